This design comes from an exercise in tuning for small area on the open sky130 flow, not from production work. RTL that was checked went through simulation tests only; none was proved equivalent to the original. Runs are listed by start time; runs that overlapped did not see each other's results, and the first one shown may already differ from the original design. Some runs may be left out. An edit can pass the tests and still lose a function that they never use. The RTL of run 10 was laid out without a check of its function. Power figures rest on the tool's default switching activity, not on a simulated workload.

$ cat flow/design.v
`timescale 1ns / 1ps
module clk_10(clk,rst,clk_1ms,clk_10ms);
input clk;
input rst;
input clk_1ms;
output clk_10ms;
reg [3:0]cnter;
reg c10ms;
reg c10ms_d;
always@(posedge clk) begin
	if(rst) begin
		cnter[3:0]<=0;
		c10ms<=0;
	end
	else if(clk_1ms) begin
	if(cnter[3:0]==4'b1010) begin
		cnter[3:0]<=0;
		c10ms<=1;
	end
	else if(cnter[3:0]<4'b1010) begin
		cnter[3:0]<=cnter[3:0]+4'b0001;
		c10ms<=0;
	end
	end
end
always@(posedge clk) begin
	if(rst) c10ms_d<=0;
	else c10ms_d<=c10ms;
end
assign clk_10ms=c10ms&&!c10ms_d;
endmodule
`timescale 1ns / 1ps
module bossp(clk,rst,enma1,enma2,enma3,enma4,bosshp,bossx,bossy,boss);
input clk;
input rst;
input enma1;
input enma2;
input enma3;
input enma4;
input [9:0]bosshp;
output reg [9:0]bossx;
output [9:0]bossy;
output reg boss;
wire enma;
assign enma=enma1|enma2|enma3|enma4; 
assign bossy=10'd166;
always @(*) begin
	if((bosshp>0)&&(!enma))
		boss=1;
	else
		boss=0;
end
always@(posedge clk)if(rst)begin bossx<=0; end else begin
	if(boss)begin
		if(bossx<344)
			bossx<=bossx+1;
		else
			bossx<=344;
	end
	else
		bossx<=0;
end
endmodule
`timescale 1ns / 1ps
module plane(clk,rst,en,gameover,btnstate,planex,planey);
input clk;
input rst;
input en;
input gameover;
input [3:0]btnstate;
output reg [9:0]planex;
output reg [9:0]planey;
always@(posedge clk)if(rst)begin planex<=10'd344; planey<=10'd413; end else if(en)begin
	if(gameover)begin
		planex<=0;
		planey<=planey+1;
	end
	else begin
		if(btnstate[0]&&(planex>=199)&&(planex<=489)&&(planey>=91)&&(planey<=453))
			planey<=planey-1;
		else if(btnstate[1]&&(planex>=200)&&(planex<=489)&&(planey>=90)&&(planey<=453))
			planex<=planex-1;
		else if(btnstate[3]&&(planex>=199)&&(planex<=489)&&(planey>=90)&&(planey<=452))
			planey<=planey+1;
		else if(btnstate[2]&&(planex>=199)&&(planex<=488)&&(planey>=90)&&(planey<=453))
			planex<=planex+1;
		else if(planex<=0) begin
			planex<=160+184;
			planey<=342+71;
		end
		else
			planex<=planex;
	end
end
endmodule
`timescale 1ns / 1ps
module enm(
		input clk,
		input rst,
		input en,
		input switch,
		input [6:0]enmhp1,
		input [6:0]enmhp2,
		input [6:0]enmhp3,
		input [6:0]enmhp4,
		input [9:0]planex,
		input [9:0]planey,
		output reg [9:0]enmx1,
		output reg [9:0]enmy1,
		output reg [9:0]enmx2,
		output reg [9:0]enmy2,
		output reg [9:0]enmx3,
		output reg [9:0]enmy3,
		output reg [9:0]enmx4,
		output reg [9:0]enmy4,
		output enmrst);
assign enmrst=1'b0;
always@(posedge clk)if(rst)begin enmx1<=0; enmy1<=0; end else if(en)begin
	if(switch)begin
		enmx1<=248;
		enmy1<=40;
	end
	else begin
		if(enmhp1>80)begin
			if(enmy1<200)enmy1<=enmy1+1;
			else enmy1<=200;
		end
		else if(enmhp1>40)begin
			if(enmx1<504)enmx1<=enmx1+1;
			else enmx1<=184;
		end
		else if(enmhp1==0)
			enmx1<=0;
		else begin
			if(enmx1<344)begin
				enmx1<=enmx1+1;
				enmy1<=enmx1+87;
			end
			else if(enmx1<504)begin
				enmx1<=enmx1+1;
				enmy1<=775-enmx1;
			end
			else begin
				enmx1<=184;
				enmy1<=271;
			end
		end
	end
end
always@(posedge clk)if(rst)begin enmx2<=0; enmy2<=0; end else if(en)begin
	if(switch)begin
		enmx2<=312;
		enmy2<=40;
	end
	else begin
		if(enmhp2>80)begin
			if(enmy2<150)enmy2<=enmy2+1;
			else enmy2<=150;
		end
		else if(enmhp2>40)begin
			if(enmx2<504)enmx2<=enmx2+1;
			else enmx2<=184;
		end
		else if(enmhp2==0)
			enmx2<=0;
		else begin
			if(enmx2>344)begin
				enmx2<=enmx2-1;
				enmy2<=enmx2-233;
			end
			else if(enmx2>184)begin
				enmx2<=enmx2-1;
				enmy2<=455-enmx2;
			end
			else begin
				enmx2<=504;
				enmy2<=271;
			end
		end
	end
end
always@(posedge clk)if(rst)begin enmx3<=0; enmy3<=0; end else if(en)begin
	if(switch)begin
		enmx3<=376;
		enmy3<=40;
	end
	else begin
		if(enmhp3>80)begin
			if(enmy3<150)enmy3<=enmy3+1;
			else enmy3<=150;
		end
		else if(enmhp3>40)begin
			if(enmx3<504)enmx3<=enmx3+1;
			else enmx3<=184;
		end
		else if(enmhp3==0)
			enmx3<=0;
		else begin
			if(enmx3>344)begin
				enmx3<=enmx3-1;
				enmy3<=enmx3-233;
			end
			else if(enmx3>184)begin
				enmx3<=enmx3-1;
				enmy3<=455-enmx3;
			end
			else begin
				enmx3<=504;
				enmy3<=271;
			end
		end
	end
end
always@(posedge clk)if(rst)begin enmx4<=0; enmy4<=0; end else if(en)begin
	if(switch)begin
		enmx4<=440;
		enmy4<=40;
	end
	else begin
		if(enmhp4>80)begin
			if(enmy4<200)enmy4<=enmy4+1;
			else enmy4<=200;
		end
		else if(enmhp4>40)begin
			if(enmx4<504)enmx4<=enmx4+1;
			else enmx4<=184;
		end
		else if(enmhp4==0)
			enmx4<=0;
		else begin
			if(enmx4<344)begin
				enmx4<=enmx4+1;
				enmy4<=enmx4+87;
			end
			else if(enmx4<504)begin
				enmx4<=enmx4+1;
				enmy4<=775-enmx4;
			end
			else begin
				enmx4<=184;
				enmy4<=271;
			end
		end
	end
end
endmodule
`timescale 1ns / 1ps
module bullet(
	input clk,
	input rst,
	input en,
	input [9:0]planex,
	input [9:0]planey,
	input [9:0]enmx1,
	input [9:0]enmy1,
	input [9:0]enmx2,
	input [9:0]enmy2,
	input [9:0]enmx3,
	input [9:0]enmy3,
	input [9:0]enmx4,
	input [9:0]enmy4,
	input [6:0]enmhp1,
	input [6:0]enmhp2,
	input [6:0]enmhp3,
	input [6:0]enmhp4,
	input [9:0]bossx,
	input [9:0]bossy,
	input boss,
	input switch,
	output shot,
	output reg [9:0]bigbulletx1,
	output reg [9:0]bigbullety1,
	output reg [9:0]bigbulletx2,
	output reg [9:0]bigbullety2,
	output reg [9:0]bulletx1,
	output reg [9:0]bullety1,
	output reg [9:0]bulletx2,
	output reg [9:0]bullety2,
	output reg [9:0]bulletx3,
	output reg [9:0]bullety3,
	output reg [9:0]bulletx4,
	output reg [9:0]bullety4,
	output reg [9:0]bulletx5,
	output reg [9:0]bullety5,
	output reg [9:0]bulletx6,
	output reg [9:0]bullety6,
	output reg [9:0]bulletx7,
	output reg [9:0]bullety7,
	output reg [9:0]bulletx8,
	output reg [9:0]bullety8,
	output reg [9:0]bulletx9,
	output reg [9:0]bullety9,
	output reg [9:0]bulletx10,
	output reg [9:0]bullety10,
	output reg [9:0]bulletx11,
	output reg [9:0]bullety11,
	output reg [9:0]bulletx12,
	output reg [9:0]bullety12);
reg shot1,shot2,shot3,shot4,shot5,shot6,shot7,shot8,shot9,shot10,shot11,shot12,shot13,shot14;
assign shot=shot1|shot2|shot3|shot4|shot5|shot6|shot7|shot8|shot9|shot10|shot11|shot12|shot13|shot14;
reg [6:0]fst;
reg [4:0]counter30;
always@(posedge clk)if(rst)begin fst<=7'b1111111; counter30<=0; end else if(en)begin
	if(switch)begin
		fst<=7'b1111111;
		counter30<=0;
	end
	else begin
		if(boss)begin
			if(counter30>=30)begin
				counter30<=0;
				fst<=fst<<1;
			end
			else
				counter30<=counter30+1;
		end
		else counter30<=0;
	end
end
always@(posedge clk)if(rst)begin shot13<=0; end else if(en)begin
	if((bigbulletx1>planex-25)&&(bigbulletx1<planex+25)&&(bigbullety1<planey+25)&&(bigbullety1>planey-25))
		shot13<=1;
	else
		shot13<=0;
end
always@(posedge clk)if(rst)begin bigbulletx1<=0; bigbullety1<=0; end else if(en)begin
	if(boss&&(!switch))begin
		if((bigbulletx1<184)||(bigbulletx1>504)||(bigbullety1<61)||(bigbullety1>471))begin
			bigbulletx1<=260;
			bigbullety1<=190;
		end
		else begin
			bigbullety1<=bigbullety1+1;
		end
	end
	else begin
		bigbulletx1<=0;
		bigbullety1<=0;
	end
end
always@(posedge clk)if(rst)begin shot14<=0; end else if(en)begin
	if((bigbulletx2>planex-25)&&(bigbulletx2<planex+25)&&(bigbullety2<planey+25)&&(bigbullety2>planey-25))
		shot14<=1;
	else
		shot14<=0;
end
always@(posedge clk)if(rst)begin bigbulletx2<=0; bigbullety2<=0; end else if(en)begin
	if(boss&&(!switch))begin
		if((bigbulletx2<184)||(bigbulletx2>504)||(bigbullety2<61)||(bigbullety2>471))begin
			bigbulletx2<=428;
			bigbullety2<=190;
		end
		else begin
			bigbullety2<=bigbullety2+1;
		end
	end
	else begin
		bigbulletx2<=0;
		bigbullety2<=0;
	end
end
always@(posedge clk)if(rst)begin shot1<=0; end else if(en)begin
	if((bulletx1>planex-6)&&(bulletx1<planex+6)&&(bullety1<planey+6)&&(bullety1>planey-6))
		shot1<=1;
	else
		shot1<=0;
end
always@(posedge clk)if(rst)begin bulletx1<=0; bullety1<=0; end else if(en)begin
	if(!boss)begin
		if((bulletx1<184)||(bulletx1>504)||(bullety1<61)||(bullety1>471)||switch)begin
			bulletx1<=enmx1;
			bullety1<=enmy1;
		end
		else if((enmhp1>80)||(0<enmhp1<40))
			bullety1<=bullety1+1;
		else
			bullety1<=bullety1;
	end
	else begin
		if(fst[0]) begin
			bulletx1<=294;
			bullety1<=221;
		end
		else begin
			if((bulletx1<184)||(bulletx1>504)||(bullety1<61)||(bullety1>471))begin
				bulletx1<=294;
				bullety1<=221;
			end
			else
				bullety1<=bullety1+1;
		end
	end
end
always@(posedge clk)if(rst)begin shot2<=0; end else if(en)begin
	if((bulletx2>planex-6)&&(bulletx2<planex+6)&&(bullety2<planey+6)&&(bullety2>planey-6))
		shot2<=1;
	else
		shot2<=0;
end
always@(posedge clk)if(rst)begin bulletx2<=0; bullety2<=0; end else if(en)begin
	if(!boss)begin
		if((bulletx2<184)||(bulletx2>504)||(bullety2<61)||(bullety2>471)||switch)begin
			bulletx2<=enmx2;
			bullety2<=enmy2;
		end
		else if((enmhp2>80)||(0<enmhp2<40))
			bullety2<=bullety2+1;
		else
			bullety2<=bullety2;
	end
	else begin
		if(fst[1]) begin
			bulletx2<=344;
			bullety2<=221;
		end
		else begin
			if((bulletx2<184)||(bulletx2>504)||(bullety2<61)||(bullety2>471))begin
				bulletx2<=344;
				bullety2<=221;
			end
			else
				bullety2<=bullety2+1;
		end
	end
end
always@(posedge clk)if(rst)begin shot3<=0; end else if(en)begin
	if((bulletx3>planex-6)&&(bulletx3<planex+6)&&(bullety3<planey+6)&&(bullety3>planey-6))
		shot3<=1;
	else
		shot3<=0;
end
always@(posedge clk)if(rst)begin bulletx3<=0; bullety3<=0; end else if(en)begin
	if(!boss)begin
		if((bulletx3<184)||(bulletx3>504)||(bullety3<61)||(bullety3>471)||switch)begin
			bulletx3<=enmx3;
			bullety3<=enmy3;
		end
		else if((enmhp3>80)||(0<enmhp3<40))
			bullety3<=bullety3+1;
		else
			bullety3<=bullety3;
	end
	else begin
		if(fst[2])begin
			bulletx3<=394;
			bullety3<=221;
		end
		else begin
			if((bulletx3<184)||(bulletx3>504)||(bullety3<61)||(bullety3>471))begin
				bulletx3<=394;
				bullety3<=221;
			end
			else
				bullety3<=bullety3+1;
		end
	end
end
always@(posedge clk)if(rst)begin shot4<=0; end else if(en)begin
	if((bulletx4>planex-6)&&(bulletx4<planex+6)&&(bullety4<planey+6)&&(bullety4>planey-6))
		shot4<=1;
	else
		shot4<=0;
end
always@(posedge clk)if(rst)begin bulletx4<=0; bullety4<=0; end else if(en)begin
	if(!boss)begin
		if((bulletx4<184)||(bulletx4>504)||(bullety4<61)||(bullety4>471)||switch)begin
			bulletx4<=enmx4;
			bullety4<=enmy4;
		end
		else if((enmhp4>80)||(0<enmhp4<40))
			bullety4<=bullety4+1;
		else
			bullety4<=bullety4;
	end
	else begin
		if(fst[3])begin
			bulletx4<=419;
			bullety4<=221;
		end
		else begin
			if((bulletx4<184)||(bulletx4>504)||(bullety4<61)||(bullety4>471))begin
				bulletx4<=419;
				bullety4<=221;
			end
			else
				bullety4<=bullety4+1;
		end
	end
end
always@(posedge clk)if(rst)begin shot5<=0; end else if(en)begin
	if((bulletx5>planex-6)&&(bulletx5<planex+6)&&(bullety5<planey+6)&&(bullety5>planey-6))
		shot5<=1;
	else
		shot5<=0;
end
always@(posedge clk)if(rst)begin bulletx5<=0; bullety5<=0; end else if(en)begin
	if(!boss)begin
		if((bulletx5<184)||(bulletx5>504)||(bullety5<61)||(bullety5>471)||switch)begin
			bulletx5<=enmx1;
			bullety5<=enmy1;
		end
		else if(enmhp1<=80)begin
			bulletx5<=bulletx5+1;
			bullety5<=bullety5+1;
		end
		else begin
			bulletx5<=bulletx5;
			bullety5<=bullety5;
		end
	end
	else begin
		if(fst[4])begin
			bulletx5<=369;
			bullety5<=221;
		end
		else begin
			if((bulletx5<184)||(bulletx5>504)||(bullety5<61)||(bullety5>471))begin
				bulletx5<=369;
				bullety5<=221;
			end
			else
				bullety5<=bullety5+1;
		end
	end
end
always@(posedge clk)if(rst)begin shot6<=0; end else if(en)begin
	if((bulletx6>planex-6)&&(bulletx6<planex+6)&&(bullety6<planey+6)&&(bullety6>planey-6))
		shot6<=1;
	else
		shot6<=0;
end
always@(posedge clk)if(rst)begin bulletx6<=0; bullety6<=0; end else if(en)begin
	if(!boss)begin
		if((bulletx6<184)||(bulletx6>504)||(bullety6<61)||(bullety6>471)||switch)begin
			bulletx6<=enmx2;
			bullety6<=enmy2;
		end
		else if(enmhp2<=80)begin
			bulletx6<=bulletx6+1;
			bullety6<=bullety6+1;
		end
		else begin
			bulletx6<=bulletx6;
			bullety6<=bullety6;
		end
	end
	else begin
		if(fst[5])begin
			bulletx6<=319;
			bullety6<=221;
		end
		else begin
			if((bulletx6<184)||(bulletx6>504)||(bullety6<61)||(bullety6>471))begin
				bulletx6<=319;
				bullety6<=221;
			end
			else
				bullety6<=bullety6+1;
		end
	end
end
always@(posedge clk)if(rst)begin shot7<=0; end else if(en)begin
	if((bulletx7>planex-6)&&(bulletx7<planex+6)&&(bullety7<planey+6)&&(bullety7>planey-6))
		shot7<=1;
	else
		shot7<=0;
end
always@(posedge clk)if(rst)begin bulletx7<=0; bullety7<=0; end else if(en)begin
	if(!boss)begin
		if((bulletx7<184)||(bulletx7>504)||(bullety7<61)||(bullety7>471)||switch)begin
			bulletx7<=enmx3;
			bullety7<=enmy3;
		end
		else if(enmhp3<=80)begin
			bulletx7<=bulletx7+1;
			bullety7<=bullety7+1;
		end
		else begin
			bulletx7<=bulletx7;
			bullety7<=bullety7;
		end
	end
	else begin
		if(fst[6])begin
			bulletx7<=269;
			bullety7<=221;
		end
		else begin
			if((bulletx7<184)||(bulletx7>504)||(bullety7<61)||(bullety7>471))begin
				bulletx7<=269;
				bullety7<=221;
			end
			else
				bullety7<=bullety7+1;
		end
	end
end
always@(posedge clk)if(rst)begin shot8<=0; end else if(en)begin
	if((bulletx8>planex-6)&&(bulletx8<planex+6)&&(bullety8<planey+6)&&(bullety8>planey-6))
		shot8<=1;
	else
		shot8<=0;
end
always@(posedge clk)if(rst)begin bulletx8<=0; bullety8<=0; end else if(en)begin
	if((bulletx8<184)||(bulletx8>504)||(bullety8<61)||(bullety8>471)||switch)begin
		bulletx8<=enmx4;
		bullety8<=enmy4;
	end
	else if(enmhp4<=80)begin
		bulletx8<=bulletx8+1;
		bullety8<=bullety8+1;
	end
	else begin
		bulletx8<=bulletx8;
		bullety8<=bullety8;
	end
end
always@(posedge clk)if(rst)begin shot9<=0; end else if(en)begin
	if((bulletx9>planex-6)&&(bulletx9<planex+6)&&(bullety9<planey+6)&&(bullety9>planey-6))
		shot9<=1;
	else
		shot9<=0;
end
always@(posedge clk)if(rst)begin bulletx9<=0; bullety9<=0; end else if(en)begin
	if(((bulletx9<184)||(bulletx9>504)||(bullety9<61)||(bullety9>471)||switch)&&(enmhp1<=80))begin
		bulletx9<=enmx1;
		bullety9<=enmy1;
	end
	else begin
		bulletx9<=bulletx9-1;
		bullety9<=bullety9+1;
	end
end
always@(posedge clk)if(rst)begin shot10<=0; end else if(en)begin
	if((bulletx10>planex-6)&&(bulletx10<planex+6)&&(bullety10<planey+6)&&(bullety10>planey-6))
		shot10<=1;
	else
		shot10<=0;
end
always@(posedge clk)if(rst)begin bulletx10<=0; bullety10<=0; end else if(en)begin
	if(((bulletx10<184)||(bulletx10>504)||(bullety10<61)||(bullety10>471)||switch)&&(enmhp2<=80))begin
		bulletx10<=enmx2;
		bullety10<=enmy2;
	end
	else begin
		bulletx10<=bulletx10-1;
		bullety10<=bullety10+1;
	end
end
always@(posedge clk)if(rst)begin shot11<=0; end else if(en)begin
	if((bulletx11>planex-6)&&(bulletx11<planex+6)&&(bullety11<planey+6)&&(bullety11>planey-6))
		shot11<=1;
	else
		shot11<=0;
end
always@(posedge clk)if(rst)begin bulletx11<=0; bullety11<=0; end else if(en)begin
	if(((bulletx11<184)||(bulletx11>504)||(bullety11<61)||(bullety11>471)||switch)&&(enmhp3<=80))begin
		bulletx11<=enmx3;
		bullety11<=enmy3;
	end
	else begin
		bulletx11<=bulletx11-1;
		bullety11<=bullety11+1;
	end
end
always@(posedge clk)if(rst)begin shot12<=0; end else if(en)begin
	if((bulletx12>planex-6)&&(bulletx12<planex+6)&&(bullety12<planey+6)&&(bullety12>planey-6))
		shot12<=1;
	else
		shot12<=0;
end
always@(posedge clk)if(rst)begin bulletx12<=0; bullety12<=0; end else if(en)begin
	if(((bulletx12<184)||(bulletx12>504)||(bullety12<61)||(bullety12>471)||switch)&&(enmhp4<=80))begin
		bulletx12<=enmx4;
		bullety12<=enmy4;
	end
	else begin
		bulletx12<=bulletx12-1;
		bullety12<=bullety12+1;
	end
end
endmodule
`timescale 1ns / 1ps
module myb(
	input clk,
	input rst,
	input en,
	input switch,
	output reg [9:0]mybx,
	output reg [9:0]myby,
	input [9:0]planex,
	input [9:0]planey,
	input [9:0]bossx,
	input [9:0]bossy,
	input [9:0]enmx1,
	input [9:0]enmy1,
	input [9:0]enmx2,
	input [9:0]enmy2,
	input [9:0]enmx3,
	input [9:0]enmy3,
	input [9:0]enmx4,
	input [9:0]enmy4,
	input enmrst,
	output reg [6:0]enmhp1,
	output reg [6:0]enmhp2,
	output reg [6:0]enmhp3,
	output reg [6:0]enmhp4,
	output reg [9:0]bosshp
			);
always@(posedge clk)if(rst)begin enmhp1<=7'd120; enmhp2<=7'd120; enmhp3<=7'd120; enmhp4<=7'd120; bosshp<=10'd600; mybx<=planex; myby<=planey; end else if(en)begin
	if(switch)begin
		enmhp1<=120;
		enmhp2<=120;
		enmhp3<=120;
		enmhp4<=120;
		bosshp<=600;
	end
	else begin
		if(((mybx>=bossx-41)&&(mybx<=bossx+41)&&(myby<=bossy+24)))begin 
			mybx<=planex;
			myby<=planey;
			if(bosshp>0) bosshp<=bosshp-2;
			else bosshp<=0;
		end
		else if((mybx>enmx1-15)&&(mybx<enmx1+15)&&(myby<enmy1+18)&&(myby>enmy1-18))begin 
			mybx<=planex;
			myby<=planey;
			if(enmhp1>0) enmhp1<=enmhp1-5'b00010;
			else enmhp1<=0;
		end
		else if((mybx>enmx2-15)&&(mybx<enmx2+15)&&(myby<enmy2+18)&&(myby>enmy2-18))begin 
			mybx<=planex;
			myby<=planey;
			if(enmhp2>0) enmhp2<=enmhp2-5'b00010;
			else enmhp2<=0;
		end
		else if((mybx>enmx3-15)&&(mybx<enmx3+15)&&(myby<enmy3+18)&&(myby>enmy3-18))begin 
			mybx<=planex;
			myby<=planey;
			if(enmhp3>0) enmhp3<=enmhp3-5'b00010;
			else enmhp3<=0;
		end
		else if((mybx>enmx4-15)&&(mybx<enmx4+15)&&(myby<enmy4+18)&&(myby>enmy4-18))begin 
			mybx<=planex;
			myby<=planey;
			if(enmhp4>0) enmhp4<=enmhp4-5'b00010;
			else enmhp4<=0; 
		end
		else if(myby<=71)begin
			mybx<=planex;
			myby<=planey;
		end
		else
			myby<=myby-1;
	end
end
endmodule
`timescale 1ns / 1ps
module stg_game(
	clk,
	rst,
	tick_1ms,
	btnstate,
	switch,
	planex,
	planey,
	mybx,
	myby,
	bossx,
	bossy,
	enmx1,
	enmy1,
	enmx2,
	enmy2,
	enmx3,
	enmy3,
	enmx4,
	enmy4,
	bigbulletx1,
	bigbullety1,
	bigbulletx2,
	bigbullety2,
	bulletx1,
	bullety1,
	bulletx2,
	bullety2,
	bulletx3,
	bullety3,
	bulletx4,
	bullety4,
	bulletx5,
	bullety5,
	bulletx6,
	bullety6,
	bulletx7,
	bullety7,
	bulletx8,
	bullety8,
	bulletx9,
	bullety9,
	bulletx10,
	bullety10,
	bulletx11,
	bullety11,
	bulletx12,
	bullety12,
	life,
	boss,
	enma1,
	enma2,
	enma3,
	enma4,
	gameclear
	);
input clk;
input rst;
input tick_1ms;
input [3:0]btnstate;
input switch;
output [9:0]planex;
output [9:0]planey;
output [9:0]mybx;
output [9:0]myby;
output [9:0]bossx;
output [9:0]bossy;
output [9:0]enmx1;
output [9:0]enmy1;
output [9:0]enmx2;
output [9:0]enmy2;
output [9:0]enmx3;
output [9:0]enmy3;
output [9:0]enmx4;
output [9:0]enmy4;
output [9:0]bigbulletx1;
output [9:0]bigbullety1;
output [9:0]bigbulletx2;
output [9:0]bigbullety2;
output [9:0]bulletx1;
output [9:0]bullety1;
output [9:0]bulletx2;
output [9:0]bullety2;
output [9:0]bulletx3;
output [9:0]bullety3;
output [9:0]bulletx4;
output [9:0]bullety4;
output [9:0]bulletx5;
output [9:0]bullety5;
output [9:0]bulletx6;
output [9:0]bullety6;
output [9:0]bulletx7;
output [9:0]bullety7;
output [9:0]bulletx8;
output [9:0]bullety8;
output [9:0]bulletx9;
output [9:0]bullety9;
output [9:0]bulletx10;
output [9:0]bullety10;
output [9:0]bulletx11;
output [9:0]bullety11;
output [9:0]bulletx12;
output [9:0]bullety12;
output reg [2:0]life;
output boss;
output enma1,enma2,enma3,enma4;
output reg gameclear;
wire clk_1ms;
wire clk_10ms;
reg gameover;
wire shot;
reg shot_d;
wire [6:0]enmhp1;
wire [6:0]enmhp2;
wire [6:0]enmhp3;
wire [6:0]enmhp4;
wire [9:0]bosshp;
wire enmrst;
assign clk_1ms=tick_1ms;
always@(posedge clk)begin
	if(rst)begin
		life<=3'b111;
		shot_d<=0;
	end
	else begin
		shot_d<=shot;
		if(switch) life<=3'b111;
		else if(shot&&!shot_d) life<=life<<1;
	end
end
always @(*) begin
	if(switch)
		gameover=0;
	else begin
		if(life==3'b000)
			gameover=1;
		else
			gameover=0;
	end
end
always @(*) begin
	if(switch)
		gameclear=0;
	else begin
		if(bosshp==0)
			gameclear=1;
		else
			gameclear=0;
	end
end
assign enma1=enmhp1[0]|enmhp1[1]|enmhp1[2]|enmhp1[3]|enmhp1[4]|enmhp1[5]|enmhp1[6];
assign enma2=enmhp2[0]|enmhp2[1]|enmhp2[2]|enmhp2[3]|enmhp2[4]|enmhp1[5]|enmhp1[6];
assign enma3=enmhp3[0]|enmhp3[1]|enmhp3[2]|enmhp3[3]|enmhp3[4]|enmhp1[5]|enmhp1[6];
assign enma4=enmhp4[0]|enmhp4[1]|enmhp4[2]|enmhp4[3]|enmhp4[4]|enmhp1[5]|enmhp1[6];
clk_10 c0(clk,rst,clk_1ms,clk_10ms);
bossp m2(clk,rst,enma1,enma2,enma3,enma4,bosshp,bossx,bossy,boss);
plane m4(clk,rst,clk_10ms,gameover,btnstate,planex,planey);
enm m5(clk,rst,clk_10ms,switch,
		enmhp1,enmhp2,enmhp3,enmhp4,
		planex,planey,
		enmx1,enmy1,
		enmx2,enmy2,
		enmx3,enmy3,
		enmx4,enmy4,
		enmrst);
bullet m6(clk,rst,clk_10ms,planex,planey,
			enmx1,enmy1,
			enmx2,enmy2,
			enmx3,enmy3,
			enmx4,enmy4,
			enmhp1,enmhp2,enmhp3,enmhp4,
			bossx,bossy,boss,switch,
			shot,
			bigbulletx1,bigbullety1,
			bigbulletx2,bigbullety2,
			bulletx1,bullety1,
			bulletx2,bullety2,
			bulletx3,bullety3,
			bulletx4,bullety4,
			bulletx5,bullety5,
			bulletx6,bullety6,
			bulletx7,bullety7,
			bulletx8,bullety8,
			bulletx9,bullety9,
			bulletx10,bullety10,
			bulletx11,bullety11,
			bulletx12,bullety12);
myb m3(clk,rst,clk_1ms,switch,mybx,myby,
			planex,planey,
			bossx,bossy,
			enmx1,enmy1,
			enmx2,enmy2,
			enmx3,enmy3,
			enmx4,enmy4,
			enmrst,
			enmhp1,enmhp2,enmhp3,enmhp4,bosshp
			);
endmodule
$ cat flow/run.sh
#!/bin/bash
# synth_recipe.tcl (not shown) runs the flow's synth.tcl, then flattens the netlist and writes it again
# the make line also repeats each setting of config.mk as NAME=value (left out here)
make -C /OpenROAD-flow-scripts/flow DESIGN_CONFIG=/design/flow/config.mk WORK_HOME=/design/flow/orfs CLKGATE_MAP_FILE= SYNTH_SCRIPT=/design/flow/synth_recipe.tcl finish
$ cat flow/config.mk
export PLATFORM = sky130hd
export DESIGN_NAME = stg_game
export DESIGN_NICKNAME = stg_game
export VERILOG_FILES = /design/flow/design.v
export SDC_FILE = /design/flow/constraint.sdc
export NUM_CORES = 4
export LEC_CHECK = 0
export CAP_MARGIN = 20
export CORE_MARGIN = 2
export CORE_UTILIZATION = 40
export PLACE_DENSITY = 0.6
export SLEW_MARGIN = 20
$ cat flow/constraint.sdc
create_clock -name core_clock -period 10.0 [get_ports {clk}]
set_input_delay 2.0000 -clock core_clock [delete_from_list [all_inputs] [get_ports {clk}]]
set_output_delay 2.0000 -clock core_clock [all_outputs]
set_load 0.01 [all_outputs]
==> results.json, run 1 <==
{
  "rsz0062_at_grt": "no",
  "min_to": "m6.shot6$_SDFFE_PP0P_",
  "tightest_slew_ps": 1380,
  "stdcell_area_um2": 53500,
  "timing.reg2reg.setup_slack_ps": 4960,
  "cp_max_fo": 33,
  "cp_common_cell": "buf_4",
  "seq_area_frac_synth": 0.209,
  "postPlaceCellArea_um2": 51100,
  "cts_root_buf": "clkbuf_16",
  "crit_path_max_incr_delay_ps": 540,
  "synth.largest_area_cell": "ha_1",
  "dr.first_iter.drc_count": 5356,
  "dieHeight_um": 340,
  "gp_congestion": 0.980,
  "ys_warn_count": 7,
  "htree_num_levels": 2,
  "start_util": 0.403,
  "path_clk_slew_ps": 70,
  "die_width_um": 340,
  "cts_buffers": 61,
  "post-dp-hpwl_um": 147000,
  "fill_cells": 11100,
  "p_int_mw": 3.50,
  "netSwitchingFraction": 0.252,
  "synth_top_area_frac": 0.211,
  "synth_ff_type": "dfxtp_1",
  "hold_class": "register to register",
  "track_usage": 0.347,
  "synthCells": 5931,
  "setup_violations": 0,
  "vias_per_cell": 6.28,
  "num_io_pins": 437,
  "drive_gt1_frac": 0.0511,
  "vias": 48800,
  "drc_errors": 0,
  "grt-ovfl-total": 0,
  "grt_first_pass_wirelength_um": 304000,
  "critical_path_arrival_ps": 3730,
  "cts_max_path_buffers": 3,
  "finalCriticalPeriod_ps": 5730,
  "io_buffers": 413,
  "reg2regPathDepth": 14,
  "rows": 123,
  "p_sw_mw": 1.18,
  "fin_ws_ps": 4270,
  "min_from": "m6.shot6$_SDFFE_PP0P_",
  "max_cap_violations": 0,
  "crit_path_start_kind": "primary input",
  "power_density_nw_per_um2": 87.4,
  "hold_buffers": 0,
  "fin_cells": 7764,
  "areaGrowthSynthToFinish_pct": 18.4,
  "first_global_vias": 45400,
  "r2r_end": "m3.mybx[2]$_DFFE_PP_",
  "async_flop_share": 0,
  "slew_headroom": 0.0585,
  "maxSlewViolCount": 0,
  "ir_drop_v": 0.000149,
  "firstDrtPassIters": 7,
  "status": "no timing/DRC/antenna violations",
  "pre_cts_ws_ps": 4300,
  "grt_antenna_before_repair": 9,
  "required_ps": 8000,
  "timing.rr.start": "m5.enmx2[3]$_SDFFE_PP0P_",
  "hold_violations": 0,
  "synth.area.top_cells": "ha_1, dfxtp_1, a21oi_1",
  "routedWlPerCell_um": 26.9,
  "crit_type": "primary input to primary output",
  "cts_resized": 0,
  "syn_avg_cell_area_um2": 7.62,
  "synthDistinctLibCells": 96,
  "die_area_um2": 116000,
  "period_share": 0.573,
  "crit_chain": "buf_2 -> buf_4 -> inv_1 -> buf_4 -> and2_1 -> clkdlybuf4s50_1",
  "pwr-share-comb": 0.040,
  "hold_depth": 2,
  "p_seq_frac": 0.402,
  "clkLatencyLatePin_ps": 730,
  "final_antenna_net_count": 0,
  "leakagePower_nw": 21.6,
  "endpoint_kind": "primary output",
  "coreArea_um2": 112000,
  "netlist_area_um2": 45200,
  "synth-seq-cells": 461,
  "skew_ps": 41.8,
  "cts_tree": "yes",
  "placed_cells": 7645,
  "nets": 6980,
  "post-cts-setup-buffer-count": 0,
  "fmax_mhz": 174,
  "grt_max_degree": 184,
  "cts_sinks": 461,
  "finalSetupTns_ps": 0,
  "wl_um": 209000,
  "slowest_stage": "clkdlybuf4s50_1",
  "synth-edff-count": 20,
  "clkPwrFrac": 0.558
}
[cells in the mapped netlist, drive strengths merged (18+ instances only)]
cell type	number
a2111oi	32
a211oi	68
a21o	143
a21oi	606
a221oi	36
a22oi	36
a311oi	29
a31oi	58
and2	22
and3	39
buf	87
clkbuf	245
dfxtp	441
edfxtp	20
ha	763
inv	208
mux2i	37
nand2	533
nand2b	90
nand3	234
nand4	123
nor2	500
nor2b	79
nor3	205
nor3b	32
nor4	61
o211ai	44
o21a	68
o21ai	417
o221ai	38
o22ai	34
o31ai	42
or3	42
or4	18
xnor2	204
xor2	85
[cell families after synthesis]
kind of cell,after synthesis,share of synthesized area
muxes,43,0.00969
AOI/OAI and AO/OA,1804,0.250
adders and majority gates,763,0.211
and+or+nand+nor,2026,0.215
DFF,461,0.209
buffers and inverters,543,0.0484
other,2,0.000166
xor gates and xnor gates,289,0.0560
[metrics by stage]
step / total power, mW / utilization / hold slack, ps
after CTS: 4.69 / 0.476 / 469
after floorplan: 2.03 / - / 411
after global placement: 2.10 / 0.455 / 455
after global routing: 4.78 / 0.477 / 505
final: 4.68 / 0.477 / 467
after detailed placement: 2.10 / 0.456 / 453
[worst max-delay path: cells and delay by family]
| kind | cells | cell delay, ps |
|---|---|---|
| simple gates | 1 | 210 |
| buf+inv | 5 | 1500 |
[metal layers]
metal  part of all wire  track usage
met3               0.11       0.0949
met2               0.44        0.550
met1               0.38        0.415
met5            0.00051            0
met4              0.072        0.219
[power groups by stage]
stage	Sequential, mW	Clock (mW)	Combinational [mW]
floorplan	1.91	0	0.122
global placement	1.92	0	0.181
detailed placement	1.92	0	0.184
CTS	1.88	2.63	0.185
global route	1.88	2.70	0.204
finish	1.88	2.61	0.188
[worst max path at each step]
stage / from / endpoint
2_1_floorplan: switch / gameclear
3_3_place_gp: switch / gameclear
3_5_place_dp: switch / gameclear
4_1_cts: switch / gameclear
5_1_grt: switch / gameclear
6_report: switch / gameclear
[placed cells by master (no fill, tap or decap), types with 109 or more instances in the layout]
cell,Yosys,layout
dfxtp_1,441,437
nand2_1,533,533
a21oi_1,606,605
buf_4,32,109
nor3_1,205,205
a21o_1,143,143
o21ai_0,407,406
nand4_1,123,123
ha_1,763,763
xnor2_1,204,184
nand3_1,233,233
nor2_1,499,496
inv_1,205,205
clkdlybuf4s50_1,0,411
[area by class of cell]
class | instances | area, um^2 | area share
inverters | 211 | 792 | 0.0148
repair buffers | 525 | 5020 | 0.0939
clock buffers | 76 | 1680 | 0.0315
flip-flops and latches | 461 | 9430 | 0.176
diodes | 5 | 12.5 | 0.000234
multi-input cells | 4949 | 34000 | 0.636
well taps | 1500 | 1880 | 0.0351
clock inverters | 37 | 633 | 0.0118
==> inputs of run 2 (changes only) <==
==> flow/design.v (replaced) <==
`timescale 1ns / 1ps
module stg_game(
	clk,
	rst,
	tick_1ms,
	btnstate,
	switch,
	planex,
	planey,
	mybx,
	myby,
	bossx,
	bossy,
	enmx1,
	enmy1,
	enmx2,
	enmy2,
	enmx3,
	enmy3,
	enmx4,
	enmy4,
	bigbulletx1,
	bigbullety1,
	bigbulletx2,
	bigbullety2,
	bulletx1,
	bullety1,
	bulletx2,
	bullety2,
	bulletx3,
	bullety3,
	bulletx4,
	bullety4,
	bulletx5,
	bullety5,
	bulletx6,
	bullety6,
	bulletx7,
	bullety7,
	bulletx8,
	bullety8,
	bulletx9,
	bullety9,
	bulletx10,
	bullety10,
	bulletx11,
	bullety11,
	bulletx12,
	bullety12,
	life,
	boss,
	enma1,
	enma2,
	enma3,
	enma4,
	gameclear
	);
input clk;
input rst;
input tick_1ms;
input [3:0]btnstate;
input switch;
output [9:0]planex;
output [9:0]planey;
output [9:0]mybx;
output [9:0]myby;
output [9:0]bossx;
output [9:0]bossy;
output [9:0]enmx1;
output [9:0]enmy1;
output [9:0]enmx2;
output [9:0]enmy2;
output [9:0]enmx3;
output [9:0]enmy3;
output [9:0]enmx4;
output [9:0]enmy4;
output [9:0]bigbulletx1;
output [9:0]bigbullety1;
output [9:0]bigbulletx2;
output [9:0]bigbullety2;
output [9:0]bulletx1;
output [9:0]bullety1;
output [9:0]bulletx2;
output [9:0]bullety2;
output [9:0]bulletx3;
output [9:0]bullety3;
output [9:0]bulletx4;
output [9:0]bullety4;
output [9:0]bulletx5;
output [9:0]bullety5;
output [9:0]bulletx6;
output [9:0]bullety6;
output [9:0]bulletx7;
output [9:0]bullety7;
output [9:0]bulletx8;
output [9:0]bullety8;
output [9:0]bulletx9;
output [9:0]bullety9;
output [9:0]bulletx10;
output [9:0]bullety10;
output [9:0]bulletx11;
output [9:0]bullety11;
output [9:0]bulletx12;
output [9:0]bullety12;
output reg [2:0]life;
output boss;
output enma1,enma2,enma3,enma4;
output gameclear;
function [9:0] inc10;
	input [9:0] a; input c;
	integer i; reg k;
	begin
		k=c;
		for(i=0;i<10;i=i+1) begin inc10[i]=a[i]^k; k=a[i]&k; end
	end
endfunction
function [9:0] dec10;
	input [9:0] a; input c;
	integer i; reg k;
	begin
		k=c;
		for(i=0;i<10;i=i+1) begin dec10[i]=a[i]^k; k=~a[i]&k; end
	end
endfunction
function [9:0] updn10;
	input [9:0] a; input up;
	integer i; reg k;
	begin
		k=1'b1;
		for(i=0;i<10;i=i+1) begin updn10[i]=a[i]^k; k=k&~(a[i]^up); end
	end
endfunction
function [9:0] sub10;
	input [9:0] a; input [9:0] b;
	integer i; reg k;
	begin
		k=1'b1;
		for(i=0;i<10;i=i+1) begin
			sub10[i]=a[i]^~b[i]^k;
			k=(a[i]&~b[i])|(a[i]&k)|(~b[i]&k);
		end
	end
endfunction
function [9:0] add10;
	input [9:0] a; input [9:0] b;
	integer i; reg k;
	begin
		k=1'b0;
		for(i=0;i<10;i=i+1) begin
			add10[i]=a[i]^b[i]^k;
			k=(a[i]&b[i])|(a[i]&k)|(b[i]&k);
		end
	end
endfunction
function [8:0] inc9; input [8:0] a; input c; reg [9:0] t; begin t=inc10({1'b0,a},c); inc9=t[8:0]; end endfunction
function [8:0] dec9; input [8:0] a; input c; reg [9:0] t; begin t=dec10({1'b0,a},c); dec9=t[8:0]; end endfunction
function [8:0] add9; input [8:0] a; input [8:0] b; reg [9:0] t; begin t=add10({1'b0,a},{1'b0,b}); add9=t[8:0]; end endfunction
function [8:0] sub9; input [8:0] a; input [8:0] b; reg [9:0] t; begin t=sub10({1'b0,a},{1'b0,b}); sub9=t[8:0]; end endfunction
function lt10;
	input [9:0] a; input [9:0] b;
	integer i; reg k;
	begin
		k=1'b0;
		for(i=0;i<10;i=i+1) k=(~a[i]&b[i])|(~(a[i]^b[i])&k);
		lt10=k;
	end
endfunction
reg [3:0] cnter;         
reg step;                
reg shot, shot_d;        
reg pend;                
reg [2:0] sc;            
reg [8:0] px;            
reg [9:0] py;
reg [8:0] mx;            
reg [9:0] my;
reg [8:0] bx;            
reg [5:0] hp1,hp2,hp3,hp4;    
reg [8:0] hpb;           
reg [8:0] ex1,ey1,ex2,ey2,ex3,ey3,ex4,ey4;
reg [2:0] fn;            
reg [4:0] c30;           
reg [8:0] bby;           
reg [8:0] b1x,b1y,b2x,b2y,b3x,b3y,b4x,b4y,b5x,b5y,b6x,b6y,b7x,b7y,b8x,b8y;
reg [9:0] b9x,b9y,b10x,b10y,b11x,b11y,b12x,b12y;
assign planex={1'b0,px};
assign planey=py;
assign mybx={1'b0,mx};
assign myby=my;
assign bossx={1'b0,bx};
assign bossy=10'd166;
assign enmx1={1'b0,ex1}; assign enmy1={1'b0,ey1};
assign enmx2={1'b0,ex2}; assign enmy2={1'b0,ey2};
assign enmx3={1'b0,ex3}; assign enmy3={1'b0,ey3};
assign enmx4={1'b0,ex4}; assign enmy4={1'b0,ey4};
wire bact = bby[8]|bby[7];            
assign bigbulletx1 = bact ? 10'd260 : 10'd0;
assign bigbulletx2 = bact ? 10'd428 : 10'd0;
assign bigbullety1 = {1'b0,bby};
assign bigbullety2 = {1'b0,bby};
assign bulletx1={1'b0,b1x}; assign bullety1={1'b0,b1y};
assign bulletx2={1'b0,b2x}; assign bullety2={1'b0,b2y};
assign bulletx3={1'b0,b3x}; assign bullety3={1'b0,b3y};
assign bulletx4={1'b0,b4x}; assign bullety4={1'b0,b4y};
assign bulletx5={1'b0,b5x}; assign bullety5={1'b0,b5y};
assign bulletx6={1'b0,b6x}; assign bullety6={1'b0,b6y};
assign bulletx7={1'b0,b7x}; assign bullety7={1'b0,b7y};
assign bulletx8={1'b0,b8x}; assign bullety8={1'b0,b8y};
assign bulletx9=b9x;   assign bullety9=b9y;
assign bulletx10=b10x; assign bullety10=b10y;
assign bulletx11=b11x; assign bullety11=b11y;
assign bulletx12=b12x; assign bullety12=b12y;
wire hp1nz = |hp1;
assign enma1 = hp1nz;
assign enma2 = (|hp2[3:0])|hp1[4]|hp1[5];
assign enma3 = (|hp3[3:0])|hp1[4]|hp1[5];
assign enma4 = (|hp4[3:0])|hp1[4]|hp1[5];
wire enma = hp1nz|(|hp2[3:0])|(|hp3[3:0])|(|hp4[3:0]);
wire hpbnz = |hpb;
assign boss = hpbnz & ~enma;
assign gameclear = ~switch & ~hpbnz;
wire gameover = ~switch & ~life[2];
wire c10 = cnter[3]&cnter[1];
wire [9:0] cntn = inc10({6'd0,cnter},1'b1);
always @(posedge clk) begin
	if(rst) begin
		cnter<=0;
		step<=0;
	end
	else begin
		step<=tick_1ms&c10;
		if(tick_1ms) cnter<= c10 ? 4'd0 : cntn[3:0];
	end
end
always @(posedge clk) begin
	if(rst) begin
		life<=3'b111;
		shot_d<=0;
	end
	else begin
		shot_d<=shot;
		if(switch) life<=3'b111;
		else if(shot&&!shot_d) life<={life[1:0],1'b0};
	end
end
always @(posedge clk) begin
	if(rst) bx<=0;
	else if(boss) bx<=inc9(bx,bx!=9'd344);
	else bx<=0;
end
wire pxnz = |px;     
wire pyge90 = ~lt10(py,10'd90);
wire pyle453 = lt10(py,10'd454);
wire mvup = btnstate[0] & pxnz & ~lt10(py,10'd91) & pyle453;
wire mvlf = btnstate[1] & ~lt10({1'b0,px},10'd200) & pyge90 & pyle453;
wire mvdn = btnstate[3] & pxnz & pyge90 & lt10(py,10'd453);
wire mvrt = btnstate[2] & pxnz & lt10({1'b0,px},10'd489) & pyge90 & pyle453;
wire [9:0] pyud = updn10(py, gameover | ~mvup);
wire [9:0] pxud = updn10({1'b0,px}, ~mvlf);
always @(posedge clk) begin
	if(rst) begin px<=9'd344; py<=10'd413; end
	else if(step) begin
		if(gameover) begin px<=0; py<=pyud; end
		else if(mvup) py<=pyud;
		else if(mvlf) px<=pxud[8:0];
		else if(mvdn) py<=pyud;
		else if(mvrt) px<=pxud[8:0];
		else if(!pxnz) begin px<=9'd344; py<=10'd413; end
	end
end
wire [9:0] dbx = sub10({1'b0,mx},{1'b0,bx});
wire hitb = ~lt10({1'b0,bx},10'd41) & (lt10(dbx,10'd42) | ~lt10(dbx,10'd983)) & lt10(my,10'd191);
function ehit;
	input [8:0] mxx; input [9:0] myy; input [8:0] ex; input [8:0] ey;
	reg [9:0] dx, dy;
	begin
		dx = sub10({1'b0,mxx},{1'b0,ex});
		dy = sub10(myy,{1'b0,ey});
		ehit = ~lt10({1'b0,ex},10'd15) & (lt10(dx,10'd15) | ~lt10(dx,10'd1010))
		     & ~lt10({1'b0,ey},10'd18) & (lt10(dy,10'd18) | ~lt10(dy,10'd1007));
	end
endfunction
wire hit1 = ehit(mx,my,ex1,ey1);
wire hit2 = ehit(mx,my,ex2,ey2);
wire hit3 = ehit(mx,my,ex3,ey3);
wire hit4 = ehit(mx,my,ex4,ey4);
wire [9:0] hp1t=dec10({4'd0,hp1},hp1nz), hp2t=dec10({4'd0,hp2},|hp2), hp3t=dec10({4'd0,hp3},|hp3), hp4t=dec10({4'd0,hp4},|hp4);
wire [5:0] hp1d=hp1t[5:0], hp2d=hp2t[5:0], hp3d=hp3t[5:0], hp4d=hp4t[5:0];
wire mtop = lt10(my,10'd72);
always @(posedge clk) begin
	if(rst) begin
		hp1<=6'd60; hp2<=6'd60; hp3<=6'd60; hp4<=6'd60; hpb<=9'd300;
		mx<=px; my<=py;
	end
	else if(tick_1ms) begin
		if(switch) begin
			hp1<=6'd60; hp2<=6'd60; hp3<=6'd60; hp4<=6'd60; hpb<=9'd300;
		end
		else begin
			if(hitb|hit1|hit2|hit3|hit4|mtop) begin mx<=px; my<=py; end
			else my<=dec10(my,1'b1);
			if(hitb) hpb<=dec9(hpb,hpbnz);
			else if(hit1) hp1<=hp1d;
			else if(hit2) hp2<=hp2d;
			else if(hit3) hp3<=hp3d;
			else if(hit4) hp4<=hp4d;
		end
	end
end
function [17:0] enmA;    
	input [8:0] x; input [8:0] y; input [5:0] hp; input [8:0] cap;
	begin
		if(lt10(10'd40,{4'd0,hp})) enmA = {x, lt10({1'b0,y},{1'b0,cap}) ? inc9(y,1'b1) : cap};
		else if(lt10(10'd20,{4'd0,hp})) enmA = {lt10({1'b0,x},10'd504) ? inc9(x,1'b1) : 9'd184, y};
		else if(hp==6'd0) enmA = {9'd0, y};
		else if(lt10({1'b0,x},10'd344)) enmA = {inc9(x,1'b1), add9(x,9'd87)};
		else if(lt10({1'b0,x},10'd504)) enmA = {inc9(x,1'b1), sub9(9'd263,x)};
		else enmA = {9'd184, 9'd271};
	end
endfunction
function [17:0] enmB;
	input [8:0] x; input [8:0] y; input [5:0] hp; input [8:0] cap;
	begin
		if(lt10(10'd40,{4'd0,hp})) enmB = {x, lt10({1'b0,y},{1'b0,cap}) ? inc9(y,1'b1) : cap};
		else if(lt10(10'd20,{4'd0,hp})) enmB = {lt10({1'b0,x},10'd504) ? inc9(x,1'b1) : 9'd184, y};
		else if(hp==6'd0) enmB = {9'd0, y};
		else if(lt10(10'd344,{1'b0,x})) enmB = {dec9(x,1'b1), sub9(x,9'd233)};
		else if(lt10(10'd184,{1'b0,x})) enmB = {dec9(x,1'b1), sub9(9'd455,x)};
		else enmB = {9'd504, 9'd271};
	end
endfunction
wire [17:0] e1n = enmA(ex1,ey1,hp1,9'd200);
wire [17:0] e2n = enmB(ex2,ey2,hp2,9'd150);
wire [17:0] e3n = enmB(ex3,ey3,hp3,9'd150);
wire [17:0] e4n = enmA(ex4,ey4,hp4,9'd200);
always @(posedge clk) begin
	if(rst) begin
		ex1<=0; ey1<=0; ex2<=0; ey2<=0; ex3<=0; ey3<=0; ex4<=0; ey4<=0;
	end
	else if(step) begin
		if(switch) begin
			ex1<=9'd248; ey1<=9'd40;
			ex2<=9'd312; ey2<=9'd40;
			ex3<=9'd376; ey3<=9'd40;
			ex4<=9'd440; ey4<=9'd40;
		end
		else begin
			{ex1,ey1}<=e1n;
			{ex2,ey2}<=e2n;
			{ex3,ey3}<=e3n;
			{ex4,ey4}<=e4n;
		end
	end
end
function oob;    
	input [9:0] x; input [9:0] y;
	oob = lt10(x,10'd184) | lt10(10'd504,x) | lt10(y,10'd61) | lt10(10'd471,y);
endfunction
wire [9:0] fnt = inc10({7'd0,fn},~&fn);
wire [2:0] fnn = fnt[2:0];
wire [9:0] c30t = inc10({5'd0,c30},1'b1);
wire [4:0] c30n = c30t[4:0];
wire c30top = c30[4]&c30[3]&c30[2]&c30[1];    
always @(posedge clk) begin
	if(rst) begin fn<=0; c30<=0; end
	else if(step) begin
		if(switch) begin fn<=0; c30<=0; end
		else if(boss) begin
			if(c30top) begin
				c30<=0;
				fn<=fnn;
			end
			else c30<=c30n;
		end
		else c30<=0;
	end
end
wire [6:0] fst;
assign fst[0] = ~fn[2]&~fn[1]&~fn[0];
assign fst[1] = ~fn[2]&~fn[1];
assign fst[2] = ~fn[2]&~(fn[1]&fn[0]);
assign fst[3] = ~fn[2];
assign fst[4] = ~fn[2]|(~fn[1]&~fn[0]);
assign fst[5] = ~fn[2]|~fn[1];
assign fst[6] = ~(fn[2]&fn[1]&fn[0]);
always @(posedge clk) begin
	if(rst) bby<=0;
	else if(step) begin
		if(boss&&!switch) begin
			if(!bact || lt10(10'd471,{1'b0,bby})) bby<=9'd190;
			else bby<=inc9(bby,1'b1);
		end
		else bby<=0;
	end
end
function [17:0] bstr;
	input [8:0] x; input [8:0] y; input [8:0] ex; input [8:0] ey; input f; input [8:0] cx;
	reg o;
	begin
		o = oob({1'b0,x},{1'b0,y});
		if(!boss) bstr = (o|switch) ? {ex,ey} : {x, inc9(y,1'b1)};
		else bstr = (f|o) ? {cx,9'd221} : {x, inc9(y,1'b1)};
	end
endfunction
function [17:0] bdia;
	input [8:0] x; input [8:0] y; input [8:0] ex; input [8:0] ey; input mv; input bs; input f; input [8:0] cx;
	reg o;
	begin
		o = oob({1'b0,x},{1'b0,y});
		if(!bs) bdia = (o|switch) ? {ex,ey} : mv ? {inc9(x,1'b1), inc9(y,1'b1)} : {x,y};
		else bdia = (f|o) ? {cx,9'd221} : {x, inc9(y,1'b1)};
	end
endfunction
function [19:0] bback;
	input [9:0] x; input [9:0] y; input [8:0] ex; input [8:0] ey; input ld;
	begin
		bback = ((oob(x,y)|switch)&ld) ? {1'b0,ex,1'b0,ey} : {dec10(x,1'b1), inc10(y,1'b1)};
	end
endfunction
wire hp1le40 = lt10({4'd0,hp1},10'd41);
wire hp2le40 = lt10({4'd0,hp2},10'd41);
wire hp3le40 = lt10({4'd0,hp3},10'd41);
wire hp4le40 = lt10({4'd0,hp4},10'd41);
wire [17:0] n1 = bstr(b1x,b1y,ex1,ey1,fst[0],9'd294);
wire [17:0] n2 = bstr(b2x,b2y,ex2,ey2,fst[1],9'd344);
wire [17:0] n3 = bstr(b3x,b3y,ex3,ey3,fst[2],9'd394);
wire [17:0] n4 = bstr(b4x,b4y,ex4,ey4,fst[3],9'd419);
wire [17:0] n5 = bdia(b5x,b5y,ex1,ey1,hp1le40,boss,fst[4],9'd369);
wire [17:0] n6 = bdia(b6x,b6y,ex2,ey2,hp2le40,boss,fst[5],9'd319);
wire [17:0] n7 = bdia(b7x,b7y,ex3,ey3,hp3le40,boss,fst[6],9'd269);
wire [17:0] n8 = bdia(b8x,b8y,ex4,ey4,hp4le40,1'b0,1'b0,9'd0);
wire [19:0] n9 = bback(b9x,b9y,ex1,ey1,hp1le40);
wire [19:0] n10 = bback(b10x,b10y,ex2,ey2,hp2le40);
wire [19:0] n11 = bback(b11x,b11y,ex3,ey3,hp3le40);
wire [19:0] n12 = bback(b12x,b12y,ex4,ey4,hp4le40);
always @(posedge clk) begin
	if(rst) begin
		b1x<=0; b1y<=0; b2x<=0; b2y<=0; b3x<=0; b3y<=0; b4x<=0; b4y<=0;
		b5x<=0; b5y<=0; b6x<=0; b6y<=0; b7x<=0; b7y<=0; b8x<=0; b8y<=0;
		b9x<=0; b9y<=0; b10x<=0; b10y<=0; b11x<=0; b11y<=0; b12x<=0; b12y<=0;
	end
	else if(step) begin
		{b1x,b1y}<=n1; {b2x,b2y}<=n2; {b3x,b3y}<=n3; {b4x,b4y}<=n4;
		{b5x,b5y}<=n5; {b6x,b6y}<=n6; {b7x,b7y}<=n7; {b8x,b8y}<=n8;
		{b9x,b9y}<=n9; {b10x,b10y}<=n10; {b11x,b11y}<=n11; {b12x,b12y}<=n12;
	end
end
wire pyok = ~lt10(py,10'd6) & lt10(py,10'd1018);
function shit;
	input [9:0] x; input [9:0] y; input [8:0] pxx; input [9:0] pyy;
	reg [9:0] dx, dy;
	begin
		dx = sub10(x,{1'b0,pxx});
		dy = sub10(y,pyy);
		shit = (lt10(dx,10'd6) | ~lt10(dx,10'd1019)) & (lt10(dy,10'd6) | ~lt10(dy,10'd1019));
	end
endfunction
wire [9:0] sct = inc10({7'd0,sc},1'b1);
wire [2:0] scn = sct[2:0];
reg [9:0] sa_x, sa_y, sb_x, sb_y;
always @(*) begin
	case(sc)
	3'd0: begin sa_x={1'b0,b1x}; sa_y={1'b0,b1y}; sb_x={1'b0,b7x}; sb_y={1'b0,b7y}; end
	3'd1: begin sa_x={1'b0,b2x}; sa_y={1'b0,b2y}; sb_x={1'b0,b8x}; sb_y={1'b0,b8y}; end
	3'd2: begin sa_x={1'b0,b3x}; sa_y={1'b0,b3y}; sb_x=b9x; sb_y=b9y; end
	3'd3: begin sa_x={1'b0,b4x}; sa_y={1'b0,b4y}; sb_x=b10x; sb_y=b10y; end
	3'd4: begin sa_x={1'b0,b5x}; sa_y={1'b0,b5y}; sb_x=b11x; sb_y=b11y; end
	default: begin sa_x={1'b0,b6x}; sa_y={1'b0,b6y}; sb_x=b12x; sb_y=b12y; end
	endcase
end
wire hsa = shit(sa_x,sa_y,px,py);
wire hsb = shit(sb_x,sb_y,px,py);
wire [9:0] dby = sub10({1'b0,bby},py);
wire hbig = bact & ((~lt10({1'b0,px},10'd236) & lt10({1'b0,px},10'd285)) | (~lt10({1'b0,px},10'd404) & lt10({1'b0,px},10'd453)))
          & (lt10(dby,10'd25) | ~lt10(dby,10'd1000));
wire hnow = hbig | (pxnz & pyok & (hsa|hsb));
always @(posedge clk) begin
	if(rst) begin
		sc<=0; pend<=0; shot<=0;
	end
	else begin
		sc<=scn;
		if(step) begin
			shot<=pend|hnow;
			pend<=0;
		end
		else pend<=pend|hnow;
	end
end
endmodule
==> results.json, run 2 <==
{
  "min_from": "sc[0]$_SDFF_PP0_",
  "cts_resized": 0,
  "cp_max_fo": 11,
  "dieHeight_um": 279,
  "status": "no timing/DRC/antenna violations",
  "start_util": 0.402,
  "drive_gt1_frac": 0.0624,
  "grt_busiest_layer": "met2",
  "crit_type": "register to register",
  "synth.most_common_cell": "dfxtp_1",
  "io_buffers": 384,
  "critical_path_arrival_ps": 7310,
  "seq_area_frac_synth": 0.275,
  "synth-edff-count": 19,
  "areaGrowthSynthToFinish_pct": 20.7,
  "synth-seq-cells": 407,
  "grtUsageMet2": 0.504,
  "met3_usage": 0.0818,
  "crit_path_start_kind": "register",
  "cts_sinks": 407,
  "synth_top_area_frac": 0.256,
  "ir_drop_v": 0.000126,
  "grt_first_pass_wirelength_um": 194000,
  "skew_ps": 32.5,
  "final_antenna_net_count": 0,
  "netlist_area_um2": 30400,
  "clkLatencyLatePin_ps": 630,
  "slew_headroom": 0.292,
  "vias_per_cell": 6.26,
  "hold_buffers": 0,
  "final_cell_mix": "dfxtp_1, clkdlybuf4s50_1, ha_1",
  "track_usage": 0.335,
  "first_global_vias": 27700,
  "fill_cells": 7329,
  "cts_max_path_buffers": 3,
  "num_io_pins": 437,
  "finalSetupTns_ps": 0,
  "vias": 30400,
  "ys_warn_count": 1,
  "routedWlPerCell_um": 28.0,
  "n_antenna_cell": 0,
  "synth.area.top_cells": "dfxtp_1, ha_1, fa_1",
  "maxSlewViolCount": 0,
  "timing.rr.start": "mx[0]$_DFFE_PP_",
  "drc_errors": 0,
  "cts_tree": "yes",
  "synthCells": 3550,
  "gp_congestion": 0.997,
  "synthDistinctLibCells": 93,
  "fmax_mhz": 142,
  "coreArea_um2": 75600,
  "rsz0062_at_grt": "no",
  "nets": 4321,
  "max_cap_violations": 0,
  "path_clk_slew_ps": 60,
  "post-dp-hpwl_um": 103000,
  "grt-ovfl-total": 0,
  "wl_um": 136000,
  "final_common_cell": "dfxtp_1",
  "endpoint_kind": "register",
  "utilization": 0.485,
  "synth_ff_type": "dfxtp_1",
  "synth.largest_area_cell": "dfxtp_1",
  "rows": 101,
  "syn_avg_cell_area_um2": 8.55,
  "use_met1": 0.449,
  "tightest_slew_ps": 1060,
  "htree_num_levels": 2,
  "async_flop_share": 0,
  "grt_max_degree": 84,
  "hold_violations": 0,
  "dr.first_iter.drc_count": 4068,
  "period_share": 0.703,
  "hold_class": "register to register",
  "required_ps": 10290,
  "ff_latch_area_um2": 8340,
  "synth_commonest_cells": "dfxtp_1, ha_1, nor2_1",
  "leakagePower_nw": 14.0,
  "finalCriticalPeriod_ps": 7030,
  "cts_buffers": 51,
  "die_area_um2": 78100,
  "post-cts-setup-buffer-count": 0,
  "die_width_um": 279,
  "multiInputGateArea_um2": 20000,
  "setup_violations": 0,
  "cts_root_buf": "clkbuf_16",
  "critPathLaunch": "mx[0]$_DFFE_PP_",
  "firstDrtPassIters": 11,
  "grt_antenna_before_repair": 3,
  "power_density_nw_per_um2": 105
}
## run 2: logic make-up after synthesis
group,share of synthesized area
compound gates,0.238
xor+xnor,0.0107
fa+ha+maj,0.225
buf+inv,0.0769
flops,0.275
mux,0.0194
other cells,0.000247
simple gates,0.156
## run 2: layout make-up
cell class / instances / share of cell area
Multi-Input combinational cell: 2646 / 0.545
Inverter: 275 / 0.0282
Clock inverter: 17 / 0.00488
Timing Repair Buffer: 454 / 0.119
Clock buffer: 77 / 0.0414
Tap cell: 978 / 0.0334
Sequential cell: 407 / 0.228
## run 2: stage by stage
stage	total power, mW	cells	setup slack (ps)	instance area [um^2]	hold WS, ps
2_1_floorplan	1.88	3600	3570	30500	418
3_3_place_gp	1.94	4759	3170	34900	443
3_5_place_dp	1.94	4760	3020	34900	448
4_1_cts	3.84	4854	3020	36600	461
5_1_grt	3.94	4854	2610	36600	503
6_report	3.83	4854	2970	36600	460
## run 2: final timing paths
kind	to	slack [ps]	depth (start not counted)
setup reg to reg	mx[3]$_DFFE_PP_	2970	18
hold reg to reg	sc[0]$_SDFF_PP0_	460	1
hold / removal	sc[0]$_SDFF_PP0_	460	1
setup / recovery	mx[3]$_DFFE_PP_	2970	18
## run 2: critical path, stage by stage, from the launching register on
cell	delay, ps
edfxtp_1	390
inv_1	430
ha_1	240
inv_1	50
fa_1	370
fa_1	390
fa_1	390
fa_1	380
fa_1	400
fa_1	410
fa_1	380
inv_1	80
fa_1	420
and4b_1	220
o21ai_0	410
nor2_1	220
nor4_2	520
and3_1	670
nor2b_1	340
## run 2: metal layers
metal | routed length, um | up-vias
met3 | 15600 | 336
met2 | 58300 | 1805
li1 | - | 13600
met1 | 54100 | 14700
met5 | 114 | -
met4 | 7780 | 2
## run 2: power breakdown
group | total [mW] | switching [mW] | internal, mW
Combinational | 0.261 | 0.178 | 0.0825
Sequential | 1.66 | 0.0177 | 1.64
Clock | 1.92 | 0.796 | 1.12
==> inputs of run 3 (changes only) <==
--- a/flow/design.v
+++ b/flow/design.v
@@ -130,6 +130,14 @@
 		for(i=0;i<10;i=i+1) begin updn10[i]=a[i]^k; k=k&~(a[i]^up); end
 	end
 endfunction
+function [9:0] updne10;
+	input [9:0] a; input up; input en;
+	integer i; reg k;
+	begin
+		k=en;
+		for(i=0;i<10;i=i+1) begin updne10[i]=a[i]^k; k=k&~(a[i]^up); end
+	end
+endfunction
 function [9:0] sub10;
 	input [9:0] a; input [9:0] b;
 	integer i; reg k;
@@ -152,6 +160,7 @@
 		end
 	end
 endfunction
+function [8:0] updne9; input [8:0] a; input up; input en; reg [9:0] t; begin t=updne10({1'b0,a},up,en); updne9=t[8:0]; end endfunction
 function [8:0] inc9; input [8:0] a; input c; reg [9:0] t; begin t=inc10({1'b0,a},c); inc9=t[8:0]; end endfunction
 function [8:0] dec9; input [8:0] a; input c; reg [9:0] t; begin t=dec10({1'b0,a},c); dec9=t[8:0]; end endfunction
 function [8:0] add9; input [8:0] a; input [8:0] b; reg [9:0] t; begin t=add10({1'b0,a},{1'b0,b}); add9=t[8:0]; end endfunction
@@ -170,13 +179,16 @@
 reg shot, shot_d;        
 reg pend;                
 reg [2:0] sc;            
+reg [12:1] of;           
 reg [8:0] px;            
 reg [9:0] py;
 reg [8:0] mx;            
 reg [9:0] my;
 reg [8:0] bx;            
-reg [5:0] hp1,hp2,hp3,hp4;    
-reg [8:0] hpb;           
+reg [5:0] hpc1,hpc2,hpc3,hpc4;    
+wire [5:0] hp1=~hpc1, hp2=~hpc2, hp3=~hpc3, hp4=~hpc4;
+reg [8:0] hpbc;          
+wire [8:0] hpb=~hpbc;
 reg [8:0] ex1,ey1,ex2,ey2,ex3,ey3,ex4,ey4;
 reg [2:0] fn;            
 reg [4:0] c30;           
@@ -244,9 +256,8 @@
 	end
 end
 always @(posedge clk) begin
-	if(rst) bx<=0;
-	else if(boss) bx<=inc9(bx,bx!=9'd344);
-	else bx<=0;
+	if(rst|~boss) bx<=0;
+	else bx<=inc9(bx,bx!=9'd344);
 end
 wire pxnz = |px;     
 wire pyge90 = ~lt10(py,10'd90);
@@ -255,27 +266,27 @@
 wire mvlf = btnstate[1] & ~lt10({1'b0,px},10'd200) & pyge90 & pyle453;
 wire mvdn = btnstate[3] & pxnz & pyge90 & lt10(py,10'd453);
 wire mvrt = btnstate[2] & pxnz & lt10({1'b0,px},10'd489) & pyge90 & pyle453;
-wire [9:0] pyud = updn10(py, gameover | ~mvup);
-wire [9:0] pxud = updn10({1'b0,px}, ~mvlf);
+wire pmv = step & ~gameover;
+wire pxL = pmv & ~mvup & mvlf;
+wire pxR = pmv & ~mvup & ~mvlf & ~mvdn & mvrt;
+wire pyU = pmv & mvup;
+wire pyD = step & (gameover | (~mvup & ~mvlf & mvdn));
+wire prst = pmv & ~pxnz;      
 always @(posedge clk) begin
-	if(rst) begin px<=9'd344; py<=10'd413; end
-	else if(step) begin
-		if(gameover) begin px<=0; py<=pyud; end
-		else if(mvup) py<=pyud;
-		else if(mvlf) px<=pxud[8:0];
-		else if(mvdn) py<=pyud;
-		else if(mvrt) px<=pxud[8:0];
-		else if(!pxnz) begin px<=9'd344; py<=10'd413; end
+	if(rst|prst) begin px<=9'd344; py<=10'd413; end
+	else begin
+		px <= (step&gameover) ? 9'd0 : updne9(px, ~mvlf, pxL|pxR);
+		py <= updne10(py, ~pyU, pyU|pyD);
 	end
 end
-wire [9:0] dbx = sub10({1'b0,mx},{1'b0,bx});
+wire [9:0] dbx = sub10({1'b0,bx},{1'b0,mx});
 wire hitb = ~lt10({1'b0,bx},10'd41) & (lt10(dbx,10'd42) | ~lt10(dbx,10'd983)) & lt10(my,10'd191);
 function ehit;
 	input [8:0] mxx; input [9:0] myy; input [8:0] ex; input [8:0] ey;
 	reg [9:0] dx, dy;
 	begin
-		dx = sub10({1'b0,mxx},{1'b0,ex});
-		dy = sub10(myy,{1'b0,ey});
+		dx = sub10({1'b0,ex},{1'b0,mxx});
+		dy = sub10({1'b0,ey},myy);
 		ehit = ~lt10({1'b0,ex},10'd15) & (lt10(dx,10'd15) | ~lt10(dx,10'd1010))
 		     & ~lt10({1'b0,ey},10'd18) & (lt10(dy,10'd18) | ~lt10(dy,10'd1007));
 	end
@@ -284,72 +295,81 @@
 wire hit2 = ehit(mx,my,ex2,ey2);
 wire hit3 = ehit(mx,my,ex3,ey3);
 wire hit4 = ehit(mx,my,ex4,ey4);
-wire [9:0] hp1t=dec10({4'd0,hp1},hp1nz), hp2t=dec10({4'd0,hp2},|hp2), hp3t=dec10({4'd0,hp3},|hp3), hp4t=dec10({4'd0,hp4},|hp4);
-wire [5:0] hp1d=hp1t[5:0], hp2d=hp2t[5:0], hp3d=hp3t[5:0], hp4d=hp4t[5:0];
 wire mtop = lt10(my,10'd72);
+wire tk = tick_1ms & ~switch;
+wire hrst = rst | (tick_1ms & switch);
+wire reload = tk & (hitb|hit1|hit2|hit3|hit4|mtop);
+wire [9:0] myd = dec10(my, tk);
 always @(posedge clk) begin
-	if(rst) begin
-		hp1<=6'd60; hp2<=6'd60; hp3<=6'd60; hp4<=6'd60; hpb<=9'd300;
-		mx<=px; my<=py;
+	if(rst|reload) begin mx<=px; my<=py; end
+	else my<=myd;
+end
+wire [9:0] hp1t=inc10({4'd0,hpc1},tk&~hitb&hit1&hp1nz);
+wire [9:0] hp2t=inc10({4'd0,hpc2},tk&~hitb&~hit1&hit2&(|hp2));
+wire [9:0] hp3t=inc10({4'd0,hpc3},tk&~hitb&~hit1&~hit2&hit3&(|hp3));
+wire [9:0] hp4t=inc10({4'd0,hpc4},tk&~hitb&~hit1&~hit2&~hit3&hit4&(|hp4));
+always @(posedge clk) begin
+	if(hrst) begin
+		hpc1<=~6'd60; hpc2<=~6'd60; hpc3<=~6'd60; hpc4<=~6'd60; hpbc<=~9'd300;
 	end
-	else if(tick_1ms) begin
-		if(switch) begin
-			hp1<=6'd60; hp2<=6'd60; hp3<=6'd60; hp4<=6'd60; hpb<=9'd300;
-		end
-		else begin
-			if(hitb|hit1|hit2|hit3|hit4|mtop) begin mx<=px; my<=py; end
-			else my<=dec10(my,1'b1);
-			if(hitb) hpb<=dec9(hpb,hpbnz);
-			else if(hit1) hp1<=hp1d;
-			else if(hit2) hp2<=hp2d;
-			else if(hit3) hp3<=hp3d;
-			else if(hit4) hp4<=hp4d;
-		end
+	else begin
+		hpbc<=inc9(hpbc,tk&hitb&hpbnz);
+		hpc1<=hp1t[5:0]; hpc2<=hp2t[5:0]; hpc3<=hp3t[5:0]; hpc4<=hp4t[5:0];
 	end
 end
-function [17:0] enmA;    
-	input [8:0] x; input [8:0] y; input [5:0] hp; input [8:0] cap;
+function [17:0] enmA;
+	input [8:0] x; input [8:0] y; input [5:0] hp; input [8:0] cap; input st; input sw; input [8:0] x0;
+	reg ph1, ph2, hz, ph3, xl504, xl344;
 	begin
-		if(lt10(10'd40,{4'd0,hp})) enmA = {x, lt10({1'b0,y},{1'b0,cap}) ? inc9(y,1'b1) : cap};
-		else if(lt10(10'd20,{4'd0,hp})) enmA = {lt10({1'b0,x},10'd504) ? inc9(x,1'b1) : 9'd184, y};
-		else if(hp==6'd0) enmA = {9'd0, y};
-		else if(lt10({1'b0,x},10'd344)) enmA = {inc9(x,1'b1), add9(x,9'd87)};
-		else if(lt10({1'b0,x},10'd504)) enmA = {inc9(x,1'b1), sub9(9'd263,x)};
-		else enmA = {9'd184, 9'd271};
+		ph1 = lt10(10'd40,{4'd0,hp});
+		ph2 = ~ph1 & lt10(10'd20,{4'd0,hp});
+		hz = hp==6'd0;
+		ph3 = ~ph1 & ~ph2 & ~hz;
+		xl504 = lt10({1'b0,x},10'd504);
+		xl344 = lt10({1'b0,x},10'd344);
+		if(st&sw) enmA = {x0, 9'd40};
+		else begin
+			enmA[17:9] = (st&~ph1&hz) ? 9'd0 : (st&~ph1&~xl504) ? 9'd184 : inc9(x, st&~ph1);
+			enmA[8:0] = (st&ph1&~lt10({1'b0,y},{1'b0,cap})) ? cap :
+			            (st&ph3) ? (xl504 ? add9(x^{9{~xl344}}, {~xl344,1'b0,xl344,1'b0,xl344,~xl344,xl344,xl344,xl344}) : 9'd271) :
+			            inc9(y, st&ph1);
+		end
 	end
 endfunction
 function [17:0] enmB;
-	input [8:0] x; input [8:0] y; input [5:0] hp; input [8:0] cap;
+	input [8:0] x; input [8:0] y; input [5:0] hp; input [8:0] cap; input st; input sw; input [8:0] x0;
+	reg ph1, ph2, hz, ph3, xl504, xg344, xg184;
 	begin
-		if(lt10(10'd40,{4'd0,hp})) enmB = {x, lt10({1'b0,y},{1'b0,cap}) ? inc9(y,1'b1) : cap};
-		else if(lt10(10'd20,{4'd0,hp})) enmB = {lt10({1'b0,x},10'd504) ? inc9(x,1'b1) : 9'd184, y};
-		else if(hp==6'd0) enmB = {9'd0, y};
-		else if(lt10(10'd344,{1'b0,x})) enmB = {dec9(x,1'b1), sub9(x,9'd233)};
-		else if(lt10(10'd184,{1'b0,x})) enmB = {dec9(x,1'b1), sub9(9'd455,x)};
-		else enmB = {9'd504, 9'd271};
+		ph1 = lt10(10'd40,{4'd0,hp});
+		ph2 = ~ph1 & lt10(10'd20,{4'd0,hp});
+		hz = hp==6'd0;
+		ph3 = ~ph1 & ~ph2 & ~hz;
+		xl504 = lt10({1'b0,x},10'd504);
+		xg344 = lt10(10'd344,{1'b0,x});
+		xg184 = lt10(10'd184,{1'b0,x});
+		if(st&sw) enmB = {x0, 9'd40};
+		else begin
+			enmB[17:9] = (st&~ph1&hz) ? 9'd0 : (st&ph2&~xl504) ? 9'd184 : (st&ph3&~xg184) ? 9'd504 :
+			             updne9(x, ph2, st&(ph2|ph3));
+			enmB[8:0] = (st&ph1&~lt10({1'b0,y},{1'b0,cap})) ? cap :
+			            (st&ph3) ? (xg184 ? add9(x^{9{~xg344}}, {1'b1,~xg344,~xg344,1'b0,xg344,~xg344,xg344,xg344,xg344}) : 9'd271) :
+			            inc9(y, st&ph1);
+		end
 	end
 endfunction
-wire [17:0] e1n = enmA(ex1,ey1,hp1,9'd200);
-wire [17:0] e2n = enmB(ex2,ey2,hp2,9'd150);
-wire [17:0] e3n = enmB(ex3,ey3,hp3,9'd150);
-wire [17:0] e4n = enmA(ex4,ey4,hp4,9'd200);
+wire [17:0] e1n = enmA(ex1,ey1,hp1,9'd200,step,switch,9'd248);
+wire [17:0] e2n = enmB(ex2,ey2,hp2,9'd150,step,switch,9'd312);
+wire [17:0] e3n = enmB(ex3,ey3,hp3,9'd150,step,switch,9'd376);
+wire [17:0] e4n = enmA(ex4,ey4,hp4,9'd200,step,switch,9'd440);
 always @(posedge clk) begin
 	if(rst) begin
 		ex1<=0; ey1<=0; ex2<=0; ey2<=0; ex3<=0; ey3<=0; ex4<=0; ey4<=0;
 	end
-	else if(step) begin
-		if(switch) begin
-			ex1<=9'd248; ey1<=9'd40;
-			ex2<=9'd312; ey2<=9'd40;
-			ex3<=9'd376; ey3<=9'd40;
-			ex4<=9'd440; ey4<=9'd40;
-		end
-		else begin
-			{ex1,ey1}<=e1n;
-			{ex2,ey2}<=e2n;
-			{ex3,ey3}<=e3n;
-			{ex4,ey4}<=e4n;
-		end
+	else begin
+		{ex1,ey1}<=e1n;
+		{ex2,ey2}<=e2n;
+		{ex3,ey3}<=e3n;
+		{ex4,ey4}<=e4n;
 	end
 end
 function oob;    
@@ -384,62 +404,54 @@
 assign fst[5] = ~fn[2]|~fn[1];
 assign fst[6] = ~(fn[2]&fn[1]&fn[0]);
 always @(posedge clk) begin
-	if(rst) bby<=0;
-	else if(step) begin
-		if(boss&&!switch) begin
-			if(!bact || lt10(10'd471,{1'b0,bby})) bby<=9'd190;
-			else bby<=inc9(bby,1'b1);
-		end
-		else bby<=0;
-	end
+	if(rst | (step&~(boss&~switch))) bby<=0;
+	else if(step & (~bact | lt10(10'd471,{1'b0,bby}))) bby<=9'd190;
+	else bby<=inc9(bby,step);
 end
 function [17:0] bstr;
 	input [8:0] x; input [8:0] y; input [8:0] ex; input [8:0] ey; input f; input [8:0] cx;
-	reg o;
+	input st; input bs; input sw; input o;
 	begin
-		o = oob({1'b0,x},{1'b0,y});
-		if(!boss) bstr = (o|switch) ? {ex,ey} : {x, inc9(y,1'b1)};
-		else bstr = (f|o) ? {cx,9'd221} : {x, inc9(y,1'b1)};
+		bstr = (st&~bs&(o|sw)) ? {ex,ey} : (st&bs&(f|o)) ? {cx,9'd221} : {x, inc9(y,st)};
 	end
 endfunction
 function [17:0] bdia;
 	input [8:0] x; input [8:0] y; input [8:0] ex; input [8:0] ey; input mv; input bs; input f; input [8:0] cx;
-	reg o;
+	input st; input sw; input o;
 	begin
-		o = oob({1'b0,x},{1'b0,y});
-		if(!bs) bdia = (o|switch) ? {ex,ey} : mv ? {inc9(x,1'b1), inc9(y,1'b1)} : {x,y};
-		else bdia = (f|o) ? {cx,9'd221} : {x, inc9(y,1'b1)};
+		bdia = (st&~bs&(o|sw)) ? {ex,ey} : (st&bs&(f|o)) ? {cx,9'd221} :
+		       {inc9(x, st&~bs&mv), inc9(y, st&(bs|mv))};
 	end
 endfunction
 function [19:0] bback;
-	input [9:0] x; input [9:0] y; input [8:0] ex; input [8:0] ey; input ld;
+	input [9:0] x; input [9:0] y; input [8:0] ex; input [8:0] ey; input ld; input st; input sw; input o;
 	begin
-		bback = ((oob(x,y)|switch)&ld) ? {1'b0,ex,1'b0,ey} : {dec10(x,1'b1), inc10(y,1'b1)};
+		bback = (st&(o|sw)&ld) ? {1'b0,ex,1'b0,ey} : {dec10(x,st), inc10(y,st)};
 	end
 endfunction
 wire hp1le40 = lt10({4'd0,hp1},10'd41);
 wire hp2le40 = lt10({4'd0,hp2},10'd41);
 wire hp3le40 = lt10({4'd0,hp3},10'd41);
 wire hp4le40 = lt10({4'd0,hp4},10'd41);
-wire [17:0] n1 = bstr(b1x,b1y,ex1,ey1,fst[0],9'd294);
-wire [17:0] n2 = bstr(b2x,b2y,ex2,ey2,fst[1],9'd344);
-wire [17:0] n3 = bstr(b3x,b3y,ex3,ey3,fst[2],9'd394);
-wire [17:0] n4 = bstr(b4x,b4y,ex4,ey4,fst[3],9'd419);
-wire [17:0] n5 = bdia(b5x,b5y,ex1,ey1,hp1le40,boss,fst[4],9'd369);
-wire [17:0] n6 = bdia(b6x,b6y,ex2,ey2,hp2le40,boss,fst[5],9'd319);
-wire [17:0] n7 = bdia(b7x,b7y,ex3,ey3,hp3le40,boss,fst[6],9'd269);
-wire [17:0] n8 = bdia(b8x,b8y,ex4,ey4,hp4le40,1'b0,1'b0,9'd0);
-wire [19:0] n9 = bback(b9x,b9y,ex1,ey1,hp1le40);
-wire [19:0] n10 = bback(b10x,b10y,ex2,ey2,hp2le40);
-wire [19:0] n11 = bback(b11x,b11y,ex3,ey3,hp3le40);
-wire [19:0] n12 = bback(b12x,b12y,ex4,ey4,hp4le40);
+wire [17:0] n1 = bstr(b1x,b1y,ex1,ey1,fst[0],9'd294,step,boss,switch,of[1]);
+wire [17:0] n2 = bstr(b2x,b2y,ex2,ey2,fst[1],9'd344,step,boss,switch,of[2]);
+wire [17:0] n3 = bstr(b3x,b3y,ex3,ey3,fst[2],9'd394,step,boss,switch,of[3]);
+wire [17:0] n4 = bstr(b4x,b4y,ex4,ey4,fst[3],9'd419,step,boss,switch,of[4]);
+wire [17:0] n5 = bdia(b5x,b5y,ex1,ey1,hp1le40,boss,fst[4],9'd369,step,switch,of[5]);
+wire [17:0] n6 = bdia(b6x,b6y,ex2,ey2,hp2le40,boss,fst[5],9'd319,step,switch,of[6]);
+wire [17:0] n7 = bdia(b7x,b7y,ex3,ey3,hp3le40,boss,fst[6],9'd269,step,switch,of[7]);
+wire [17:0] n8 = bdia(b8x,b8y,ex4,ey4,hp4le40,1'b0,1'b0,9'd0,step,switch,of[8]);
+wire [19:0] n9 = bback(b9x,b9y,ex1,ey1,hp1le40,step,switch,of[9]);
+wire [19:0] n10 = bback(b10x,b10y,ex2,ey2,hp2le40,step,switch,of[10]);
+wire [19:0] n11 = bback(b11x,b11y,ex3,ey3,hp3le40,step,switch,of[11]);
+wire [19:0] n12 = bback(b12x,b12y,ex4,ey4,hp4le40,step,switch,of[12]);
 always @(posedge clk) begin
 	if(rst) begin
 		b1x<=0; b1y<=0; b2x<=0; b2y<=0; b3x<=0; b3y<=0; b4x<=0; b4y<=0;
 		b5x<=0; b5y<=0; b6x<=0; b6y<=0; b7x<=0; b7y<=0; b8x<=0; b8y<=0;
 		b9x<=0; b9y<=0; b10x<=0; b10y<=0; b11x<=0; b11y<=0; b12x<=0; b12y<=0;
 	end
-	else if(step) begin
+	else begin
 		{b1x,b1y}<=n1; {b2x,b2y}<=n2; {b3x,b3y}<=n3; {b4x,b4y}<=n4;
 		{b5x,b5y}<=n5; {b6x,b6y}<=n6; {b7x,b7y}<=n7; {b8x,b8y}<=n8;
 		{b9x,b9y}<=n9; {b10x,b10y}<=n10; {b11x,b11y}<=n11; {b12x,b12y}<=n12;
@@ -469,17 +481,30 @@
 	endcase
 end
 wire hsa = shit(sa_x,sa_y,px,py);
+wire oa = oob(sa_x,sa_y);
+wire ob = oob(sb_x,sb_y);
+always @(posedge clk) begin
+	case(sc)
+	3'd0: begin of[1]<=oa; of[7]<=ob; end
+	3'd1: begin of[2]<=oa; of[8]<=ob; end
+	3'd2: begin of[3]<=oa; of[9]<=ob; end
+	3'd3: begin of[4]<=oa; of[10]<=ob; end
+	3'd4: begin of[5]<=oa; of[11]<=ob; end
+	3'd5: begin of[6]<=oa; of[12]<=ob; end
+	default: ;
+	endcase
+end
 wire hsb = shit(sb_x,sb_y,px,py);
 wire [9:0] dby = sub10({1'b0,bby},py);
 wire hbig = bact & ((~lt10({1'b0,px},10'd236) & lt10({1'b0,px},10'd285)) | (~lt10({1'b0,px},10'd404) & lt10({1'b0,px},10'd453)))
           & (lt10(dby,10'd25) | ~lt10(dby,10'd1000));
 wire hnow = hbig | (pxnz & pyok & (hsa|hsb));
+always @(posedge clk) sc<= rst ? 3'd0 : scn;    
 always @(posedge clk) begin
 	if(rst) begin
-		sc<=0; pend<=0; shot<=0;
+		pend<=0; shot<=0;
 	end
 	else begin
-		sc<=scn;
 		if(step) begin
 			shot<=pend|hnow;
 			pend<=0;
==> flow/flow/run.sh (new file) <==
#!/bin/bash
cp standard.sh standard_sh_copy.txt
export BUFFER_PORTS_ARGS="-buffer_cell sky130_fd_sc_hd__buf_1"
export CTS_ARGS="-sink_clustering_enable -repair_clock_nets -dont_use_dummy_load -sink_clustering_size 30 -sink_clustering_max_diameter 100 -buf_list sky130_fd_sc_hd__clkbuf_16"
bash standard.sh > standard.log 2>&1
==> flow/standard.sh (new file) <==
#!/bin/bash
# synth_recipe.tcl (not shown) runs the flow's synth.tcl, then flattens the netlist and writes it again
# the make line also repeats each setting of config.mk as NAME=value (left out here)
make -C /OpenROAD-flow-scripts/flow DESIGN_CONFIG=/design/flow/config.mk WORK_HOME=/design/flow/orfs CLKGATE_MAP_FILE= SYNTH_SCRIPT=/design/flow/synth_recipe.tcl "${@:-finish}"
removed: flow/run.sh
==> results.json, run 3 <==
{
  "coreArea_um2": 65600,
  "syn_avg_cell_area_um2": 9.21,
  "synth_ff_type": "dfxtp_1",
  "synth.area.top_cells": "dfxtp_1, ha_1, fa_1",
  "hold_buffers": 0,
  "final_common_cell": "dfxtp_1",
  "slew_headroom": 0.216,
  "track_usage": 0.309,
  "fill_cells": 6550,
  "die_width_um": 261,
  "post-cts-setup-buffer-count": 0,
  "finalCriticalPeriod_ps": 7320,
  "synth.most_common_cell": "dfxtp_1",
  "cts_resized": 0,
  "period_share": 0.732,
  "wl_um": 109000,
  "grt_first_pass_wirelength_um": 153000,
  "cp_max_fo": 27,
  "vias_per_cell": 5.95,
  "tightest_slew_ps": 1170,
  "grt_max_degree": 83,
  "fmax_mhz": 137,
  "postPlaceCellArea_um2": 28500,
  "stdcell_area_um2": 29100,
  "path_clk_slew_ps": 110,
  "clkLatencyLatePin_ps": 610,
  "routedWlPerCell_um": 27.2,
  "async_flop_share": 0,
  "leakagePower_nw": 12.1,
  "maxSlewViolCount": 0,
  "num_io_pins": 437,
  "cts_sinks": 419,
  "nets": 3582,
  "multiInputGateArea_um2": 16500,
  "status": "no timing/DRC/antenna violations",
  "cts_buffers": 21,
  "required_ps": 10470,
  "cts_root_buf": "clkbuf_16",
  "max_cap_violations": 0,
  "drive_gt1_frac": 0.0532,
  "skew_ps": 76.3,
  "grt-ovfl-total": 0,
  "cts_tree": "yes",
  "netlist_area_um2": 26500,
  "final_antenna_net_count": 0,
  "die_area_um2": 68300,
  "ir_drop_v": 0.000123,
  "synth_fa_ha_area_frac": 0.227,
  "setup_violations": 0,
  "gp_congestion": 0.980,
  "ff_latch_area_um2": 8600,
  "synth_top_family_by_area": "adder cells",
  "dr.first_iter.drc_count": 2976,
  "first_global_vias": 21600,
  "htree_num_levels": 1,
  "synthXorXnorAreaFrac": 0.0351,
  "synthSimpleGateAreaFrac": 0.161,
  "crit_path_start_kind": "register",
  "critical_path_arrival_ps": 7790,
  "endpoint_kind": "register",
  "top_register": "of",
  "rows": 94,
  "synthDistinctLibCells": 85,
  "grt_antenna_before_repair": 8,
  "final_cell_mix": "dfxtp_1, buf_1, ha_1",
  "vias": 23900,
  "firstDrtPassIters": 7,
  "cts_max_path_buffers": 3,
  "rsz0062_at_grt": "no",
  "finalSetupTns_ps": 0,
  "io_buffers": 384,
  "largest_register_ffs": 12,
  "synth-compound-area-share": 0.168,
  "hold_class": "register to register",
  "synth-seq-cells": 419,
  "synth_top_area_frac": 0.301,
  "synth-edff-count": 21,
  "muxShareOfSynthArea": 0.0203,
  "n_antenna_cell": 0,
  "power_density_nw_per_um2": 98.3,
  "ys_warn_count": 1,
  "hold_violations": 0,
  "areaGrowthSynthToFinish_pct": 9.81,
  "drc_errors": 0,
  "synth_commonest_cells": "dfxtp_1, ha_1, nor2_1",
  "synth.largest_area_cell": "dfxtp_1",
  "post-dp-hpwl_um": 83800,
  "seq_area_frac_synth": 0.325,
  "crit_type": "register to register",
  "synthCells": 2877,
  "dieHeight_um": 261,
  "start_util": 0.404
}
-- run 3: worst max-delay path: stages (launching register included) --
cell and delay (ps):
dfxtp_1 360, inv_1 100, ha_2 490, and2_1 850
a222oi_1 270, o211ai_1 250, o21ai_0 190, ha_1 230
fa_1 380, fa_1 410, fa_1 390, fa_1 390
fa_1 390, fa_1 390, fa_1 360, inv_1 70
fa_1 420, or4b_2 670, mux2i_1 200, a21oi_1 90
a2111oi_0 350
-- run 3: logic make-up (layout without fill, tap and decap cells) --
group	Yosys count	in the layout
other cells	2	52
simple gates	877	877
mux	52	52
compound gates	641	641
buf+inv	367	599
flops	419	419
fa+ha+maj	413	413
xor+xnor	106	106
-- run 3: through the flow --
stage	worst slack, ps	util	total power, mW	instances	hold WS, ps
floorplan	3210	-	1.89	2927	418
global placement	2950	0.435	1.93	4002	442
detailed placement	2750	0.435	1.93	4002	450
CTS	2800	0.443	2.86	4023	472
global route	2370	0.443	2.94	4023	485
finish	2680	0.443	2.86	4023	468
-- run 3: path summary, 6_finish.rpt --
path / startpoint / cells past startpoint / slack [ps] / to
hold / removal: life[0]$_SDFFE_PP1P_ / 2 / 470 / life[0]$_SDFFE_PP1P_
setup / recovery: sc[0]$_SDFF_PP0_ / 20 / 2680 / pend$_SDFF_PP0_
hold reg to reg: life[0]$_SDFFE_PP1P_ / 2 / 470 / life[0]$_SDFFE_PP1P_
setup reg to reg: sc[0]$_SDFF_PP0_ / 20 / 2680 / pend$_SDFF_PP0_
-- run 3: final cells by class --
class,count,area share
Tap cell,864,0.0372
Inverter,131,0.0169
Sequential cell,419,0.296
Timing Repair Buffer,447,0.0660
Clock buffer,21,0.0181
Multi-Input combinational cell,2141,0.566
-- run 3: where the power goes --
group          leakage, nW  switching, mW  total (mW)  internal [mW]
logic                 8.43          0.153       0.209         0.0560
registers             3.38        0.00514        1.69           1.69
clock network        0.259          0.582       0.960          0.378
-- run 3: routing by layer --
metal  part of all wire  GRT usage
met1               0.39      0.401
met2               0.44      0.479
met3               0.11     0.0773
met4              0.054      0.149
met5                  0          0
==> inputs of run 4 (changes only) <==
==> flow/flow/run.sh (replaced) <==
#!/bin/bash
# The standard layout (standard.sh) with three changes:
#  - synthesis is synth_recipe.tcl unchanged except that the final abc call
#    maps with an area-oriented script (flow/area.abc);
#  - port buffers are sky130_fd_sc_hd__buf_1;
#  - the clock tree uses larger sink clusters and no dummy loads.
set -euo pipefail
W=$(pwd)
{
  echo "proc abc {args} { set i [lsearch \$args -script]; if {\$i >= 0} { lset args [expr {\$i+1}] $W/flow/area.abc }; yosys abc {*}\$args }"
  cat synth_recipe.tcl
} > area_synth.tcl
sed -e "s#SYNTH_SCRIPT=[^ ]*#SYNTH_SCRIPT=$W/area_synth.tcl#" standard.sh > area_standard.sh
export BUFFER_PORTS_ARGS="-buffer_cell sky130_fd_sc_hd__buf_1"
export CTS_ARGS="-sink_clustering_enable -repair_clock_nets -dont_use_dummy_load -sink_clustering_size 24 -sink_clustering_max_diameter 100 -buf_list sky130_fd_sc_hd__clkbuf_16"
bash area_standard.sh > area_standard.log 2>&1
==> flow/flow/area.abc (new file) <==
strash
ifraig
scorr
dc2
dc2
strash
dch -f
amap -F 3 -A 10
topo
--- a/flow/config.mk
+++ b/flow/config.mk
@@ -7,6 +7,7 @@
 export LEC_CHECK = 0
 export CAP_MARGIN = 20
 export CORE_MARGIN = 2
-export CORE_UTILIZATION = 40
-export PLACE_DENSITY = 0.6
+export CORE_UTILIZATION = 50
+export GPL_TIMING_DRIVEN = 0
+export PLACE_DENSITY = 0.65
 export SLEW_MARGIN = 20
==> results.json, run 4 <==
{
  "top_register": "of",
  "synth.most_common_cell": "nor2_1",
  "synth_ff_type": "dfxtp_1",
  "drive_gt1_frac": 0.0471,
  "htree_num_levels": 1,
  "largest_register_ffs": 12,
  "max_cap_violations": 0,
  "slew_headroom": 0.222,
  "coreArea_um2": 48800,
  "period_share": 0.847,
  "hold_violations": 0,
  "grt_antenna_before_repair": 8,
  "maxSlewViolCount": 0,
  "synth.largest_area_cell": "dfxtp_1",
  "met3_length_um": 10800,
  "finalCriticalPeriod_ps": 8470,
  "grt_first_pass_wirelength_um": 148000,
  "first_global_vias": 22500,
  "final_cell_mix": "nor2_1, dfxtp_1, buf_1",
  "drc_errors": 0,
  "vias_per_cell": 6.35,
  "vias": 24200,
  "grt-ovfl-total": 0,
  "routed.top_layer": "met5",
  "seq_area_frac_synth": 0.348,
  "nets": 3565,
  "final_antenna_net_count": 0,
  "postPlaceCellArea_um2": 27800,
  "cts_resized": 0,
  "post-dp-hpwl_um": 79800,
  "multiInputGateArea_um2": 14900,
  "ys_warn_count": 1,
  "synth_top_area_frac": 0.322,
  "crit_type": "register to register",
  "synth_commonest_cells": "nor2_1, dfxtp_1, ha_1",
  "firstDrtPassIters": 9,
  "stdcell_area_um2": 28300,
  "synthCells": 2655,
  "rows": 81,
  "cts_max_path_buffers": 3,
  "skew_ps": 47.9,
  "utilization": 0.579,
  "syn_avg_cell_area_um2": 9.31,
  "n_antenna_cell": 0,
  "die_area_um2": 51200,
  "grt_max_degree": 40,
  "routedWlPerCell_um": 27.1,
  "fmax_mhz": 118,
  "met1Wirelength_um": 39400,
  "rsz0062_at_grt": "no",
  "fill_cells": 4584,
  "hold_buffers": 0,
  "fin_ws_ps": 1530,
  "wl_met2_um": 45800,
  "dr.first_iter.drc_count": 2922,
  "synthDistinctLibCells": 60,
  "cts_sinks": 419,
  "start_util": 0.506,
  "crit_path_start_kind": "register",
  "ir_drop_v": 0.000129,
  "required_ps": 10450,
  "endpoint_kind": "register",
  "synth-seq-cells": 419,
  "synth.area.top_cells": "dfxtp_1, ha_1, fa_1",
  "tightest_slew_ps": 1150,
  "num_io_pins": 437,
  "ff_latch_area_um2": 8600,
  "hold_class": "register to register",
  "pre_cts_ws_ps": 1770,
  "path_clk_slew_ps": 100,
  "track_usage": 0.393,
  "cts_buffers": 21,
  "cts_root_buf": "clkbuf_16",
  "critical_path_arrival_ps": 8910,
  "cts_tree": "yes",
  "setup_violations": 0,
  "async_flop_share": 0,
  "final_common_cell": "nor2_1",
  "post-cts-setup-buffer-count": 0,
  "gp_congestion": 0.986,
  "netlist_area_um2": 24700,
  "die_width_um": 226,
  "areaGrowthSynthToFinish_pct": 14.5,
  "io_buffers": 384,
  "leakagePower_nw": 11.6,
  "clkLatencyLatePin_ps": 580,
  "dieHeight_um": 226,
  "cp_max_fo": 35,
  "status": "no timing/DRC/antenna violations",
  "wl_um": 103000,
  "synth-edff-count": 21,
  "power_density_nw_per_um2": 101
}
[run 4: cell types whose count changed in the layout (fill, tap and decap cells not counted), moves of 37 or more]
| cell | change |
|---|---|
| clkinv_1 | +269 |
| nand2_1 | -176 |
| nor2_1 | +172 |
| inv_1 | -131 |
| xnor2_1 | -75 |
| a221oi_1 | +57 |
| mux2i_1 | -49 |
| o221a_1 | +45 |
| and2_1 | -37 |
[run 4: routing by layer]
layer,vias up,global-route usage
met5,-,0
li1,10700,-
met2,1406,0.613
met3,358,0.0956
met1,11700,0.498
met4,8,0.228
[run 4: path summary, 6_finish.rpt]
path | cells past startpoint | slack (ps) | endpoint | startpoint
worst max-delay path | 24 | 1530 | shot$_SDFFE_PP0P_ | sc[0]$_SDFF_PP0_
worst min-delay path | 2 | 450 | shot_d$_SDFF_PP0_ | shot$_SDFFE_PP0P_
worst max register to register | 24 | 1530 | shot$_SDFFE_PP0P_ | sc[0]$_SDFF_PP0_
worst min register to register | 2 | 450 | shot_d$_SDFF_PP0_ | shot$_SDFFE_PP0P_
[run 4: cell type report]
class,instances,share of cell area
repair buffers,416,0.0682
flip-flops and latches,419,0.304
plain buffers,70,0.0183
clock buffers,21,0.0186
well taps,664,0.0294
multi-input cells,1943,0.525
inverters,273,0.0364
[run 4: report_power, final]
part	switching (mW)	internal (mW)
sequential	0.00919	1.69
combinational	0.150	0.0683
clock	0.570	0.378
[run 4: critical path: stages (launching register included)]
cell	delay, ps
dfxtp_1	410
clkinv_1	120
ha_1	220
nand2_1	350
clkinv_2	650
nor4_2	560
buf_4	260
buf_4	200
clkinv_1	410
o211ai_1	580
clkinv_1	190
fa_1	450
fa_1	400
fa_1	390
fa_1	410
fa_1	430
fa_1	400
fa_1	380
clkinv_1	70
fa_1	430
a31o_1	230
a31oi_1	190
nor3_1	60
a311oi_1	360
a221oi_1	130
[run 4: logic make-up after synthesis]
| logic type | share of synthesized area |
|---|---|
| compound gates | 0.217 |
| flops | 0.348 |
| fa+ha+maj | 0.243 |
| buf+inv | 0.0624 |
| simple gates | 0.129 |
| xor+xnor | 0.000709 |
| other cells | 0.000304 |
[run 4: through the flow]
step                      total power [mW]  hold WS, ps  cells   TNS, ps
after floorplan                       1.84          415   2705         0
after global placement                1.91          432   3753  -1009910
after detailed placement              1.94          440   3785         0
after CTS                             2.86          455   3806         0
after global routing                  2.94          484   3806         0
final                                 2.86          452   3806         0
==> inputs of run 5 (changes only) <==
--- a/flow/config.mk
+++ b/flow/config.mk
@@ -7,7 +7,6 @@
 export LEC_CHECK = 0
 export CAP_MARGIN = 20
 export CORE_MARGIN = 2
-export CORE_UTILIZATION = 50
-export GPL_TIMING_DRIVEN = 0
-export PLACE_DENSITY = 0.65
+export CORE_UTILIZATION = 40
+export PLACE_DENSITY = 0.6
 export SLEW_MARGIN = 20
==> results.json, run 5 <==
{
  "nets": 3534,
  "maxSlewViolCount": 0,
  "final_common_cell": "nor2_1",
  "hold_buffers": 0,
  "grt_max_degree": 53,
  "grt_first_pass_wirelength_um": 158000,
  "drive_gt1_frac": 0.0328,
  "num_io_pins": 437,
  "cts_root_buf": "clkbuf_16",
  "synth-edff-count": 21,
  "status": "no timing/DRC/antenna violations",
  "cts_resized": 0,
  "fill_cells": 6063,
  "async_flop_share": 0,
  "cp_top_family": "adder cells",
  "crit_chain": "clkinv_1 -> ha_1 -> nand2_1 -> clkinv_1 -> nor4_2 -> buf_4 -> clkinv_1 -> o211ai_1 -> clkinv_1 -> fa_1 -> fa_1 -> fa_1 -> fa_1 -> fa_1 -> fa_1 -> fa_1 -> clkinv_1 -> fa_1 -> nand4b_1 -> o21ai_0 -> a31oi_1 -> nor3_1 -> a311oi_1 -> a221oi_1",
  "timing.reg2reg.setup_slack_ps": 2890,
  "rows": 91,
  "hold_class": "register to register",
  "setup_violations": 0,
  "slew_headroom": 0.214,
  "slowest_stage": "fa_1",
  "synthCells": 2655,
  "cts_tree": "yes",
  "power_mw": 2.91,
  "ys_warn_count": 1,
  "top_register": "of",
  "required_ps": 10500,
  "cts_buffers": 24,
  "synth-seq-cells": 419,
  "synth.most_common_cell": "nor2_1",
  "n_antenna_cell": 0,
  "postPlaceCellArea_um2": 27400,
  "rsz0062_at_grt": "no",
  "stdcell_area_um2": 28000,
  "crit_path_max_incr_delay_ps": 420,
  "finalCriticalPeriod_ps": 7110,
  "synth_ff_type": "dfxtp_1",
  "ir_drop_v": 0.000118,
  "tightest_slew_ps": 1170,
  "utilization": 0.456,
  "finalSetupTns_ps": 0,
  "crit_type": "register to register",
  "synth_commonest_cells": "nor2_1, dfxtp_1, ha_1",
  "crit_path_start_kind": "register",
  "synth.area.top_cells": "dfxtp_1, ha_1, fa_1",
  "drc_errors": 0,
  "htree_num_levels": 1,
  "vias": 24100,
  "final_cell_mix": "nor2_1, dfxtp_1, buf_1",
  "firstDrtPassIters": 9,
  "synth_top_area_frac": 0.322,
  "track_usage": 0.339,
  "post-cts-setup-buffer-count": 0,
  "clkLatencyLatePin_ps": 600,
  "die_width_um": 253,
  "grt-ovfl-total": 0,
  "io_buffers": 384,
  "cp_max_fo": 31,
  "period_share": 0.711,
  "cts_sinks": 419,
  "post-dp-hpwl_um": 86700,
  "largest_register_ffs": 12,
  "wl_um": 112000,
  "netlist_area_um2": 24700,
  "skew_ps": 57.7,
  "grt_antenna_before_repair": 3,
  "power_density_nw_per_um2": 104,
  "areaGrowthSynthToFinish_pct": 13.2,
  "hold_violations": 0,
  "endpoint_kind": "register",
  "dieHeight_um": 253,
  "crit_buf_inv": 6,
  "fmax_mhz": 141,
  "final_antenna_net_count": 0,
  "path_clk_slew_ps": 100,
  "seq_area_frac_synth": 0.348,
  "synth.largest_area_cell": "dfxtp_1",
  "routedWlPerCell_um": 28.6,
  "die_area_um2": 63800,
  "coreArea_um2": 61400,
  "gp_congestion": 0.992,
  "first_global_vias": 22800,
  "critical_path_arrival_ps": 7610,
  "synthDistinctLibCells": 60,
  "vias_per_cell": 6.18,
  "start_util": 0.403,
  "cts_max_path_buffers": 3,
  "cp_common_cell": "fa_1",
  "max_cap_violations": 0,
  "dr.first_iter.drc_count": 2885,
  "syn_avg_cell_area_um2": 9.31,
  "leakagePower_nw": 11.3
}
[run 5: cell counts after synthesis]
Identical to the previous run, type by type.
[run 5: worst register-to-register path, stage by stage, from the launching register on]
cell      delay (ps)
dfxtp_1          410
clkinv_1         130
ha_1             220
nand2_1          290
clkinv_1         180
nor4_2           160
buf_4            380
clkinv_1         380
o211ai_1         340
clkinv_1         140
fa_1             420
fa_1             400
fa_1             400
fa_1             390
fa_1             400
fa_1             400
fa_1             380
clkinv_1          70
fa_1             410
nand4b_1         180
o21ai_0          230
a31oi_1          170
nor3_1           160
a311oi_1          80
a221oi_1         280
[run 5: where the power goes]
part	internal, mW	switching, mW	total [mW]
registers	1.69	0.00815	1.70
clock network	0.428	0.603	1.03
logic	0.0416	0.143	0.185
total	2.16	0.755	2.91
[run 5: area by class of cell]
type                       instances  area [um^2]  share of cell area
sequential                       419         8600               0.307
inverter                         273         1020              0.0366
tap                              790          988              0.0353
clock buffer                      24          601              0.0215
multi-input combinational       1943        14800               0.530
timing repair buffer             452         1960              0.0699
[run 5: cell families (layout without fill, tap and decap cells)]
kind of cell	after synthesis	after routing	share of synthesized area
other	2	52	0.000304
buffers and inverters	343	749	0.0624
AOI/OAI and AO/OA	753	753	0.217
xor gates and xnor gates	2	2	0.000709
DFF	419	419	0.348
adders and majority gates	413	413	0.243
and+or+nand+nor	723	723	0.129
[run 5: path summary, 6_finish.rpt]
path	from	to	depth (start not counted)
setup / recovery	sc[0]$_SDFF_PP0_	shot$_SDFFE_PP0P_	24
hold / removal	shot$_SDFFE_PP0P_	shot_d$_SDFF_PP0_	2
setup reg to reg	sc[0]$_SDFF_PP0_	shot$_SDFFE_PP0P_	24
hold reg to reg	shot$_SDFFE_PP0P_	shot_d$_SDFF_PP0_	2
[run 5: through the flow]
step                hold slack (ps)  worst slack [ps]  std cells
finish                          472              2890       3901
global route                    495              2480       3901
CTS                             472              2990       3901
detailed placement              453              3010       3877
global placement                435              3210       3877
floorplan                       415              1000       2705
[run 5: metal layers]
metal,global-route usage,part of all wire
met1,0.438,0.39
met2,0.535,0.45
met3,0.0661,0.10
met4,0.180,0.062
met5,0,0
==> inputs of run 6 (changes only) <==
--- a/flow/flow/run.sh
+++ b/flow/flow/run.sh
@@ -12,5 +12,6 @@
 } > area_synth.tcl
 sed -e "s#SYNTH_SCRIPT=[^ ]*#SYNTH_SCRIPT=$W/area_synth.tcl#" standard.sh > area_standard.sh
 export BUFFER_PORTS_ARGS="-buffer_cell sky130_fd_sc_hd__buf_1"
-export CTS_ARGS="-sink_clustering_enable -repair_clock_nets -dont_use_dummy_load -sink_clustering_size 24 -sink_clustering_max_diameter 100 -buf_list sky130_fd_sc_hd__clkbuf_16"
+export SYNTH_INSBUF=0
+export CTS_ARGS="-sink_clustering_enable -repair_clock_nets -dont_use_dummy_load -sink_clustering_size 16 -sink_clustering_max_diameter 80 -buf_list sky130_fd_sc_hd__clkbuf_8"
 bash area_standard.sh > area_standard.log 2>&1
==> results.json, run 6 <==
{
  "status": "no timing/DRC/antenna violations",
  "synth-compound-area-share": 0.221,
  "grt_antenna_before_repair": 2,
  "cts_resized": 0,
  "clkLatencyLatePin_ps": 660,
  "ff_latch_area_um2": 8600,
  "ir_drop_v": 0.0000813,
  "final_antenna_net_count": 0,
  "largest_register_ffs": 12,
  "synth.area.top_cells": "dfxtp_1, ha_1, fa_1",
  "power_density_nw_per_um2": 101,
  "final_common_cell": "nor2_1",
  "crit_path_start_kind": "register",
  "pwr-share-comb": 0.067,
  "slew_headroom": 0.205,
  "htree_num_levels": 2,
  "p_sw_uw": 762,
  "synth_ff_type": "dfxtp_1",
  "post-cts-setup-buffer-count": 0,
  "crit_chain": "clkinv_1 -> fa_1 -> fa_1 -> fa_1 -> fa_1 -> fa_1 -> fa_1 -> fa_1 -> clkinv_1 -> fa_1 -> clkinv_1 -> or4_1 -> nor4_1 -> a21oi_1 -> nor4_1 -> clkinv_1 -> nand4_1 -> nor2_1 -> ha_1 -> ha_1 -> ha_1 -> ha_1 -> ha_1 -> a211oi_1",
  "track_usage": 0.345,
  "cp_common_cell": "fa_1",
  "routedWlPerCell_um": 28.5,
  "synthXorXnorAreaFrac": 0.000723,
  "netlist_area_um2": 24200,
  "synthCells": 2587,
  "num_io_pins": 437,
  "grt_max_degree": 70,
  "maxSlewViolCount": 0,
  "cts_root_buf": "clkbuf_8",
  "syn_avg_cell_area_um2": 9.36,
  "start_util": 0.403,
  "crit_type": "register to register",
  "synth-edff-count": 21,
  "seq_area_frac_synth": 0.355,
  "synthSimpleGateAreaFrac": 0.132,
  "p_int_mw": 2.05,
  "coreArea_um2": 60100,
  "hold_violations": 0,
  "p_seq_frac": 0.604,
  "synth.most_common_cell": "nor2_1",
  "drc_errors": 0,
  "hold_class": "register to register",
  "areaGrowthSynthToFinish_pct": 14.7,
  "synth-seq-cells": 419,
  "finalSetupTns_ps": 0,
  "vias_per_cell": 6.20,
  "grt_first_pass_wirelength_um": 157000,
  "finalCriticalPeriod_ps": 7390,
  "required_ps": 10540,
  "async_flop_share": 0,
  "leakagePower_nw": 11.2,
  "drive_gt1_frac": 0.0312,
  "period_share": 0.739,
  "timing.reg2reg.setup_slack_ps": 2610,
  "clkPwrFrac": 0.329,
  "multiInputGateArea_um2": 14800,
  "tightest_slew_ps": 1180,
  "setup_violations": 0,
  "synth_fa_ha_area_frac": 0.248,
  "synth_top_family_by_area": "adder cells",
  "muxShareOfSynthArea": 0,
  "rsz0062_at_grt": "no",
  "post-dp-hpwl_um": 85100,
  "skew_ps": 86.3,
  "power_mw": 2.81,
  "crit_path_max_incr_delay_ps": 670,
  "dieHeight_um": 250,
  "firstDrtPassIters": 6,
  "fill_cells": 5928,
  "max_cap_violations": 0,
  "vias": 24100,
  "hold_buffers": 0,
  "cp_top_family": "adder cells",
  "die_width_um": 250,
  "dr.first_iter.drc_count": 2700,
  "cp_max_fo": 5,
  "path_clk_slew_ps": 110,
  "critical_path_arrival_ps": 7930,
  "crit_buf_inv": 4,
  "nets": 3529,
  "cts_buffers": 35,
  "fmax_mhz": 135,
  "wl_um": 111000,
  "io_buffers": 384,
  "synth_commonest_cells": "nor2_1, dfxtp_1, ha_1",
  "cts_sinks": 419,
  "netSwitchingFraction": 0.271,
  "endpoint_kind": "register",
  "synthDistinctLibCells": 59,
  "cts_max_path_buffers": 3,
  "first_global_vias": 22400,
  "synth_top_area_frac": 0.329,
  "gp_congestion": 0.992,
  "ys_warn_count": 1,
  "synth.largest_area_cell": "dfxtp_1",
  "grt-ovfl-total": 0,
  "top_register": "of",
  "final_cell_mix": "nor2_1, dfxtp_1, buf_1",
  "die_area_um2": 62500,
  "cts_tree": "yes",
  "slowest_stage": "fa_1",
  "rows": 90
}
==> run 6: layout make-up <==
| class | instances | area share |
|---|---|---|
| inverters | 273 | 0.0369 |
| well taps | 782 | 0.0352 |
| flip-flops and latches | 419 | 0.310 |
| repair buffers | 436 | 0.0668 |
| clock buffers | 35 | 0.0174 |
| multi-input cells | 1943 | 0.534 |
| diodes | 3 | 0.000270 |
==> run 6: layer usage <==
metal / wire (um) / track usage / up-vias
met3: 11800 / 0.0818 / 290
met2: 47900 / 0.521 / 1449
li1: - / - / 10600
met5: 16 / 0 / -
met4: 6810 / 0.177 / 2
met1: 44300 / 0.459 / 11700
==> run 6: stage by stage <==
step	cell area (um^2)	std cells	hold WS [ps]	setup slack, ps	util
2_1_floorplan	24400	2637	415	1000	-
3_3_place_gp	27200	3851	442	2910	0.453
3_5_place_dp	27200	3851	450	2750	0.453
4_1_cts	27700	3886	477	2710	0.461
5_1_grt	27800	3888	500	2290	0.462
6_report	27800	3891	474	2610	0.462
==> run 6: path summary, 6_finish.rpt <==
kind | startpoint | endpoint | cells past startpoint
min reg2reg | c30[0]$_SDFFE_PP0P_ | c30[0]$_SDFFE_PP0P_ | 1
max | mx[1]$_DFFE_PP_ | hpc3[5]$_SDFF_PP0_ | 24
min | c30[0]$_SDFFE_PP0P_ | c30[0]$_SDFFE_PP0P_ | 1
max reg2reg | mx[1]$_DFFE_PP_ | hpc3[5]$_SDFF_PP0_ | 24
==> run 6: kinds of logic (layout without fill, tap and decap cells) <==
| logic type | after synthesis | in the layout |
|---|---|---|
| other | 2 | 55 |
| XOR/XNOR | 2 | 2 |
| AND/OR/NAND/NOR | 723 | 723 |
| adder cells (fa/ha/maj) | 413 | 413 |
| buffers and inverters | 275 | 744 |
| flip-flops | 419 | 419 |
| AO/OA/AOI/OAI | 753 | 753 |
==> run 6: power by group through the flow <==
| stage | Sequential (mW) | Combinational, mW | Clock (mW) |
|---|---|---|---|
| final | 1.70 | 0.187 | 0.924 |
| after global routing | 1.70 | 0.199 | 0.986 |
| after CTS | 1.70 | 0.180 | 0.931 |
| after detailed placement | 1.73 | 0.180 | 0 |
| after global placement | 1.73 | 0.175 | 0 |
| after floorplan | 1.73 | 0.0934 | 0 |
==> inputs of run 7 (changes only) <==
--- a/flow/config.mk
+++ b/flow/config.mk
@@ -8,5 +8,6 @@
 export CAP_MARGIN = 20
 export CORE_MARGIN = 2
 export CORE_UTILIZATION = 40
+export GPL_TIMING_DRIVEN = 0
 export PLACE_DENSITY = 0.6
 export SLEW_MARGIN = 20
==> results.json, run 7 <==
{
  "status": "no timing/DRC/antenna violations",
  "power_density_nw_per_um2": 101,
  "coreArea_um2": 60100,
  "post-dp-hpwl_um": 83600,
  "track_usage": 0.334,
  "cts_max_path_buffers": 3,
  "gp_congestion": 0.968,
  "rows": 90,
  "cts_tree": "yes",
  "reg2regPathDepth": 21,
  "synth.largest_area_cell": "dfxtp_1",
  "skew_ps": 69.4,
  "crit_type": "register to register",
  "stdcell_area_um2": 27900,
  "dr.first_iter.drc_count": 2810,
  "crit_path_start_kind": "register",
  "syn_avg_cell_area_um2": 9.36,
  "synth_fa_ha_area_frac": 0.248,
  "final_cell_mix": "nor2_1, dfxtp_1, buf_1",
  "drive_gt1_frac": 0.0298,
  "grt-ovfl-total": 0,
  "hold_violations": 0,
  "fmax_mhz": 119,
  "setup_violations": 0,
  "slowest_stage": "nor4_2",
  "p_int_mw": 2.06,
  "r2r_end": "shot$_SDFFE_PP0P_",
  "async_flop_share": 0,
  "ir_drop_v": 0.0000623,
  "clkPwrFrac": 0.328,
  "num_io_pins": 437,
  "grt_antenna_before_repair": 2,
  "path_clk_slew_ps": 100,
  "hold_buffers": 0,
  "pwr-share-comb": 0.071,
  "first_global_vias": 22500,
  "postPlaceCellArea_um2": 27400,
  "top_register": "of",
  "synth_top_area_frac": 0.329,
  "fin_cells": 3869,
  "synth_commonest_cells": "nor2_1, dfxtp_1, ha_1",
  "p_seq_frac": 0.601,
  "ys_warn_count": 1,
  "utilization": 0.464,
  "endpoint_kind": "register",
  "timing.reg2reg.setup_slack_ps": 1610,
  "timing.rr.start": "sc[2]$_SDFF_PP0_",
  "nets": 3508,
  "hold_class": "register to register",
  "die_area_um2": 62500,
  "slew_headroom": 0.125,
  "crit_path_max_incr_delay_ps": 700,
  "synthDistinctLibCells": 59,
  "dieHeight_um": 250,
  "largest_register_ffs": 12,
  "synthXorXnorAreaFrac": 0.000723,
  "cts_root_buf": "clkbuf_8",
  "post-cts-setup-buffer-count": 0,
  "htree_num_levels": 2,
  "synth-compound-area-share": 0.221,
  "io_buffers": 384,
  "min_from": "shot$_SDFFE_PP0P_",
  "wl_um": 108000,
  "fin_ws_ps": 1610,
  "netlist_area_um2": 24200,
  "max_cap_violations": 0,
  "firstDrtPassIters": 19,
  "synth-seq-cells": 419,
  "pre_cts_ws_ps": 1870,
  "synthSimpleGateAreaFrac": 0.132,
  "final_common_cell": "nor2_1",
  "required_ps": 10490,
  "netSwitchingFraction": 0.272,
  "cts_resized": 0,
  "grt_max_degree": 67,
  "synth.most_common_cell": "nor2_1",
  "routedWlPerCell_um": 27.8,
  "vias": 23800,
  "synth_top_family_by_area": "adder cells",
  "hold_depth": 2,
  "p_sw_uw": 767,
  "muxShareOfSynthArea": 0,
  "synth.area.top_cells": "dfxtp_1, ha_1, fa_1",
  "cts_sinks": 419,
  "critical_path_arrival_ps": 8890,
  "fill_cells": 5958,
  "leakagePower_nw": 11.2,
  "final_antenna_net_count": 0,
  "tightest_slew_ps": 1310,
  "rsz0062_at_grt": "no",
  "cp_max_fo": 35,
  "drc_errors": 0,
  "areaGrowthSynthToFinish_pct": 15.2,
  "grt_first_pass_wirelength_um": 153000,
  "maxSlewViolCount": 0,
  "placed_cells": 3832,
  "vias_per_cell": 6.16,
  "synth_ff_type": "dfxtp_1",
  "min_to": "shot_d$_SDFF_PP0_",
  "clkLatencyLatePin_ps": 660,
  "start_util": 0.403,
  "die_width_um": 250,
  "synth-edff-count": 21,
  "seq_area_frac_synth": 0.355,
  "cp_common_cell": "fa_1",
  "crit_chain": "clkinv_1 -> nand2_1 -> clkinv_2 -> nor4_2 -> clkinv_1 -> o211ai_1 -> clkinv_1 -> fa_1 -> fa_1 -> fa_1 -> fa_1 -> fa_1 -> fa_1 -> fa_1 -> clkinv_1 -> fa_1 -> a31o_1 -> a31oi_1 -> nor3_1 -> a311oi_1 -> a221oi_1",
  "power_mw": 2.82,
  "period_share": 0.839,
  "holdWs_ps": 446,
  "finalCriticalPeriod_ps": 8390,
  "cts_buffers": 35,
  "synthCells": 2587,
  "critPathLaunch": "sc[2]$_SDFF_PP0_",
  "finalSetupTns_ps": 0
}
run 7: changes by cell type in the layout (fill, tap and decap cells not counted), moves of 2 or more:
cell      before  now
buf_12         0    6
o21ai_0      113  107
o21ai_1        9    7
buf_2          0    4
clkinv_1     272  269
buf_16         1    8
buf_6          0    6
buf_4         51    7
o21ai_2        1    8
clkinv_2       0    3
run 7: cell families (layout without fill, tap and decap cells):
kind of cell / after synthesis / after routing
compound gates: 753 / 753
simple gates: 723 / 723
flops: 419 / 419
fa+ha+maj: 413 / 413
buf+inv: 275 / 723
other cells: 2 / 54
xor+xnor: 2 / 2
run 7: final cells by class:
cell class,count,area (um^2),area share
diodes,2,5.00,0.000179
plain buffers,2,7.51,0.000269
clock buffers,35,482,0.0173
inverters,273,1030,0.0370
multi-input cells,1943,14900,0.533
flip-flops and latches,419,8600,0.308
well taps,782,978,0.0351
repair buffers,413,1910,0.0686
run 7: worst max-delay path: cells and delay by family, from the launching register on:
kind	cells	cell delay (ps)
AO/OA/AOI/OAI	5	1600
flip-flops	1	460
buffers and inverters	5	1770
adder cells (fa/ha/maj)	8	3240
AND/OR/NAND/NOR	3	1190
run 7: worst max path at each step:
stage / to / slack [ps]
finish: shot$_SDFFE_PP0P_ / 1610
global route: shot$_SDFFE_PP0P_ / 1390
CTS: shot$_SDFFE_PP0P_ / 1830
detailed placement: shot$_SDFFE_PP0P_ / 1870
global placement: my[7]$_DFF_P_ / -8390
floorplan: shot$_SDFFE_PP0P_ / 1000
run 7: per-layer routing:
metal,up-vias,share of wire,global-route usage
met5,-,0,0
met4,0,0.063,0.175
met3,297,0.11,0.0924
met2,1331,0.43,0.510
met1,11600,0.40,0.430
li1,10600,-,-
run 7: power by group through the flow:
stage | sequential, mW | combinational [mW] | clock (mW)
floorplan | 1.73 | 0.0934 | 0
global placement | 1.73 | 0.164 | 0
detailed placement | 1.73 | 0.195 | 0
CTS | 1.70 | 0.196 | 0.935
global route | 1.70 | 0.213 | 0.989
finish | 1.70 | 0.202 | 0.926
==> inputs of run 8 (changes only) <==
--- a/flow/flow/run.sh
+++ b/flow/flow/run.sh
@@ -13,5 +13,5 @@
 sed -e "s#SYNTH_SCRIPT=[^ ]*#SYNTH_SCRIPT=$W/area_synth.tcl#" standard.sh > area_standard.sh
 export BUFFER_PORTS_ARGS="-buffer_cell sky130_fd_sc_hd__buf_1"
 export SYNTH_INSBUF=0
-export CTS_ARGS="-sink_clustering_enable -repair_clock_nets -dont_use_dummy_load -sink_clustering_size 16 -sink_clustering_max_diameter 80 -buf_list sky130_fd_sc_hd__clkbuf_8"
+export CTS_ARGS="-sink_clustering_enable -repair_clock_nets -dont_use_dummy_load -sink_clustering_size 22 -sink_clustering_max_diameter 70 -buf_list sky130_fd_sc_hd__clkbuf_8"
 bash area_standard.sh > area_standard.log 2>&1
--- a/flow/config.mk
+++ b/flow/config.mk
@@ -8,6 +8,5 @@
 export CAP_MARGIN = 20
 export CORE_MARGIN = 2
 export CORE_UTILIZATION = 40
-export GPL_TIMING_DRIVEN = 0
 export PLACE_DENSITY = 0.6
 export SLEW_MARGIN = 20
==> results.json, run 8 <==
{
  "reg2regPathDepth": 24,
  "num_io_pins": 437,
  "synth-compound-area-share": 0.221,
  "synthXorXnorAreaFrac": 0.000723,
  "cp_max_fo": 5,
  "firstDrtPassIters": 9,
  "synth_top_family_by_area": "adder cells",
  "netSwitchingFraction": 0.269,
  "nets": 3529,
  "dr.first_iter.drc_count": 2699,
  "gp_congestion": 0.992,
  "hold_buffers": 0,
  "crit_type": "register to register",
  "hold_class": "register to register",
  "grt_max_degree": 70,
  "netlist_area_um2": 24200,
  "power_density_nw_per_um2": 101,
  "vias": 24100,
  "synth_commonest_cells": "nor2_1, dfxtp_1, ha_1",
  "synth_ff_type": "dfxtp_1",
  "ir_drop_v": 0.0000731,
  "pwr-share-comb": 0.067,
  "drive_gt1_frac": 0.0312,
  "cts_root_buf": "clkbuf_8",
  "r2r_end": "hpc3[5]$_SDFF_PP0_",
  "fmax_mhz": 135,
  "fill_cells": 5909,
  "drc_errors": 0,
  "dieHeight_um": 250,
  "critical_path_arrival_ps": 7920,
  "coreArea_um2": 60100,
  "routedWlPerCell_um": 28.5,
  "top_register": "of",
  "grt_antenna_before_repair": 4,
  "synth_top_area_frac": 0.329,
  "grt_first_pass_wirelength_um": 157000,
  "cts_tree": "yes",
  "synth-edff-count": 21,
  "muxShareOfSynthArea": 0,
  "crit_path_start_kind": "register",
  "cts_sinks": 419,
  "p_sw_uw": 752,
  "skew_ps": 84.4,
  "grt-ovfl-total": 0,
  "power_mw": 2.80,
  "maxSlewViolCount": 0,
  "hold_depth": 1,
  "p_seq_frac": 0.606,
  "setup_violations": 0,
  "synthSimpleGateAreaFrac": 0.132,
  "placed_cells": 3851,
  "holdWs_ps": 462,
  "seq_area_frac_synth": 0.355,
  "rsz0062_at_grt": "no",
  "slew_headroom": 0.258,
  "status": "no timing/DRC/antenna violations",
  "synthDistinctLibCells": 59,
  "post-cts-setup-buffer-count": 0,
  "max_cap_violations": 0,
  "synth-seq-cells": 419,
  "endpoint_kind": "register",
  "wl_um": 111000,
  "synthCells": 2587,
  "leakagePower_nw": 11.2,
  "async_flop_share": 0,
  "tightest_slew_ps": 1110,
  "cts_resized": 0,
  "p_int_mw": 2.04,
  "start_util": 0.403,
  "clkPwrFrac": 0.327,
  "syn_avg_cell_area_um2": 9.36,
  "final_cell_mix": "nor2_1, dfxtp_1, buf_1",
  "min_to": "sc[0]$_SDFF_PP0_",
  "min_from": "sc[0]$_SDFF_PP0_",
  "first_global_vias": 22400,
  "synth.largest_area_cell": "dfxtp_1",
  "fin_ws_ps": 2620,
  "timing.rr.start": "mx[1]$_DFFE_PP_",
  "clkLatencyLatePin_ps": 660,
  "track_usage": 0.344,
  "hold_violations": 0,
  "post-dp-hpwl_um": 85100,
  "timing.reg2reg.setup_slack_ps": 2620,
  "period_share": 0.738,
  "synth.most_common_cell": "nor2_1",
  "io_buffers": 384,
  "areaGrowthSynthToFinish_pct": 14.6,
  "n_antenna_cell": 0,
  "critPathLaunch": "mx[1]$_DFFE_PP_",
  "cts_max_path_buffers": 3,
  "htree_num_levels": 2,
  "path_clk_slew_ps": 100,
  "die_area_um2": 62500,
  "finalCriticalPeriod_ps": 7380,
  "ys_warn_count": 1,
  "synth_fa_ha_area_frac": 0.248,
  "final_antenna_net_count": 0,
  "required_ps": 10540,
  "synth.area.top_cells": "dfxtp_1, ha_1, fa_1",
  "die_width_um": 250,
  "finalSetupTns_ps": 0,
  "pre_cts_ws_ps": 2750,
  "vias_per_cell": 6.19,
  "cts_buffers": 35,
  "rows": 90,
  "fin_cells": 3888,
  "largest_register_ffs": 12,
  "final_common_cell": "nor2_1"
}
run 8: cell counts after synthesis:
No cell type changed its count.
run 8: final cells by class:
cell class / instances / area (um^2) / share of cell area
clock buffers: 35 / 482 / 0.0174
flip-flops and latches: 419 / 8600 / 0.310
well taps: 782 / 978 / 0.0353
multi-input cells: 1943 / 14800 / 0.534
inverters: 273 / 1020 / 0.0369
repair buffers: 436 / 1850 / 0.0666
run 8: cell families after synthesis:
kind of cell	count (synthesis)
buf+inv	275
fa+ha+maj	413
simple gates	723
compound gates	753
flops	419
other cells	2
xor+xnor	2
run 8: metal layers:
| layer | track usage | up-vias | wire, um |
|---|---|---|---|
| li1 | - | 10600 | - |
| met1 | 0.457 | 11700 | 44900 |
| met2 | 0.520 | 1434 | 47700 |
| met3 | 0.0812 | 279 | 11400 |
| met4 | 0.178 | 8 | 6700 |
| met5 | 0 | - | 51 |
run 8: power by group through the flow:
stage / logic [mW] / clock network (mW) / registers [mW]
4_1_cts: 0.181 / 0.925 / 1.70
3_5_place_dp: 0.180 / 0 / 1.73
5_1_grt: 0.199 / 0.978 / 1.70
6_report: 0.188 / 0.914 / 1.70
3_3_place_gp: 0.175 / 0 / 1.73
2_1_floorplan: 0.0934 / 0 / 1.73
run 8: metrics by stage:
step,cell area (um^2),util
after floorplan,24400,-
after global placement,27200,0.453
after detailed placement,27200,0.453
after CTS,27700,0.461
after global routing,27700,0.461
final,27700,0.461
run 8: worst max-delay path by stage:
| stage | endpoint | cells past startpoint |
|---|---|---|
| final | hpc3[5]$_SDFF_PP0_ | 24 |
| after global routing | shot$_SDFFE_PP0P_ | 23 |
| after floorplan | shot$_SDFFE_PP0P_ | 22 |
| after global placement | hpc4[4]$_SDFF_PP0_ | 24 |
| after CTS | hpc3[5]$_SDFF_PP0_ | 24 |
| after detailed placement | hpc4[4]$_SDFF_PP0_ | 24 |
run 8: worst max-delay path: stages, from the launching register on:
cell and delay [ps]:
edfxtp_1 370, clkinv_1 600, fa_1 680, fa_1 390, fa_1 390, fa_1 390, fa_1 400, fa_1 410
fa_1 390, clkinv_1 70, fa_1 170, clkinv_1 80, or4_1 490, nor4_1 240, a21oi_1 80, nor4_1 460
clkinv_1 210, nand4_1 210, nor2_1 80, ha_1 190, ha_1 180, ha_1 190, ha_1 180, ha_1 190
a211oi_1 250
==> inputs of run 9 (changes only) <==
--- a/flow/flow/run.sh
+++ b/flow/flow/run.sh
@@ -13,5 +13,5 @@
 sed -e "s#SYNTH_SCRIPT=[^ ]*#SYNTH_SCRIPT=$W/area_synth.tcl#" standard.sh > area_standard.sh
 export BUFFER_PORTS_ARGS="-buffer_cell sky130_fd_sc_hd__buf_1"
 export SYNTH_INSBUF=0
-export CTS_ARGS="-sink_clustering_enable -repair_clock_nets -dont_use_dummy_load -sink_clustering_size 22 -sink_clustering_max_diameter 70 -buf_list sky130_fd_sc_hd__clkbuf_8"
+export CTS_ARGS="-sink_clustering_enable -repair_clock_nets -dont_use_dummy_load -sink_clustering_size 16 -sink_clustering_max_diameter 80 -buf_list sky130_fd_sc_hd__clkbuf_8"
 bash area_standard.sh > area_standard.log 2>&1
--- a/flow/config.mk
+++ b/flow/config.mk
@@ -7,6 +7,6 @@
 export LEC_CHECK = 0
 export CAP_MARGIN = 20
 export CORE_MARGIN = 2
-export CORE_UTILIZATION = 40
-export PLACE_DENSITY = 0.6
+export CORE_UTILIZATION = 55
+export PLACE_DENSITY = 0.7
 export SLEW_MARGIN = 20
==> results.json, run 9 <==
{
  "cts_tree": "yes",
  "vias": 24500,
  "postPlaceCellArea_um2": 27000,
  "crit_path_max_incr_delay_ps": 540,
  "first_global_vias": 22400,
  "routedWlPerCell_um": 27.9,
  "track_usage": 0.440,
  "crit_chain": "clkinv_1 -> nand2_1 -> clkinv_1 -> nor4_2 -> buf_4 -> a21oi_1 -> ha_1 -> fa_1 -> fa_1 -> fa_1 -> fa_1 -> fa_1 -> fa_1 -> fa_1 -> fa_1 -> clkinv_1 -> nand4_1 -> or4_1 -> o22ai_1 -> a31oi_1 -> nor3_1 -> a311oi_1 -> a221oi_1",
  "cts_buffers": 34,
  "ir_drop_v": 0.000105,
  "timing.reg2reg.setup_slack_ps": 2570,
  "cp_max_fo": 30,
  "coreArea_um2": 43300,
  "async_flop_share": 0,
  "crit_path_start_kind": "register",
  "seq_area_frac_synth": 0.355,
  "synthCells": 2587,
  "cts_max_path_buffers": 3,
  "num_io_pins": 437,
  "final_common_cell": "nor2_1",
  "ys_warn_count": 1,
  "synth.most_common_cell": "nor2_1",
  "maxSlewViolCount": 0,
  "fin_ws_ps": 2570,
  "pre_cts_ws_ps": 2800,
  "required_ps": 10500,
  "finalSetupTns_ps": 0,
  "cp_common_cell": "fa_1",
  "vias_per_cell": 6.63,
  "grt_antenna_before_repair": 3,
  "crit_buf_inv": 4,
  "synth.area.top_cells": "dfxtp_1, ha_1, fa_1",
  "cp_top_family": "adder cells",
  "max_cap_violations": 0,
  "dieHeight_um": 214,
  "tightest_slew_ps": 1240,
  "synth-edff-count": 21,
  "fill_cells": 3793,
  "nets": 3525,
  "fmax_mhz": 135,
  "final_antenna_net_count": 0,
  "holdWs_ps": 476,
  "stdcell_area_um2": 27500,
  "slew_headroom": 0.168,
  "top_register": "of",
  "io_buffers": 384,
  "skew_ps": 68.8,
  "syn_avg_cell_area_um2": 9.36,
  "endpoint_kind": "register",
  "largest_register_ffs": 12,
  "netlist_area_um2": 24200,
  "critical_path_arrival_ps": 7930,
  "cts_root_buf": "clkbuf_8",
  "rows": 76,
  "slowest_stage": "clkinv_1",
  "cts_resized": 0,
  "grt_first_pass_wirelength_um": 146000,
  "post-dp-hpwl_um": 78400,
  "synth.largest_area_cell": "dfxtp_1",
  "synthDistinctLibCells": 59,
  "drc_errors": 0,
  "synth_ff_type": "dfxtp_1",
  "final_cell_mix": "nor2_1, dfxtp_1, buf_1",
  "post-cts-setup-buffer-count": 0,
  "start_util": 0.560,
  "crit_type": "register to register",
  "synth_top_area_frac": 0.329,
  "wl_um": 103000,
  "grt_max_degree": 67,
  "gp_congestion": 1.04,
  "die_width_um": 214,
  "finalCriticalPeriod_ps": 7430,
  "drive_gt1_frac": 0.0300,
  "leakagePower_nw": 11.2,
  "hold_buffers": 0,
  "firstDrtPassIters": 10,
  "synth-seq-cells": 419,
  "htree_num_levels": 2,
  "hold_class": "register to register",
  "synth_commonest_cells": "nor2_1, dfxtp_1, ha_1",
  "die_area_um2": 45700,
  "power_density_nw_per_um2": 101,
  "power_mw": 2.78,
  "rsz0062_at_grt": "no",
  "grt-ovfl-total": 0,
  "clkLatencyLatePin_ps": 660,
  "path_clk_slew_ps": 100,
  "period_share": 0.743,
  "hold_violations": 0,
  "setup_violations": 0,
  "dr.first_iter.drc_count": 3354,
  "areaGrowthSynthToFinish_pct": 13.4,
  "cts_sinks": 419,
  "status": "no timing/DRC/antenna violations"
}
==> run 9: cell counts after synthesis <==
No cell type changed its count.
==> run 9: cell type report <==
cell class	instances	area, um^2	area share
diodes	3	7.51	0.000273
flip-flops and latches	419	8600	0.313
clock buffers	34	468	0.0170
repair buffers	433	1810	0.0659
well taps	585	732	0.0266
multi-input cells	1943	14800	0.540
inverters	273	1020	0.0373
==> run 9: metal layers <==
layer / wire length (um) / vias up / global-route usage / share of wire
met4: 7760 / 4 / 0.289 / 0.075
met5: 29 / - / 0 / 0.00028
met3: 12700 / 372 / 0.115 / 0.12
met1: 39000 / 11800 / 0.568 / 0.38
li1: - / 10600 / - / -
met2: 43500 / 1640 / 0.650 / 0.42
==> run 9: cell families after synthesis <==
group / synth area share
XOR/XNOR: 0.000724
flip-flops: 0.355
AO/OA/AOI/OAI: 0.221
buffers and inverters: 0.0426
other: 0.000310
AND/OR/NAND/NOR: 0.132
adder cells (fa/ha/maj): 0.248
==> run 9: through the flow <==
stage,std cells,util
2_1_floorplan,2637,-
3_3_place_gp,3652,0.624
3_5_place_dp,3652,0.624
4_1_cts,3686,0.635
5_1_grt,3687,0.635
6_report,3690,0.635
==> run 9: power breakdown <==
group / switching, mW / internal (mW)
clock network: 0.591 / 0.307
logic: 0.142 / 0.0410
registers: 0.00809 / 1.69
==> run 9: worst paths after layout <==
kind / startpoint / end / depth (start not counted)
setup / recovery: sc[2]$_SDFF_PP0_ / shot$_SDFFE_PP0P_ / 23
hold / removal: sc[0]$_SDFF_PP0_ / sc[0]$_SDFF_PP0_ / 1
setup reg to reg: sc[2]$_SDFF_PP0_ / shot$_SDFFE_PP0P_ / 23
hold reg to reg: sc[0]$_SDFF_PP0_ / sc[0]$_SDFF_PP0_ / 1
==> run 9: worst register-to-register path: cells and delay by family, from the launching register on <==
family	cells	cell delay, ps
flip-flops	1	460
adder cells (fa/ha/maj)	9	3400
AO/OA/AOI/OAI	5	850
AND/OR/NAND/NOR	5	1370
buffers and inverters	4	1210
==> inputs of run 10 (changes only) <==
--- a/flow/design.v
+++ b/flow/design.v
@@ -459,12 +459,13 @@
 end
 wire pyok = ~lt10(py,10'd6) & lt10(py,10'd1018);
 function shit;
-	input [9:0] x; input [9:0] y; input [8:0] pxx; input [9:0] pyy;
+	input [9:0] x; input [9:0] y; input [8:0] pxx; input [9:0] pyy; input big;
 	reg [9:0] dx, dy;
 	begin
 		dx = sub10(x,{1'b0,pxx});
 		dy = sub10(y,pyy);
-		shit = (lt10(dx,10'd6) | ~lt10(dx,10'd1019)) & (lt10(dy,10'd6) | ~lt10(dy,10'd1019));
+		if(big) shit = (lt10(dx,10'd25) | ~lt10(dx,10'd1000)) & (lt10(dy,10'd25) | ~lt10(dy,10'd1000));
+		else shit = (lt10(dx,10'd6) | ~lt10(dx,10'd1019)) & (lt10(dy,10'd6) | ~lt10(dy,10'd1019));
 	end
 endfunction
 wire [9:0] sct = inc10({7'd0,sc},1'b1);
@@ -477,10 +478,13 @@
 	3'd2: begin sa_x={1'b0,b3x}; sa_y={1'b0,b3y}; sb_x=b9x; sb_y=b9y; end
 	3'd3: begin sa_x={1'b0,b4x}; sa_y={1'b0,b4y}; sb_x=b10x; sb_y=b10y; end
 	3'd4: begin sa_x={1'b0,b5x}; sa_y={1'b0,b5y}; sb_x=b11x; sb_y=b11y; end
-	default: begin sa_x={1'b0,b6x}; sa_y={1'b0,b6y}; sb_x=b12x; sb_y=b12y; end
+	3'd5: begin sa_x={1'b0,b6x}; sa_y={1'b0,b6y}; sb_x=b12x; sb_y=b12y; end
+	3'd6: begin sa_x=10'd260; sa_y={1'b0,bby}; sb_x=b12x; sb_y=b12y; end      
+	default: begin sa_x=10'd428; sa_y={1'b0,bby}; sb_x=b12x; sb_y=b12y; end   
 	endcase
 end
-wire hsa = shit(sa_x,sa_y,px,py);
+wire sbig = sc[2]&sc[1];    
+wire hsa = shit(sa_x,sa_y,px,py,sbig) & (bact|~sbig);
 wire oa = oob(sa_x,sa_y);
 wire ob = oob(sb_x,sb_y);
 always @(posedge clk) begin
@@ -494,11 +498,8 @@
 	default: ;
 	endcase
 end
-wire hsb = shit(sb_x,sb_y,px,py);
-wire [9:0] dby = sub10({1'b0,bby},py);
-wire hbig = bact & ((~lt10({1'b0,px},10'd236) & lt10({1'b0,px},10'd285)) | (~lt10({1'b0,px},10'd404) & lt10({1'b0,px},10'd453)))
-          & (lt10(dby,10'd25) | ~lt10(dby,10'd1000));
-wire hnow = hbig | (pxnz & pyok & (hsa|hsb));
+wire hsb = shit(sb_x,sb_y,px,py,1'b0);
+wire hnow = pxnz & pyok & (hsa|hsb);
 always @(posedge clk) sc<= rst ? 3'd0 : scn;    
 always @(posedge clk) begin
 	if(rst) begin
==> results.json, run 10 <==
{
  "status": "no timing/DRC/antenna violations",
  "final_common_cell": "nor2_1",
  "largest_register_ffs": 12,
  "synth-edff-count": 21,
  "grt_antenna_before_repair": 2,
  "dieHeight_um": 213,
  "crit_type": "register to register",
  "fill_cells": 3809,
  "fmax_mhz": 131,
  "period_share": 0.761,
  "ys_warn_count": 1,
  "first_global_vias": 22800,
  "grt_max_degree": 75,
  "io_buffers": 384,
  "synth_commonest_cells": "nor2_1, dfxtp_1, ha_1",
  "r2r_end": "shot$_SDFFE_PP0P_",
  "post-cts-setup-buffer-count": 0,
  "grt-ovfl-total": 0,
  "hold_buffers": 0,
  "p_seq_frac": 0.607,
  "timing.reg2reg.setup_slack_ps": 2390,
  "ir_drop_v": 0.000100,
  "synth_ff_type": "dfxtp_1",
  "synth-seq-cells": 419,
  "synth.area.top_cells": "dfxtp_1, ha_1, fa_1",
  "htree_num_levels": 2,
  "clkLatencyLatePin_ps": 650,
  "pwr-share-comb": 0.073,
  "slew_headroom": 0.317,
  "endpoint_kind": "register",
  "seq_area_frac_synth": 0.357,
  "skew_ps": 66.0,
  "drc_errors": 0,
  "critical_path.endpoint": "shot$_SDFFE_PP0P_",
  "nets": 3521,
  "rows": 76,
  "top_register": "of",
  "path_clk_slew_ps": 110,
  "ff_latch_area_um2": 8600,
  "synth_top_area_frac": 0.331,
  "synthDistinctLibCells": 56,
  "crit_path_start_kind": "register",
  "synthCells": 2581,
  "cts_max_path_buffers": 3,
  "timing.rr.start": "sc[2]$_SDFF_PP0_",
  "die_width_um": 213,
  "drive_gt1_frac": 0.0332,
  "areaGrowthSynthToFinish_pct": 13.8,
  "critPathLaunch": "sc[2]$_SDFF_PP0_",
  "synth.most_common_cell": "nor2_1",
  "track_usage": 0.449,
  "clkPwrFrac": 0.319,
  "cts_resized": 0,
  "holdWs_ps": 481,
  "wl_um": 104000,
  "vias_per_cell": 6.60,
  "grt_first_pass_wirelength_um": 148000,
  "gp_congestion": 1.02,
  "required_ps": 10530,
  "synth.largest_area_cell": "dfxtp_1",
  "die_area_um2": 45400,
  "vias": 24400,
  "netlist_area_um2": 24100,
  "multiInputGateArea_um2": 14600,
  "hold_depth": 2,
  "final_cell_mix": "nor2_1, dfxtp_1, buf_1",
  "reg2regPathDepth": 25,
  "stdcell_area_um2": 27400,
  "num_io_pins": 437,
  "p_sw_uw": 746,
  "leakagePower_nw": 11.2,
  "firstDrtPassIters": 9,
  "tightest_slew_ps": 1020,
  "crit_path_max_incr_delay_ps": 550,
  "setup_violations": 0,
  "maxSlewViolCount": 0,
  "cp_num_cells": 25,
  "async_flop_share": 0,
  "finalSetupTns_ps": 0,
  "p_int_mw": 2.04,
  "max_cap_violations": 0,
  "final_antenna_net_count": 0,
  "cts_buffers": 34,
  "finalCriticalPeriod_ps": 7610,
  "cts_root_buf": "clkbuf_8",
  "hold_class": "register to register",
  "postPlaceCellArea_um2": 26900,
  "power_density_nw_per_um2": 102,
  "critical_path_arrival_ps": 8140,
  "crit_buf_inv": 5,
  "hold_violations": 0,
  "start_util": 0.558,
  "rsz0062_at_grt": "no",
  "post-dp-hpwl_um": 79300,
  "netSwitchingFraction": 0.268,
  "cp_max_fo": 18,
  "cts_tree": "yes",
  "dr.first_iter.drc_count": 3349,
  "routedWlPerCell_um": 28.0,
  "cp_common_cell": "fa_1",
  "cts_sinks": 419,
  "syn_avg_cell_area_um2": 9.32,
  "slowest_stage": "dfxtp_1",
  "coreArea_um2": 43100,
  "cp_top_family": "adder cells"
}
==> run 10: cell types whose count changed after synthesis, moves of 7 or more <==
cell,previous run,this run
a221oi_1,63,56
a32oi_1,22,29
a222oi_1,36,54
o21a_1,19,11
or4_1,11,3
a22oi_1,119,105
a21oi_1,155,145
o221a_1,45,38
fa_1,112,104
==> run 10: through the flow <==
step / setup WS, ps / instances / power (mW) / util
after floorplan: 1920 / 2631 / 1.84 / -
after global placement: 2650 / 3657 / 1.92 / 0.624
after detailed placement: 2500 / 3657 / 1.93 / 0.624
after CTS: 2420 / 3691 / 2.78 / 0.635
after global routing: 1940 / 3692 / 2.86 / 0.635
final: 2390 / 3693 / 2.79 / 0.636
==> run 10: worst min-delay path by stage <==
| stage | startpoint | end | slack, ps |
|---|---|---|---|
| global placement | sc[0]$_SDFF_PP0_ | sc[0]$_SDFF_PP0_ | 440 |
| global route | shot$_SDFFE_PP0P_ | shot_d$_SDFF_PP0_ | 490 |
| finish | life[0]$_SDFFE_PP1P_ | life[0]$_SDFFE_PP1P_ | 480 |
| CTS | shot$_SDFFE_PP0P_ | shot_d$_SDFF_PP0_ | 470 |
| floorplan | shot$_SDFFE_PP0P_ | shot_d$_SDFF_PP0_ | 420 |
| detailed placement | sc[0]$_SDFF_PP0_ | sc[0]$_SDFF_PP0_ | 460 |
==> run 10: worst register-to-register path: stages, from the launching register on <==
cell and delay (ps):
dfxtp_1 550, clkinv_1 280, ha_1 300, nor4_2 260, buf_4 250, clkinv_1 160, nor2_1 530, clkinv_1 210
nor2_1 310, nor2_1 140, fa_1 410, fa_1 430, fa_1 430, fa_1 440, fa_1 430, fa_1 400
clkinv_1 70, fa_1 420, nor2_1 120, nand4_1 130, o32a_1 320, nor4_1 270, o221ai_1 170, a21oi_1 140
nor2_1 70, a221oi_1 250
==> run 10: final cells by class <==
type                       count  share of cell area
sequential                   419               0.314
antenna                        1           0.0000914
timing repair buffer         444              0.0692
clock buffer                  34              0.0171
multi-input combinational   1935               0.535
inverter                     275              0.0377
tap                          585              0.0267
==> run 10: power groups by stage <==
stage	sequential (mW)	clock, mW	combinational, mW
final	1.69	0.890	0.205
after global routing	1.69	0.942	0.219
after CTS	1.69	0.887	0.196
after detailed placement	1.73	0	0.195
after global placement	1.73	0	0.189
after floorplan	1.73	0	0.106
==> run 10: logic make-up after synthesis <==
logic type,after synthesis,synth area share
AND/OR/NAND/NOR,733,0.134
other,2,0.000312
adder cells (fa/ha/maj),404,0.243
XOR/XNOR,5,0.00182
flip-flops,419,0.357
AO/OA/AOI/OAI,741,0.220
buffers and inverters,277,0.0432
==> run 10: metal layers <==
layer | global-route usage | vias to the layer above | routed length (um)
met3 | 0.120 | 333 | 13600
met5 | 0 | - | 0
li1 | - | 10600 | -
met2 | 0.670 | 1761 | 44100
met4 | 0.266 | 0 | 7220
met1 | 0.584 | 11700 | 38600
==> inputs of run 11 (changes only) <==
--- a/flow/design.v
+++ b/flow/design.v
@@ -331,8 +331,8 @@
 		else begin
 			enmA[17:9] = (st&~ph1&hz) ? 9'd0 : (st&~ph1&~xl504) ? 9'd184 : inc9(x, st&~ph1);
 			enmA[8:0] = (st&ph1&~lt10({1'b0,y},{1'b0,cap})) ? cap :
-			            (st&ph3) ? (xl504 ? add9(x^{9{~xl344}}, {~xl344,1'b0,xl344,1'b0,xl344,~xl344,xl344,xl344,xl344}) : 9'd271) :
-			            inc9(y, st&ph1);
+			            (st&ph3&~xl504) ? 9'd271 :
+			            add9((st&ph3) ? x^{9{~xl344}} : y, (st&ph3) ? {~xl344,1'b0,xl344,1'b0,xl344,~xl344,xl344,xl344,xl344} : {8'd0,st&ph1});
 		end
 	end
 endfunction
--- a/flow/flow/run.sh
+++ b/flow/flow/run.sh
@@ -1,9 +1,12 @@
 #!/bin/bash
-# The standard layout (standard.sh) with three changes:
+# The standard layout (standard.sh) with these changes:
 #  - synthesis is synth_recipe.tcl unchanged except that the final abc call
 #    maps with an area-oriented script (flow/area.abc);
-#  - port buffers are sky130_fd_sc_hd__buf_1;
-#  - the clock tree uses larger sink clusters and no dummy loads.
+#  - synthesis inserts no pass-through buffers (SYNTH_INSBUF=0); every port
+#    still gets its buffer from buffer_ports, as sky130_fd_sc_hd__buf_1;
+#  - the clock tree uses clkbuf_8, larger sink clusters and no dummy loads.
+# ORFS keeps each step's log under orfs/logs; make's output goes to
+# area_standard.log.
 set -euo pipefail
 W=$(pwd)
 {
==> flow/flow/area.abc (replaced) <==
strash
&get -n
&deepsyn -T 30
&put
dch -f
amap -F 3 -A 10
topo
==> results.json, run 11 <==
{
  "num_io_pins": 437,
  "synth_top_family_by_area": "adder cells",
  "hold_violations": 0,
  "final_common_cell": "dfxtp_1",
  "hold_depth": 1,
  "clkLatencyLatePin_ps": 650,
  "tightest_slew_ps": 1100,
  "firstDrtPassIters": 8,
  "ys_warn_count": 1,
  "min_to": "sc[0]$_SDFF_PP0_",
  "r2r_end": "shot$_SDFFE_PP0P_",
  "cts_max_path_buffers": 3,
  "synth.area.top_cells": "dfxtp_1, ha_1, fa_1",
  "status": "no timing/DRC/antenna violations",
  "timing.reg2reg.setup_slack_ps": 2180,
  "synth-edff-count": 21,
  "fill_cells": 3720,
  "cts_resized": 0,
  "ir_drop_v": 0.000103,
  "vias": 23300,
  "areaGrowthSynthToFinish_pct": 13.2,
  "die_width_um": 211,
  "path_clk_slew_ps": 100,
  "final_antenna_net_count": 0,
  "synth_ff_type": "dfxtp_1",
  "skew_ps": 50.9,
  "rows": 75,
  "coreArea_um2": 42000,
  "cts_root_buf": "clkbuf_8",
  "vias_per_cell": 6.55,
  "io_buffers": 384,
  "htree_num_levels": 2,
  "cts_sinks": 419,
  "critical_path_arrival_ps": 8380,
  "nets": 3415,
  "cts_tree": "yes",
  "synth-compound-area-share": 0.215,
  "synth_top_area_frac": 0.339,
  "endpoint_kind": "register",
  "cp_max_fo": 11,
  "finalSetupTns_ps": 0,
  "finalCriticalPeriod_ps": 7820,
  "seq_area_frac_synth": 0.366,
  "maxSlewViolCount": 0,
  "post-dp-hpwl_um": 79200,
  "synth-seq-cells": 419,
  "netlist_area_um2": 23500,
  "rsz0062_at_grt": "no",
  "synth.largest_area_cell": "dfxtp_1",
  "hold_class": "register to register",
  "cts_buffers": 35,
  "synth_fa_ha_area_frac": 0.241,
  "utilization": 0.633,
  "gp_congestion": 1.03,
  "grt_antenna_before_repair": 1,
  "hold_buffers": 0,
  "setup_violations": 0,
  "die_area_um2": 44400,
  "required_ps": 10570,
  "drive_gt1_frac": 0.0269,
  "start_util": 0.560,
  "grt-ovfl-total": 0,
  "syn_avg_cell_area_um2": 9.37,
  "crit_type": "register to register",
  "slowest_stage": "dfxtp_1",
  "track_usage": 0.433,
  "first_global_vias": 21800,
  "dieHeight_um": 211,
  "cp_common_cell": "fa_1",
  "dr.first_iter.drc_count": 2879,
  "routedWlPerCell_um": 27.7,
  "final_cell_mix": "dfxtp_1, buf_1, clkinv_1",
  "crit_path_max_incr_delay_ps": 500,
  "synth.most_common_cell": "dfxtp_1",
  "period_share": 0.782,
  "max_cap_violations": 0,
  "grt_max_degree": 53,
  "leakagePower_nw": 10.5,
  "synthXorXnorAreaFrac": 0.000372,
  "fmax_mhz": 128,
  "reg2regPathDepth": 26,
  "timing.rr.start": "sc[2]$_SDFF_PP0_",
  "post-cts-setup-buffer-count": 0,
  "synthSimpleGateAreaFrac": 0.120,
  "crit_path_start_kind": "register",
  "synthDistinctLibCells": 59,
  "slew_headroom": 0.264,
  "drc_errors": 0,
  "synth_commonest_cells": "dfxtp_1, clkinv_1, ha_1",
  "muxShareOfSynthArea": 0,
  "power_density_nw_per_um2": 105,
  "synthCells": 2511,
  "wl_um": 98500,
  "async_flop_share": 0,
  "grt_first_pass_wirelength_um": 140000,
  "min_from": "sc[0]$_SDFF_PP0_",
  "largest_register_ffs": 12,
  "top_register": "of"
}
[run 11: cells by family (layout without fill, tap and decap cells)]
group	Yosys count	after routing
xor+xnor	1	1
compound gates	718	718
other cells	2	53
fa+ha+maj	390	390
buf+inv	369	823
flops	419	419
simple gates	612	612
[run 11: cell type report]
| cell class | instances | area (um^2) | share of cell area |
|---|---|---|---|
| diodes | 1 | 2.50 | 0.0000940 |
| flip-flops and latches | 419 | 8600 | 0.323 |
| inverters | 367 | 1380 | 0.0517 |
| multi-input cells | 1773 | 13800 | 0.517 |
| repair buffers | 421 | 1720 | 0.0646 |
| well taps | 539 | 674 | 0.0253 |
| clock buffers | 35 | 482 | 0.0181 |
[run 11: power breakdown]
group          internal [mW]  switching, mW  leakage, nW  total [mW]
Combinational         0.0555          0.156         6.90       0.212
Clock                  0.316          0.582        0.252       0.898
Sequential              1.69         0.0103         3.37        1.70
Total                   2.06          0.749         10.5        2.81
[run 11: worst max-delay path by stage]
stage | start | end | slack, ps | depth (start not counted)
finish | sc[2]$_SDFF_PP0_ | shot$_SDFFE_PP0P_ | 2180 | 26
global route | sc[2]$_SDFF_PP0_ | shot$_SDFFE_PP0P_ | 1650 | 26
CTS | sc[2]$_SDFF_PP0_ | shot$_SDFFE_PP0P_ | 2240 | 26
detailed placement | sc[2]$_SDFF_PP0_ | shot$_SDFFE_PP0P_ | 2240 | 26
global placement | sc[2]$_SDFF_PP0_ | shot$_SDFFE_PP0P_ | 2340 | 26
floorplan | sc[1]$_SDFF_PP0_ | shot$_SDFFE_PP0P_ | 2460 | 27
[run 11: critical path, delay by kind of cell, from the launching register on]
kind / cells / cell delay, ps
buffers and inverters: 3 / 620
AO/OA/AOI/OAI: 6 / 1460
adder cells (fa/ha/maj): 10 / 3690
flip-flops: 1 / 500
AND/OR/NAND/NOR: 7 / 1500
[run 11: layer usage]
layer / routed length (um) / share of wire / GRT usage
met4: 6940 / 0.070 / 0.261
met5: 14 / 0.00014 / 0
met2: 43000 / 0.44 / 0.664
met3: 11800 / 0.12 / 0.108
met1: 36800 / 0.37 / 0.554
[run 11: through the flow]
| step | total power [mW] | instances | hold slack (ps) | setup slack (ps) | instance area, um^2 |
|---|---|---|---|---|---|
| finish | 2.81 | 3555 | 469 | 2180 | 26600 |
| global route | 2.88 | 3554 | 485 | 1650 | 26600 |
| CTS | 2.80 | 3554 | 460 | 2240 | 26600 |
| detailed placement | 1.94 | 3519 | 445 | 2240 | 26100 |
| global placement | 1.93 | 3519 | 445 | 2340 | 26100 |
| floorplan | 1.86 | 2561 | 421 | 2460 | 23700 |
==> inputs of run 12 (changes only) <==
==> flow/config.mk (replaced) <==
export PLATFORM = sky130hd
export DESIGN_NAME = stg_game
export DESIGN_NICKNAME = stg_game
export VERILOG_FILES = /design/flow/design.v
export SDC_FILE = /design/flow/constraint.sdc
export NUM_CORES = 4
export LEC_CHECK = 0
export CAP_MARGIN = 5
export CORE_MARGIN = 2
export CORE_UTILIZATION = 65
export PLACE_DENSITY = 0.8
export SLEW_MARGIN = 5
==> results.json, run 12 <==
{
  "async_flop_share": 0,
  "vias": 24200,
  "final_cell_mix": "dfxtp_1, buf_1, clkinv_1",
  "synth-edff-count": 21,
  "p_sw_uw": 737,
  "cp_max_fo": 32,
  "path_clk_slew_ps": 110,
  "synth_commonest_cells": "dfxtp_1, clkinv_1, ha_1",
  "endpoint_kind": "register",
  "wl_um": 98500,
  "post-cts-setup-buffer-count": 0,
  "rsz0062_at_grt": "no",
  "hold_buffers": 0,
  "coreArea_um2": 35600,
  "netlist_area_um2": 23500,
  "cts_tree": "yes",
  "ys_warn_count": 1,
  "tightest_slew_ps": 1230,
  "finalSetupTns_ps": 0,
  "required_ps": 10580,
  "cts_max_path_buffers": 3,
  "dieHeight_um": 194,
  "synthDistinctLibCells": 59,
  "synth_top_area_frac": 0.339,
  "io_buffers": 384,
  "cts_sinks": 419,
  "die_width_um": 194,
  "syn_avg_cell_area_um2": 9.37,
  "rows": 69,
  "p_int_mw": 2.01,
  "crit_path_start_kind": "register",
  "critical_path_arrival_ps": 8780,
  "clkPwrFrac": 0.304,
  "status": "no timing/DRC/antenna violations",
  "firstDrtPassIters": 12,
  "synth.area.top_cells": "dfxtp_1, ha_1, fa_1",
  "cts_resized": 0,
  "fmax_mhz": 122,
  "areaGrowthSynthToFinish_pct": 12.6,
  "grt_antenna_before_repair": 4,
  "num_io_pins": 437,
  "post-dp-hpwl_um": 77900,
  "hold_class": "register to register",
  "fin_ws_ps": 1800,
  "clkLatencyLatePin_ps": 690,
  "setup_violations": 0,
  "max_cap_violations": 0,
  "vias_per_cell": 6.96,
  "nets": 3413,
  "htree_num_levels": 1,
  "leakagePower_nw": 10.5,
  "seq_area_frac_synth": 0.366,
  "synth.largest_area_cell": "dfxtp_1",
  "p_seq_frac": 0.618,
  "slew_headroom": 0.182,
  "dr.first_iter.drc_count": 3798,
  "routedWlPerCell_um": 28.3,
  "ir_drop_v": 0.000123,
  "cts_root_buf": "clkbuf_8",
  "period_share": 0.820,
  "final_common_cell": "dfxtp_1",
  "crit_type": "register to register",
  "pwr-share-comb": 0.078,
  "synthCells": 2511,
  "grt_first_pass_wirelength_um": 143000,
  "track_usage": 0.508,
  "first_global_vias": 23200,
  "top_register": "of",
  "drive_gt1_frac": 0.0262,
  "hold_violations": 0,
  "pre_cts_ws_ps": 1980,
  "netSwitchingFraction": 0.268,
  "finalCriticalPeriod_ps": 8200,
  "final_antenna_net_count": 0,
  "synth_ff_type": "dfxtp_1",
  "skew_ps": 35.8,
  "gp_congestion": 1.08,
  "synth.most_common_cell": "dfxtp_1",
  "largest_register_ffs": 12,
  "grt_max_degree": 58,
  "die_area_um2": 37700,
  "holdWs_ps": 472,
  "power_density_nw_per_um2": 104,
  "cts_buffers": 30,
  "start_util": 0.661,
  "maxSlewViolCount": 0,
  "synth-seq-cells": 419,
  "drc_errors": 0,
  "grt-ovfl-total": 0
}
==> run 12: cell counts after synthesis <==
Identical to the previous run, type by type.
==> run 12: cell type report <==
type                       count  area, um^2
timing repair buffer         424        1740
antenna                        2        5.00
inverter                     367        1380
clock buffer                  30         413
multi-input combinational   1773       13800
fill                        2651        9090
sequential                   419        8600
tap                          461         577
==> run 12: kinds of logic (layout without fill, tap and decap cells) <==
family,Yosys count,in the layout,synth area share
buffers and inverters,369,821,0.0589
xor gates and xnor gates,1,1,0.000372
and+or+nand+nor,612,612,0.120
AOI/OAI and AO/OA,718,718,0.215
adders and majority gates,390,390,0.241
DFF,419,419,0.366
other,2,54,0.000319
==> run 12: critical path: stages (launching register included) <==
cell and delay (ps):
dfxtp_1 500, clkinv_1 280, ha_1 270, buf_4 260
clkinv_1 270, nand4_1 460, o211a_1 410, ha_1 210
fa_1 390, fa_1 410, fa_1 420, fa_1 420
fa_1 400, fa_1 390, fa_1 390, fa_1 410
nor2_1 90, a21oi_1 60, or3_1 310, nor3_1 230
clkinv_1 140, o41ai_1 310, o21ai_0 140, nor3_1 220
nor3b_1 90, a2111oi_0 290, nor2_1 110, o32ai_1 220
==> run 12: routing by layer <==
layer | track usage | up-vias | wire [um] | share of wire
li1 | - | 10200 | - | -
met3 | 0.151 | 538 | 14900 | 0.15
met4 | 0.377 | 4 | 8750 | 0.089
met1 | 0.629 | 11300 | 33300 | 0.34
met5 | 0 | - | 21 | 0.00021
met2 | 0.753 | 2198 | 41500 | 0.42
==> run 12: path summary, 6_finish.rpt <==
check / startpoint / endpoint / slack (ps) / depth (start not counted)
worst min-delay path: shot$_SDFFE_PP0P_ / shot_d$_SDFF_PP0_ / 470 / 2
worst max register to register: sc[2]$_SDFF_PP0_ / shot$_SDFFE_PP0P_ / 1800 / 27
worst max-delay path: sc[2]$_SDFF_PP0_ / shot$_SDFFE_PP0P_ / 1800 / 27
worst min register to register: shot$_SDFFE_PP0P_ / shot_d$_SDFF_PP0_ / 470 / 2
==> run 12: power groups by stage <==
stage / clock network [mW] / logic, mW / registers, mW
floorplan: 0 / 0.128 / 1.73
global placement: 0 / 0.192 / 1.74
detailed placement: 0 / 0.202 / 1.74
CTS: 0.823 / 0.202 / 1.70
global route: 0.878 / 0.226 / 1.70
finish: 0.836 / 0.213 / 1.70
==> run 12: per-stage QoR <==
| stage | util | total power [mW] | area (um^2) | cells |
|---|---|---|---|---|
| finish | 0.744 | 2.75 | 26500 | 3476 |
| global route | 0.744 | 2.80 | 26500 | 3474 |
| CTS | 0.744 | 2.72 | 26500 | 3474 |
| detailed placement | 0.733 | 1.94 | 26100 | 3444 |
| global placement | 0.733 | 1.93 | 26100 | 3444 |
| floorplan | - | 1.86 | 23700 | 2561 |
==> inputs of run 13 (changes only) <==
--- a/flow/config.mk
+++ b/flow/config.mk
@@ -7,6 +7,6 @@
 export LEC_CHECK = 0
 export CAP_MARGIN = 5
 export CORE_MARGIN = 2
-export CORE_UTILIZATION = 65
-export PLACE_DENSITY = 0.8
+export CORE_UTILIZATION = 55
+export PLACE_DENSITY = 0.7
 export SLEW_MARGIN = 5
==> results.json, run 13 <==
{
  "status": "no timing/DRC/antenna violations",
  "crit_path_max_incr_delay_ps": 500,
  "cp_max_fo": 11,
  "grt_antenna_before_repair": 1,
  "dieHeight_um": 211,
  "skew_ps": 49.2,
  "gp_congestion": 1.03,
  "fmax_mhz": 128,
  "synth_ff_type": "dfxtp_1",
  "io_buffers": 384,
  "cp_num_cells": 26,
  "final_common_cell": "dfxtp_1",
  "die_area_um2": 44400,
  "hold_violations": 0,
  "drive_gt1_frac": 0.0269,
  "period_share": 0.784,
  "grt_max_degree": 53,
  "die_width_um": 211,
  "final_cell_mix": "dfxtp_1, buf_1, clkinv_1",
  "crit_buf_inv": 3,
  "post-cts-setup-buffer-count": 0,
  "synthSimpleGateAreaFrac": 0.120,
  "cts_buffers": 35,
  "crit_type": "register to register",
  "synthCells": 2511,
  "rows": 75,
  "slew_headroom": 0.200,
  "maxSlewViolCount": 0,
  "grt-ovfl-total": 0,
  "synthDistinctLibCells": 59,
  "coreArea_um2": 42000,
  "setup_violations": 0,
  "hold_buffers": 0,
  "finalCriticalPeriod_ps": 7840,
  "vias": 23200,
  "seq_area_frac_synth": 0.366,
  "synthXorXnorAreaFrac": 0.000372,
  "path_clk_slew_ps": 100,
  "syn_avg_cell_area_um2": 9.37,
  "critical_path.endpoint": "shot$_SDFFE_PP0P_",
  "post-dp-hpwl_um": 79200,
  "synth_top_area_frac": 0.339,
  "vias_per_cell": 6.52,
  "routedWlPerCell_um": 27.7,
  "hold_class": "register to register",
  "crit_path_start_kind": "register",
  "start_util": 0.560,
  "synth.largest_area_cell": "dfxtp_1",
  "n_antenna_cell": 0,
  "track_usage": 0.433,
  "drc_errors": 0,
  "fill_cells": 3718,
  "final_antenna_net_count": 0,
  "ff_latch_area_um2": 8600,
  "leakagePower_nw": 10.5,
  "slowest_stage": "dfxtp_1",
  "synth_top_family_by_area": "adder cells",
  "multiInputGateArea_um2": 13800,
  "synth_commonest_cells": "dfxtp_1, clkinv_1, ha_1",
  "postPlaceCellArea_um2": 26100,
  "areaGrowthSynthToFinish_pct": 13.2,
  "cts_sinks": 419,
  "grt_first_pass_wirelength_um": 140000,
  "dr.first_iter.drc_count": 2886,
  "power_density_nw_per_um2": 105,
  "ys_warn_count": 1,
  "finalSetupTns_ps": 0,
  "tightest_slew_ps": 1200,
  "power_mw": 2.81,
  "ir_drop_v": 0.000103,
  "max_cap_violations": 0,
  "synth.most_common_cell": "dfxtp_1",
  "rsz0062_at_grt": "no",
  "htree_num_levels": 2,
  "first_global_vias": 21800,
  "critical_path_arrival_ps": 8400,
  "critPathLaunch": "sc[2]$_SDFF_PP0_",
  "endpoint_kind": "register",
  "firstDrtPassIters": 7,
  "nets": 3415,
  "stdcell_area_um2": 26600,
  "synth.area.top_cells": "dfxtp_1, ha_1, fa_1",
  "synth-compound-area-share": 0.215,
  "r2r_end": "shot$_SDFFE_PP0P_",
  "clkLatencyLatePin_ps": 650,
  "cp_top_family": "adder cells",
  "netlist_area_um2": 23500,
  "top_register": "of",
  "cp_common_cell": "fa_1",
  "cts_root_buf": "clkbuf_8",
  "cts_max_path_buffers": 3,
  "cts_tree": "yes",
  "synth-seq-cells": 419,
  "num_io_pins": 437,
  "largest_register_ffs": 12,
  "reg2regPathDepth": 26,
  "wl_um": 98600,
  "muxShareOfSynthArea": 0,
  "async_flop_share": 0,
  "synth_fa_ha_area_frac": 0.241,
  "synth-edff-count": 21,
  "timing.rr.start": "sc[2]$_SDFF_PP0_",
  "required_ps": 10560,
  "timing.reg2reg.setup_slack_ps": 2160,
  "cts_resized": 0
}
## run 13: worst reg2reg max path, delay by kind of cell, from the launching register on
family / cells / cell delay [ps]
buf+inv: 3 / 630
fa+ha+maj: 10 / 3680
compound gates: 6 / 1450
simple gates: 7 / 1540
flops: 1 / 500
## run 13: kinds of logic (layout without fill, tap and decap cells)
group,after synthesis,after routing
AOI/OAI and AO/OA,718,718
and+or+nand+nor,612,612
DFF,419,419
adders and majority gates,390,390
buffers and inverters,369,823
other,2,52
xor gates and xnor gates,1,1
## run 13: final cells by class
type                    instances  area share
inverters                     367      0.0518
clock buffers                  35      0.0181
multi-input cells            1773       0.517
well taps                     539      0.0253
flip-flops and latches        419       0.323
repair buffers                421      0.0646
## run 13: per-stage QoR
step           hold slack (ps)  setup slack [ps]  instances   util
6_report                   466              2160       3554  0.633
5_1_grt                    485              1650       3554  0.633
4_1_cts                    460              2240       3554  0.633
3_5_place_dp               445              2240       3519  0.622
3_3_place_gp               445              2340       3519  0.622
2_1_floorplan              421              2460       2561      -
## run 13: metal layers
layer  share of wire  up-vias  track usage
met5         0.00014        -            0
met4           0.070        2        0.261
met3            0.11      362        0.108
met2            0.44     1571        0.664
met1            0.38    11000        0.554
li1                -    10200            -
## run 13: worst min path at each step
stage                          startpoint                    end  slack (ps)  depth (start not counted)
finish                   sc[0]$_SDFF_PP0_       sc[0]$_SDFF_PP0_         470                          1
global route             sc[0]$_SDFF_PP0_       sc[0]$_SDFF_PP0_         480                          1
CTS                      sc[0]$_SDFF_PP0_       sc[0]$_SDFF_PP0_         460                          1
detailed placement        pend$_SDFF_PP0_        pend$_SDFF_PP0_         450                          2
global placement    cnter[2]$_SDFFE_PP0P_  cnter[2]$_SDFFE_PP0P_         450                          2
floorplan                sc[0]$_SDFF_PP0_       sc[0]$_SDFF_PP0_         420                          1
## run 13: report_power, final
part / switching [mW] / internal [mW] / leakage [nW] / total, mW
Combinational: 0.156 / 0.0554 / 6.89 / 0.212
Clock: 0.583 / 0.316 / 0.252 / 0.899
Sequential: 0.0103 / 1.69 / 3.37 / 1.70
Total: 0.750 / 2.06 / 10.5 / 2.81
==> inputs of run 14 (changes only) <==
--- a/flow/flow/run.sh
+++ b/flow/flow/run.sh
@@ -16,5 +16,6 @@
 sed -e "s#SYNTH_SCRIPT=[^ ]*#SYNTH_SCRIPT=$W/area_synth.tcl#" standard.sh > area_standard.sh
 export BUFFER_PORTS_ARGS="-buffer_cell sky130_fd_sc_hd__buf_1"
 export SYNTH_INSBUF=0
+export GPL_KEEP_OVERFLOW=0
 export CTS_ARGS="-sink_clustering_enable -repair_clock_nets -dont_use_dummy_load -sink_clustering_size 16 -sink_clustering_max_diameter 80 -buf_list sky130_fd_sc_hd__clkbuf_8"
 bash area_standard.sh > area_standard.log 2>&1
==> results.json, run 14 <==
{
  "fmax_mhz": 114,
  "clkLatencyLatePin_ps": 700,
  "cts_resized": 0,
  "first_global_vias": 21500,
  "cts_tree": "yes",
  "path_clk_slew_ps": 110,
  "synth_ff_type": "dfxtp_1",
  "hold_violations": 0,
  "drc_errors": 0,
  "synth.largest_area_cell": "dfxtp_1",
  "power_mw": 2.77,
  "grt_max_degree": 99,
  "gp_congestion": 1.03,
  "tightest_slew_ps": 1380,
  "die_width_um": 211,
  "timing.reg2reg.setup_slack_ps": 1240,
  "coreArea_um2": 42000,
  "skew_ps": 44.2,
  "status": "no timing/DRC/antenna violations",
  "p_sw_uw": 744,
  "synth-edff-count": 21,
  "finalCriticalPeriod_ps": 8760,
  "areaGrowthSynthToFinish_pct": 13.1,
  "placed_cells": 3503,
  "cts_sinks": 419,
  "netlist_area_um2": 23500,
  "hold_buffers": 0,
  "track_usage": 0.428,
  "setup_violations": 0,
  "stdcell_area_um2": 26600,
  "synth.most_common_cell": "dfxtp_1",
  "maxSlewViolCount": 0,
  "num_io_pins": 437,
  "synth-seq-cells": 419,
  "ys_warn_count": 1,
  "finalSetupTns_ps": 0,
  "cts_root_buf": "clkbuf_8",
  "top_register": "of",
  "endpoint_kind": "register",
  "required_ps": 10600,
  "crit_type": "register to register",
  "p_int_mw": 2.02,
  "clkPwrFrac": 0.307,
  "slew_headroom": 0.0792,
  "critical_path_arrival_ps": 9360,
  "start_util": 0.560,
  "p_seq_frac": 0.613,
  "cp_max_fo": 32,
  "grt_first_pass_wirelength_um": 139000,
  "largest_register_ffs": 12,
  "post-cts-setup-buffer-count": 0,
  "firstDrtPassIters": 9,
  "max_cap_violations": 0,
  "syn_avg_cell_area_um2": 9.37,
  "final_cell_mix": "dfxtp_1, buf_1, clkinv_1",
  "routedWlPerCell_um": 27.6,
  "drive_gt1_frac": 0.0230,
  "io_buffers": 384,
  "synth.area.top_cells": "dfxtp_1, ha_1, fa_1",
  "pwr-share-comb": 0.079,
  "vias": 23200,
  "final_common_cell": "dfxtp_1",
  "fill_cells": 3655,
  "final_antenna_net_count": 0,
  "rows": 75,
  "netSwitchingFraction": 0.269,
  "period_share": 0.876,
  "synthDistinctLibCells": 59,
  "fin_cells": 3538,
  "htree_num_levels": 1,
  "synthCells": 2511,
  "crit_path_start_kind": "register",
  "cp_common_cell": "fa_1",
  "rsz0062_at_grt": "no",
  "dieHeight_um": 211,
  "seq_area_frac_synth": 0.366,
  "grt-ovfl-total": 0,
  "cts_max_path_buffers": 3,
  "synth_top_area_frac": 0.339,
  "async_flop_share": 0,
  "hold_class": "register to register",
  "slowest_stage": "ha_1",
  "post-dp-hpwl_um": 78600,
  "ir_drop_v": 0.000108,
  "crit_path_max_incr_delay_ps": 750,
  "postPlaceCellArea_um2": 26200,
  "dr.first_iter.drc_count": 3043,
  "leakagePower_nw": 10.5,
  "nets": 3398,
  "vias_per_cell": 6.55,
  "power_density_nw_per_um2": 104,
  "die_area_um2": 44400,
  "synth_commonest_cells": "dfxtp_1, clkinv_1, ha_1",
  "wl_um": 97800,
  "cts_buffers": 31,
  "grt_antenna_before_repair": 2
}
==> run 14: stage by stage <==
stage	util	hold slack [ps]	setup slack, ps
after floorplan	-	421	2460
after global placement	0.614	446	-898
after detailed placement	0.622	454	1400
after CTS	0.632	473	1350
after global routing	0.633	512	775
final	0.633	470	1240
==> run 14: critical path: cells and delay by family (launching register included) <==
kind,cells,cell delay [ps]
compound gates,6,1510
fa+ha+maj,10,4150
buf+inv,3,880
flops,1,570
simple gates,7,1560
==> run 14: power groups by stage <==
stage / sequential, mW / clock (mW) / combinational (mW)
3_3_place_gp: 1.74 / 0 / 0.190
6_report: 1.70 / 0.851 / 0.219
3_5_place_dp: 1.74 / 0 / 0.211
2_1_floorplan: 1.73 / 0 / 0.128
4_1_cts: 1.70 / 0.849 / 0.212
5_1_grt: 1.70 / 0.901 / 0.235
==> run 14: kinds of logic after synthesis <==
| kind of cell | share of synthesized area |
|---|---|
| AOI/OAI and AO/OA | 0.215 |
| and+or+nand+nor | 0.120 |
| DFF | 0.366 |
| adders and majority gates | 0.241 |
| buffers and inverters | 0.0589 |
| other | 0.000319 |
| xor gates and xnor gates | 0.000372 |
==> run 14: layout make-up <==
type                       count  area (um^2)  share of cell area
multi-input combinational   1773        13800               0.518
sequential                   419         8600               0.323
timing repair buffer         408         1740              0.0654
inverter                     367         1380              0.0520
tap                          539          674              0.0253
clock buffer                  31          427              0.0160
antenna                        1         2.50           0.0000940
==> run 14: worst paths after layout <==
check	to	startpoint	depth (start not counted)
min reg2reg	hpbc[8]$_SDFF_PP0_	hpbc[8]$_SDFF_PP0_	1
max	shot$_SDFFE_PP0P_	sc[2]$_SDFF_PP0_	26
min	hpbc[8]$_SDFF_PP0_	hpbc[8]$_SDFF_PP0_	1
max reg2reg	shot$_SDFFE_PP0P_	sc[2]$_SDFF_PP0_	26
==> run 14: routing by layer <==
layer | routed length [um] | vias to the layer above | track usage | part of all wire
li1 | - | 10200 | - | -
met1 | 36500 | 11000 | 0.552 | 0.37
met2 | 42300 | 1599 | 0.649 | 0.43
met3 | 12000 | 379 | 0.103 | 0.12
met4 | 6940 | 2 | 0.268 | 0.071
met5 | 15 | - | 0 | 0.00015

what the ideal ports hide:
No port has a modelled driver above. Below, the same layouts with a new extraction and two added sets of constraints. Step 1 assumes that a clkbuf_16 drives the clock port and a buf_2 every other input. Step 2 also shifts input and output timing later by t, the mid clock arrival at the registers, as if the neighbouring blocks saw the same clock. Slacks: ideal / step 1 / step 2; pairs: ideal / step 1.
run | shift t [ns] | setup slack, ns | hold slack, ns | worst setup path at the end | clock arrival spread, ns
run 1 | 0.786 | 4.266 / 4.246 / 4.246 | 0.467 / 0.467 / 0.467 | input to output | 0.041 / 0.042
run 2 | 0.684 | 2.972 / 2.972 / 2.972 | 0.460 / 0.460 / 0.460 | register to register | 0.034 / 0.034
run 3 | 0.639 | 2.680 / 2.680 / 2.680 | 0.468 / 0.468 / 0.468 | register to register | 0.076 / 0.077
run 4 | 0.627 | 1.535 / 1.535 / 1.535 | 0.452 / 0.452 / 0.452 | register to register | 0.054 / 0.054
run 5 | 0.638 | 2.891 / 2.891 / 2.891 | 0.472 / 0.472 / 0.472 | register to register | 0.058 / 0.058
run 6 | 0.675 | 2.609 / 2.609 / 2.609 | 0.474 / 0.474 / 0.474 | register to register | 0.086 / 0.086
run 7 | 0.684 | 1.608 / 1.608 / 1.608 | 0.446 / 0.446 / 0.446 | register to register | 0.070 / 0.069
run 8 | 0.685 | 2.619 / 2.619 / 2.619 | 0.462 / 0.462 / 0.462 | register to register | 0.085 / 0.085
run 9 | 0.682 | 2.571 / 2.571 / 2.571 | 0.476 / 0.476 / 0.476 | register to register | 0.069 / 0.070
run 10 | 0.680 | 2.394 / 2.394 / 2.394 | 0.481 / 0.481 / 0.481 | register to register | 0.069 / 0.069
run 11 | 0.678 | 2.185 / 2.185 / 2.185 | 0.469 / 0.469 / 0.469 | register to register | 0.051 / 0.051
run 12 | 0.732 | 1.797 / 1.797 / 1.797 | 0.472 / 0.472 / 0.472 | register to register | 0.036 / 0.035
run 13 | 0.676 | 2.160 / 2.160 / 2.160 | 0.466 / 0.466 / 0.466 | register to register | 0.050 / 0.049
run 14 | 0.738 | 1.237 / 1.237 / 1.237 | 0.470 / 0.470 / 0.470 | register to register | 0.045 / 0.045
After both steps setup and hold are still met in every run listed. For run 1, which loses most, drivers alone change the setup slack by -0.020 ns; drivers and shift together by -0.020 ns.
